This is an optimization exercise on Yosys and OpenROAD, whose aim is small area and a short achievable clock period, not a production implementation.
Only simulation tests tie the RTL to the original design; equivalence was not proved.
The runs stand in the order in which they began. Some may have run side by side, so a run need not build on the results above it, and the first need not be the original design.
Some runs may be left out. An edit can pass the tests and still lose a function that they never use.
Power and IR drop assume default switching activity.

==> design/flow/design.v <==
typedef struct packed {
    logic sos;
    logic eos;
    logic [(64/16)-1:0][16-1:0] FV_data;
    logic [$clog2(128)-1:0] Node_id;
} Bank2RS;
typedef struct packed {
    logic [4-1:0][4-1:0][16-1:0] FV_data;
    logic [4-1:0][$clog2(128)-1:0] Node_id;
    logic fire;
} RS2Vertex_PE;
module Vertex_RS(
    input clk,
    input reset,
    input we,
    input [1:0] wslot,
    input [2:0] wbeat,
    input [63:0] wdata,
    input rd,
    input [4:0] idx,
    output logic [3:0][3:0][15:0] F
);
logic [3:0][7:0][63:0] data;
logic [3:0][7:0] vld;
always_ff @(posedge clk or negedge reset) begin
    if (!reset) vld <= '0;
    else if (we) vld[wslot][wbeat] <= 1'b1;
end
genvar n, b;
generate
for (n = 0; n < 4; n++) begin : g_slot
    for (b = 0; b < 8; b++) begin : g_beat
        always_ff @(posedge clk) begin
            if (we && wslot == n && wbeat == b) data[n][b] <= wdata;
        end
    end
end
endgenerate
wire [7:0] sa;
wire [2:0] ge;
wire [3:0] sb;
wire [3:0][7:0] gsel;
generate
for (b = 0; b < 8; b++) begin : g_gs
    assign sa[b] = rd & (idx[4:2] == b);
end
for (b = 0; b < 4; b++) begin : g_sb
    assign sb[b] = (idx[1:0] == b);
end
for (b = 0; b < 3; b++) begin : g_ge
    assign ge[b] = (idx[1:0] <= b);
end
for (b = 0; b < 8; b++) begin : g_gsel
    assign gsel[0][b] = ge[0] ? sa[b] : sa[(b + 7) % 8];
    assign gsel[1][b] = ge[1] ? sa[b] : sa[(b + 7) % 8];
    assign gsel[2][b] = ge[2] ? sa[b] : sa[(b + 7) % 8];
    assign gsel[3][b] = sa[b];
end
for (n = 0; n < 4; n++) begin : g_rd
    logic [63:0] G;
    always_comb begin
        G = '0;
        for (int g = 0; g < 8; g++)
            for (int r = 0; r < 4; r++)
                G[16*r +: 16] = G[16*r +: 16] | ({16{gsel[r][g] & vld[n][g]}} & data[n][g][16*r +: 16]);
    end
    logic [63:0] R;
    always_comb begin
        for (int k = 0; k < 4; k++)
            R[16*k +: 16] = ({16{sb[(4 - k) & 3]}} & G[0 +: 16]) | ({16{sb[(5 - k) & 3]}} & G[16 +: 16]) |
                   ({16{sb[(6 - k) & 3]}} & G[32 +: 16]) | ({16{sb[(7 - k) & 3]}} & G[48 +: 16]);
    end
    always_ff @(posedge clk or negedge reset) begin
        if (!reset) F[n] <= '0;
        else F[n] <= R;
    end
end
endgenerate
endmodule
module Vertex_PE_A(
    input  [15:0] W0, W1, W2, W3,
    input  [15:0] F0, F1, F2, F3,
    output [191:0] rows
);
wire one0_0 = F0[0] ^ 1'b0;
wire two0_0 = (F0[1] & ~F0[0] & ~1'b0) | (~F0[1] & F0[0] & 1'b0);
wire neg0_0 = F0[1];
wire p0_0_0 = (one0_0 & W0[0]) ^ neg0_0;
wire p0_0_1 = ((one0_0 & W0[1]) | (two0_0 & W0[0])) ^ neg0_0;
wire p0_0_2 = ((one0_0 & W0[2]) | (two0_0 & W0[1])) ^ neg0_0;
wire p0_0_3 = ((one0_0 & W0[3]) | (two0_0 & W0[2])) ^ neg0_0;
wire p0_0_4 = ((one0_0 & W0[4]) | (two0_0 & W0[3])) ^ neg0_0;
wire p0_0_5 = ((one0_0 & W0[5]) | (two0_0 & W0[4])) ^ neg0_0;
wire p0_0_6 = ((one0_0 & W0[6]) | (two0_0 & W0[5])) ^ neg0_0;
wire p0_0_7 = ((one0_0 & W0[7]) | (two0_0 & W0[6])) ^ neg0_0;
wire p0_0_8 = ((one0_0 & W0[8]) | (two0_0 & W0[7])) ^ neg0_0;
wire p0_0_9 = ((one0_0 & W0[9]) | (two0_0 & W0[8])) ^ neg0_0;
wire p0_0_10 = ((one0_0 & W0[10]) | (two0_0 & W0[9])) ^ neg0_0;
wire p0_0_11 = ((one0_0 & W0[11]) | (two0_0 & W0[10])) ^ neg0_0;
wire p0_0_12 = ((one0_0 & W0[12]) | (two0_0 & W0[11])) ^ neg0_0;
wire p0_0_13 = ((one0_0 & W0[13]) | (two0_0 & W0[12])) ^ neg0_0;
wire p0_0_14 = ((one0_0 & W0[14]) | (two0_0 & W0[13])) ^ neg0_0;
wire p0_0_15 = ((one0_0 & W0[15]) | (two0_0 & W0[14])) ^ neg0_0;
wire one0_1 = F0[2] ^ F0[1];
wire two0_1 = (F0[3] & ~F0[2] & ~F0[1]) | (~F0[3] & F0[2] & F0[1]);
wire neg0_1 = F0[3];
wire p0_1_0 = (one0_1 & W0[0]) ^ neg0_1;
wire p0_1_1 = ((one0_1 & W0[1]) | (two0_1 & W0[0])) ^ neg0_1;
wire p0_1_2 = ((one0_1 & W0[2]) | (two0_1 & W0[1])) ^ neg0_1;
wire p0_1_3 = ((one0_1 & W0[3]) | (two0_1 & W0[2])) ^ neg0_1;
wire p0_1_4 = ((one0_1 & W0[4]) | (two0_1 & W0[3])) ^ neg0_1;
wire p0_1_5 = ((one0_1 & W0[5]) | (two0_1 & W0[4])) ^ neg0_1;
wire p0_1_6 = ((one0_1 & W0[6]) | (two0_1 & W0[5])) ^ neg0_1;
wire p0_1_7 = ((one0_1 & W0[7]) | (two0_1 & W0[6])) ^ neg0_1;
wire p0_1_8 = ((one0_1 & W0[8]) | (two0_1 & W0[7])) ^ neg0_1;
wire p0_1_9 = ((one0_1 & W0[9]) | (two0_1 & W0[8])) ^ neg0_1;
wire p0_1_10 = ((one0_1 & W0[10]) | (two0_1 & W0[9])) ^ neg0_1;
wire p0_1_11 = ((one0_1 & W0[11]) | (two0_1 & W0[10])) ^ neg0_1;
wire p0_1_12 = ((one0_1 & W0[12]) | (two0_1 & W0[11])) ^ neg0_1;
wire p0_1_13 = ((one0_1 & W0[13]) | (two0_1 & W0[12])) ^ neg0_1;
wire one0_2 = F0[4] ^ F0[3];
wire two0_2 = (F0[5] & ~F0[4] & ~F0[3]) | (~F0[5] & F0[4] & F0[3]);
wire neg0_2 = F0[5];
wire p0_2_0 = (one0_2 & W0[0]) ^ neg0_2;
wire p0_2_1 = ((one0_2 & W0[1]) | (two0_2 & W0[0])) ^ neg0_2;
wire p0_2_2 = ((one0_2 & W0[2]) | (two0_2 & W0[1])) ^ neg0_2;
wire p0_2_3 = ((one0_2 & W0[3]) | (two0_2 & W0[2])) ^ neg0_2;
wire p0_2_4 = ((one0_2 & W0[4]) | (two0_2 & W0[3])) ^ neg0_2;
wire p0_2_5 = ((one0_2 & W0[5]) | (two0_2 & W0[4])) ^ neg0_2;
wire p0_2_6 = ((one0_2 & W0[6]) | (two0_2 & W0[5])) ^ neg0_2;
wire p0_2_7 = ((one0_2 & W0[7]) | (two0_2 & W0[6])) ^ neg0_2;
wire p0_2_8 = ((one0_2 & W0[8]) | (two0_2 & W0[7])) ^ neg0_2;
wire p0_2_9 = ((one0_2 & W0[9]) | (two0_2 & W0[8])) ^ neg0_2;
wire p0_2_10 = ((one0_2 & W0[10]) | (two0_2 & W0[9])) ^ neg0_2;
wire p0_2_11 = ((one0_2 & W0[11]) | (two0_2 & W0[10])) ^ neg0_2;
wire one0_3 = F0[6] ^ F0[5];
wire two0_3 = (F0[7] & ~F0[6] & ~F0[5]) | (~F0[7] & F0[6] & F0[5]);
wire neg0_3 = F0[7];
wire p0_3_0 = (one0_3 & W0[0]) ^ neg0_3;
wire p0_3_1 = ((one0_3 & W0[1]) | (two0_3 & W0[0])) ^ neg0_3;
wire p0_3_2 = ((one0_3 & W0[2]) | (two0_3 & W0[1])) ^ neg0_3;
wire p0_3_3 = ((one0_3 & W0[3]) | (two0_3 & W0[2])) ^ neg0_3;
wire p0_3_4 = ((one0_3 & W0[4]) | (two0_3 & W0[3])) ^ neg0_3;
wire p0_3_5 = ((one0_3 & W0[5]) | (two0_3 & W0[4])) ^ neg0_3;
wire p0_3_6 = ((one0_3 & W0[6]) | (two0_3 & W0[5])) ^ neg0_3;
wire p0_3_7 = ((one0_3 & W0[7]) | (two0_3 & W0[6])) ^ neg0_3;
wire p0_3_8 = ((one0_3 & W0[8]) | (two0_3 & W0[7])) ^ neg0_3;
wire p0_3_9 = ((one0_3 & W0[9]) | (two0_3 & W0[8])) ^ neg0_3;
wire one0_4 = F0[8] ^ F0[7];
wire two0_4 = (F0[9] & ~F0[8] & ~F0[7]) | (~F0[9] & F0[8] & F0[7]);
wire neg0_4 = F0[9];
wire p0_4_0 = (one0_4 & W0[0]) ^ neg0_4;
wire p0_4_1 = ((one0_4 & W0[1]) | (two0_4 & W0[0])) ^ neg0_4;
wire p0_4_2 = ((one0_4 & W0[2]) | (two0_4 & W0[1])) ^ neg0_4;
wire p0_4_3 = ((one0_4 & W0[3]) | (two0_4 & W0[2])) ^ neg0_4;
wire p0_4_4 = ((one0_4 & W0[4]) | (two0_4 & W0[3])) ^ neg0_4;
wire p0_4_5 = ((one0_4 & W0[5]) | (two0_4 & W0[4])) ^ neg0_4;
wire p0_4_6 = ((one0_4 & W0[6]) | (two0_4 & W0[5])) ^ neg0_4;
wire p0_4_7 = ((one0_4 & W0[7]) | (two0_4 & W0[6])) ^ neg0_4;
wire one0_5 = F0[10] ^ F0[9];
wire two0_5 = (F0[11] & ~F0[10] & ~F0[9]) | (~F0[11] & F0[10] & F0[9]);
wire neg0_5 = F0[11];
wire p0_5_0 = (one0_5 & W0[0]) ^ neg0_5;
wire p0_5_1 = ((one0_5 & W0[1]) | (two0_5 & W0[0])) ^ neg0_5;
wire p0_5_2 = ((one0_5 & W0[2]) | (two0_5 & W0[1])) ^ neg0_5;
wire p0_5_3 = ((one0_5 & W0[3]) | (two0_5 & W0[2])) ^ neg0_5;
wire p0_5_4 = ((one0_5 & W0[4]) | (two0_5 & W0[3])) ^ neg0_5;
wire p0_5_5 = ((one0_5 & W0[5]) | (two0_5 & W0[4])) ^ neg0_5;
wire one0_6 = F0[12] ^ F0[11];
wire two0_6 = (F0[13] & ~F0[12] & ~F0[11]) | (~F0[13] & F0[12] & F0[11]);
wire neg0_6 = F0[13];
wire p0_6_0 = (one0_6 & W0[0]) ^ neg0_6;
wire p0_6_1 = ((one0_6 & W0[1]) | (two0_6 & W0[0])) ^ neg0_6;
wire p0_6_2 = ((one0_6 & W0[2]) | (two0_6 & W0[1])) ^ neg0_6;
wire p0_6_3 = ((one0_6 & W0[3]) | (two0_6 & W0[2])) ^ neg0_6;
wire one0_7 = F0[14] ^ F0[13];
wire two0_7 = (F0[15] & ~F0[14] & ~F0[13]) | (~F0[15] & F0[14] & F0[13]);
wire neg0_7 = F0[15];
wire p0_7_0 = (one0_7 & W0[0]) ^ neg0_7;
wire p0_7_1 = ((one0_7 & W0[1]) | (two0_7 & W0[0])) ^ neg0_7;
wire one1_0 = F1[0] ^ 1'b0;
wire two1_0 = (F1[1] & ~F1[0] & ~1'b0) | (~F1[1] & F1[0] & 1'b0);
wire neg1_0 = F1[1];
wire p1_0_0 = (one1_0 & W1[0]) ^ neg1_0;
wire p1_0_1 = ((one1_0 & W1[1]) | (two1_0 & W1[0])) ^ neg1_0;
wire p1_0_2 = ((one1_0 & W1[2]) | (two1_0 & W1[1])) ^ neg1_0;
wire p1_0_3 = ((one1_0 & W1[3]) | (two1_0 & W1[2])) ^ neg1_0;
wire p1_0_4 = ((one1_0 & W1[4]) | (two1_0 & W1[3])) ^ neg1_0;
wire p1_0_5 = ((one1_0 & W1[5]) | (two1_0 & W1[4])) ^ neg1_0;
wire p1_0_6 = ((one1_0 & W1[6]) | (two1_0 & W1[5])) ^ neg1_0;
wire p1_0_7 = ((one1_0 & W1[7]) | (two1_0 & W1[6])) ^ neg1_0;
wire p1_0_8 = ((one1_0 & W1[8]) | (two1_0 & W1[7])) ^ neg1_0;
wire p1_0_9 = ((one1_0 & W1[9]) | (two1_0 & W1[8])) ^ neg1_0;
wire p1_0_10 = ((one1_0 & W1[10]) | (two1_0 & W1[9])) ^ neg1_0;
wire p1_0_11 = ((one1_0 & W1[11]) | (two1_0 & W1[10])) ^ neg1_0;
wire p1_0_12 = ((one1_0 & W1[12]) | (two1_0 & W1[11])) ^ neg1_0;
wire p1_0_13 = ((one1_0 & W1[13]) | (two1_0 & W1[12])) ^ neg1_0;
wire p1_0_14 = ((one1_0 & W1[14]) | (two1_0 & W1[13])) ^ neg1_0;
wire p1_0_15 = ((one1_0 & W1[15]) | (two1_0 & W1[14])) ^ neg1_0;
wire one1_1 = F1[2] ^ F1[1];
wire two1_1 = (F1[3] & ~F1[2] & ~F1[1]) | (~F1[3] & F1[2] & F1[1]);
wire neg1_1 = F1[3];
wire p1_1_0 = (one1_1 & W1[0]) ^ neg1_1;
wire p1_1_1 = ((one1_1 & W1[1]) | (two1_1 & W1[0])) ^ neg1_1;
wire p1_1_2 = ((one1_1 & W1[2]) | (two1_1 & W1[1])) ^ neg1_1;
wire p1_1_3 = ((one1_1 & W1[3]) | (two1_1 & W1[2])) ^ neg1_1;
wire p1_1_4 = ((one1_1 & W1[4]) | (two1_1 & W1[3])) ^ neg1_1;
wire p1_1_5 = ((one1_1 & W1[5]) | (two1_1 & W1[4])) ^ neg1_1;
wire p1_1_6 = ((one1_1 & W1[6]) | (two1_1 & W1[5])) ^ neg1_1;
wire p1_1_7 = ((one1_1 & W1[7]) | (two1_1 & W1[6])) ^ neg1_1;
wire p1_1_8 = ((one1_1 & W1[8]) | (two1_1 & W1[7])) ^ neg1_1;
wire p1_1_9 = ((one1_1 & W1[9]) | (two1_1 & W1[8])) ^ neg1_1;
wire p1_1_10 = ((one1_1 & W1[10]) | (two1_1 & W1[9])) ^ neg1_1;
wire p1_1_11 = ((one1_1 & W1[11]) | (two1_1 & W1[10])) ^ neg1_1;
wire p1_1_12 = ((one1_1 & W1[12]) | (two1_1 & W1[11])) ^ neg1_1;
wire p1_1_13 = ((one1_1 & W1[13]) | (two1_1 & W1[12])) ^ neg1_1;
wire one1_2 = F1[4] ^ F1[3];
wire two1_2 = (F1[5] & ~F1[4] & ~F1[3]) | (~F1[5] & F1[4] & F1[3]);
wire neg1_2 = F1[5];
wire p1_2_0 = (one1_2 & W1[0]) ^ neg1_2;
wire p1_2_1 = ((one1_2 & W1[1]) | (two1_2 & W1[0])) ^ neg1_2;
wire p1_2_2 = ((one1_2 & W1[2]) | (two1_2 & W1[1])) ^ neg1_2;
wire p1_2_3 = ((one1_2 & W1[3]) | (two1_2 & W1[2])) ^ neg1_2;
wire p1_2_4 = ((one1_2 & W1[4]) | (two1_2 & W1[3])) ^ neg1_2;
wire p1_2_5 = ((one1_2 & W1[5]) | (two1_2 & W1[4])) ^ neg1_2;
wire p1_2_6 = ((one1_2 & W1[6]) | (two1_2 & W1[5])) ^ neg1_2;
wire p1_2_7 = ((one1_2 & W1[7]) | (two1_2 & W1[6])) ^ neg1_2;
wire p1_2_8 = ((one1_2 & W1[8]) | (two1_2 & W1[7])) ^ neg1_2;
wire p1_2_9 = ((one1_2 & W1[9]) | (two1_2 & W1[8])) ^ neg1_2;
wire p1_2_10 = ((one1_2 & W1[10]) | (two1_2 & W1[9])) ^ neg1_2;
wire p1_2_11 = ((one1_2 & W1[11]) | (two1_2 & W1[10])) ^ neg1_2;
wire one1_3 = F1[6] ^ F1[5];
wire two1_3 = (F1[7] & ~F1[6] & ~F1[5]) | (~F1[7] & F1[6] & F1[5]);
wire neg1_3 = F1[7];
wire p1_3_0 = (one1_3 & W1[0]) ^ neg1_3;
wire p1_3_1 = ((one1_3 & W1[1]) | (two1_3 & W1[0])) ^ neg1_3;
wire p1_3_2 = ((one1_3 & W1[2]) | (two1_3 & W1[1])) ^ neg1_3;
wire p1_3_3 = ((one1_3 & W1[3]) | (two1_3 & W1[2])) ^ neg1_3;
wire p1_3_4 = ((one1_3 & W1[4]) | (two1_3 & W1[3])) ^ neg1_3;
wire p1_3_5 = ((one1_3 & W1[5]) | (two1_3 & W1[4])) ^ neg1_3;
wire p1_3_6 = ((one1_3 & W1[6]) | (two1_3 & W1[5])) ^ neg1_3;
wire p1_3_7 = ((one1_3 & W1[7]) | (two1_3 & W1[6])) ^ neg1_3;
wire p1_3_8 = ((one1_3 & W1[8]) | (two1_3 & W1[7])) ^ neg1_3;
wire p1_3_9 = ((one1_3 & W1[9]) | (two1_3 & W1[8])) ^ neg1_3;
wire one1_4 = F1[8] ^ F1[7];
wire two1_4 = (F1[9] & ~F1[8] & ~F1[7]) | (~F1[9] & F1[8] & F1[7]);
wire neg1_4 = F1[9];
wire p1_4_0 = (one1_4 & W1[0]) ^ neg1_4;
wire p1_4_1 = ((one1_4 & W1[1]) | (two1_4 & W1[0])) ^ neg1_4;
wire p1_4_2 = ((one1_4 & W1[2]) | (two1_4 & W1[1])) ^ neg1_4;
wire p1_4_3 = ((one1_4 & W1[3]) | (two1_4 & W1[2])) ^ neg1_4;
wire p1_4_4 = ((one1_4 & W1[4]) | (two1_4 & W1[3])) ^ neg1_4;
wire p1_4_5 = ((one1_4 & W1[5]) | (two1_4 & W1[4])) ^ neg1_4;
wire p1_4_6 = ((one1_4 & W1[6]) | (two1_4 & W1[5])) ^ neg1_4;
wire p1_4_7 = ((one1_4 & W1[7]) | (two1_4 & W1[6])) ^ neg1_4;
wire one1_5 = F1[10] ^ F1[9];
wire two1_5 = (F1[11] & ~F1[10] & ~F1[9]) | (~F1[11] & F1[10] & F1[9]);
wire neg1_5 = F1[11];
wire p1_5_0 = (one1_5 & W1[0]) ^ neg1_5;
wire p1_5_1 = ((one1_5 & W1[1]) | (two1_5 & W1[0])) ^ neg1_5;
wire p1_5_2 = ((one1_5 & W1[2]) | (two1_5 & W1[1])) ^ neg1_5;
wire p1_5_3 = ((one1_5 & W1[3]) | (two1_5 & W1[2])) ^ neg1_5;
wire p1_5_4 = ((one1_5 & W1[4]) | (two1_5 & W1[3])) ^ neg1_5;
wire p1_5_5 = ((one1_5 & W1[5]) | (two1_5 & W1[4])) ^ neg1_5;
wire one1_6 = F1[12] ^ F1[11];
wire two1_6 = (F1[13] & ~F1[12] & ~F1[11]) | (~F1[13] & F1[12] & F1[11]);
wire neg1_6 = F1[13];
wire p1_6_0 = (one1_6 & W1[0]) ^ neg1_6;
wire p1_6_1 = ((one1_6 & W1[1]) | (two1_6 & W1[0])) ^ neg1_6;
wire p1_6_2 = ((one1_6 & W1[2]) | (two1_6 & W1[1])) ^ neg1_6;
wire p1_6_3 = ((one1_6 & W1[3]) | (two1_6 & W1[2])) ^ neg1_6;
wire one1_7 = F1[14] ^ F1[13];
wire two1_7 = (F1[15] & ~F1[14] & ~F1[13]) | (~F1[15] & F1[14] & F1[13]);
wire neg1_7 = F1[15];
wire p1_7_0 = (one1_7 & W1[0]) ^ neg1_7;
wire p1_7_1 = ((one1_7 & W1[1]) | (two1_7 & W1[0])) ^ neg1_7;
wire one2_0 = F2[0] ^ 1'b0;
wire two2_0 = (F2[1] & ~F2[0] & ~1'b0) | (~F2[1] & F2[0] & 1'b0);
wire neg2_0 = F2[1];
wire p2_0_0 = (one2_0 & W2[0]) ^ neg2_0;
wire p2_0_1 = ((one2_0 & W2[1]) | (two2_0 & W2[0])) ^ neg2_0;
wire p2_0_2 = ((one2_0 & W2[2]) | (two2_0 & W2[1])) ^ neg2_0;
wire p2_0_3 = ((one2_0 & W2[3]) | (two2_0 & W2[2])) ^ neg2_0;
wire p2_0_4 = ((one2_0 & W2[4]) | (two2_0 & W2[3])) ^ neg2_0;
wire p2_0_5 = ((one2_0 & W2[5]) | (two2_0 & W2[4])) ^ neg2_0;
wire p2_0_6 = ((one2_0 & W2[6]) | (two2_0 & W2[5])) ^ neg2_0;
wire p2_0_7 = ((one2_0 & W2[7]) | (two2_0 & W2[6])) ^ neg2_0;
wire p2_0_8 = ((one2_0 & W2[8]) | (two2_0 & W2[7])) ^ neg2_0;
wire p2_0_9 = ((one2_0 & W2[9]) | (two2_0 & W2[8])) ^ neg2_0;
wire p2_0_10 = ((one2_0 & W2[10]) | (two2_0 & W2[9])) ^ neg2_0;
wire p2_0_11 = ((one2_0 & W2[11]) | (two2_0 & W2[10])) ^ neg2_0;
wire p2_0_12 = ((one2_0 & W2[12]) | (two2_0 & W2[11])) ^ neg2_0;
wire p2_0_13 = ((one2_0 & W2[13]) | (two2_0 & W2[12])) ^ neg2_0;
wire p2_0_14 = ((one2_0 & W2[14]) | (two2_0 & W2[13])) ^ neg2_0;
wire p2_0_15 = ((one2_0 & W2[15]) | (two2_0 & W2[14])) ^ neg2_0;
wire one2_1 = F2[2] ^ F2[1];
wire two2_1 = (F2[3] & ~F2[2] & ~F2[1]) | (~F2[3] & F2[2] & F2[1]);
wire neg2_1 = F2[3];
wire p2_1_0 = (one2_1 & W2[0]) ^ neg2_1;
wire p2_1_1 = ((one2_1 & W2[1]) | (two2_1 & W2[0])) ^ neg2_1;
wire p2_1_2 = ((one2_1 & W2[2]) | (two2_1 & W2[1])) ^ neg2_1;
wire p2_1_3 = ((one2_1 & W2[3]) | (two2_1 & W2[2])) ^ neg2_1;
wire p2_1_4 = ((one2_1 & W2[4]) | (two2_1 & W2[3])) ^ neg2_1;
wire p2_1_5 = ((one2_1 & W2[5]) | (two2_1 & W2[4])) ^ neg2_1;
wire p2_1_6 = ((one2_1 & W2[6]) | (two2_1 & W2[5])) ^ neg2_1;
wire p2_1_7 = ((one2_1 & W2[7]) | (two2_1 & W2[6])) ^ neg2_1;
wire p2_1_8 = ((one2_1 & W2[8]) | (two2_1 & W2[7])) ^ neg2_1;
wire p2_1_9 = ((one2_1 & W2[9]) | (two2_1 & W2[8])) ^ neg2_1;
wire p2_1_10 = ((one2_1 & W2[10]) | (two2_1 & W2[9])) ^ neg2_1;
wire p2_1_11 = ((one2_1 & W2[11]) | (two2_1 & W2[10])) ^ neg2_1;
wire p2_1_12 = ((one2_1 & W2[12]) | (two2_1 & W2[11])) ^ neg2_1;
wire p2_1_13 = ((one2_1 & W2[13]) | (two2_1 & W2[12])) ^ neg2_1;
wire one2_2 = F2[4] ^ F2[3];
wire two2_2 = (F2[5] & ~F2[4] & ~F2[3]) | (~F2[5] & F2[4] & F2[3]);
wire neg2_2 = F2[5];
wire p2_2_0 = (one2_2 & W2[0]) ^ neg2_2;
wire p2_2_1 = ((one2_2 & W2[1]) | (two2_2 & W2[0])) ^ neg2_2;
wire p2_2_2 = ((one2_2 & W2[2]) | (two2_2 & W2[1])) ^ neg2_2;
wire p2_2_3 = ((one2_2 & W2[3]) | (two2_2 & W2[2])) ^ neg2_2;
wire p2_2_4 = ((one2_2 & W2[4]) | (two2_2 & W2[3])) ^ neg2_2;
wire p2_2_5 = ((one2_2 & W2[5]) | (two2_2 & W2[4])) ^ neg2_2;
wire p2_2_6 = ((one2_2 & W2[6]) | (two2_2 & W2[5])) ^ neg2_2;
wire p2_2_7 = ((one2_2 & W2[7]) | (two2_2 & W2[6])) ^ neg2_2;
wire p2_2_8 = ((one2_2 & W2[8]) | (two2_2 & W2[7])) ^ neg2_2;
wire p2_2_9 = ((one2_2 & W2[9]) | (two2_2 & W2[8])) ^ neg2_2;
wire p2_2_10 = ((one2_2 & W2[10]) | (two2_2 & W2[9])) ^ neg2_2;
wire p2_2_11 = ((one2_2 & W2[11]) | (two2_2 & W2[10])) ^ neg2_2;
wire one2_3 = F2[6] ^ F2[5];
wire two2_3 = (F2[7] & ~F2[6] & ~F2[5]) | (~F2[7] & F2[6] & F2[5]);
wire neg2_3 = F2[7];
wire p2_3_0 = (one2_3 & W2[0]) ^ neg2_3;
wire p2_3_1 = ((one2_3 & W2[1]) | (two2_3 & W2[0])) ^ neg2_3;
wire p2_3_2 = ((one2_3 & W2[2]) | (two2_3 & W2[1])) ^ neg2_3;
wire p2_3_3 = ((one2_3 & W2[3]) | (two2_3 & W2[2])) ^ neg2_3;
wire p2_3_4 = ((one2_3 & W2[4]) | (two2_3 & W2[3])) ^ neg2_3;
wire p2_3_5 = ((one2_3 & W2[5]) | (two2_3 & W2[4])) ^ neg2_3;
wire p2_3_6 = ((one2_3 & W2[6]) | (two2_3 & W2[5])) ^ neg2_3;
wire p2_3_7 = ((one2_3 & W2[7]) | (two2_3 & W2[6])) ^ neg2_3;
wire p2_3_8 = ((one2_3 & W2[8]) | (two2_3 & W2[7])) ^ neg2_3;
wire p2_3_9 = ((one2_3 & W2[9]) | (two2_3 & W2[8])) ^ neg2_3;
wire one2_4 = F2[8] ^ F2[7];
wire two2_4 = (F2[9] & ~F2[8] & ~F2[7]) | (~F2[9] & F2[8] & F2[7]);
wire neg2_4 = F2[9];
wire p2_4_0 = (one2_4 & W2[0]) ^ neg2_4;
wire p2_4_1 = ((one2_4 & W2[1]) | (two2_4 & W2[0])) ^ neg2_4;
wire p2_4_2 = ((one2_4 & W2[2]) | (two2_4 & W2[1])) ^ neg2_4;
wire p2_4_3 = ((one2_4 & W2[3]) | (two2_4 & W2[2])) ^ neg2_4;
wire p2_4_4 = ((one2_4 & W2[4]) | (two2_4 & W2[3])) ^ neg2_4;
wire p2_4_5 = ((one2_4 & W2[5]) | (two2_4 & W2[4])) ^ neg2_4;
wire p2_4_6 = ((one2_4 & W2[6]) | (two2_4 & W2[5])) ^ neg2_4;
wire p2_4_7 = ((one2_4 & W2[7]) | (two2_4 & W2[6])) ^ neg2_4;
wire one2_5 = F2[10] ^ F2[9];
wire two2_5 = (F2[11] & ~F2[10] & ~F2[9]) | (~F2[11] & F2[10] & F2[9]);
wire neg2_5 = F2[11];
wire p2_5_0 = (one2_5 & W2[0]) ^ neg2_5;
wire p2_5_1 = ((one2_5 & W2[1]) | (two2_5 & W2[0])) ^ neg2_5;
wire p2_5_2 = ((one2_5 & W2[2]) | (two2_5 & W2[1])) ^ neg2_5;
wire p2_5_3 = ((one2_5 & W2[3]) | (two2_5 & W2[2])) ^ neg2_5;
wire p2_5_4 = ((one2_5 & W2[4]) | (two2_5 & W2[3])) ^ neg2_5;
wire p2_5_5 = ((one2_5 & W2[5]) | (two2_5 & W2[4])) ^ neg2_5;
wire one2_6 = F2[12] ^ F2[11];
wire two2_6 = (F2[13] & ~F2[12] & ~F2[11]) | (~F2[13] & F2[12] & F2[11]);
wire neg2_6 = F2[13];
wire p2_6_0 = (one2_6 & W2[0]) ^ neg2_6;
wire p2_6_1 = ((one2_6 & W2[1]) | (two2_6 & W2[0])) ^ neg2_6;
wire p2_6_2 = ((one2_6 & W2[2]) | (two2_6 & W2[1])) ^ neg2_6;
wire p2_6_3 = ((one2_6 & W2[3]) | (two2_6 & W2[2])) ^ neg2_6;
wire one2_7 = F2[14] ^ F2[13];
wire two2_7 = (F2[15] & ~F2[14] & ~F2[13]) | (~F2[15] & F2[14] & F2[13]);
wire neg2_7 = F2[15];
wire p2_7_0 = (one2_7 & W2[0]) ^ neg2_7;
wire p2_7_1 = ((one2_7 & W2[1]) | (two2_7 & W2[0])) ^ neg2_7;
wire one3_0 = F3[0] ^ 1'b0;
wire two3_0 = (F3[1] & ~F3[0] & ~1'b0) | (~F3[1] & F3[0] & 1'b0);
wire neg3_0 = F3[1];
wire p3_0_0 = (one3_0 & W3[0]) ^ neg3_0;
wire p3_0_1 = ((one3_0 & W3[1]) | (two3_0 & W3[0])) ^ neg3_0;
wire p3_0_2 = ((one3_0 & W3[2]) | (two3_0 & W3[1])) ^ neg3_0;
wire p3_0_3 = ((one3_0 & W3[3]) | (two3_0 & W3[2])) ^ neg3_0;
wire p3_0_4 = ((one3_0 & W3[4]) | (two3_0 & W3[3])) ^ neg3_0;
wire p3_0_5 = ((one3_0 & W3[5]) | (two3_0 & W3[4])) ^ neg3_0;
wire p3_0_6 = ((one3_0 & W3[6]) | (two3_0 & W3[5])) ^ neg3_0;
wire p3_0_7 = ((one3_0 & W3[7]) | (two3_0 & W3[6])) ^ neg3_0;
wire p3_0_8 = ((one3_0 & W3[8]) | (two3_0 & W3[7])) ^ neg3_0;
wire p3_0_9 = ((one3_0 & W3[9]) | (two3_0 & W3[8])) ^ neg3_0;
wire p3_0_10 = ((one3_0 & W3[10]) | (two3_0 & W3[9])) ^ neg3_0;
wire p3_0_11 = ((one3_0 & W3[11]) | (two3_0 & W3[10])) ^ neg3_0;
wire p3_0_12 = ((one3_0 & W3[12]) | (two3_0 & W3[11])) ^ neg3_0;
wire p3_0_13 = ((one3_0 & W3[13]) | (two3_0 & W3[12])) ^ neg3_0;
wire p3_0_14 = ((one3_0 & W3[14]) | (two3_0 & W3[13])) ^ neg3_0;
wire p3_0_15 = ((one3_0 & W3[15]) | (two3_0 & W3[14])) ^ neg3_0;
wire one3_1 = F3[2] ^ F3[1];
wire two3_1 = (F3[3] & ~F3[2] & ~F3[1]) | (~F3[3] & F3[2] & F3[1]);
wire neg3_1 = F3[3];
wire p3_1_0 = (one3_1 & W3[0]) ^ neg3_1;
wire p3_1_1 = ((one3_1 & W3[1]) | (two3_1 & W3[0])) ^ neg3_1;
wire p3_1_2 = ((one3_1 & W3[2]) | (two3_1 & W3[1])) ^ neg3_1;
wire p3_1_3 = ((one3_1 & W3[3]) | (two3_1 & W3[2])) ^ neg3_1;
wire p3_1_4 = ((one3_1 & W3[4]) | (two3_1 & W3[3])) ^ neg3_1;
wire p3_1_5 = ((one3_1 & W3[5]) | (two3_1 & W3[4])) ^ neg3_1;
wire p3_1_6 = ((one3_1 & W3[6]) | (two3_1 & W3[5])) ^ neg3_1;
wire p3_1_7 = ((one3_1 & W3[7]) | (two3_1 & W3[6])) ^ neg3_1;
wire p3_1_8 = ((one3_1 & W3[8]) | (two3_1 & W3[7])) ^ neg3_1;
wire p3_1_9 = ((one3_1 & W3[9]) | (two3_1 & W3[8])) ^ neg3_1;
wire p3_1_10 = ((one3_1 & W3[10]) | (two3_1 & W3[9])) ^ neg3_1;
wire p3_1_11 = ((one3_1 & W3[11]) | (two3_1 & W3[10])) ^ neg3_1;
wire p3_1_12 = ((one3_1 & W3[12]) | (two3_1 & W3[11])) ^ neg3_1;
wire p3_1_13 = ((one3_1 & W3[13]) | (two3_1 & W3[12])) ^ neg3_1;
wire one3_2 = F3[4] ^ F3[3];
wire two3_2 = (F3[5] & ~F3[4] & ~F3[3]) | (~F3[5] & F3[4] & F3[3]);
wire neg3_2 = F3[5];
wire p3_2_0 = (one3_2 & W3[0]) ^ neg3_2;
wire p3_2_1 = ((one3_2 & W3[1]) | (two3_2 & W3[0])) ^ neg3_2;
wire p3_2_2 = ((one3_2 & W3[2]) | (two3_2 & W3[1])) ^ neg3_2;
wire p3_2_3 = ((one3_2 & W3[3]) | (two3_2 & W3[2])) ^ neg3_2;
wire p3_2_4 = ((one3_2 & W3[4]) | (two3_2 & W3[3])) ^ neg3_2;
wire p3_2_5 = ((one3_2 & W3[5]) | (two3_2 & W3[4])) ^ neg3_2;
wire p3_2_6 = ((one3_2 & W3[6]) | (two3_2 & W3[5])) ^ neg3_2;
wire p3_2_7 = ((one3_2 & W3[7]) | (two3_2 & W3[6])) ^ neg3_2;
wire p3_2_8 = ((one3_2 & W3[8]) | (two3_2 & W3[7])) ^ neg3_2;
wire p3_2_9 = ((one3_2 & W3[9]) | (two3_2 & W3[8])) ^ neg3_2;
wire p3_2_10 = ((one3_2 & W3[10]) | (two3_2 & W3[9])) ^ neg3_2;
wire p3_2_11 = ((one3_2 & W3[11]) | (two3_2 & W3[10])) ^ neg3_2;
wire one3_3 = F3[6] ^ F3[5];
wire two3_3 = (F3[7] & ~F3[6] & ~F3[5]) | (~F3[7] & F3[6] & F3[5]);
wire neg3_3 = F3[7];
wire p3_3_0 = (one3_3 & W3[0]) ^ neg3_3;
wire p3_3_1 = ((one3_3 & W3[1]) | (two3_3 & W3[0])) ^ neg3_3;
wire p3_3_2 = ((one3_3 & W3[2]) | (two3_3 & W3[1])) ^ neg3_3;
wire p3_3_3 = ((one3_3 & W3[3]) | (two3_3 & W3[2])) ^ neg3_3;
wire p3_3_4 = ((one3_3 & W3[4]) | (two3_3 & W3[3])) ^ neg3_3;
wire p3_3_5 = ((one3_3 & W3[5]) | (two3_3 & W3[4])) ^ neg3_3;
wire p3_3_6 = ((one3_3 & W3[6]) | (two3_3 & W3[5])) ^ neg3_3;
wire p3_3_7 = ((one3_3 & W3[7]) | (two3_3 & W3[6])) ^ neg3_3;
wire p3_3_8 = ((one3_3 & W3[8]) | (two3_3 & W3[7])) ^ neg3_3;
wire p3_3_9 = ((one3_3 & W3[9]) | (two3_3 & W3[8])) ^ neg3_3;
wire one3_4 = F3[8] ^ F3[7];
wire two3_4 = (F3[9] & ~F3[8] & ~F3[7]) | (~F3[9] & F3[8] & F3[7]);
wire neg3_4 = F3[9];
wire p3_4_0 = (one3_4 & W3[0]) ^ neg3_4;
wire p3_4_1 = ((one3_4 & W3[1]) | (two3_4 & W3[0])) ^ neg3_4;
wire p3_4_2 = ((one3_4 & W3[2]) | (two3_4 & W3[1])) ^ neg3_4;
wire p3_4_3 = ((one3_4 & W3[3]) | (two3_4 & W3[2])) ^ neg3_4;
wire p3_4_4 = ((one3_4 & W3[4]) | (two3_4 & W3[3])) ^ neg3_4;
wire p3_4_5 = ((one3_4 & W3[5]) | (two3_4 & W3[4])) ^ neg3_4;
wire p3_4_6 = ((one3_4 & W3[6]) | (two3_4 & W3[5])) ^ neg3_4;
wire p3_4_7 = ((one3_4 & W3[7]) | (two3_4 & W3[6])) ^ neg3_4;
wire one3_5 = F3[10] ^ F3[9];
wire two3_5 = (F3[11] & ~F3[10] & ~F3[9]) | (~F3[11] & F3[10] & F3[9]);
wire neg3_5 = F3[11];
wire p3_5_0 = (one3_5 & W3[0]) ^ neg3_5;
wire p3_5_1 = ((one3_5 & W3[1]) | (two3_5 & W3[0])) ^ neg3_5;
wire p3_5_2 = ((one3_5 & W3[2]) | (two3_5 & W3[1])) ^ neg3_5;
wire p3_5_3 = ((one3_5 & W3[3]) | (two3_5 & W3[2])) ^ neg3_5;
wire p3_5_4 = ((one3_5 & W3[4]) | (two3_5 & W3[3])) ^ neg3_5;
wire p3_5_5 = ((one3_5 & W3[5]) | (two3_5 & W3[4])) ^ neg3_5;
wire one3_6 = F3[12] ^ F3[11];
wire two3_6 = (F3[13] & ~F3[12] & ~F3[11]) | (~F3[13] & F3[12] & F3[11]);
wire neg3_6 = F3[13];
wire p3_6_0 = (one3_6 & W3[0]) ^ neg3_6;
wire p3_6_1 = ((one3_6 & W3[1]) | (two3_6 & W3[0])) ^ neg3_6;
wire p3_6_2 = ((one3_6 & W3[2]) | (two3_6 & W3[1])) ^ neg3_6;
wire p3_6_3 = ((one3_6 & W3[3]) | (two3_6 & W3[2])) ^ neg3_6;
wire one3_7 = F3[14] ^ F3[13];
wire two3_7 = (F3[15] & ~F3[14] & ~F3[13]) | (~F3[15] & F3[14] & F3[13]);
wire neg3_7 = F3[15];
wire p3_7_0 = (one3_7 & W3[0]) ^ neg3_7;
wire p3_7_1 = ((one3_7 & W3[1]) | (two3_7 & W3[0])) ^ neg3_7;
wire t1 = neg0_0 ^ neg1_0 ^ neg2_0;
wire t2 = (neg0_0 & neg1_0) | (neg0_0 & neg2_0) | (neg1_0 & neg2_0);
wire t3 = neg3_0 ^ p0_0_0 ^ p1_0_0;
wire t4 = (neg3_0 & p0_0_0) | (neg3_0 & p1_0_0) | (p0_0_0 & p1_0_0);
wire t5 = p2_0_0 ^ p3_0_0 ^ t1;
wire t6 = (p2_0_0 & p3_0_0) | (p2_0_0 & t1) | (p3_0_0 & t1);
wire t7 = p0_0_1 ^ p1_0_1 ^ p2_0_1;
wire t8 = (p0_0_1 & p1_0_1) | (p0_0_1 & p2_0_1) | (p1_0_1 & p2_0_1);
wire t9 = p3_0_1 ^ t2 ^ t4;
wire t10 = (p3_0_1 & t2) | (p3_0_1 & t4) | (t2 & t4);
wire t11 = t7 ^ t6;
wire t12 = t7 & t6;
wire t13 = neg0_1 ^ neg1_1 ^ neg2_1;
wire t14 = (neg0_1 & neg1_1) | (neg0_1 & neg2_1) | (neg1_1 & neg2_1);
wire t15 = neg3_1 ^ p0_0_2 ^ p0_1_0;
wire t16 = (neg3_1 & p0_0_2) | (neg3_1 & p0_1_0) | (p0_0_2 & p0_1_0);
wire t17 = p1_0_2 ^ p1_1_0 ^ p2_0_2;
wire t18 = (p1_0_2 & p1_1_0) | (p1_0_2 & p2_0_2) | (p1_1_0 & p2_0_2);
wire t19 = p2_1_0 ^ p3_0_2 ^ p3_1_0;
wire t20 = (p2_1_0 & p3_0_2) | (p2_1_0 & p3_1_0) | (p3_0_2 & p3_1_0);
wire t21 = t8 ^ t13 ^ t15;
wire t22 = (t8 & t13) | (t8 & t15) | (t13 & t15);
wire t23 = t17 ^ t19 ^ t10;
wire t24 = (t17 & t19) | (t17 & t10) | (t19 & t10);
wire t25 = t21 ^ t12;
wire t26 = t21 & t12;
wire t27 = p0_0_3 ^ p0_1_1 ^ p1_0_3;
wire t28 = (p0_0_3 & p0_1_1) | (p0_0_3 & p1_0_3) | (p0_1_1 & p1_0_3);
wire t29 = p1_1_1 ^ p2_0_3 ^ p2_1_1;
wire t30 = (p1_1_1 & p2_0_3) | (p1_1_1 & p2_1_1) | (p2_0_3 & p2_1_1);
wire t31 = p3_0_3 ^ p3_1_1 ^ t14;
wire t32 = (p3_0_3 & p3_1_1) | (p3_0_3 & t14) | (p3_1_1 & t14);
wire t33 = t16 ^ t18 ^ t20;
wire t34 = (t16 & t18) | (t16 & t20) | (t18 & t20);
wire t35 = t27 ^ t29 ^ t22;
wire t36 = (t27 & t29) | (t27 & t22) | (t29 & t22);
wire t37 = t31 ^ t33 ^ t24;
wire t38 = (t31 & t33) | (t31 & t24) | (t33 & t24);
wire t39 = t26 ^ t35;
wire t40 = t26 & t35;
wire t41 = neg0_2 ^ neg1_2 ^ neg2_2;
wire t42 = (neg0_2 & neg1_2) | (neg0_2 & neg2_2) | (neg1_2 & neg2_2);
wire t43 = neg3_2 ^ p0_0_4 ^ p0_1_2;
wire t44 = (neg3_2 & p0_0_4) | (neg3_2 & p0_1_2) | (p0_0_4 & p0_1_2);
wire t45 = p0_2_0 ^ p1_0_4 ^ p1_1_2;
wire t46 = (p0_2_0 & p1_0_4) | (p0_2_0 & p1_1_2) | (p1_0_4 & p1_1_2);
wire t47 = p1_2_0 ^ p2_0_4 ^ p2_1_2;
wire t48 = (p1_2_0 & p2_0_4) | (p1_2_0 & p2_1_2) | (p2_0_4 & p2_1_2);
wire t49 = p2_2_0 ^ p3_0_4 ^ p3_1_2;
wire t50 = (p2_2_0 & p3_0_4) | (p2_2_0 & p3_1_2) | (p3_0_4 & p3_1_2);
wire t51 = p3_2_0 ^ t28 ^ t30;
wire t52 = (p3_2_0 & t28) | (p3_2_0 & t30) | (t28 & t30);
wire t53 = t41 ^ t43 ^ t45;
wire t54 = (t41 & t43) | (t41 & t45) | (t43 & t45);
wire t55 = t47 ^ t49 ^ t32;
wire t56 = (t47 & t49) | (t47 & t32) | (t49 & t32);
wire t57 = t34 ^ t51 ^ t53;
wire t58 = (t34 & t51) | (t34 & t53) | (t51 & t53);
wire t59 = t36 ^ t55 ^ t57;
wire t60 = (t36 & t55) | (t36 & t57) | (t55 & t57);
wire t61 = t40 ^ t38;
wire t62 = t40 & t38;
wire t63 = p0_0_5 ^ p0_1_3 ^ p0_2_1;
wire t64 = (p0_0_5 & p0_1_3) | (p0_0_5 & p0_2_1) | (p0_1_3 & p0_2_1);
wire t65 = p1_0_5 ^ p1_1_3 ^ p1_2_1;
wire t66 = (p1_0_5 & p1_1_3) | (p1_0_5 & p1_2_1) | (p1_1_3 & p1_2_1);
wire t67 = p2_0_5 ^ p2_1_3 ^ p2_2_1;
wire t68 = (p2_0_5 & p2_1_3) | (p2_0_5 & p2_2_1) | (p2_1_3 & p2_2_1);
wire t69 = p3_0_5 ^ p3_1_3 ^ p3_2_1;
wire t70 = (p3_0_5 & p3_1_3) | (p3_0_5 & p3_2_1) | (p3_1_3 & p3_2_1);
wire t71 = t42 ^ t44 ^ t46;
wire t72 = (t42 & t44) | (t42 & t46) | (t44 & t46);
wire t73 = t48 ^ t50 ^ t63;
wire t74 = (t48 & t50) | (t48 & t63) | (t50 & t63);
wire t75 = t65 ^ t67 ^ t69;
wire t76 = (t65 & t67) | (t65 & t69) | (t67 & t69);
wire t77 = t52 ^ t54 ^ t71;
wire t78 = (t52 & t54) | (t52 & t71) | (t54 & t71);
wire t79 = t73 ^ t75 ^ t56;
wire t80 = (t73 & t75) | (t73 & t56) | (t75 & t56);
wire t81 = t58 ^ t77 ^ t79;
wire t82 = (t58 & t77) | (t58 & t79) | (t77 & t79);
wire t83 = t60 ^ t62;
wire t84 = t60 & t62;
wire t85 = neg0_3 ^ neg1_3 ^ neg2_3;
wire t86 = (neg0_3 & neg1_3) | (neg0_3 & neg2_3) | (neg1_3 & neg2_3);
wire t87 = neg3_3 ^ p0_0_6 ^ p0_1_4;
wire t88 = (neg3_3 & p0_0_6) | (neg3_3 & p0_1_4) | (p0_0_6 & p0_1_4);
wire t89 = p0_2_2 ^ p0_3_0 ^ p1_0_6;
wire t90 = (p0_2_2 & p0_3_0) | (p0_2_2 & p1_0_6) | (p0_3_0 & p1_0_6);
wire t91 = p1_1_4 ^ p1_2_2 ^ p1_3_0;
wire t92 = (p1_1_4 & p1_2_2) | (p1_1_4 & p1_3_0) | (p1_2_2 & p1_3_0);
wire t93 = p2_0_6 ^ p2_1_4 ^ p2_2_2;
wire t94 = (p2_0_6 & p2_1_4) | (p2_0_6 & p2_2_2) | (p2_1_4 & p2_2_2);
wire t95 = p2_3_0 ^ p3_0_6 ^ p3_1_4;
wire t96 = (p2_3_0 & p3_0_6) | (p2_3_0 & p3_1_4) | (p3_0_6 & p3_1_4);
wire t97 = p3_2_2 ^ p3_3_0 ^ t64;
wire t98 = (p3_2_2 & p3_3_0) | (p3_2_2 & t64) | (p3_3_0 & t64);
wire t99 = t66 ^ t68 ^ t70;
wire t100 = (t66 & t68) | (t66 & t70) | (t68 & t70);
wire t101 = t85 ^ t87 ^ t89;
wire t102 = (t85 & t87) | (t85 & t89) | (t87 & t89);
wire t103 = t91 ^ t93 ^ t95;
wire t104 = (t91 & t93) | (t91 & t95) | (t93 & t95);
wire t105 = t72 ^ t74 ^ t76;
wire t106 = (t72 & t74) | (t72 & t76) | (t74 & t76);
wire t107 = t97 ^ t99 ^ t101;
wire t108 = (t97 & t99) | (t97 & t101) | (t99 & t101);
wire t109 = t103 ^ t78 ^ t105;
wire t110 = (t103 & t78) | (t103 & t105) | (t78 & t105);
wire t111 = t107 ^ t80 ^ t109;
wire t112 = (t107 & t80) | (t107 & t109) | (t80 & t109);
wire t113 = t84 ^ t82;
wire t114 = t84 & t82;
wire t115 = p0_0_7 ^ p0_1_5 ^ p0_2_3;
wire t116 = (p0_0_7 & p0_1_5) | (p0_0_7 & p0_2_3) | (p0_1_5 & p0_2_3);
wire t117 = p0_3_1 ^ p1_0_7 ^ p1_1_5;
wire t118 = (p0_3_1 & p1_0_7) | (p0_3_1 & p1_1_5) | (p1_0_7 & p1_1_5);
wire t119 = p1_2_3 ^ p1_3_1 ^ p2_0_7;
wire t120 = (p1_2_3 & p1_3_1) | (p1_2_3 & p2_0_7) | (p1_3_1 & p2_0_7);
wire t121 = p2_1_5 ^ p2_2_3 ^ p2_3_1;
wire t122 = (p2_1_5 & p2_2_3) | (p2_1_5 & p2_3_1) | (p2_2_3 & p2_3_1);
wire t123 = p3_0_7 ^ p3_1_5 ^ p3_2_3;
wire t124 = (p3_0_7 & p3_1_5) | (p3_0_7 & p3_2_3) | (p3_1_5 & p3_2_3);
wire t125 = p3_3_1 ^ t86 ^ t88;
wire t126 = (p3_3_1 & t86) | (p3_3_1 & t88) | (t86 & t88);
wire t127 = t90 ^ t92 ^ t94;
wire t128 = (t90 & t92) | (t90 & t94) | (t92 & t94);
wire t129 = t96 ^ t115 ^ t117;
wire t130 = (t96 & t115) | (t96 & t117) | (t115 & t117);
wire t131 = t119 ^ t121 ^ t123;
wire t132 = (t119 & t121) | (t119 & t123) | (t121 & t123);
wire t133 = t100 ^ t98 ^ t102;
wire t134 = (t100 & t98) | (t100 & t102) | (t98 & t102);
wire t135 = t104 ^ t125 ^ t127;
wire t136 = (t104 & t125) | (t104 & t127) | (t125 & t127);
wire t137 = t129 ^ t131 ^ t106;
wire t138 = (t129 & t131) | (t129 & t106) | (t131 & t106);
wire t139 = t108 ^ t133 ^ t135;
wire t140 = (t108 & t133) | (t108 & t135) | (t133 & t135);
wire t141 = t110 ^ t137 ^ t139;
wire t142 = (t110 & t137) | (t110 & t139) | (t137 & t139);
wire t143 = t112 ^ t141;
wire t144 = t112 & t141;
wire t145 = neg0_4 ^ neg1_4 ^ neg2_4;
wire t146 = (neg0_4 & neg1_4) | (neg0_4 & neg2_4) | (neg1_4 & neg2_4);
wire t147 = neg3_4 ^ p0_0_8 ^ p0_1_6;
wire t148 = (neg3_4 & p0_0_8) | (neg3_4 & p0_1_6) | (p0_0_8 & p0_1_6);
wire t149 = p0_2_4 ^ p0_3_2 ^ p0_4_0;
wire t150 = (p0_2_4 & p0_3_2) | (p0_2_4 & p0_4_0) | (p0_3_2 & p0_4_0);
wire t151 = p1_0_8 ^ p1_1_6 ^ p1_2_4;
wire t152 = (p1_0_8 & p1_1_6) | (p1_0_8 & p1_2_4) | (p1_1_6 & p1_2_4);
wire t153 = p1_3_2 ^ p1_4_0 ^ p2_0_8;
wire t154 = (p1_3_2 & p1_4_0) | (p1_3_2 & p2_0_8) | (p1_4_0 & p2_0_8);
wire t155 = p2_1_6 ^ p2_2_4 ^ p2_3_2;
wire t156 = (p2_1_6 & p2_2_4) | (p2_1_6 & p2_3_2) | (p2_2_4 & p2_3_2);
wire t157 = p2_4_0 ^ p3_0_8 ^ p3_1_6;
wire t158 = (p2_4_0 & p3_0_8) | (p2_4_0 & p3_1_6) | (p3_0_8 & p3_1_6);
wire t159 = p3_2_4 ^ p3_3_2 ^ p3_4_0;
wire t160 = (p3_2_4 & p3_3_2) | (p3_2_4 & p3_4_0) | (p3_3_2 & p3_4_0);
wire t161 = t116 ^ t118 ^ t120;
wire t162 = (t116 & t118) | (t116 & t120) | (t118 & t120);
wire t163 = t122 ^ t124 ^ t145;
wire t164 = (t122 & t124) | (t122 & t145) | (t124 & t145);
wire t165 = t147 ^ t149 ^ t151;
wire t166 = (t147 & t149) | (t147 & t151) | (t149 & t151);
wire t167 = t153 ^ t155 ^ t157;
wire t168 = (t153 & t155) | (t153 & t157) | (t155 & t157);
wire t169 = t159 ^ t126 ^ t128;
wire t170 = (t159 & t126) | (t159 & t128) | (t126 & t128);
wire t171 = t130 ^ t132 ^ t161;
wire t172 = (t130 & t132) | (t130 & t161) | (t132 & t161);
wire t173 = t163 ^ t165 ^ t167;
wire t174 = (t163 & t165) | (t163 & t167) | (t165 & t167);
wire t175 = t134 ^ t136 ^ t169;
wire t176 = (t134 & t136) | (t134 & t169) | (t136 & t169);
wire t177 = t171 ^ t173 ^ t138;
wire t178 = (t171 & t173) | (t171 & t138) | (t173 & t138);
wire t179 = t140 ^ t175 ^ t177;
wire t180 = (t140 & t175) | (t140 & t177) | (t175 & t177);
wire t181 = t142 ^ t144;
wire t182 = t142 & t144;
wire t183 = p0_0_9 ^ p0_1_7 ^ p0_2_5;
wire t184 = (p0_0_9 & p0_1_7) | (p0_0_9 & p0_2_5) | (p0_1_7 & p0_2_5);
wire t185 = p0_3_3 ^ p0_4_1 ^ p1_0_9;
wire t186 = (p0_3_3 & p0_4_1) | (p0_3_3 & p1_0_9) | (p0_4_1 & p1_0_9);
wire t187 = p1_1_7 ^ p1_2_5 ^ p1_3_3;
wire t188 = (p1_1_7 & p1_2_5) | (p1_1_7 & p1_3_3) | (p1_2_5 & p1_3_3);
wire t189 = p1_4_1 ^ p2_0_9 ^ p2_1_7;
wire t190 = (p1_4_1 & p2_0_9) | (p1_4_1 & p2_1_7) | (p2_0_9 & p2_1_7);
wire t191 = p2_2_5 ^ p2_3_3 ^ p2_4_1;
wire t192 = (p2_2_5 & p2_3_3) | (p2_2_5 & p2_4_1) | (p2_3_3 & p2_4_1);
wire t193 = p3_0_9 ^ p3_1_7 ^ p3_2_5;
wire t194 = (p3_0_9 & p3_1_7) | (p3_0_9 & p3_2_5) | (p3_1_7 & p3_2_5);
wire t195 = p3_3_3 ^ p3_4_1 ^ t146;
wire t196 = (p3_3_3 & p3_4_1) | (p3_3_3 & t146) | (p3_4_1 & t146);
wire t197 = t148 ^ t150 ^ t152;
wire t198 = (t148 & t150) | (t148 & t152) | (t150 & t152);
wire t199 = t154 ^ t156 ^ t158;
wire t200 = (t154 & t156) | (t154 & t158) | (t156 & t158);
wire t201 = t160 ^ t183 ^ t185;
wire t202 = (t160 & t183) | (t160 & t185) | (t183 & t185);
wire t203 = t187 ^ t189 ^ t191;
wire t204 = (t187 & t189) | (t187 & t191) | (t189 & t191);
wire t205 = t193 ^ t162 ^ t164;
wire t206 = (t193 & t162) | (t193 & t164) | (t162 & t164);
wire t207 = t166 ^ t168 ^ t195;
wire t208 = (t166 & t168) | (t166 & t195) | (t168 & t195);
wire t209 = t197 ^ t199 ^ t201;
wire t210 = (t197 & t199) | (t197 & t201) | (t199 & t201);
wire t211 = t203 ^ t170 ^ t172;
wire t212 = (t203 & t170) | (t203 & t172) | (t170 & t172);
wire t213 = t174 ^ t205 ^ t207;
wire t214 = (t174 & t205) | (t174 & t207) | (t205 & t207);
wire t215 = t209 ^ t176 ^ t211;
wire t216 = (t209 & t176) | (t209 & t211) | (t176 & t211);
wire t217 = t213 ^ t178 ^ t215;
wire t218 = (t213 & t178) | (t213 & t215) | (t178 & t215);
wire t219 = t180 ^ t217;
wire t220 = t180 & t217;
wire t221 = neg0_5 ^ neg1_5 ^ neg2_5;
wire t222 = (neg0_5 & neg1_5) | (neg0_5 & neg2_5) | (neg1_5 & neg2_5);
wire t223 = neg3_5 ^ p0_0_10 ^ p0_1_8;
wire t224 = (neg3_5 & p0_0_10) | (neg3_5 & p0_1_8) | (p0_0_10 & p0_1_8);
wire t225 = p0_2_6 ^ p0_3_4 ^ p0_4_2;
wire t226 = (p0_2_6 & p0_3_4) | (p0_2_6 & p0_4_2) | (p0_3_4 & p0_4_2);
wire t227 = p0_5_0 ^ p1_0_10 ^ p1_1_8;
wire t228 = (p0_5_0 & p1_0_10) | (p0_5_0 & p1_1_8) | (p1_0_10 & p1_1_8);
wire t229 = p1_2_6 ^ p1_3_4 ^ p1_4_2;
wire t230 = (p1_2_6 & p1_3_4) | (p1_2_6 & p1_4_2) | (p1_3_4 & p1_4_2);
wire t231 = p1_5_0 ^ p2_0_10 ^ p2_1_8;
wire t232 = (p1_5_0 & p2_0_10) | (p1_5_0 & p2_1_8) | (p2_0_10 & p2_1_8);
wire t233 = p2_2_6 ^ p2_3_4 ^ p2_4_2;
wire t234 = (p2_2_6 & p2_3_4) | (p2_2_6 & p2_4_2) | (p2_3_4 & p2_4_2);
wire t235 = p2_5_0 ^ p3_0_10 ^ p3_1_8;
wire t236 = (p2_5_0 & p3_0_10) | (p2_5_0 & p3_1_8) | (p3_0_10 & p3_1_8);
wire t237 = p3_2_6 ^ p3_3_4 ^ p3_4_2;
wire t238 = (p3_2_6 & p3_3_4) | (p3_2_6 & p3_4_2) | (p3_3_4 & p3_4_2);
wire t239 = p3_5_0 ^ t184 ^ t186;
wire t240 = (p3_5_0 & t184) | (p3_5_0 & t186) | (t184 & t186);
wire t241 = t188 ^ t190 ^ t192;
wire t242 = (t188 & t190) | (t188 & t192) | (t190 & t192);
wire t243 = t194 ^ t221 ^ t223;
wire t244 = (t194 & t221) | (t194 & t223) | (t221 & t223);
wire t245 = t225 ^ t227 ^ t229;
wire t246 = (t225 & t227) | (t225 & t229) | (t227 & t229);
wire t247 = t231 ^ t233 ^ t235;
wire t248 = (t231 & t233) | (t231 & t235) | (t233 & t235);
wire t249 = t237 ^ t196 ^ t198;
wire t250 = (t237 & t196) | (t237 & t198) | (t196 & t198);
wire t251 = t200 ^ t202 ^ t204;
wire t252 = (t200 & t202) | (t200 & t204) | (t202 & t204);
wire t253 = t239 ^ t241 ^ t243;
wire t254 = (t239 & t241) | (t239 & t243) | (t241 & t243);
wire t255 = t245 ^ t247 ^ t206;
wire t256 = (t245 & t247) | (t245 & t206) | (t247 & t206);
wire t257 = t208 ^ t249 ^ t210;
wire t258 = (t208 & t249) | (t208 & t210) | (t249 & t210);
wire t259 = t251 ^ t253 ^ t212;
wire t260 = (t251 & t253) | (t251 & t212) | (t253 & t212);
wire t261 = t214 ^ t255 ^ t257;
wire t262 = (t214 & t255) | (t214 & t257) | (t255 & t257);
wire t263 = t259 ^ t216 ^ t261;
wire t264 = (t259 & t216) | (t259 & t261) | (t216 & t261);
wire t265 = t218 ^ t263;
wire t266 = t218 & t263;
wire t267 = p0_0_11 ^ p0_1_9 ^ p0_2_7;
wire t268 = (p0_0_11 & p0_1_9) | (p0_0_11 & p0_2_7) | (p0_1_9 & p0_2_7);
wire t269 = p0_3_5 ^ p0_4_3 ^ p0_5_1;
wire t270 = (p0_3_5 & p0_4_3) | (p0_3_5 & p0_5_1) | (p0_4_3 & p0_5_1);
wire t271 = p1_0_11 ^ p1_1_9 ^ p1_2_7;
wire t272 = (p1_0_11 & p1_1_9) | (p1_0_11 & p1_2_7) | (p1_1_9 & p1_2_7);
wire t273 = p1_3_5 ^ p1_4_3 ^ p1_5_1;
wire t274 = (p1_3_5 & p1_4_3) | (p1_3_5 & p1_5_1) | (p1_4_3 & p1_5_1);
wire t275 = p2_0_11 ^ p2_1_9 ^ p2_2_7;
wire t276 = (p2_0_11 & p2_1_9) | (p2_0_11 & p2_2_7) | (p2_1_9 & p2_2_7);
wire t277 = p2_3_5 ^ p2_4_3 ^ p2_5_1;
wire t278 = (p2_3_5 & p2_4_3) | (p2_3_5 & p2_5_1) | (p2_4_3 & p2_5_1);
wire t279 = p3_0_11 ^ p3_1_9 ^ p3_2_7;
wire t280 = (p3_0_11 & p3_1_9) | (p3_0_11 & p3_2_7) | (p3_1_9 & p3_2_7);
wire t281 = p3_3_5 ^ p3_4_3 ^ p3_5_1;
wire t282 = (p3_3_5 & p3_4_3) | (p3_3_5 & p3_5_1) | (p3_4_3 & p3_5_1);
wire t283 = t222 ^ t224 ^ t226;
wire t284 = (t222 & t224) | (t222 & t226) | (t224 & t226);
wire t285 = t228 ^ t230 ^ t232;
wire t286 = (t228 & t230) | (t228 & t232) | (t230 & t232);
wire t287 = t234 ^ t236 ^ t238;
wire t288 = (t234 & t236) | (t234 & t238) | (t236 & t238);
wire t289 = t267 ^ t269 ^ t271;
wire t290 = (t267 & t269) | (t267 & t271) | (t269 & t271);
wire t291 = t273 ^ t275 ^ t277;
wire t292 = (t273 & t275) | (t273 & t277) | (t275 & t277);
wire t293 = t279 ^ t281 ^ t240;
wire t294 = (t279 & t281) | (t279 & t240) | (t281 & t240);
wire t295 = t242 ^ t244 ^ t246;
wire t296 = (t242 & t244) | (t242 & t246) | (t244 & t246);
wire t297 = t248 ^ t283 ^ t285;
wire t298 = (t248 & t283) | (t248 & t285) | (t283 & t285);
wire t299 = t287 ^ t289 ^ t291;
wire t300 = (t287 & t289) | (t287 & t291) | (t289 & t291);
wire t301 = t250 ^ t252 ^ t293;
wire t302 = (t250 & t252) | (t250 & t293) | (t252 & t293);
wire t303 = t254 ^ t295 ^ t297;
wire t304 = (t254 & t295) | (t254 & t297) | (t295 & t297);
wire t305 = t299 ^ t256 ^ t258;
wire t306 = (t299 & t256) | (t299 & t258) | (t256 & t258);
wire t307 = t301 ^ t303 ^ t260;
wire t308 = (t301 & t303) | (t301 & t260) | (t303 & t260);
wire t309 = t262 ^ t305 ^ t307;
wire t310 = (t262 & t305) | (t262 & t307) | (t305 & t307);
wire t311 = t264 ^ t266;
wire t312 = t264 & t266;
wire t313 = neg0_6 ^ neg1_6 ^ neg2_6;
wire t314 = (neg0_6 & neg1_6) | (neg0_6 & neg2_6) | (neg1_6 & neg2_6);
wire t315 = neg3_6 ^ p0_0_12 ^ p0_1_10;
wire t316 = (neg3_6 & p0_0_12) | (neg3_6 & p0_1_10) | (p0_0_12 & p0_1_10);
wire t317 = p0_2_8 ^ p0_3_6 ^ p0_4_4;
wire t318 = (p0_2_8 & p0_3_6) | (p0_2_8 & p0_4_4) | (p0_3_6 & p0_4_4);
wire t319 = p0_5_2 ^ p0_6_0 ^ p1_0_12;
wire t320 = (p0_5_2 & p0_6_0) | (p0_5_2 & p1_0_12) | (p0_6_0 & p1_0_12);
wire t321 = p1_1_10 ^ p1_2_8 ^ p1_3_6;
wire t322 = (p1_1_10 & p1_2_8) | (p1_1_10 & p1_3_6) | (p1_2_8 & p1_3_6);
wire t323 = p1_4_4 ^ p1_5_2 ^ p1_6_0;
wire t324 = (p1_4_4 & p1_5_2) | (p1_4_4 & p1_6_0) | (p1_5_2 & p1_6_0);
wire t325 = p2_0_12 ^ p2_1_10 ^ p2_2_8;
wire t326 = (p2_0_12 & p2_1_10) | (p2_0_12 & p2_2_8) | (p2_1_10 & p2_2_8);
wire t327 = p2_3_6 ^ p2_4_4 ^ p2_5_2;
wire t328 = (p2_3_6 & p2_4_4) | (p2_3_6 & p2_5_2) | (p2_4_4 & p2_5_2);
wire t329 = p2_6_0 ^ p3_0_12 ^ p3_1_10;
wire t330 = (p2_6_0 & p3_0_12) | (p2_6_0 & p3_1_10) | (p3_0_12 & p3_1_10);
wire t331 = p3_2_8 ^ p3_3_6 ^ p3_4_4;
wire t332 = (p3_2_8 & p3_3_6) | (p3_2_8 & p3_4_4) | (p3_3_6 & p3_4_4);
wire t333 = p3_5_2 ^ p3_6_0 ^ t268;
wire t334 = (p3_5_2 & p3_6_0) | (p3_5_2 & t268) | (p3_6_0 & t268);
wire t335 = t270 ^ t272 ^ t274;
wire t336 = (t270 & t272) | (t270 & t274) | (t272 & t274);
wire t337 = t276 ^ t278 ^ t280;
wire t338 = (t276 & t278) | (t276 & t280) | (t278 & t280);
wire t339 = t282 ^ t313 ^ t315;
wire t340 = (t282 & t313) | (t282 & t315) | (t313 & t315);
wire t341 = t317 ^ t319 ^ t321;
wire t342 = (t317 & t319) | (t317 & t321) | (t319 & t321);
wire t343 = t323 ^ t325 ^ t327;
wire t344 = (t323 & t325) | (t323 & t327) | (t325 & t327);
wire t345 = t329 ^ t331 ^ t284;
wire t346 = (t329 & t331) | (t329 & t284) | (t331 & t284);
wire t347 = t286 ^ t288 ^ t290;
wire t348 = (t286 & t288) | (t286 & t290) | (t288 & t290);
wire t349 = t292 ^ t333 ^ t335;
wire t350 = (t292 & t333) | (t292 & t335) | (t333 & t335);
wire t351 = t337 ^ t339 ^ t341;
wire t352 = (t337 & t339) | (t337 & t341) | (t339 & t341);
wire t353 = t343 ^ t294 ^ t296;
wire t354 = (t343 & t294) | (t343 & t296) | (t294 & t296);
wire t355 = t298 ^ t345 ^ t300;
wire t356 = (t298 & t345) | (t298 & t300) | (t345 & t300);
wire t357 = t347 ^ t349 ^ t351;
wire t358 = (t347 & t349) | (t347 & t351) | (t349 & t351);
wire t359 = t302 ^ t304 ^ t353;
wire t360 = (t302 & t304) | (t302 & t353) | (t304 & t353);
wire t361 = t355 ^ t357 ^ t306;
wire t362 = (t355 & t357) | (t355 & t306) | (t357 & t306);
wire t363 = t359 ^ t308 ^ t361;
wire t364 = (t359 & t308) | (t359 & t361) | (t308 & t361);
wire t365 = p0_0_13 ^ p0_1_11 ^ p0_2_9;
wire t366 = (p0_0_13 & p0_1_11) | (p0_0_13 & p0_2_9) | (p0_1_11 & p0_2_9);
wire t367 = p0_3_7 ^ p0_4_5 ^ p0_5_3;
wire t368 = (p0_3_7 & p0_4_5) | (p0_3_7 & p0_5_3) | (p0_4_5 & p0_5_3);
wire t369 = p0_6_1 ^ p1_0_13 ^ p1_1_11;
wire t370 = (p0_6_1 & p1_0_13) | (p0_6_1 & p1_1_11) | (p1_0_13 & p1_1_11);
wire t371 = p1_2_9 ^ p1_3_7 ^ p1_4_5;
wire t372 = (p1_2_9 & p1_3_7) | (p1_2_9 & p1_4_5) | (p1_3_7 & p1_4_5);
wire t373 = p1_5_3 ^ p1_6_1 ^ p2_0_13;
wire t374 = (p1_5_3 & p1_6_1) | (p1_5_3 & p2_0_13) | (p1_6_1 & p2_0_13);
wire t375 = p2_1_11 ^ p2_2_9 ^ p2_3_7;
wire t376 = (p2_1_11 & p2_2_9) | (p2_1_11 & p2_3_7) | (p2_2_9 & p2_3_7);
wire t377 = p2_4_5 ^ p2_5_3 ^ p2_6_1;
wire t378 = (p2_4_5 & p2_5_3) | (p2_4_5 & p2_6_1) | (p2_5_3 & p2_6_1);
wire t379 = p3_0_13 ^ p3_1_11 ^ p3_2_9;
wire t380 = (p3_0_13 & p3_1_11) | (p3_0_13 & p3_2_9) | (p3_1_11 & p3_2_9);
wire t381 = p3_3_7 ^ p3_4_5 ^ p3_5_3;
wire t382 = (p3_3_7 & p3_4_5) | (p3_3_7 & p3_5_3) | (p3_4_5 & p3_5_3);
wire t383 = p3_6_1 ^ t314 ^ t316;
wire t384 = (p3_6_1 & t314) | (p3_6_1 & t316) | (t314 & t316);
wire t385 = t318 ^ t320 ^ t322;
wire t386 = (t318 & t320) | (t318 & t322) | (t320 & t322);
wire t387 = t324 ^ t326 ^ t328;
wire t388 = (t324 & t326) | (t324 & t328) | (t326 & t328);
wire t389 = t330 ^ t332 ^ t365;
wire t390 = (t330 & t332) | (t330 & t365) | (t332 & t365);
wire t391 = t367 ^ t369 ^ t371;
wire t392 = (t367 & t369) | (t367 & t371) | (t369 & t371);
wire t393 = t373 ^ t375 ^ t377;
wire t394 = (t373 & t375) | (t373 & t377) | (t375 & t377);
wire t395 = t379 ^ t381 ^ t334;
wire t396 = (t379 & t381) | (t379 & t334) | (t381 & t334);
wire t397 = t336 ^ t338 ^ t340;
wire t398 = (t336 & t338) | (t336 & t340) | (t338 & t340);
wire t399 = t342 ^ t344 ^ t383;
wire t400 = (t342 & t344) | (t342 & t383) | (t344 & t383);
wire t401 = t385 ^ t387 ^ t389;
wire t402 = (t385 & t387) | (t385 & t389) | (t387 & t389);
wire t403 = t391 ^ t393 ^ t346;
wire t404 = (t391 & t393) | (t391 & t346) | (t393 & t346);
wire t405 = t348 ^ t350 ^ t395;
wire t406 = (t348 & t350) | (t348 & t395) | (t350 & t395);
wire t407 = t352 ^ t397 ^ t399;
wire t408 = (t352 & t397) | (t352 & t399) | (t397 & t399);
wire t409 = t401 ^ t354 ^ t403;
wire t410 = (t401 & t354) | (t401 & t403) | (t354 & t403);
wire t411 = t356 ^ t405 ^ t358;
wire t412 = (t356 & t405) | (t356 & t358) | (t405 & t358);
wire t413 = t407 ^ t360 ^ t409;
wire t414 = (t407 & t360) | (t407 & t409) | (t360 & t409);
wire t415 = t411 ^ t362;
wire t416 = t411 & t362;
wire t417 = neg0_7 ^ neg1_7 ^ neg2_7;
wire t418 = (neg0_7 & neg1_7) | (neg0_7 & neg2_7) | (neg1_7 & neg2_7);
wire t419 = neg3_7 ^ p0_0_14 ^ p0_1_12;
wire t420 = (neg3_7 & p0_0_14) | (neg3_7 & p0_1_12) | (p0_0_14 & p0_1_12);
wire t421 = p0_2_10 ^ p0_3_8 ^ p0_4_6;
wire t422 = (p0_2_10 & p0_3_8) | (p0_2_10 & p0_4_6) | (p0_3_8 & p0_4_6);
wire t423 = p0_5_4 ^ p0_6_2 ^ p0_7_0;
wire t424 = (p0_5_4 & p0_6_2) | (p0_5_4 & p0_7_0) | (p0_6_2 & p0_7_0);
wire t425 = p1_0_14 ^ p1_1_12 ^ p1_2_10;
wire t426 = (p1_0_14 & p1_1_12) | (p1_0_14 & p1_2_10) | (p1_1_12 & p1_2_10);
wire t427 = p1_3_8 ^ p1_4_6 ^ p1_5_4;
wire t428 = (p1_3_8 & p1_4_6) | (p1_3_8 & p1_5_4) | (p1_4_6 & p1_5_4);
wire t429 = p1_6_2 ^ p1_7_0 ^ p2_0_14;
wire t430 = (p1_6_2 & p1_7_0) | (p1_6_2 & p2_0_14) | (p1_7_0 & p2_0_14);
wire t431 = p2_1_12 ^ p2_2_10 ^ p2_3_8;
wire t432 = (p2_1_12 & p2_2_10) | (p2_1_12 & p2_3_8) | (p2_2_10 & p2_3_8);
wire t433 = p2_4_6 ^ p2_5_4 ^ p2_6_2;
wire t434 = (p2_4_6 & p2_5_4) | (p2_4_6 & p2_6_2) | (p2_5_4 & p2_6_2);
wire t435 = p2_7_0 ^ p3_0_14 ^ p3_1_12;
wire t436 = (p2_7_0 & p3_0_14) | (p2_7_0 & p3_1_12) | (p3_0_14 & p3_1_12);
wire t437 = p3_2_10 ^ p3_3_8 ^ p3_4_6;
wire t438 = (p3_2_10 & p3_3_8) | (p3_2_10 & p3_4_6) | (p3_3_8 & p3_4_6);
wire t439 = p3_5_4 ^ p3_6_2 ^ p3_7_0;
wire t440 = (p3_5_4 & p3_6_2) | (p3_5_4 & p3_7_0) | (p3_6_2 & p3_7_0);
wire t441 = t366 ^ t368 ^ t370;
wire t442 = (t366 & t368) | (t366 & t370) | (t368 & t370);
wire t443 = t372 ^ t374 ^ t376;
wire t444 = (t372 & t374) | (t372 & t376) | (t374 & t376);
wire t445 = t378 ^ t380 ^ t382;
wire t446 = (t378 & t380) | (t378 & t382) | (t380 & t382);
wire t447 = t417 ^ t419 ^ t421;
wire t448 = (t417 & t419) | (t417 & t421) | (t419 & t421);
wire t449 = t423 ^ t425 ^ t427;
wire t450 = (t423 & t425) | (t423 & t427) | (t425 & t427);
wire t451 = t429 ^ t431 ^ t433;
wire t452 = (t429 & t431) | (t429 & t433) | (t431 & t433);
wire t453 = t435 ^ t437 ^ t439;
wire t454 = (t435 & t437) | (t435 & t439) | (t437 & t439);
wire t455 = t384 ^ t386 ^ t388;
wire t456 = (t384 & t386) | (t384 & t388) | (t386 & t388);
wire t457 = t390 ^ t392 ^ t394;
wire t458 = (t390 & t392) | (t390 & t394) | (t392 & t394);
wire t459 = t441 ^ t443 ^ t445;
wire t460 = (t441 & t443) | (t441 & t445) | (t443 & t445);
wire t461 = t447 ^ t449 ^ t451;
wire t462 = (t447 & t449) | (t447 & t451) | (t449 & t451);
wire t463 = t453 ^ t396 ^ t398;
wire t464 = (t453 & t396) | (t453 & t398) | (t396 & t398);
wire t465 = t400 ^ t455 ^ t402;
wire t466 = (t400 & t455) | (t400 & t402) | (t455 & t402);
wire t467 = t457 ^ t459 ^ t461;
wire t468 = (t457 & t459) | (t457 & t461) | (t459 & t461);
wire t469 = t404 ^ t406 ^ t408;
wire t470 = (t404 & t406) | (t404 & t408) | (t406 & t408);
wire t471 = t463 ^ t465 ^ t467;
wire t472 = (t463 & t465) | (t463 & t467) | (t465 & t467);
wire t473 = t410 ^ t412 ^ t469;
wire t474 = (t410 & t412) | (t410 & t469) | (t412 & t469);
wire t475 = t471 ^ t414;
wire t476 = t471 & t414;
wire t477 = p0_0_15 ^ p0_1_13 ^ p0_2_11;
wire t478 = (p0_0_15 & p0_1_13) | (p0_0_15 & p0_2_11) | (p0_1_13 & p0_2_11);
wire t479 = p0_3_9 ^ p0_4_7 ^ p0_5_5;
wire t480 = (p0_3_9 & p0_4_7) | (p0_3_9 & p0_5_5) | (p0_4_7 & p0_5_5);
wire t481 = p0_6_3 ^ p0_7_1 ^ p1_0_15;
wire t482 = (p0_6_3 & p0_7_1) | (p0_6_3 & p1_0_15) | (p0_7_1 & p1_0_15);
wire t483 = p1_1_13 ^ p1_2_11 ^ p1_3_9;
wire t484 = (p1_1_13 & p1_2_11) | (p1_1_13 & p1_3_9) | (p1_2_11 & p1_3_9);
wire t485 = p1_4_7 ^ p1_5_5 ^ p1_6_3;
wire t486 = (p1_4_7 & p1_5_5) | (p1_4_7 & p1_6_3) | (p1_5_5 & p1_6_3);
wire t487 = p1_7_1 ^ p2_0_15 ^ p2_1_13;
wire t488 = (p1_7_1 & p2_0_15) | (p1_7_1 & p2_1_13) | (p2_0_15 & p2_1_13);
wire t489 = p2_2_11 ^ p2_3_9 ^ p2_4_7;
wire t490 = (p2_2_11 & p2_3_9) | (p2_2_11 & p2_4_7) | (p2_3_9 & p2_4_7);
wire t491 = p2_5_5 ^ p2_6_3 ^ p2_7_1;
wire t492 = (p2_5_5 & p2_6_3) | (p2_5_5 & p2_7_1) | (p2_6_3 & p2_7_1);
wire t493 = p3_0_15 ^ p3_1_13 ^ p3_2_11;
wire t494 = (p3_0_15 & p3_1_13) | (p3_0_15 & p3_2_11) | (p3_1_13 & p3_2_11);
wire t495 = p3_3_9 ^ p3_4_7 ^ p3_5_5;
wire t496 = (p3_3_9 & p3_4_7) | (p3_3_9 & p3_5_5) | (p3_4_7 & p3_5_5);
wire t497 = p3_6_3 ^ p3_7_1 ^ t418;
wire t498 = (p3_6_3 & p3_7_1) | (p3_6_3 & t418) | (p3_7_1 & t418);
wire t499 = t420 ^ t422 ^ t424;
wire t500 = (t420 & t422) | (t420 & t424) | (t422 & t424);
wire t501 = t426 ^ t428 ^ t430;
wire t502 = (t426 & t428) | (t426 & t430) | (t428 & t430);
wire t503 = t432 ^ t434 ^ t436;
wire t504 = (t432 & t434) | (t432 & t436) | (t434 & t436);
wire t505 = t438 ^ t440 ^ t477;
wire t506 = (t438 & t440) | (t438 & t477) | (t440 & t477);
wire t507 = t479 ^ t481 ^ t483;
wire t508 = (t479 & t481) | (t479 & t483) | (t481 & t483);
wire t509 = t485 ^ t487 ^ t489;
wire t510 = (t485 & t487) | (t485 & t489) | (t487 & t489);
wire t511 = t491 ^ t493 ^ t495;
wire t512 = (t491 & t493) | (t491 & t495) | (t493 & t495);
wire t513 = t442 ^ t444 ^ t446;
wire t514 = (t442 & t444) | (t442 & t446) | (t444 & t446);
wire t515 = t448 ^ t450 ^ t452;
wire t516 = (t448 & t450) | (t448 & t452) | (t450 & t452);
wire t517 = t454 ^ t497 ^ t499;
wire t518 = (t454 & t497) | (t454 & t499) | (t497 & t499);
wire t519 = t501 ^ t503 ^ t505;
wire t520 = (t501 & t503) | (t501 & t505) | (t503 & t505);
wire t521 = t507 ^ t509 ^ t511;
wire t522 = (t507 & t509) | (t507 & t511) | (t509 & t511);
wire t523 = t456 ^ t458 ^ t460;
wire t524 = (t456 & t458) | (t456 & t460) | (t458 & t460);
wire t525 = t513 ^ t462 ^ t515;
wire t526 = (t513 & t462) | (t513 & t515) | (t462 & t515);
wire [7:0] la, lb;
assign la[0] = t3;
assign lb[0] = t5;
assign la[1] = t9;
assign lb[1] = t11;
assign la[2] = t23;
assign lb[2] = t25;
assign la[3] = t39;
assign lb[3] = t37;
assign la[4] = t59;
assign lb[4] = t61;
assign la[5] = t83;
assign lb[5] = t81;
assign la[6] = t111;
assign lb[6] = t113;
assign la[7] = t114;
assign lb[7] = t143;
wire [8:0] ls = la + lb;
assign rows[0] = ls[0];
assign rows[1] = ls[1];
assign rows[2] = ls[2];
assign rows[3] = ls[3];
assign rows[4] = ls[4];
assign rows[5] = ls[5];
assign rows[6] = ls[6];
assign rows[7] = ls[7];
assign rows[8] = t179;
assign rows[9] = t182;
assign rows[10] = t220;
assign rows[11] = t309;
assign rows[12] = t310;
assign rows[13] = t413;
assign rows[14] = t473;
assign rows[15] = t517;
assign rows[16] = ls[8];
assign rows[17] = 1'b0;
assign rows[18] = 1'b0;
assign rows[19] = 1'b0;
assign rows[20] = 1'b0;
assign rows[21] = 1'b0;
assign rows[22] = 1'b0;
assign rows[23] = 1'b0;
assign rows[24] = t181;
assign rows[25] = t219;
assign rows[26] = t265;
assign rows[27] = t311;
assign rows[28] = t363;
assign rows[29] = t415;
assign rows[30] = t416;
assign rows[31] = t519;
assign rows[32] = 1'b0;
assign rows[33] = 1'b0;
assign rows[34] = 1'b0;
assign rows[35] = 1'b0;
assign rows[36] = 1'b0;
assign rows[37] = 1'b0;
assign rows[38] = 1'b0;
assign rows[39] = 1'b0;
assign rows[40] = 1'b0;
assign rows[41] = 1'b0;
assign rows[42] = 1'b0;
assign rows[43] = 1'b0;
assign rows[44] = t312;
assign rows[45] = t364;
assign rows[46] = t475;
assign rows[47] = t521;
assign rows[48] = 1'b0;
assign rows[49] = 1'b0;
assign rows[50] = 1'b0;
assign rows[51] = 1'b0;
assign rows[52] = 1'b0;
assign rows[53] = 1'b0;
assign rows[54] = 1'b0;
assign rows[55] = 1'b0;
assign rows[56] = 1'b0;
assign rows[57] = 1'b0;
assign rows[58] = 1'b0;
assign rows[59] = 1'b0;
assign rows[60] = 1'b0;
assign rows[61] = 1'b0;
assign rows[62] = 1'b0;
assign rows[63] = t464;
assign rows[64] = 1'b0;
assign rows[65] = 1'b0;
assign rows[66] = 1'b0;
assign rows[67] = 1'b0;
assign rows[68] = 1'b0;
assign rows[69] = 1'b0;
assign rows[70] = 1'b0;
assign rows[71] = 1'b0;
assign rows[72] = 1'b0;
assign rows[73] = 1'b0;
assign rows[74] = 1'b0;
assign rows[75] = 1'b0;
assign rows[76] = 1'b0;
assign rows[77] = 1'b0;
assign rows[78] = 1'b0;
assign rows[79] = t466;
assign rows[80] = 1'b0;
assign rows[81] = 1'b0;
assign rows[82] = 1'b0;
assign rows[83] = 1'b0;
assign rows[84] = 1'b0;
assign rows[85] = 1'b0;
assign rows[86] = 1'b0;
assign rows[87] = 1'b0;
assign rows[88] = 1'b0;
assign rows[89] = 1'b0;
assign rows[90] = 1'b0;
assign rows[91] = 1'b0;
assign rows[92] = 1'b0;
assign rows[93] = 1'b0;
assign rows[94] = 1'b0;
assign rows[95] = t523;
assign rows[96] = 1'b0;
assign rows[97] = 1'b0;
assign rows[98] = 1'b0;
assign rows[99] = 1'b0;
assign rows[100] = 1'b0;
assign rows[101] = 1'b0;
assign rows[102] = 1'b0;
assign rows[103] = 1'b0;
assign rows[104] = 1'b0;
assign rows[105] = 1'b0;
assign rows[106] = 1'b0;
assign rows[107] = 1'b0;
assign rows[108] = 1'b0;
assign rows[109] = 1'b0;
assign rows[110] = 1'b0;
assign rows[111] = t468;
assign rows[112] = 1'b0;
assign rows[113] = 1'b0;
assign rows[114] = 1'b0;
assign rows[115] = 1'b0;
assign rows[116] = 1'b0;
assign rows[117] = 1'b0;
assign rows[118] = 1'b0;
assign rows[119] = 1'b0;
assign rows[120] = 1'b0;
assign rows[121] = 1'b0;
assign rows[122] = 1'b0;
assign rows[123] = 1'b0;
assign rows[124] = 1'b0;
assign rows[125] = 1'b0;
assign rows[126] = 1'b0;
assign rows[127] = t525;
assign rows[128] = 1'b0;
assign rows[129] = 1'b0;
assign rows[130] = 1'b0;
assign rows[131] = 1'b0;
assign rows[132] = 1'b0;
assign rows[133] = 1'b0;
assign rows[134] = 1'b0;
assign rows[135] = 1'b0;
assign rows[136] = 1'b0;
assign rows[137] = 1'b0;
assign rows[138] = 1'b0;
assign rows[139] = 1'b0;
assign rows[140] = 1'b0;
assign rows[141] = 1'b0;
assign rows[142] = 1'b0;
assign rows[143] = t470;
assign rows[144] = 1'b0;
assign rows[145] = 1'b0;
assign rows[146] = 1'b0;
assign rows[147] = 1'b0;
assign rows[148] = 1'b0;
assign rows[149] = 1'b0;
assign rows[150] = 1'b0;
assign rows[151] = 1'b0;
assign rows[152] = 1'b0;
assign rows[153] = 1'b0;
assign rows[154] = 1'b0;
assign rows[155] = 1'b0;
assign rows[156] = 1'b0;
assign rows[157] = 1'b0;
assign rows[158] = 1'b0;
assign rows[159] = t472;
assign rows[160] = 1'b0;
assign rows[161] = 1'b0;
assign rows[162] = 1'b0;
assign rows[163] = 1'b0;
assign rows[164] = 1'b0;
assign rows[165] = 1'b0;
assign rows[166] = 1'b0;
assign rows[167] = 1'b0;
assign rows[168] = 1'b0;
assign rows[169] = 1'b0;
assign rows[170] = 1'b0;
assign rows[171] = 1'b0;
assign rows[172] = 1'b0;
assign rows[173] = 1'b0;
assign rows[174] = 1'b0;
assign rows[175] = t474;
assign rows[176] = 1'b0;
assign rows[177] = 1'b0;
assign rows[178] = 1'b0;
assign rows[179] = 1'b0;
assign rows[180] = 1'b0;
assign rows[181] = 1'b0;
assign rows[182] = 1'b0;
assign rows[183] = 1'b0;
assign rows[184] = 1'b0;
assign rows[185] = 1'b0;
assign rows[186] = 1'b0;
assign rows[187] = 1'b0;
assign rows[188] = 1'b0;
assign rows[189] = 1'b0;
assign rows[190] = 1'b0;
assign rows[191] = t476;
endmodule
module Vertex_PE_B(
    input  [191:0] rows,
    output [15:0] y
);
assign y[0] = rows[0];
assign y[1] = rows[1];
assign y[2] = rows[2];
assign y[3] = rows[3];
assign y[4] = rows[4];
assign y[5] = rows[5];
assign y[6] = rows[6];
assign y[7] = rows[7];
wire t1 = rows[12] ^ rows[28];
wire t2 = rows[12] & rows[28];
wire t3 = rows[13] ^ rows[29] ^ rows[45];
wire t4 = (rows[13] & rows[29]) | (rows[13] & rows[45]) | (rows[29] & rows[45]);
wire t5 = rows[14] ^ rows[30] ^ rows[46];
wire t6 = (rows[14] & rows[30]) | (rows[14] & rows[46]) | (rows[30] & rows[46]);
wire t7 = rows[111] ^ rows[127] ^ rows[143];
wire t8 = (rows[111] & rows[127]) | (rows[111] & rows[143]) | (rows[127] & rows[143]);
wire t9 = rows[159] ^ rows[15] ^ rows[175];
wire t10 = (rows[159] & rows[15]) | (rows[159] & rows[175]) | (rows[15] & rows[175]);
wire t11 = rows[191] ^ rows[31] ^ rows[47];
wire t12 = (rows[191] & rows[31]) | (rows[191] & rows[47]) | (rows[31] & rows[47]);
wire t13 = rows[63] ^ rows[79] ^ rows[95];
wire t14 = (rows[63] & rows[79]) | (rows[63] & rows[95]) | (rows[79] & rows[95]);
wire t15 = t6 ^ t11 ^ t13;
wire t16 = (t6 & t11) | (t6 & t13) | (t11 & t13);
wire t17 = t7 ^ t9;
wire t18 = t7 & t9;
wire [7:0] ra, rb;
assign ra[0] = rows[24];
assign rb[0] = rows[8];
assign ra[1] = rows[25];
assign rb[1] = rows[9];
assign ra[2] = rows[10];
assign rb[2] = rows[26];
assign ra[3] = rows[11];
assign rb[3] = rows[27];
assign ra[4] = rows[44];
assign rb[4] = t1;
assign ra[5] = t2;
assign rb[5] = t3;
assign ra[6] = t4;
assign rb[6] = t5;
assign ra[7] = t17;
assign rb[7] = t15;
assign y[15:8] = ra + rb + rows[16];
endmodule
module Vertex_PE(
    input clk,
    input reset,
    input  [15:0] W0, W1, W2, W3,
    input  [15:0] F0, F1, F2, F3,
    output [15:0] y
);
wire [191:0] rows_d;
logic [191:0] rows_q;
Vertex_PE_A pa(.W0(W0), .W1(W1), .W2(W2), .W3(W3), .F0(F0), .F1(F1), .F2(F2), .F3(F3), .rows(rows_d));
always_ff @(posedge clk or negedge reset) begin
    if (!reset) rows_q <= '0;
    else rows_q <= rows_d;
end
Vertex_PE_B pb(.rows(rows_q), .y(y));
endmodule
module Vertex_Unit(
    input clk,
    input reset,
    input Bank2RS_in_sos,
    input Bank2RS_in_eos,
    input [16-1:0] Bank2RS_in_FV_data_0,
    input [16-1:0] Bank2RS_in_FV_data_1,
    input [16-1:0] Bank2RS_in_FV_data_2,
    input [16-1:0] Bank2RS_in_FV_data_3,
    input [$clog2(128)-1:0] Bank2RS_in_Node_id,
    input [$clog2(32)-1:0] start_idx,
    input Vertex_buf_idle,
    input complete,
    input [16-1:0] Weight_data_in_0,
    input [16-1:0] Weight_data_in_1,
    input [16-1:0] Weight_data_in_2,
    input [16-1:0] Weight_data_in_3,
    output logic [16-1:0] vertex_data_0,
    output logic [16-1:0] vertex_data_1,
    output logic [16-1:0] vertex_data_2,
    output logic [16-1:0] vertex_data_3,
    output logic [$clog2(128)-1:0] vertex_Node_id_0,
    output logic [$clog2(128)-1:0] vertex_Node_id_1,
    output logic [$clog2(128)-1:0] vertex_Node_id_2,
    output logic [$clog2(128)-1:0] vertex_Node_id_3,
    output logic fire,
    output logic RS_available,
    output logic Vertex_RS_empty
);
logic st_rx, st_wv, st_wvb;
logic [1:0] ptr;
logic [2:0] bc;
wire st_idle = ~(st_rx | st_wv | st_wvb);
wire we = (st_idle & Bank2RS_in_sos) | st_rx;
assign fire = st_rx & Bank2RS_in_eos & (ptr == 2'd3);
assign RS_available = st_idle & ~Bank2RS_in_sos;
assign Vertex_RS_empty = st_idle & (ptr == 2'd0);
always_ff @(posedge clk or negedge reset) begin
    if (!reset) begin
        st_rx <= 1'b0;
        st_wv <= 1'b0;
        st_wvb <= 1'b0;
        ptr <= 2'd0;
        bc <= 3'd0;
    end else if (st_idle) begin
        if (Bank2RS_in_sos) begin
            st_rx <= 1'b1;
            bc <= 3'd1;
        end
    end else if (st_rx) begin
        if (Bank2RS_in_eos) begin
            st_rx <= 1'b0;
            bc <= 3'd0;
            if (ptr == 2'd3) st_wv <= 1'b1;
            ptr <= ptr + 2'd1;
        end else begin
            bc <= bc + 3'd1;
        end
    end else if (st_wv) begin
        if (complete) begin
            st_wv <= 1'b0;
            st_wvb <= 1'b1;
        end
    end else begin
        if (Vertex_buf_idle) st_wvb <= 1'b0;
    end
end
logic [3:0][6:0] nid;
always_ff @(posedge clk or negedge reset) begin
    if (!reset) nid <= '0;
    else if (st_idle & Bank2RS_in_sos) nid[ptr] <= Bank2RS_in_Node_id;
end
logic v1, v2;
always_ff @(posedge clk or negedge reset) begin
    if (!reset) begin
        v1 <= 1'b0;
        v2 <= 1'b0;
    end else begin
        v1 <= st_wv;
        v2 <= v1;
    end
end
logic [3:0][3:0][15:0] F;
Vertex_RS rs(
    .clk(clk), .reset(reset),
    .we(we), .wslot(ptr), .wbeat(bc),
    .wdata({Bank2RS_in_FV_data_3, Bank2RS_in_FV_data_2, Bank2RS_in_FV_data_1, Bank2RS_in_FV_data_0}),
    .rd(st_wv), .idx(start_idx), .F(F)
);
logic [3:0][15:0] vd;
genvar n;
generate
for (n = 0; n < 4; n++) begin : g_pe
    Vertex_PE pe(
        .clk(clk), .reset(reset),
        .W0(Weight_data_in_0), .W1(Weight_data_in_1),
        .W2(Weight_data_in_2), .W3(Weight_data_in_3),
        .F0(F[n][0]), .F1(F[n][1]), .F2(F[n][2]), .F3(F[n][3]),
        .y(vd[n])
    );
end
endgenerate
assign vertex_data_0 = vd[0];
assign vertex_data_1 = vd[1];
assign vertex_data_2 = vd[2];
assign vertex_data_3 = vd[3];
assign vertex_Node_id_0 = v2 ? nid[0] : 7'd0;
assign vertex_Node_id_1 = v2 ? nid[1] : 7'd0;
assign vertex_Node_id_2 = v2 ? nid[2] : 7'd0;
assign vertex_Node_id_3 = v2 ? nid[3] : 7'd0;
endmodule
==> design/flow/run.sh <==
#!/bin/bash
# synth_recipe.tcl (not shown) runs the flow's synth.tcl, then flattens the netlist and writes it again
# the make line also repeats each setting of config.mk as NAME=value (left out here)
make -C /OpenROAD-flow-scripts/flow DESIGN_CONFIG=/design/flow/config.mk WORK_HOME=/design/flow/orfs CLKGATE_MAP_FILE= SYNTH_SCRIPT=/design/flow/synth_recipe.tcl finish
==> design/flow/config.mk <==
export PLATFORM = sky130hd
export DESIGN_NAME = Vertex_Unit
export DESIGN_NICKNAME = Vertex_Unit
export VERILOG_FILES = /design/flow/design.v
export SDC_FILE = /design/flow/constraint.sdc
export NUM_CORES = 4
export LEC_CHECK = 0
export CAP_MARGIN = 40
export CORE_MARGIN = 2
export CORE_UTILIZATION = 35
export PLACE_DENSITY = 0.5
export SETUP_SLACK_MARGIN = 5
export SLEW_MARGIN = 40
export TNS_END_PERCENT = 5
==> design/flow/constraint.sdc <==
create_clock -name core_clock -period 10.0 [get_ports {clk}]
set_input_delay 2.0000 -clock core_clock [delete_from_list [all_inputs] [get_ports {clk}]]
set_output_delay 2.0000 -clock core_clock [all_outputs]
set_load 0.01 [all_outputs]
==> results_dict.tcl, run 1 <==
set metrics [dict create \
    status "finished clean" \
    routed_wl_um 667200 \
    core_mm2 0.4405 \
    synth_edf_count 2048 \
    drt_first_pass_iters 9 \
    die-area_mm2 0.4469 \
    max_stage_delay_ps 570 \
    yosys_warnings 3 \
    maxSlewViolCount 0 \
    setup_viol 0 \
    globalRouteOverflowTotal 0 \
    via_count 117338 \
    maxCapViolCount 0 \
    rsz0062_at_grt "yes" \
    grt_pass1_wl_um 888200 \
    cts-root-buf "clkbuf_16" \
    ys.flop_type "edfxtp_1" \
    cp.buffers_inverters 5 \
    final_cell_area_mm2 0.1818 \
    final_hold_viol_count 0 \
    route.detailed.drc 0 \
    ant_nets 0 \
    min_path_type "reg2reg" \
    vdd_drop_max_mv 0.4384 \
    cp_common_cell "fa_1" \
    clk_path_buf_depth 4 \
    async_flop_share 0.1892 \
    grt_max_degree 146 \
    cts_buffers 286 \
    dp_hpwl_um 421700 \
    cts_tree "built" \
    placed_cell_area_mm2 0.1637 \
    cp_slowest_cell "fa_1" \
    crit_chain "buf_16 > buf_12 > buf_16 > buf_4 > nor2_4 > a211oi_2 > o21ai_2 > fa_2 > fa_2 > fa_1 > inv_1 > fa_1 > fa_1 > ha_4 > ha_4 > a21o_1" \
    clk_pin_slew_ps 50 \
    regToRegStartpoint "rs.F[81]$_DFF_PN0_" \
    yosysSeqAreaShare 0.4754 \
    cts.sink_count 2526 \
    die_w_um 668.5 \
    critPathTopFamily "adder cells" \
    min_to "v2$_DFF_PN0_" \
    boundaryPins 241 \
    reg2reg_slack_ps 4640 \
    power_leakage_nw 64.06 \
    cp.arrival_ps 6350 \
    fin_crit_sh 0.5517 \
    synth_cell_types 88 \
    path_max_fanout 14 \
    hp-start "v1$_DFF_PN0_" \
    antenna_found_initial 25 \
    startpoint_type "input pin" \
    grt_pass1_vias 107355 \
    syn_nets 14953 \
    die_h_um 668.5 \
    relSlewSlack 0.3518 \
    required_ps 10840 \
    grt_use_total 0.2821 \
    whs_path_depth 0 \
    max_freq_ghz 0.1813 \
    final_nets 14883 \
    worstReg2RegEnd "g_pe[1].pe.rows_q[27]$_DFF_PN0_" \
    htreeDepth 5 \
    fin_skew_ps 82.30 \
    clock_latency_ps 960 \
    dr.first_iter.drc_count 17881 \
    avgViaCountPerCell 5.915 \
    num_rows 244 \
    timing.setup.tns_ps 0 \
    gp_congestion 0.9475 \
    syn-cell-area_mm2 0.1545 \
    period_minus_slack_ps 5517 \
    crit_type "in2reg" \
    port_buffers 240 \
    worstRegToRegCells 13 \
    powerDensity_mw_per_mm2 284.0 \
    routedWlPerCell_um 33.63 \
    drive_gt1_frac 0.1667 \
    worst_pin_slew_ps 968.7 \
    synth_seq_cells 2526 \
    syn_to_final_growth_pct 17.66 \
    final_core_util 0.4128 \
    initial_utilization 0.3508 \
    synth_cells 13760 \
    crit_path_end_kind "register" \
    syn_avg_cell_area_um2 11.23 \
]
-- cell type report --
cell class,instances,area (µm²)
inverter,882,3496
clock buffer,374,7672
fill,41279,258700
antenna,21,52.55
multi-input combinational,9022,75680
clock inverter,138,1425
sequential,2526,73510
timing repair buffer,970,12590
tap,5904,7387
timing repair inverter,2,27.53
-- what timing repair did --
action | CTS | global route
hold buffers | 0 | 0
setup buffers | 141 | 79
gates resized for setup | 631 | 274
gates cloned | 67 | 42
pin swaps | 119 | 110
endpoints found under the setup margin | 242 | 319
-- stage by stage --
stage	setup WS (ps)	std cells	hold WS (ps)	total power, mW
2_1_floorplan	3986	13760	331.2	30.66
3_3_place_gp	2689	18955	334.1	39.56
3_5_place_dp	2667	18970	336.3	39.72
4_1_cts	4557	19690	361.6	51.17
5_1_grt	4492	19821	373.9	55.08
6_report	4483	19839	355.0	51.64
-- Yosys cell counts, types with 183 or more instances --
cell type	n	area (µm²)
a22oi_1	801	6013
a21oi_1	700	3503
edfxtp_1	2048	61500
mux2i_1	356	3563
fa_1	920	18420
inv_1	875	3284
o21ai_0	686	3433
xor2_1	331	2899
xnor2_1	378	3311
nor2_1	708	2658
nand2_1	1228	4609
a22o_1	257	2251
a221oi_1	288	2522
a211oi_1	216	1622
dfrtp_1	478	11960
buf_1	248	930.9
a222oi_1	183	1832
and3_1	218	1364
mux2_2	254	2860
clkbuf_1	935	3510
-- power breakdown --
group	switching (mW)	internal, mW	leakage, nW	total (mW)
sequential	0.869	12.9	24.7	13.8
clock	4.49	5.92	4.42	10.4
combinational	16.1	11.4	35.0	27.5
-- state kept, by name, summed over array words and instances (netlist names) --
| signal | cells |
|---|---|
| st_wv | 1 |
| rs.vld | 32 |
| ptr | 2 |
| st_wvb | 1 |
| nid | 28 |
| v1 | 1 |
| g_pe.pe.rows_q | 152 |
| rs.F | 256 |
| v2 | 1 |
| bc | 3 |
| st_rx | 1 |
| rs.data | 2048 |
-- cell families (layout without fill, tap and decap cells) --
kind of cell,after synthesis,count (layout),share of synthesized area
simple gates,2878,2878,0.08582
compound gates,3690,3690,0.1657
fa+ha+maj,1128,1128,0.1347
xor+xnor,715,715,0.04102
flops,2526,2526,0.4754
mux,611,611,0.04166
other cells,0,21,0
buf+inv,2212,2366,0.05571
-- worst max path at each step --
stage                              startpoint                         endpoint  slack [ps]  cells after the start
2_1_floorplan             Weight_data_in_0[2]  g_pe[1].pe.rows_q[27]$_DFF_PN0_        3990                     13
3_3_place_gp              Weight_data_in_0[1]  g_pe[3].pe.rows_q[16]$_DFF_PN0_        2690                     18
3_5_place_dp              Weight_data_in_0[1]  g_pe[3].pe.rows_q[16]$_DFF_PN0_        2670                     18
6_report                  Weight_data_in_0[1]  g_pe[2].pe.rows_q[16]$_DFF_PN0_        4480                     16
5_1_grt                   Weight_data_in_0[3]  g_pe[2].pe.rows_q[28]$_DFF_PN0_        4490                     13
4_1_cts        g_pe[2].pe.rows_q[8]$_DFF_PN0_                vertex_data_2[15]        4560                     11
-- metal layers --
| layer | share of wire | GRT usage | up-vias |
|---|---|---|---|
| met3 | 0.10 | 0.06265 | 1443 |
| met2 | 0.43 | 0.4215 | 7029 |
| met1 | 0.40 | 0.3871 | 58952 |
| li1 | - | - | 49907 |
| met5 | 0.00016 | 0 | - |
| met4 | 0.067 | 0.1361 | 7 |
-- layout by cell type, fill, tap and decap left out, drive strengths merged, types with 42 or more instances in the layout --
cell and n:
a22o 257, nand2 1228, nor2 712, o21ai 694, o22ai 144, nor2b 83
a211oi 216, xor2 331, edfxtp 2048, nor3 58, maj3 81, xnor2 379
a222oi 183, a221o 64, inv 875, dfrtp 478, nand4 49, nor3b 45
o221ai 78, buf 719, clkbuf 417, clkinv 110, mux2i 357, a21oi 700
ha 127, a22oi 801, and2 188, a31oi 42, nand3 135, mux2 254
a32oi 44, and3 218, bufbuf 46, a221oi 297, nand2b 93, clkdlybuf4s50 150
fa 920
==> run 2: changes to the inputs <==
--- a/design/flow/design.v
+++ b/design/flow/design.v
@@ -1303,7 +1303,31 @@
 wire st_idle = ~(st_rx | st_wv | st_wvb);
 wire we = (st_idle & Bank2RS_in_sos) | st_rx;
-assign fire = st_rx & Bank2RS_in_eos & (ptr == 2'd3);
-assign RS_available = st_idle & ~Bank2RS_in_sos;
-assign Vertex_RS_empty = st_idle & (ptr == 2'd0);
+logic busy, last, nonempty;
+assign fire = last & Bank2RS_in_eos;
+assign RS_available = ~(busy | Bank2RS_in_sos);
+assign Vertex_RS_empty = ~nonempty;
+always_ff @(posedge clk or negedge reset) begin
+    if (!reset) begin
+        busy <= 1'b0;
+        last <= 1'b0;
+        nonempty <= 1'b0;
+    end else if (st_idle) begin
+        if (Bank2RS_in_sos) begin
+            busy <= 1'b1;
+            last <= (ptr == 2'd3);
+            nonempty <= 1'b1;
+        end
+    end else if (st_rx) begin
+        if (Bank2RS_in_eos) begin
+            busy <= (ptr == 2'd3);
+            last <= 1'b0;
+        end
+    end else if (st_wvb) begin
+        if (Vertex_buf_idle) begin
+            busy <= 1'b0;
+            nonempty <= 1'b0;
+        end
+    end
+end
 always_ff @(posedge clk or negedge reset) begin
     if (!reset) begin
--- a/design/flow/config.mk
+++ b/design/flow/config.mk
@@ -9,4 +9,5 @@
 export CORE_MARGIN = 2
 export CORE_UTILIZATION = 35
+export MIN_ROUTING_LAYER = met2
 export PLACE_DENSITY = 0.5
 export SETUP_SLACK_MARGIN = 5
==> run 2 against run 1 <==
  * The run now fails in global routing
  * Area after synthesis fell by 0.20%
  * Synthesized cell count is 0.95% lower
==> results_dict.tcl, run 2 <==
set metrics [dict create \
    status "aborted with a tool error" \
    lastStage "global routing" \
    error "[ERROR GRT-0232] Routing congestion too high. Check the congestion heatmap in the GUI." \
    grt_use_total 0.4834 \
    syn_avg_cell_area_um2 11.32 \
    synth_seq_cells 2529 \
    muxShareOfSynthArea 0.04007 \
    synth_common_cells "edfxtp_1 (2048), nand2_1 (1201), clkbuf_1 (957)" \
    synth_xor_area_frac 0.04178 \
    synthSimpleGateAreaFrac 0.08124 \
    boundaryPins 241 \
    synth_cells 13629 \
    synth_top_cell_area_share 0.3987 \
    yosys_warnings 3 \
    syn_nets 14823 \
    synth_area_leader_cell "edfxtp_1" \
    grt_max_degree 146 \
    clk_path_buf_depth 4 \
    synth_edf_count 2048 \
    synth_cell_types 81 \
    async_flop_share 0.1902 \
    cts.sink_count 2529 \
    initial_utilization 0.3518 \
    htreeDepth 5 \
    syn-cell-area_mm2 0.1542 \
    port_buffers 240 \
    synth_top_family_by_area "compound AO/OA/AOI/OAI gates" \
    gp_congestion 1.058 \
    dp_hpwl_um 449900 \
    cts_buffers 288 \
    ys.flop_type "edfxtp_1" \
    cts-root-buf "clkbuf_16" \
    synth.most_common_cell "edfxtp_1" \
    synthAdderAreaFrac 0.1351 \
    num_rows 243 \
    die_h_um 667.8 \
    synth_compound_area_frac 0.1695 \
    synth_area_leaders "edfxtp_1 (40%), fa_1 (12%), dfrtp_1 (7.8%), a22oi_1 (4.1%), nand2_1 (2.9%)" \
    globalRouteOverflowTotal 5 \
    yosysSeqAreaShare 0.4768 \
    die_w_um 667.8 \
    postCtsHoldBufs 0 \
]
run 2: changes by cell type after synthesis, moves of 40 or more:
cell / delta
a221o_1: +51
a22o_1: +49
a22oi_1: +41
and3_1: -58
nand3_1: +45
nand4_1: -44
nor3_1: -40
run 2: power by group through the flow:
| stage | clock network [mW] | registers, mW | logic (mW) |
|---|---|---|---|
| after CTS | 10.7 | 13.8 | 22.7 |
| after detailed placement | 0 | 14.0 | 22.2 |
| after global placement | 0 | 14.0 | 22.0 |
| after floorplan | 0 | 13.5 | 14.5 |
run 2: worst min path at each step:
stage	end	slack (ps)	start
2_1_floorplan	v2$_DFF_PN0_	330	v1$_DFF_PN0_
3_3_place_gp	v2$_DFF_PN0_	330	v1$_DFF_PN0_
3_5_place_dp	v2$_DFF_PN0_	340	v1$_DFF_PN0_
4_1_cts	v2$_DFF_PN0_	350	v1$_DFF_PN0_
run 2: timing repair:
action / CTS
gates cloned: 60
buffers inserted: 87
pin swaps: 51
setup endpoints to repair: 230
gates resized for setup: 466
run 2: metal layers:
layer  GRT usage  overflow
met5      0.4014         0
met4      0.2668         2
met3      0.5864         0
met2      0.5127         3
met1           -         -
run 2: logic make-up after synthesis:
kind of cell	after synthesis
buf+inv	2191
fa+ha+maj	1129
xor+xnor	731
simple gates	2725
flops	2529
mux	587
compound gates	3737
run 2: stage by stage:
step           hold WS [ps]  power [mW]  setup WS, ps  instance area [µm²]  std cells
3_5_place_dp          336.3       36.12          2708               164400      18934
2_1_floorplan         331.2       27.96          4024               157600      13629
3_3_place_gp          332.4       35.98          2690               164100      18920
4_1_cts               350.7       47.14          4507               178400      19593
==> run 3: changes to the inputs <==
--- a/design/flow/config.mk
+++ b/design/flow/config.mk
@@ -9,4 +9,6 @@
 export CORE_MARGIN = 2
 export CORE_UTILIZATION = 35
+export CTS_CLUSTER_DIAMETER = 120
+export CTS_CLUSTER_SIZE = 30
 export MIN_ROUTING_LAYER = met2
 export PLACE_DENSITY = 0.5
==> run 3 against run 2 <==
  * The run again fails in global routing
  * Area after synthesis stayed put
  * Synthesized cell count unchanged
==> results_dict.tcl, run 3 <==
set metrics [dict create \
    error "[ERROR GRT-0232] Routing congestion too high. Check the congestion heatmap in the GUI." \
    synth_edf_count 2048 \
    num_rows 243 \
    syn-cell-area_mm2 0.1542 \
    ys.flop_type "edfxtp_1" \
    lastStage "global routing" \
    die_h_um 667.8 \
    cts_buffers 113 \
    htreeDepth 3 \
    dp_slack_ps 2708 \
    grt_use_total 0.4846 \
    synth_common_cells "edfxtp_1 (2048), nand2_1 (1201), clkbuf_1 (957)" \
    synth_area_leader_cell "edfxtp_1" \
    async_flop_share 0.1902 \
    synth_seq_cells 2529 \
    syn_nets 14823 \
    grt_max_degree 146 \
    port_buffers 240 \
    yosys_warnings 3 \
    synth_cells 13629 \
    dp_hpwl_um 449900 \
    boundaryPins 241 \
    clk_path_buf_depth 4 \
    syn_avg_cell_area_um2 11.32 \
    cts-root-buf "clkbuf_16" \
    globalRouteOverflowTotal 1 \
    cts.sink_count 2529 \
    yosysSeqAreaShare 0.4768 \
    initial_utilization 0.3518 \
    status "aborted with a tool error" \
    synth_area_leaders "edfxtp_1 (40%), fa_1 (12%), dfrtp_1 (7.8%), a22oi_1 (4.1%), nand2_1 (2.9%)" \
    synth_cell_types 81 \
    synth_top_cell_area_share 0.3987 \
    die_w_um 667.8 \
    synth.most_common_cell "edfxtp_1" \
    place_inst 18934 \
    gp_congestion 1.058 \
]
[run 3: cell counts after synthesis]
No cell type changed its count.
[run 3: cells by family after synthesis]
family | share of synthesized area
compound gates | 0.1695
xor+xnor | 0.04178
fa+ha+maj | 0.1351
buf+inv | 0.05559
flops | 0.4768
mux | 0.04007
simple gates | 0.08124
[run 3: power by group through the flow]
stage	combinational (mW)	sequential [mW]	clock [mW]
2_1_floorplan	14.5	13.5	0
3_3_place_gp	22.0	14.0	0
3_5_place_dp	22.2	14.0	0
4_1_cts	22.6	13.7	6.04
[run 3: routing by layer]
| layer | global-route usage | overflow |
|---|---|---|
| met3 | 0.5849 | 0 |
| met2 | 0.5176 | 1 |
| met5 | 0.4026 | 0 |
| met4 | 0.2647 | 0 |
| met1 | - | - |
[run 3: repair_timing]
item                       CTS
setup endpoints to repair  216
buffers inserted            73
cloned                      60
pin swaps                   47
resized for setup          486
hold buffers                 0
[run 3: how the worst max path moves through the flow]
| stage | startpoint | end | slack (ps) | depth (start not counted) |
|---|---|---|---|---|
| floorplan | Weight_data_in_0[6] | g_pe[3].pe.rows_q[16]$_DFF_PN0_ | 4020 | 17 |
| global placement | Weight_data_in_1[1] | g_pe[2].pe.rows_q[27]$_DFF_PN0_ | 2690 | 18 |
| detailed placement | Weight_data_in_1[2] | g_pe[3].pe.rows_q[27]$_DFF_PN0_ | 2710 | 18 |
| CTS | g_pe[2].pe.rows_q[16]$_DFF_PN0_ | vertex_data_2[15] | 4510 | 11 |
[run 3: through the flow]
step                area [µm²]    util
floorplan               157600       -
global placement        164100  0.3742
detailed placement      164400  0.3750
CTS                     172600  0.3937
==> run 4: changes to the inputs <==
--- a/design/flow/config.mk
+++ b/design/flow/config.mk
@@ -9,7 +9,6 @@
 export CORE_MARGIN = 2
 export CORE_UTILIZATION = 35
-export CTS_CLUSTER_DIAMETER = 120
-export CTS_CLUSTER_SIZE = 30
-export MIN_ROUTING_LAYER = met2
+export CTS_CLUSTER_DIAMETER = 80
+export CTS_CLUSTER_SIZE = 20
 export PLACE_DENSITY = 0.5
 export SETUP_SLACK_MARGIN = 5
==> run 4 against run 3 <==
  * The run now finishes clean
  * Area after synthesis did not move
  * Synthesized cell count unchanged
==> results_dict.tcl, run 4 <==
set metrics [dict create \
    status "finished clean" \
    nFillCells 42021 \
    syn_to_final_growth_pct 14.68 \
    timing.setup.tns_ps 0 \
    cp_common_cell "fa_2" \
    required_ps 10820 \
    die-area_mm2 0.4460 \
    relSlewSlack 0.3224 \
    async_flop_share 0.1902 \
    cp.buffers_inverters 3 \
    final_core_util 0.4034 \
    yosysSeqAreaShare 0.4768 \
    grt_pass1_wl_um 912200 \
    dp_slack_ps 2692 \
    rsz0062_at_grt "yes" \
    cp.arrival_ps 6310 \
    globalRouteOverflowTotal 0 \
    port_buffers 240 \
    synth.most_common_cell "edfxtp_1" \
    max_freq_ghz 0.1821 \
    placed_cell_area_mm2 0.1643 \
    die_w_um 667.8 \
    fin_skew_ps 83.92 \
    crit_type "in2reg" \
    maxSlewViolCount 0 \
    dr.first_iter.drc_count 17505 \
    routed_wl_um 678100 \
    grt_pass1_vias 108866 \
    max_stage_delay_ps 590 \
    worst_pin_slew_ps 1009 \
    htreeDepth 4 \
    clk_pin_slew_ps 90 \
    cp_slowest_cell "fa_2" \
    drt_first_pass_iters 9 \
    maxCapViolCount 0 \
    gp_congestion 0.9365 \
    syn-cell-area_mm2 0.1542 \
    avgViaCountPerCell 6.008 \
    synth_top_cell_area_share 0.3987 \
    synth_cells 13629 \
    power_leakage_nw 62.21 \
    clock_latency_ps 960 \
    via_count 116834 \
    layout_setup_ws_ps 4510 \
    top_register "rs.data" \
    hp-start "v1$_DFF_PN0_" \
    startpoint_type "input pin" \
    min_path_type "reg2reg" \
    grt_max_degree 142 \
    grt_use_total 0.2917 \
    critPathTopFamily "adder cells" \
    vdd_drop_max_mv 0.3724 \
    period_minus_slack_ps 5490 \
    synth_area_leader_cell "edfxtp_1" \
    postCtsHoldBufs 0 \
    cts_tree "built" \
    clk_path_buf_depth 4 \
    synth_cell_types 81 \
    largest_register_ffs 2048 \
    synth_common_cells "edfxtp_1 (2048), nand2_1 (1201), clkbuf_1 (957)" \
    cts-root-buf "clkbuf_16" \
    initial_utilization 0.3518 \
    cts.sink_count 2529 \
    antenna_found_initial 39 \
    route.detailed.drc 0 \
    die_h_um 667.8 \
    yosys_warnings 3 \
    cp-startpoint "Weight_data_in_2[0]" \
    path_max_fanout 13 \
    ant_nets 0 \
    final_cell_area_mm2 0.1769 \
    final_hold_viol_count 0 \
    fin_crit_sh 0.5490 \
    syn_nets 14823 \
    regToRegStartpoint "rs.F[161]$_DFF_PN0_" \
    powerDensity_mw_per_mm2 249.0 \
    synth_area_leaders "edfxtp_1 (40%), fa_1 (12%), dfrtp_1 (7.8%), a22oi_1 (4.1%), nand2_1 (2.9%)" \
    setup_viol 0 \
    core_mm2 0.4384 \
    crit_chain "buf_16 > buf_16 > nand3_1 > a21oi_1 > o21ai_0 > fa_2 > fa_2 > fa_2 > fa_2 > fa_1 > inv_2 > ha_4 > o21ai_0 > nand2b_1 > a21o_1" \
    num_rows 243 \
    boundaryPins 241 \
    synth_seq_cells 2529 \
    crit_path_end_kind "register" \
    layout_commonest_cell "edfxtp_1" \
    cts_buffers 169 \
    routedWlPerCell_um 34.87 \
    dp_hpwl_um 441500 \
    syn_avg_cell_area_um2 11.32 \
    final_nets 14639 \
    layout.cells.most_common_list "edfxtp_1 (2048), nand2_1 (1197), a22oi_1 (834), inv_1 (803), fa_1 (717)" \
    power_mw 44.04 \
    top_regs "rs.data x2048, rs.F x256, g_pe.pe.rows_q x152" \
    drive_gt1_frac 0.1494 \
    synth_edf_count 2048 \
    ys.flop_type "edfxtp_1" \
]
==> run 4: cell counts after synthesis <==
Identical to the previous run, type by type.
==> run 4: final timing paths <==
path / endpoint / cells past startpoint / slack (ps)
setup / recovery: g_pe[2].pe.rows_q[16]$_DFF_PN0_ / 15 / 4510
hold / removal: v2$_DFF_PN0_ / 0 / 360
setup reg to reg: g_pe[2].pe.rows_q[27]$_DFF_PN0_ / 14 / 4550
hold reg to reg: v2$_DFF_PN0_ / 0 / 360
max in group asynchronous: g_pe[3].pe.rows_q[3]$_DFF_PN0_ / 4 / 6890
min in group asynchronous: busy$_DFFE_PN0P_ / 1 / 990
==> run 4: kinds of logic after synthesis <==
logic type      synth area share
compound gates            0.1695
simple gates             0.08124
flops                     0.4768
buf+inv                  0.05559
fa+ha+maj                 0.1351
xor+xnor                 0.04178
mux                      0.04007
==> run 4: metrics by stage <==
| stage | hold WS [ps] | std cells |
|---|---|---|
| after floorplan | 331.2 | 13629 |
| after global placement | 332.5 | 18902 |
| after detailed placement | 344.3 | 18917 |
| after CTS | 357.5 | 19359 |
| after global routing | 377.8 | 19426 |
| final | 355.1 | 19447 |
==> run 4: layout make-up <==
type                            instances  area [µm²]  area share
Antenna cell                           26       65.06   0.0003678
Clock buffer                          222        4481     0.02533
Clock inverter                         45       649.4    0.003671
Inverter                              874        3473     0.01964
Multi-Input combinational cell       8909       75160      0.4249
Sequential cell                      2529       73580      0.4160
Tap cell                             5880        7357     0.04159
Timing Repair Buffer                  961       12100     0.06842
Timing Repair inverter                  1       16.27  0.00009196
==> run 4: power breakdown <==
part,switching (mW),internal (mW)
sequential,0.943,12.8
combinational,13.7,9.34
clock,3.88,3.36
total,18.5,25.5
==> run 4: timing repair <==
action | 4_1_cts | 5_1_grt
setup endpoints to repair | 195 | 189
cloned | 74 | 24
gates resized for setup | 592 | 203
setup buffers | 101 | 32
pin swaps | 75 | 54
==> run 4: metal layers <==
| layer | GRT usage | part of all wire |
|---|---|---|
| met5 | 0 | 0.00024 |
| met4 | 0.1551 | 0.070 |
| met3 | 0.07002 | 0.10 |
| met2 | 0.4417 | 0.43 |
| met1 | 0.3864 | 0.40 |
==> run 4: worst register-to-register path: cells and delay by family (launching register included) <==
kind | cells | cell delay [ps]
compound gates | 2 | 390
xor+xnor | 1 | 280
fa+ha+maj | 8 | 3260
buf+inv | 2 | 520
flops | 1 | 350
simple gates | 1 | 630
==> run 5: changes to the inputs <==
--- a/design/flow/config.mk
+++ b/design/flow/config.mk
@@ -9,6 +9,6 @@
 export CORE_MARGIN = 2
 export CORE_UTILIZATION = 35
-export CTS_CLUSTER_DIAMETER = 80
-export CTS_CLUSTER_SIZE = 20
+export CTS_CLUSTER_DIAMETER = 100
+export CTS_CLUSTER_SIZE = 25
 export PLACE_DENSITY = 0.5
 export SETUP_SLACK_MARGIN = 5
==> run 5 against run 4 <==
  * Still clean
  * Non-clock buffer count decreased by 39
  * Routed wire length decreased by 1.3%
  * First-iteration DRC count decreased by 2.5%
  * Sequential share of layout area increased by 0.46 points
  * Register-to-register slack got worse by 40 ps
  * Critical path type unchanged
==> results_dict.tcl, run 5 <==
set metrics [dict create \
    status "finished clean" \
    cp.arrival_ps 6410 \
    synth_area_leaders "edfxtp_1 (40%), fa_1 (12%), dfrtp_1 (7.8%), a22oi_1 (4.1%), nand2_1 (2.9%)" \
    syn_avg_cell_area_um2 11.32 \
    cts_tree "built" \
    regToRegStartpoint "rs.F[178]$_DFF_PN0_" \
    place_inst 18917 \
    crit_path_end_kind "register" \
    avgViaCountPerCell 6.007 \
    core_mm2 0.4384 \
    timing.setup.tns_ps 0 \
    layout_setup_ws_ps 4395 \
    syn_to_final_growth_pct 13.43 \
    hp-start "v1$_DFF_PN0_" \
    yosys_warnings 3 \
    maxCapViolCount 0 \
    crit_type "in2reg" \
    final_core_util 0.3990 \
    cts-root-buf "clkbuf_16" \
    fin_crit_sh 0.5605 \
    synth_cell_types 81 \
    dp_slack_ps 2692 \
    final_nets 14572 \
    dp_hpwl_um 441500 \
    synth.most_common_cell "edfxtp_1" \
    syn-cell-area_mm2 0.1542 \
    period_minus_slack_ps 5605 \
    whs_path_depth 0 \
    clock_latency_ps 940 \
    top_regs "rs.data x2048, rs.F x256, g_pe.pe.rows_q x152" \
    synth_common_cells "edfxtp_1 (2048), nand2_1 (1201), clkbuf_1 (957)" \
    gp_congestion 0.9365 \
    htreeDepth 4 \
    grt_use_total 0.2839 \
    initial_utilization 0.3518 \
    synth_seq_cells 2529 \
    reg2reg_slack_ps 4510 \
    worstReg2RegEnd "g_pe[2].pe.rows_q[27]$_DFF_PN0_" \
    fin_skew_ps 49.93 \
    vdd_drop_max_mv 0.3704 \
    routed_wl_um 669400 \
    clk_path_buf_depth 4 \
    grt_pass1_wl_um 892000 \
    rsz0062_at_grt "yes" \
    num_rows 243 \
    drt_first_pass_iters 9 \
    synth_top_cell_area_share 0.3987 \
    maxSlewViolCount 0 \
    die_h_um 667.8 \
    largest_register_ffs 2048 \
    die-area_mm2 0.4460 \
    synth_edf_count 2048 \
    cts.sink_count 2529 \
    max_freq_ghz 0.1784 \
    route.detailed.drc 0 \
    synth_cells 13629 \
    final_hold_viol_count 0 \
    min_to "v2$_DFF_PN0_" \
    worst_pin_slew_ps 998.1 \
    setup_viol 0 \
    boundaryPins 241 \
    ant_nets 0 \
    clk_pin_slew_ps 100 \
    grt_max_degree 142 \
    worstRegToRegCells 15 \
    die_w_um 667.8 \
    yosysSeqAreaShare 0.4768 \
    power_mw 43.25 \
    via_count 116371 \
    routedWlPerCell_um 34.56 \
    cp-startpoint "Weight_data_in_3[6]" \
    top_register "rs.data" \
    powerDensity_mw_per_mm2 247.2 \
    ys.flop_type "edfxtp_1" \
    layout.cells.most_common_list "edfxtp_1 (2048), nand2_1 (1198), a22oi_1 (833), inv_1 (807), fa_1 (721)" \
    synth_area_leader_cell "edfxtp_1" \
    path_max_fanout 27 \
    grt_pass1_vias 107538 \
    async_flop_share 0.1902 \
    required_ps 10810 \
    layout_commonest_cell "edfxtp_1" \
    dr.first_iter.drc_count 17066 \
    port_buffers 240 \
    globalRouteOverflowTotal 0 \
    layout.cells.non_filler 19373 \
    power_leakage_nw 61.28 \
    startpoint_type "input pin" \
    cts_buffers 141 \
    relSlewSlack 0.3315 \
    syn_nets 14823 \
    antenna_found_initial 38 \
    drive_gt1_frac 0.1425 \
    min_path_type "reg2reg" \
]
## run 5: repair_timing
item | in CTS | in global routing
setup endpoints to repair | 204 | 204
hold buffers | 0 | 0
gates cloned | 47 | 35
resized for setup | 453 | 226
buffers inserted | 48 | 62
pin swaps | 32 | 60
## run 5: layer usage
layer	part of all wire	vias to the layer above	GRT usage
met2	0.44	6619	0.4376
met5	0.00026	-	0
li1	-	48981	-
met3	0.098	1371	0.05874
met4	0.066	24	0.1316
met1	0.40	59376	0.3834
## run 5: how the worst max path moves through the flow
stage	slack [ps]	cells after the start	end
final	4390	13	g_pe[2].pe.rows_q[27]$_DFF_PN0_
after global routing	4410	15	g_pe[2].pe.rows_q[27]$_DFF_PN0_
after CTS	4560	15	g_pe[2].pe.rows_q[27]$_DFF_PN0_
after detailed placement	2690	13	g_pe[2].pe.rows_q[28]$_DFF_PN0_
after global placement	2700	17	g_pe[0].pe.rows_q[16]$_DFF_PN0_
after floorplan	4020	17	g_pe[3].pe.rows_q[16]$_DFF_PN0_
## run 5: final cells by class
cell class / count / area, µm²
Tap cell: 5880 / 7357
Fill cell: 42234 / 263500
Timing Repair Buffer: 922 / 11180
Sequential cell: 2529 / 73580
Timing Repair inverter: 1 / 11.26
Inverter: 874 / 3440
Multi-Input combinational cell: 8909 / 74980
Clock buffer: 186 / 3760
Clock inverter: 42 / 566.8
Antenna cell: 30 / 75.07
## run 5: through the flow
step | cell area, µm² | hold WS, ps
floorplan | 157600 | 331.2
detailed placement | 164300 | 344.3
global placement | 163900 | 332.5
global route | 174900 | 388.9
finish | 175000 | 358.3
CTS | 172400 | 364.1
## run 5: critical path: stages
cell and delay (ps):
buf_12 150, buf_16 230, maj3_1 360, o221ai_2 300, fa_1 480, fa_2 380
fa_2 490, fa_2 420, fa_1 540, fa_1 540, inv_2 40, ha_4 150
ha_4 200
## run 5: power by group
part	total, mW	internal [mW]	leakage, nW	switching [mW]
logic	22.9	9.27	34.5	13.6
registers	13.8	12.8	24.7	0.946
clock network	6.58	2.80	2.09	3.79
total	43.2	24.9	61.3	18.3
## run 5: cells by family (layout without fill, tap and decap cells)
family	after synthesis	after routing	synth area share
compound gates	3737	3737	0.1695
xor+xnor	731	731	0.04178
fa+ha+maj	1129	1129	0.1351
buf+inv	2191	2025	0.05559
flops	2529	2529	0.4768
mux	587	587	0.04007
other cells	0	30	0
simple gates	2725	2725	0.08124
==> run 6: changes to the inputs <==
--- a/design/flow/design.v
+++ b/design/flow/design.v
@@ -731,267 +731,263 @@
 wire t263 = t259 ^ t216 ^ t261;
 wire t264 = (t259 & t216) | (t259 & t261) | (t216 & t261);
-wire t265 = t218 ^ t263;
-wire t266 = t218 & t263;
-wire t267 = p0_0_11 ^ p0_1_9 ^ p0_2_7;
-wire t268 = (p0_0_11 & p0_1_9) | (p0_0_11 & p0_2_7) | (p0_1_9 & p0_2_7);
-wire t269 = p0_3_5 ^ p0_4_3 ^ p0_5_1;
-wire t270 = (p0_3_5 & p0_4_3) | (p0_3_5 & p0_5_1) | (p0_4_3 & p0_5_1);
-wire t271 = p1_0_11 ^ p1_1_9 ^ p1_2_7;
-wire t272 = (p1_0_11 & p1_1_9) | (p1_0_11 & p1_2_7) | (p1_1_9 & p1_2_7);
-wire t273 = p1_3_5 ^ p1_4_3 ^ p1_5_1;
-wire t274 = (p1_3_5 & p1_4_3) | (p1_3_5 & p1_5_1) | (p1_4_3 & p1_5_1);
-wire t275 = p2_0_11 ^ p2_1_9 ^ p2_2_7;
-wire t276 = (p2_0_11 & p2_1_9) | (p2_0_11 & p2_2_7) | (p2_1_9 & p2_2_7);
-wire t277 = p2_3_5 ^ p2_4_3 ^ p2_5_1;
-wire t278 = (p2_3_5 & p2_4_3) | (p2_3_5 & p2_5_1) | (p2_4_3 & p2_5_1);
-wire t279 = p3_0_11 ^ p3_1_9 ^ p3_2_7;
-wire t280 = (p3_0_11 & p3_1_9) | (p3_0_11 & p3_2_7) | (p3_1_9 & p3_2_7);
-wire t281 = p3_3_5 ^ p3_4_3 ^ p3_5_1;
-wire t282 = (p3_3_5 & p3_4_3) | (p3_3_5 & p3_5_1) | (p3_4_3 & p3_5_1);
-wire t283 = t222 ^ t224 ^ t226;
-wire t284 = (t222 & t224) | (t222 & t226) | (t224 & t226);
-wire t285 = t228 ^ t230 ^ t232;
-wire t286 = (t228 & t230) | (t228 & t232) | (t230 & t232);
-wire t287 = t234 ^ t236 ^ t238;
-wire t288 = (t234 & t236) | (t234 & t238) | (t236 & t238);
-wire t289 = t267 ^ t269 ^ t271;
-wire t290 = (t267 & t269) | (t267 & t271) | (t269 & t271);
-wire t291 = t273 ^ t275 ^ t277;
-wire t292 = (t273 & t275) | (t273 & t277) | (t275 & t277);
-wire t293 = t279 ^ t281 ^ t240;
-wire t294 = (t279 & t281) | (t279 & t240) | (t281 & t240);
-wire t295 = t242 ^ t244 ^ t246;
-wire t296 = (t242 & t244) | (t242 & t246) | (t244 & t246);
-wire t297 = t248 ^ t283 ^ t285;
-wire t298 = (t248 & t283) | (t248 & t285) | (t283 & t285);
-wire t299 = t287 ^ t289 ^ t291;
-wire t300 = (t287 & t289) | (t287 & t291) | (t289 & t291);
-wire t301 = t250 ^ t252 ^ t293;
-wire t302 = (t250 & t252) | (t250 & t293) | (t252 & t293);
-wire t303 = t254 ^ t295 ^ t297;
-wire t304 = (t254 & t295) | (t254 & t297) | (t295 & t297);
-wire t305 = t299 ^ t256 ^ t258;
-wire t306 = (t299 & t256) | (t299 & t258) | (t256 & t258);
-wire t307 = t301 ^ t303 ^ t260;
-wire t308 = (t301 & t303) | (t301 & t260) | (t303 & t260);
-wire t309 = t262 ^ t305 ^ t307;
-wire t310 = (t262 & t305) | (t262 & t307) | (t305 & t307);
-wire t311 = t264 ^ t266;
-wire t312 = t264 & t266;
-wire t313 = neg0_6 ^ neg1_6 ^ neg2_6;
-wire t314 = (neg0_6 & neg1_6) | (neg0_6 & neg2_6) | (neg1_6 & neg2_6);
-wire t315 = neg3_6 ^ p0_0_12 ^ p0_1_10;
-wire t316 = (neg3_6 & p0_0_12) | (neg3_6 & p0_1_10) | (p0_0_12 & p0_1_10);
-wire t317 = p0_2_8 ^ p0_3_6 ^ p0_4_4;
-wire t318 = (p0_2_8 & p0_3_6) | (p0_2_8 & p0_4_4) | (p0_3_6 & p0_4_4);
-wire t319 = p0_5_2 ^ p0_6_0 ^ p1_0_12;
-wire t320 = (p0_5_2 & p0_6_0) | (p0_5_2 & p1_0_12) | (p0_6_0 & p1_0_12);
-wire t321 = p1_1_10 ^ p1_2_8 ^ p1_3_6;
-wire t322 = (p1_1_10 & p1_2_8) | (p1_1_10 & p1_3_6) | (p1_2_8 & p1_3_6);
-wire t323 = p1_4_4 ^ p1_5_2 ^ p1_6_0;
-wire t324 = (p1_4_4 & p1_5_2) | (p1_4_4 & p1_6_0) | (p1_5_2 & p1_6_0);
-wire t325 = p2_0_12 ^ p2_1_10 ^ p2_2_8;
-wire t326 = (p2_0_12 & p2_1_10) | (p2_0_12 & p2_2_8) | (p2_1_10 & p2_2_8);
-wire t327 = p2_3_6 ^ p2_4_4 ^ p2_5_2;
-wire t328 = (p2_3_6 & p2_4_4) | (p2_3_6 & p2_5_2) | (p2_4_4 & p2_5_2);
-wire t329 = p2_6_0 ^ p3_0_12 ^ p3_1_10;
-wire t330 = (p2_6_0 & p3_0_12) | (p2_6_0 & p3_1_10) | (p3_0_12 & p3_1_10);
-wire t331 = p3_2_8 ^ p3_3_6 ^ p3_4_4;
-wire t332 = (p3_2_8 & p3_3_6) | (p3_2_8 & p3_4_4) | (p3_3_6 & p3_4_4);
-wire t333 = p3_5_2 ^ p3_6_0 ^ t268;
-wire t334 = (p3_5_2 & p3_6_0) | (p3_5_2 & t268) | (p3_6_0 & t268);
-wire t335 = t270 ^ t272 ^ t274;
-wire t336 = (t270 & t272) | (t270 & t274) | (t272 & t274);
-wire t337 = t276 ^ t278 ^ t280;
-wire t338 = (t276 & t278) | (t276 & t280) | (t278 & t280);
-wire t339 = t282 ^ t313 ^ t315;
-wire t340 = (t282 & t313) | (t282 & t315) | (t313 & t315);
-wire t341 = t317 ^ t319 ^ t321;
-wire t342 = (t317 & t319) | (t317 & t321) | (t319 & t321);
-wire t343 = t323 ^ t325 ^ t327;
-wire t344 = (t323 & t325) | (t323 & t327) | (t325 & t327);
-wire t345 = t329 ^ t331 ^ t284;
-wire t346 = (t329 & t331) | (t329 & t284) | (t331 & t284);
-wire t347 = t286 ^ t288 ^ t290;
-wire t348 = (t286 & t288) | (t286 & t290) | (t288 & t290);
-wire t349 = t292 ^ t333 ^ t335;
-wire t350 = (t292 & t333) | (t292 & t335) | (t333 & t335);
-wire t351 = t337 ^ t339 ^ t341;
-wire t352 = (t337 & t339) | (t337 & t341) | (t339 & t341);
-wire t353 = t343 ^ t294 ^ t296;
-wire t354 = (t343 & t294) | (t343 & t296) | (t294 & t296);
-wire t355 = t298 ^ t345 ^ t300;
-wire t356 = (t298 & t345) | (t298 & t300) | (t345 & t300);
-wire t357 = t347 ^ t349 ^ t351;
-wire t358 = (t347 & t349) | (t347 & t351) | (t349 & t351);
-wire t359 = t302 ^ t304 ^ t353;
-wire t360 = (t302 & t304) | (t302 & t353) | (t304 & t353);
-wire t361 = t355 ^ t357 ^ t306;
-wire t362 = (t355 & t357) | (t355 & t306) | (t357 & t306);
-wire t363 = t359 ^ t308 ^ t361;
-wire t364 = (t359 & t308) | (t359 & t361) | (t308 & t361);
-wire t365 = p0_0_13 ^ p0_1_11 ^ p0_2_9;
-wire t366 = (p0_0_13 & p0_1_11) | (p0_0_13 & p0_2_9) | (p0_1_11 & p0_2_9);
-wire t367 = p0_3_7 ^ p0_4_5 ^ p0_5_3;
-wire t368 = (p0_3_7 & p0_4_5) | (p0_3_7 & p0_5_3) | (p0_4_5 & p0_5_3);
-wire t369 = p0_6_1 ^ p1_0_13 ^ p1_1_11;
-wire t370 = (p0_6_1 & p1_0_13) | (p0_6_1 & p1_1_11) | (p1_0_13 & p1_1_11);
-wire t371 = p1_2_9 ^ p1_3_7 ^ p1_4_5;
-wire t372 = (p1_2_9 & p1_3_7) | (p1_2_9 & p1_4_5) | (p1_3_7 & p1_4_5);
-wire t373 = p1_5_3 ^ p1_6_1 ^ p2_0_13;
-wire t374 = (p1_5_3 & p1_6_1) | (p1_5_3 & p2_0_13) | (p1_6_1 & p2_0_13);
-wire t375 = p2_1_11 ^ p2_2_9 ^ p2_3_7;
-wire t376 = (p2_1_11 & p2_2_9) | (p2_1_11 & p2_3_7) | (p2_2_9 & p2_3_7);
-wire t377 = p2_4_5 ^ p2_5_3 ^ p2_6_1;
-wire t378 = (p2_4_5 & p2_5_3) | (p2_4_5 & p2_6_1) | (p2_5_3 & p2_6_1);
-wire t379 = p3_0_13 ^ p3_1_11 ^ p3_2_9;
-wire t380 = (p3_0_13 & p3_1_11) | (p3_0_13 & p3_2_9) | (p3_1_11 & p3_2_9);
-wire t381 = p3_3_7 ^ p3_4_5 ^ p3_5_3;
-wire t382 = (p3_3_7 & p3_4_5) | (p3_3_7 & p3_5_3) | (p3_4_5 & p3_5_3);
-wire t383 = p3_6_1 ^ t314 ^ t316;
-wire t384 = (p3_6_1 & t314) | (p3_6_1 & t316) | (t314 & t316);
-wire t385 = t318 ^ t320 ^ t322;
-wire t386 = (t318 & t320) | (t318 & t322) | (t320 & t322);
-wire t387 = t324 ^ t326 ^ t328;
-wire t388 = (t324 & t326) | (t324 & t328) | (t326 & t328);
-wire t389 = t330 ^ t332 ^ t365;
-wire t390 = (t330 & t332) | (t330 & t365) | (t332 & t365);
-wire t391 = t367 ^ t369 ^ t371;
-wire t392 = (t367 & t369) | (t367 & t371) | (t369 & t371);
-wire t393 = t373 ^ t375 ^ t377;
-wire t394 = (t373 & t375) | (t373 & t377) | (t375 & t377);
-wire t395 = t379 ^ t381 ^ t334;
-wire t396 = (t379 & t381) | (t379 & t334) | (t381 & t334);
-wire t397 = t336 ^ t338 ^ t340;
-wire t398 = (t336 & t338) | (t336 & t340) | (t338 & t340);
-wire t399 = t342 ^ t344 ^ t383;
-wire t400 = (t342 & t344) | (t342 & t383) | (t344 & t383);
-wire t401 = t385 ^ t387 ^ t389;
-wire t402 = (t385 & t387) | (t385 & t389) | (t387 & t389);
-wire t403 = t391 ^ t393 ^ t346;
-wire t404 = (t391 & t393) | (t391 & t346) | (t393 & t346);
-wire t405 = t348 ^ t350 ^ t395;
-wire t406 = (t348 & t350) | (t348 & t395) | (t350 & t395);
-wire t407 = t352 ^ t397 ^ t399;
-wire t408 = (t352 & t397) | (t352 & t399) | (t397 & t399);
-wire t409 = t401 ^ t354 ^ t403;
-wire t410 = (t401 & t354) | (t401 & t403) | (t354 & t403);
-wire t411 = t356 ^ t405 ^ t358;
-wire t412 = (t356 & t405) | (t356 & t358) | (t405 & t358);
-wire t413 = t407 ^ t360 ^ t409;
-wire t414 = (t407 & t360) | (t407 & t409) | (t360 & t409);
-wire t415 = t411 ^ t362;
-wire t416 = t411 & t362;
-wire t417 = neg0_7 ^ neg1_7 ^ neg2_7;
-wire t418 = (neg0_7 & neg1_7) | (neg0_7 & neg2_7) | (neg1_7 & neg2_7);
-wire t419 = neg3_7 ^ p0_0_14 ^ p0_1_12;
-wire t420 = (neg3_7 & p0_0_14) | (neg3_7 & p0_1_12) | (p0_0_14 & p0_1_12);
-wire t421 = p0_2_10 ^ p0_3_8 ^ p0_4_6;
-wire t422 = (p0_2_10 & p0_3_8) | (p0_2_10 & p0_4_6) | (p0_3_8 & p0_4_6);
-wire t423 = p0_5_4 ^ p0_6_2 ^ p0_7_0;
-wire t424 = (p0_5_4 & p0_6_2) | (p0_5_4 & p0_7_0) | (p0_6_2 & p0_7_0);
-wire t425 = p1_0_14 ^ p1_1_12 ^ p1_2_10;
-wire t426 = (p1_0_14 & p1_1_12) | (p1_0_14 & p1_2_10) | (p1_1_12 & p1_2_10);
-wire t427 = p1_3_8 ^ p1_4_6 ^ p1_5_4;
-wire t428 = (p1_3_8 & p1_4_6) | (p1_3_8 & p1_5_4) | (p1_4_6 & p1_5_4);
-wire t429 = p1_6_2 ^ p1_7_0 ^ p2_0_14;
-wire t430 = (p1_6_2 & p1_7_0) | (p1_6_2 & p2_0_14) | (p1_7_0 & p2_0_14);
-wire t431 = p2_1_12 ^ p2_2_10 ^ p2_3_8;
-wire t432 = (p2_1_12 & p2_2_10) | (p2_1_12 & p2_3_8) | (p2_2_10 & p2_3_8);
-wire t433 = p2_4_6 ^ p2_5_4 ^ p2_6_2;
-wire t434 = (p2_4_6 & p2_5_4) | (p2_4_6 & p2_6_2) | (p2_5_4 & p2_6_2);
-wire t435 = p2_7_0 ^ p3_0_14 ^ p3_1_12;
-wire t436 = (p2_7_0 & p3_0_14) | (p2_7_0 & p3_1_12) | (p3_0_14 & p3_1_12);
-wire t437 = p3_2_10 ^ p3_3_8 ^ p3_4_6;
-wire t438 = (p3_2_10 & p3_3_8) | (p3_2_10 & p3_4_6) | (p3_3_8 & p3_4_6);
-wire t439 = p3_5_4 ^ p3_6_2 ^ p3_7_0;
-wire t440 = (p3_5_4 & p3_6_2) | (p3_5_4 & p3_7_0) | (p3_6_2 & p3_7_0);
-wire t441 = t366 ^ t368 ^ t370;
-wire t442 = (t366 & t368) | (t366 & t370) | (t368 & t370);
-wire t443 = t372 ^ t374 ^ t376;
-wire t444 = (t372 & t374) | (t372 & t376) | (t374 & t376);
-wire t445 = t378 ^ t380 ^ t382;
-wire t446 = (t378 & t380) | (t378 & t382) | (t380 & t382);
-wire t447 = t417 ^ t419 ^ t421;
-wire t448 = (t417 & t419) | (t417 & t421) | (t419 & t421);
-wire t449 = t423 ^ t425 ^ t427;
-wire t450 = (t423 & t425) | (t423 & t427) | (t425 & t427);
-wire t451 = t429 ^ t431 ^ t433;
-wire t452 = (t429 & t431) | (t429 & t433) | (t431 & t433);
-wire t453 = t435 ^ t437 ^ t439;
-wire t454 = (t435 & t437) | (t435 & t439) | (t437 & t439);
-wire t455 = t384 ^ t386 ^ t388;
-wire t456 = (t384 & t386) | (t384 & t388) | (t386 & t388);
-wire t457 = t390 ^ t392 ^ t394;
-wire t458 = (t390 & t392) | (t390 & t394) | (t392 & t394);
-wire t459 = t441 ^ t443 ^ t445;
-wire t460 = (t441 & t443) | (t441 & t445) | (t443 & t445);
-wire t461 = t447 ^ t449 ^ t451;
-wire t462 = (t447 & t449) | (t447 & t451) | (t449 & t451);
-wire t463 = t453 ^ t396 ^ t398;
-wire t464 = (t453 & t396) | (t453 & t398) | (t396 & t398);
-wire t465 = t400 ^ t455 ^ t402;
-wire t466 = (t400 & t455) | (t400 & t402) | (t455 & t402);
-wire t467 = t457 ^ t459 ^ t461;
-wire t468 = (t457 & t459) | (t457 & t461) | (t459 & t461);
-wire t469 = t404 ^ t406 ^ t408;
-wire t470 = (t404 & t406) | (t404 & t408) | (t406 & t408);
-wire t471 = t463 ^ t465 ^ t467;
-wire t472 = (t463 & t465) | (t463 & t467) | (t465 & t467);
-wire t473 = t410 ^ t412 ^ t469;
-wire t474 = (t410 & t412) | (t410 & t469) | (t412 & t469);
-wire t475 = t471 ^ t414;
-wire t476 = t471 & t414;
-wire t477 = p0_0_15 ^ p0_1_13 ^ p0_2_11;
-wire t478 = (p0_0_15 & p0_1_13) | (p0_0_15 & p0_2_11) | (p0_1_13 & p0_2_11);
-wire t479 = p0_3_9 ^ p0_4_7 ^ p0_5_5;
-wire t480 = (p0_3_9 & p0_4_7) | (p0_3_9 & p0_5_5) | (p0_4_7 & p0_5_5);
-wire t481 = p0_6_3 ^ p0_7_1 ^ p1_0_15;
-wire t482 = (p0_6_3 & p0_7_1) | (p0_6_3 & p1_0_15) | (p0_7_1 & p1_0_15);
-wire t483 = p1_1_13 ^ p1_2_11 ^ p1_3_9;
-wire t484 = (p1_1_13 & p1_2_11) | (p1_1_13 & p1_3_9) | (p1_2_11 & p1_3_9);
-wire t485 = p1_4_7 ^ p1_5_5 ^ p1_6_3;
-wire t486 = (p1_4_7 & p1_5_5) | (p1_4_7 & p1_6_3) | (p1_5_5 & p1_6_3);
-wire t487 = p1_7_1 ^ p2_0_15 ^ p2_1_13;
-wire t488 = (p1_7_1 & p2_0_15) | (p1_7_1 & p2_1_13) | (p2_0_15 & p2_1_13);
-wire t489 = p2_2_11 ^ p2_3_9 ^ p2_4_7;
-wire t490 = (p2_2_11 & p2_3_9) | (p2_2_11 & p2_4_7) | (p2_3_9 & p2_4_7);
-wire t491 = p2_5_5 ^ p2_6_3 ^ p2_7_1;
-wire t492 = (p2_5_5 & p2_6_3) | (p2_5_5 & p2_7_1) | (p2_6_3 & p2_7_1);
-wire t493 = p3_0_15 ^ p3_1_13 ^ p3_2_11;
-wire t494 = (p3_0_15 & p3_1_13) | (p3_0_15 & p3_2_11) | (p3_1_13 & p3_2_11);
-wire t495 = p3_3_9 ^ p3_4_7 ^ p3_5_5;
-wire t496 = (p3_3_9 & p3_4_7) | (p3_3_9 & p3_5_5) | (p3_4_7 & p3_5_5);
-wire t497 = p3_6_3 ^ p3_7_1 ^ t418;
-wire t498 = (p3_6_3 & p3_7_1) | (p3_6_3 & t418) | (p3_7_1 & t418);
-wire t499 = t420 ^ t422 ^ t424;
-wire t500 = (t420 & t422) | (t420 & t424) | (t422 & t424);
-wire t501 = t426 ^ t428 ^ t430;
-wire t502 = (t426 & t428) | (t426 & t430) | (t428 & t430);
-wire t503 = t432 ^ t434 ^ t436;
-wire t504 = (t432 & t434) | (t432 & t436) | (t434 & t436);
-wire t505 = t438 ^ t440 ^ t477;
-wire t506 = (t438 & t440) | (t438 & t477) | (t440 & t477);
-wire t507 = t479 ^ t481 ^ t483;
-wire t508 = (t479 & t481) | (t479 & t483) | (t481 & t483);
-wire t509 = t485 ^ t487 ^ t489;
-wire t510 = (t485 & t487) | (t485 & t489) | (t487 & t489);
-wire t511 = t491 ^ t493 ^ t495;
-wire t512 = (t491 & t493) | (t491 & t495) | (t493 & t495);
-wire t513 = t442 ^ t444 ^ t446;
-wire t514 = (t442 & t444) | (t442 & t446) | (t444 & t446);
-wire t515 = t448 ^ t450 ^ t452;
-wire t516 = (t448 & t450) | (t448 & t452) | (t450 & t452);
-wire t517 = t454 ^ t497 ^ t499;
-wire t518 = (t454 & t497) | (t454 & t499) | (t497 & t499);
-wire t519 = t501 ^ t503 ^ t505;
-wire t520 = (t501 & t503) | (t501 & t505) | (t503 & t505);
-wire t521 = t507 ^ t509 ^ t511;
-wire t522 = (t507 & t509) | (t507 & t511) | (t509 & t511);
-wire t523 = t456 ^ t458 ^ t460;
-wire t524 = (t456 & t458) | (t456 & t460) | (t458 & t460);
-wire t525 = t513 ^ t462 ^ t515;
-wire t526 = (t513 & t462) | (t513 & t515) | (t462 & t515);
-wire [7:0] la, lb;
+wire t265 = p0_0_11 ^ p0_1_9 ^ p0_2_7;
+wire t266 = (p0_0_11 & p0_1_9) | (p0_0_11 & p0_2_7) | (p0_1_9 & p0_2_7);
+wire t267 = p0_3_5 ^ p0_4_3 ^ p0_5_1;
+wire t268 = (p0_3_5 & p0_4_3) | (p0_3_5 & p0_5_1) | (p0_4_3 & p0_5_1);
+wire t269 = p1_0_11 ^ p1_1_9 ^ p1_2_7;
+wire t270 = (p1_0_11 & p1_1_9) | (p1_0_11 & p1_2_7) | (p1_1_9 & p1_2_7);
+wire t271 = p1_3_5 ^ p1_4_3 ^ p1_5_1;
+wire t272 = (p1_3_5 & p1_4_3) | (p1_3_5 & p1_5_1) | (p1_4_3 & p1_5_1);
+wire t273 = p2_0_11 ^ p2_1_9 ^ p2_2_7;
+wire t274 = (p2_0_11 & p2_1_9) | (p2_0_11 & p2_2_7) | (p2_1_9 & p2_2_7);
+wire t275 = p2_3_5 ^ p2_4_3 ^ p2_5_1;
+wire t276 = (p2_3_5 & p2_4_3) | (p2_3_5 & p2_5_1) | (p2_4_3 & p2_5_1);
+wire t277 = p3_0_11 ^ p3_1_9 ^ p3_2_7;
+wire t278 = (p3_0_11 & p3_1_9) | (p3_0_11 & p3_2_7) | (p3_1_9 & p3_2_7);
+wire t279 = p3_3_5 ^ p3_4_3 ^ p3_5_1;
+wire t280 = (p3_3_5 & p3_4_3) | (p3_3_5 & p3_5_1) | (p3_4_3 & p3_5_1);
+wire t281 = t222 ^ t224 ^ t226;
+wire t282 = (t222 & t224) | (t222 & t226) | (t224 & t226);
+wire t283 = t228 ^ t230 ^ t232;
+wire t284 = (t228 & t230) | (t228 & t232) | (t230 & t232);
+wire t285 = t234 ^ t236 ^ t238;
+wire t286 = (t234 & t236) | (t234 & t238) | (t236 & t238);
+wire t287 = t265 ^ t267 ^ t269;
+wire t288 = (t265 & t267) | (t265 & t269) | (t267 & t269);
+wire t289 = t271 ^ t273 ^ t275;
+wire t290 = (t271 & t273) | (t271 & t275) | (t273 & t275);
+wire t291 = t277 ^ t279 ^ t240;
+wire t292 = (t277 & t279) | (t277 & t240) | (t279 & t240);
+wire t293 = t242 ^ t244 ^ t246;
+wire t294 = (t242 & t244) | (t242 & t246) | (t244 & t246);
+wire t295 = t248 ^ t281 ^ t283;
+wire t296 = (t248 & t281) | (t248 & t283) | (t281 & t283);
+wire t297 = t285 ^ t287 ^ t289;
+wire t298 = (t285 & t287) | (t285 & t289) | (t287 & t289);
+wire t299 = t250 ^ t252 ^ t291;
+wire t300 = (t250 & t252) | (t250 & t291) | (t252 & t291);
+wire t301 = t254 ^ t293 ^ t295;
+wire t302 = (t254 & t293) | (t254 & t295) | (t293 & t295);
+wire t303 = t297 ^ t256 ^ t258;
+wire t304 = (t297 & t256) | (t297 & t258) | (t256 & t258);
+wire t305 = t299 ^ t301 ^ t260;
+wire t306 = (t299 & t301) | (t299 & t260) | (t301 & t260);
+wire t307 = t262 ^ t303;
+wire t308 = t262 & t303;
+wire t309 = neg0_6 ^ neg1_6 ^ neg2_6;
+wire t310 = (neg0_6 & neg1_6) | (neg0_6 & neg2_6) | (neg1_6 & neg2_6);
+wire t311 = neg3_6 ^ p0_0_12 ^ p0_1_10;
+wire t312 = (neg3_6 & p0_0_12) | (neg3_6 & p0_1_10) | (p0_0_12 & p0_1_10);
+wire t313 = p0_2_8 ^ p0_3_6 ^ p0_4_4;
+wire t314 = (p0_2_8 & p0_3_6) | (p0_2_8 & p0_4_4) | (p0_3_6 & p0_4_4);
+wire t315 = p0_5_2 ^ p0_6_0 ^ p1_0_12;
+wire t316 = (p0_5_2 & p0_6_0) | (p0_5_2 & p1_0_12) | (p0_6_0 & p1_0_12);
+wire t317 = p1_1_10 ^ p1_2_8 ^ p1_3_6;
+wire t318 = (p1_1_10 & p1_2_8) | (p1_1_10 & p1_3_6) | (p1_2_8 & p1_3_6);
+wire t319 = p1_4_4 ^ p1_5_2 ^ p1_6_0;
+wire t320 = (p1_4_4 & p1_5_2) | (p1_4_4 & p1_6_0) | (p1_5_2 & p1_6_0);
+wire t321 = p2_0_12 ^ p2_1_10 ^ p2_2_8;
+wire t322 = (p2_0_12 & p2_1_10) | (p2_0_12 & p2_2_8) | (p2_1_10 & p2_2_8);
+wire t323 = p2_3_6 ^ p2_4_4 ^ p2_5_2;
+wire t324 = (p2_3_6 & p2_4_4) | (p2_3_6 & p2_5_2) | (p2_4_4 & p2_5_2);
+wire t325 = p2_6_0 ^ p3_0_12 ^ p3_1_10;
+wire t326 = (p2_6_0 & p3_0_12) | (p2_6_0 & p3_1_10) | (p3_0_12 & p3_1_10);
+wire t327 = p3_2_8 ^ p3_3_6 ^ p3_4_4;
+wire t328 = (p3_2_8 & p3_3_6) | (p3_2_8 & p3_4_4) | (p3_3_6 & p3_4_4);
+wire t329 = p3_5_2 ^ p3_6_0 ^ t266;
+wire t330 = (p3_5_2 & p3_6_0) | (p3_5_2 & t266) | (p3_6_0 & t266);
+wire t331 = t268 ^ t270 ^ t272;
+wire t332 = (t268 & t270) | (t268 & t272) | (t270 & t272);
+wire t333 = t274 ^ t276 ^ t278;
+wire t334 = (t274 & t276) | (t274 & t278) | (t276 & t278);
+wire t335 = t280 ^ t309 ^ t311;
+wire t336 = (t280 & t309) | (t280 & t311) | (t309 & t311);
+wire t337 = t313 ^ t315 ^ t317;
+wire t338 = (t313 & t315) | (t313 & t317) | (t315 & t317);
+wire t339 = t319 ^ t321 ^ t323;
+wire t340 = (t319 & t321) | (t319 & t323) | (t321 & t323);
+wire t341 = t325 ^ t327 ^ t282;
+wire t342 = (t325 & t327) | (t325 & t282) | (t327 & t282);
+wire t343 = t284 ^ t286 ^ t288;
+wire t344 = (t284 & t286) | (t284 & t288) | (t286 & t288);
+wire t345 = t290 ^ t329 ^ t331;
+wire t346 = (t290 & t329) | (t290 & t331) | (t329 & t331);
+wire t347 = t333 ^ t335 ^ t337;
+wire t348 = (t333 & t335) | (t333 & t337) | (t335 & t337);
+wire t349 = t339 ^ t292 ^ t294;
+wire t350 = (t339 & t292) | (t339 & t294) | (t292 & t294);
+wire t351 = t296 ^ t341 ^ t298;
+wire t352 = (t296 & t341) | (t296 & t298) | (t341 & t298);
+wire t353 = t343 ^ t345 ^ t347;
+wire t354 = (t343 & t345) | (t343 & t347) | (t345 & t347);
+wire t355 = t300 ^ t302 ^ t349;
+wire t356 = (t300 & t302) | (t300 & t349) | (t302 & t349);
+wire t357 = t351 ^ t353 ^ t304;
+wire t358 = (t351 & t353) | (t351 & t304) | (t353 & t304);
+wire t359 = t355 ^ t308;
+wire t360 = t355 & t308;
+wire t361 = p0_0_13 ^ p0_1_11 ^ p0_2_9;
+wire t362 = (p0_0_13 & p0_1_11) | (p0_0_13 & p0_2_9) | (p0_1_11 & p0_2_9);
+wire t363 = p0_3_7 ^ p0_4_5 ^ p0_5_3;
+wire t364 = (p0_3_7 & p0_4_5) | (p0_3_7 & p0_5_3) | (p0_4_5 & p0_5_3);
+wire t365 = p0_6_1 ^ p1_0_13 ^ p1_1_11;
+wire t366 = (p0_6_1 & p1_0_13) | (p0_6_1 & p1_1_11) | (p1_0_13 & p1_1_11);
+wire t367 = p1_2_9 ^ p1_3_7 ^ p1_4_5;
+wire t368 = (p1_2_9 & p1_3_7) | (p1_2_9 & p1_4_5) | (p1_3_7 & p1_4_5);
+wire t369 = p1_5_3 ^ p1_6_1 ^ p2_0_13;
+wire t370 = (p1_5_3 & p1_6_1) | (p1_5_3 & p2_0_13) | (p1_6_1 & p2_0_13);
+wire t371 = p2_1_11 ^ p2_2_9 ^ p2_3_7;
+wire t372 = (p2_1_11 & p2_2_9) | (p2_1_11 & p2_3_7) | (p2_2_9 & p2_3_7);
+wire t373 = p2_4_5 ^ p2_5_3 ^ p2_6_1;
+wire t374 = (p2_4_5 & p2_5_3) | (p2_4_5 & p2_6_1) | (p2_5_3 & p2_6_1);
+wire t375 = p3_0_13 ^ p3_1_11 ^ p3_2_9;
+wire t376 = (p3_0_13 & p3_1_11) | (p3_0_13 & p3_2_9) | (p3_1_11 & p3_2_9);
+wire t377 = p3_3_7 ^ p3_4_5 ^ p3_5_3;
+wire t378 = (p3_3_7 & p3_4_5) | (p3_3_7 & p3_5_3) | (p3_4_5 & p3_5_3);
+wire t379 = p3_6_1 ^ t310 ^ t312;
+wire t380 = (p3_6_1 & t310) | (p3_6_1 & t312) | (t310 & t312);
+wire t381 = t314 ^ t316 ^ t318;
+wire t382 = (t314 & t316) | (t314 & t318) | (t316 & t318);
+wire t383 = t320 ^ t322 ^ t324;
+wire t384 = (t320 & t322) | (t320 & t324) | (t322 & t324);
+wire t385 = t326 ^ t328 ^ t361;
+wire t386 = (t326 & t328) | (t326 & t361) | (t328 & t361);
+wire t387 = t363 ^ t365 ^ t367;
+wire t388 = (t363 & t365) | (t363 & t367) | (t365 & t367);
+wire t389 = t369 ^ t371 ^ t373;
+wire t390 = (t369 & t371) | (t369 & t373) | (t371 & t373);
+wire t391 = t375 ^ t377 ^ t330;
+wire t392 = (t375 & t377) | (t375 & t330) | (t377 & t330);
+wire t393 = t332 ^ t334 ^ t336;
+wire t394 = (t332 & t334) | (t332 & t336) | (t334 & t336);
+wire t395 = t338 ^ t340 ^ t379;
+wire t396 = (t338 & t340) | (t338 & t379) | (t340 & t379);
+wire t397 = t381 ^ t383 ^ t385;
+wire t398 = (t381 & t383) | (t381 & t385) | (t383 & t385);
+wire t399 = t387 ^ t389 ^ t342;
+wire t400 = (t387 & t389) | (t387 & t342) | (t389 & t342);
+wire t401 = t344 ^ t346 ^ t391;
+wire t402 = (t344 & t346) | (t344 & t391) | (t346 & t391);
+wire t403 = t348 ^ t393 ^ t395;
+wire t404 = (t348 & t393) | (t348 & t395) | (t393 & t395);
+wire t405 = t397 ^ t350 ^ t399;
+wire t406 = (t397 & t350) | (t397 & t399) | (t350 & t399);
+wire t407 = t352 ^ t401 ^ t354;
+wire t408 = (t352 & t401) | (t352 & t354) | (t401 & t354);
+wire t409 = t403 ^ t356 ^ t405;
+wire t410 = (t403 & t356) | (t403 & t405) | (t356 & t405);
+wire t411 = t407 ^ t358;
+wire t412 = t407 & t358;
+wire t413 = neg0_7 ^ neg1_7 ^ neg2_7;
+wire t414 = (neg0_7 & neg1_7) | (neg0_7 & neg2_7) | (neg1_7 & neg2_7);
+wire t415 = neg3_7 ^ p0_0_14 ^ p0_1_12;
+wire t416 = (neg3_7 & p0_0_14) | (neg3_7 & p0_1_12) | (p0_0_14 & p0_1_12);
+wire t417 = p0_2_10 ^ p0_3_8 ^ p0_4_6;
+wire t418 = (p0_2_10 & p0_3_8) | (p0_2_10 & p0_4_6) | (p0_3_8 & p0_4_6);
+wire t419 = p0_5_4 ^ p0_6_2 ^ p0_7_0;
+wire t420 = (p0_5_4 & p0_6_2) | (p0_5_4 & p0_7_0) | (p0_6_2 & p0_7_0);
+wire t421 = p1_0_14 ^ p1_1_12 ^ p1_2_10;
+wire t422 = (p1_0_14 & p1_1_12) | (p1_0_14 & p1_2_10) | (p1_1_12 & p1_2_10);
+wire t423 = p1_3_8 ^ p1_4_6 ^ p1_5_4;
+wire t424 = (p1_3_8 & p1_4_6) | (p1_3_8 & p1_5_4) | (p1_4_6 & p1_5_4);
+wire t425 = p1_6_2 ^ p1_7_0 ^ p2_0_14;
+wire t426 = (p1_6_2 & p1_7_0) | (p1_6_2 & p2_0_14) | (p1_7_0 & p2_0_14);
+wire t427 = p2_1_12 ^ p2_2_10 ^ p2_3_8;
+wire t428 = (p2_1_12 & p2_2_10) | (p2_1_12 & p2_3_8) | (p2_2_10 & p2_3_8);
+wire t429 = p2_4_6 ^ p2_5_4 ^ p2_6_2;
+wire t430 = (p2_4_6 & p2_5_4) | (p2_4_6 & p2_6_2) | (p2_5_4 & p2_6_2);
+wire t431 = p2_7_0 ^ p3_0_14 ^ p3_1_12;
+wire t432 = (p2_7_0 & p3_0_14) | (p2_7_0 & p3_1_12) | (p3_0_14 & p3_1_12);
+wire t433 = p3_2_10 ^ p3_3_8 ^ p3_4_6;
+wire t434 = (p3_2_10 & p3_3_8) | (p3_2_10 & p3_4_6) | (p3_3_8 & p3_4_6);
+wire t435 = p3_5_4 ^ p3_6_2 ^ p3_7_0;
+wire t436 = (p3_5_4 & p3_6_2) | (p3_5_4 & p3_7_0) | (p3_6_2 & p3_7_0);
+wire t437 = t362 ^ t364 ^ t366;
+wire t438 = (t362 & t364) | (t362 & t366) | (t364 & t366);
+wire t439 = t368 ^ t370 ^ t372;
+wire t440 = (t368 & t370) | (t368 & t372) | (t370 & t372);
+wire t441 = t374 ^ t376 ^ t378;
+wire t442 = (t374 & t376) | (t374 & t378) | (t376 & t378);
+wire t443 = t413 ^ t415 ^ t417;
+wire t444 = (t413 & t415) | (t413 & t417) | (t415 & t417);
+wire t445 = t419 ^ t421 ^ t423;
+wire t446 = (t419 & t421) | (t419 & t423) | (t421 & t423);
+wire t447 = t425 ^ t427 ^ t429;
+wire t448 = (t425 & t427) | (t425 & t429) | (t427 & t429);
+wire t449 = t431 ^ t433 ^ t435;
+wire t450 = (t431 & t433) | (t431 & t435) | (t433 & t435);
+wire t451 = t380 ^ t382 ^ t384;
+wire t452 = (t380 & t382) | (t380 & t384) | (t382 & t384);
+wire t453 = t386 ^ t388 ^ t390;
+wire t454 = (t386 & t388) | (t386 & t390) | (t388 & t390);
+wire t455 = t437 ^ t439 ^ t441;
+wire t456 = (t437 & t439) | (t437 & t441) | (t439 & t441);
+wire t457 = t443 ^ t445 ^ t447;
+wire t458 = (t443 & t445) | (t443 & t447) | (t445 & t447);
+wire t459 = t449 ^ t392 ^ t394;
+wire t460 = (t449 & t392) | (t449 & t394) | (t392 & t394);
+wire t461 = t396 ^ t451 ^ t398;
+wire t462 = (t396 & t451) | (t396 & t398) | (t451 & t398);
+wire t463 = t453 ^ t455 ^ t457;
+wire t464 = (t453 & t455) | (t453 & t457) | (t455 & t457);
+wire t465 = t400 ^ t402 ^ t404;
+wire t466 = (t400 & t402) | (t400 & t404) | (t402 & t404);
+wire t467 = t459 ^ t461 ^ t463;
+wire t468 = (t459 & t461) | (t459 & t463) | (t461 & t463);
+wire t469 = t406 ^ t408 ^ t465;
+wire t470 = (t406 & t408) | (t406 & t465) | (t408 & t465);
+wire t471 = t467 ^ t410;
+wire t472 = t467 & t410;
+wire t473 = p0_0_15 ^ p0_1_13 ^ p0_2_11;
+wire t474 = (p0_0_15 & p0_1_13) | (p0_0_15 & p0_2_11) | (p0_1_13 & p0_2_11);
+wire t475 = p0_3_9 ^ p0_4_7 ^ p0_5_5;
+wire t476 = (p0_3_9 & p0_4_7) | (p0_3_9 & p0_5_5) | (p0_4_7 & p0_5_5);
+wire t477 = p0_6_3 ^ p0_7_1 ^ p1_0_15;
+wire t478 = (p0_6_3 & p0_7_1) | (p0_6_3 & p1_0_15) | (p0_7_1 & p1_0_15);
+wire t479 = p1_1_13 ^ p1_2_11 ^ p1_3_9;
+wire t480 = (p1_1_13 & p1_2_11) | (p1_1_13 & p1_3_9) | (p1_2_11 & p1_3_9);
+wire t481 = p1_4_7 ^ p1_5_5 ^ p1_6_3;
+wire t482 = (p1_4_7 & p1_5_5) | (p1_4_7 & p1_6_3) | (p1_5_5 & p1_6_3);
+wire t483 = p1_7_1 ^ p2_0_15 ^ p2_1_13;
+wire t484 = (p1_7_1 & p2_0_15) | (p1_7_1 & p2_1_13) | (p2_0_15 & p2_1_13);
+wire t485 = p2_2_11 ^ p2_3_9 ^ p2_4_7;
+wire t486 = (p2_2_11 & p2_3_9) | (p2_2_11 & p2_4_7) | (p2_3_9 & p2_4_7);
+wire t487 = p2_5_5 ^ p2_6_3 ^ p2_7_1;
+wire t488 = (p2_5_5 & p2_6_3) | (p2_5_5 & p2_7_1) | (p2_6_3 & p2_7_1);
+wire t489 = p3_0_15 ^ p3_1_13 ^ p3_2_11;
+wire t490 = (p3_0_15 & p3_1_13) | (p3_0_15 & p3_2_11) | (p3_1_13 & p3_2_11);
+wire t491 = p3_3_9 ^ p3_4_7 ^ p3_5_5;
+wire t492 = (p3_3_9 & p3_4_7) | (p3_3_9 & p3_5_5) | (p3_4_7 & p3_5_5);
+wire t493 = p3_6_3 ^ p3_7_1 ^ t414;
+wire t494 = (p3_6_3 & p3_7_1) | (p3_6_3 & t414) | (p3_7_1 & t414);
+wire t495 = t416 ^ t418 ^ t420;
+wire t496 = (t416 & t418) | (t416 & t420) | (t418 & t420);
+wire t497 = t422 ^ t424 ^ t426;
+wire t498 = (t422 & t424) | (t422 & t426) | (t424 & t426);
+wire t499 = t428 ^ t430 ^ t432;
+wire t500 = (t428 & t430) | (t428 & t432) | (t430 & t432);
+wire t501 = t434 ^ t436 ^ t473;
+wire t502 = (t434 & t436) | (t434 & t473) | (t436 & t473);
+wire t503 = t475 ^ t477 ^ t479;
+wire t504 = (t475 & t477) | (t475 & t479) | (t477 & t479);
+wire t505 = t481 ^ t483 ^ t485;
+wire t506 = (t481 & t483) | (t481 & t485) | (t483 & t485);
+wire t507 = t487 ^ t489 ^ t491;
+wire t508 = (t487 & t489) | (t487 & t491) | (t489 & t491);
+wire t509 = t438 ^ t440 ^ t442;
+wire t510 = (t438 & t440) | (t438 & t442) | (t440 & t442);
+wire t511 = t444 ^ t446 ^ t448;
+wire t512 = (t444 & t446) | (t444 & t448) | (t446 & t448);
+wire t513 = t450 ^ t493 ^ t495;
+wire t514 = (t450 & t493) | (t450 & t495) | (t493 & t495);
+wire t515 = t497 ^ t499 ^ t501;
+wire t516 = (t497 & t499) | (t497 & t501) | (t499 & t501);
+wire t517 = t503 ^ t505 ^ t507;
+wire t518 = (t503 & t505) | (t503 & t507) | (t505 & t507);
+wire t519 = t452 ^ t454 ^ t456;
+wire t520 = (t452 & t454) | (t452 & t456) | (t454 & t456);
+wire t521 = t509 ^ t458 ^ t511;
+wire t522 = (t509 & t458) | (t509 & t511) | (t458 & t511);
+wire [6:0] la, lb;
 assign la[0] = t3;
 assign lb[0] = t5;
@@ -1008,7 +1004,5 @@
 assign la[6] = t111;
 assign lb[6] = t113;
-assign la[7] = t114;
-assign lb[7] = t143;
-wire [8:0] ls = la + lb;
+wire [7:0] ls = la + lb;
 assign rows[0] = ls[0];
 assign rows[1] = ls[1];
@@ -1018,14 +1012,14 @@
 assign rows[5] = ls[5];
 assign rows[6] = ls[6];
-assign rows[7] = ls[7];
+assign rows[7] = t114;
 assign rows[8] = t179;
 assign rows[9] = t182;
-assign rows[10] = t220;
-assign rows[11] = t309;
-assign rows[12] = t310;
-assign rows[13] = t413;
-assign rows[14] = t473;
-assign rows[15] = t517;
-assign rows[16] = ls[8];
+assign rows[10] = t218;
+assign rows[11] = t307;
+assign rows[12] = t306;
+assign rows[13] = t360;
+assign rows[14] = t469;
+assign rows[15] = t513;
+assign rows[16] = ls[7];
 assign rows[17] = 1'b0;
 assign rows[18] = 1'b0;
@@ -1034,13 +1028,13 @@
 assign rows[21] = 1'b0;
 assign rows[22] = 1'b0;
-assign rows[23] = 1'b0;
+assign rows[23] = t143;
 assign rows[24] = t181;
 assign rows[25] = t219;
-assign rows[26] = t265;
-assign rows[27] = t311;
-assign rows[28] = t363;
-assign rows[29] = t415;
-assign rows[30] = t416;
-assign rows[31] = t519;
+assign rows[26] = t263;
+assign rows[27] = t305;
+assign rows[28] = t357;
+assign rows[29] = t409;
+assign rows[30] = t412;
+assign rows[31] = t515;
 assign rows[32] = 1'b0;
 assign rows[33] = 1'b0;
@@ -1053,10 +1047,10 @@
 assign rows[40] = 1'b0;
 assign rows[41] = 1'b0;
-assign rows[42] = 1'b0;
-assign rows[43] = 1'b0;
-assign rows[44] = t312;
-assign rows[45] = t364;
-assign rows[46] = t475;
-assign rows[47] = t521;
+assign rows[42] = t220;
+assign rows[43] = t264;
+assign rows[44] = t359;
+assign rows[45] = t411;
+assign rows[46] = t471;
+assign rows[47] = t517;
 assign rows[48] = 1'b0;
 assign rows[49] = 1'b0;
@@ -1074,5 +1068,5 @@
 assign rows[61] = 1'b0;
 assign rows[62] = 1'b0;
-assign rows[63] = t464;
+assign rows[63] = t460;
 assign rows[64] = 1'b0;
 assign rows[65] = 1'b0;
@@ -1090,5 +1084,5 @@
 assign rows[77] = 1'b0;
 assign rows[78] = 1'b0;
-assign rows[79] = t466;
+assign rows[79] = t462;
 assign rows[80] = 1'b0;
 assign rows[81] = 1'b0;
@@ -1106,5 +1100,5 @@
 assign rows[93] = 1'b0;
 assign rows[94] = 1'b0;
-assign rows[95] = t523;
+assign rows[95] = t519;
 assign rows[96] = 1'b0;
 assign rows[97] = 1'b0;
@@ -1122,5 +1116,5 @@
 assign rows[109] = 1'b0;
 assign rows[110] = 1'b0;
-assign rows[111] = t468;
+assign rows[111] = t464;
 assign rows[112] = 1'b0;
 assign rows[113] = 1'b0;
@@ -1138,5 +1132,5 @@
 assign rows[125] = 1'b0;
 assign rows[126] = 1'b0;
-assign rows[127] = t525;
+assign rows[127] = t521;
 assign rows[128] = 1'b0;
 assign rows[129] = 1'b0;
@@ -1154,5 +1148,5 @@
 assign rows[141] = 1'b0;
 assign rows[142] = 1'b0;
-assign rows[143] = t470;
+assign rows[143] = t466;
 assign rows[144] = 1'b0;
 assign rows[145] = 1'b0;
@@ -1170,5 +1164,5 @@
 assign rows[157] = 1'b0;
 assign rows[158] = 1'b0;
-assign rows[159] = t472;
+assign rows[159] = t468;
 assign rows[160] = 1'b0;
 assign rows[161] = 1'b0;
@@ -1186,5 +1180,5 @@
 assign rows[173] = 1'b0;
 assign rows[174] = 1'b0;
-assign rows[175] = t474;
+assign rows[175] = t470;
 assign rows[176] = 1'b0;
 assign rows[177] = 1'b0;
@@ -1202,5 +1196,5 @@
 assign rows[189] = 1'b0;
 assign rows[190] = 1'b0;
-assign rows[191] = t476;
+assign rows[191] = t472;
 endmodule
 module Vertex_PE_B(
@@ -1215,41 +1209,46 @@
 assign y[5] = rows[5];
 assign y[6] = rows[6];
-assign y[7] = rows[7];
-wire t1 = rows[12] ^ rows[28];
-wire t2 = rows[12] & rows[28];
-wire t3 = rows[13] ^ rows[29] ^ rows[45];
-wire t4 = (rows[13] & rows[29]) | (rows[13] & rows[45]) | (rows[29] & rows[45]);
-wire t5 = rows[14] ^ rows[30] ^ rows[46];
-wire t6 = (rows[14] & rows[30]) | (rows[14] & rows[46]) | (rows[30] & rows[46]);
-wire t7 = rows[111] ^ rows[127] ^ rows[143];
-wire t8 = (rows[111] & rows[127]) | (rows[111] & rows[143]) | (rows[127] & rows[143]);
-wire t9 = rows[159] ^ rows[15] ^ rows[175];
-wire t10 = (rows[159] & rows[15]) | (rows[159] & rows[175]) | (rows[15] & rows[175]);
-wire t11 = rows[191] ^ rows[31] ^ rows[47];
-wire t12 = (rows[191] & rows[31]) | (rows[191] & rows[47]) | (rows[31] & rows[47]);
-wire t13 = rows[63] ^ rows[79] ^ rows[95];
-wire t14 = (rows[63] & rows[79]) | (rows[63] & rows[95]) | (rows[79] & rows[95]);
-wire t15 = t6 ^ t11 ^ t13;
-wire t16 = (t6 & t11) | (t6 & t13) | (t11 & t13);
-wire t17 = t7 ^ t9;
-wire t18 = t7 & t9;
-wire [7:0] ra, rb;
-assign ra[0] = rows[24];
-assign rb[0] = rows[8];
-assign ra[1] = rows[25];
-assign rb[1] = rows[9];
-assign ra[2] = rows[10];
-assign rb[2] = rows[26];
-assign ra[3] = rows[11];
-assign rb[3] = rows[27];
-assign ra[4] = rows[44];
-assign rb[4] = t1;
-assign ra[5] = t2;
-assign rb[5] = t3;
-assign ra[6] = t4;
-assign rb[6] = t5;
-assign ra[7] = t17;
-assign rb[7] = t15;
-assign y[15:8] = ra + rb + rows[16];
+wire t1 = rows[10] ^ rows[26];
+wire t2 = rows[10] & rows[26];
+wire t3 = rows[11] ^ rows[27] ^ rows[43];
+wire t4 = (rows[11] & rows[27]) | (rows[11] & rows[43]) | (rows[27] & rows[43]);
+wire t5 = rows[12] ^ rows[28] ^ rows[44];
+wire t6 = (rows[12] & rows[28]) | (rows[12] & rows[44]) | (rows[28] & rows[44]);
+wire t7 = rows[13] ^ rows[29] ^ rows[45];
+wire t8 = (rows[13] & rows[29]) | (rows[13] & rows[45]) | (rows[29] & rows[45]);
+wire t9 = rows[14] ^ rows[30] ^ rows[46];
+wire t10 = (rows[14] & rows[30]) | (rows[14] & rows[46]) | (rows[30] & rows[46]);
+wire t11 = rows[111] ^ rows[127] ^ rows[143];
+wire t12 = (rows[111] & rows[127]) | (rows[111] & rows[143]) | (rows[127] & rows[143]);
+wire t13 = rows[159] ^ rows[15] ^ rows[175];
+wire t14 = (rows[159] & rows[15]) | (rows[159] & rows[175]) | (rows[15] & rows[175]);
+wire t15 = rows[191] ^ rows[31] ^ rows[47];
+wire t16 = (rows[191] & rows[31]) | (rows[191] & rows[47]) | (rows[31] & rows[47]);
+wire t17 = rows[63] ^ rows[79] ^ rows[95];
+wire t18 = (rows[63] & rows[79]) | (rows[63] & rows[95]) | (rows[79] & rows[95]);
+wire t19 = t10 ^ t11 ^ t13;
+wire t20 = (t10 & t11) | (t10 & t13) | (t11 & t13);
+wire t21 = t15 ^ t17;
+wire t22 = t15 & t17;
+wire [8:0] ra, rb;
+assign ra[0] = rows[23];
+assign rb[0] = rows[7];
+assign ra[1] = rows[24];
+assign rb[1] = rows[8];
+assign ra[2] = rows[25];
+assign rb[2] = rows[9];
+assign ra[3] = rows[42];
+assign rb[3] = t1;
+assign ra[4] = t2;
+assign rb[4] = t3;
+assign ra[5] = t4;
+assign rb[5] = t5;
+assign ra[6] = t6;
+assign rb[6] = t7;
+assign ra[7] = t8;
+assign rb[7] = t9;
+assign ra[8] = t21;
+assign rb[8] = t19;
+assign y[15:7] = ra + rb + rows[16];
 endmodule
 module Vertex_PE(
--- a/design/flow/config.mk
+++ b/design/flow/config.mk
@@ -9,6 +9,6 @@
 export CORE_MARGIN = 2
 export CORE_UTILIZATION = 35
-export CTS_CLUSTER_DIAMETER = 100
-export CTS_CLUSTER_SIZE = 25
+export CTS_CLUSTER_DIAMETER = 80
+export CTS_CLUSTER_SIZE = 20
 export PLACE_DENSITY = 0.5
 export SETUP_SLACK_MARGIN = 5
==> run 6 against run 5 <==
  * Via count is 0.99% lower
  * Power is 8.2% lower
  * Global-route usage is 0.93 points higher
  * Fmax is 5.6% higher
  * Routed wire length is 1.4% higher
  * Area after synthesis is 0.40% lower
  * Die area is 0.40% lower
  * Final cell count is 0.97% lower
  * Clock power is 13% higher
  * Clock skew is 32 ps higher
  * Critical path depth is 1 lower
  * Critical endpoint is now g_pe[2].pe.rows_q[26]$_DFF_PN0_
  * Largest power group unchanged
  * Highest routed layer unchanged
==> results_dict.tcl, run 6 <==
set metrics [dict create \
    synth_cell_types 79 \
    min_path_type "reg2reg" \
    core_mm2 0.4375 \
    setup_viol 0 \
    startpoint_type "input pin" \
    syn_avg_cell_area_um2 11.42 \
    clock_latency_ps 940 \
    globalRouteOverflowTotal 0 \
    async_flop_share 0.1940 \
    synth.most_common_cell "edfxtp_1" \
    yosysSeqAreaShare 0.4807 \
    synth_common_cells "edfxtp_1 (2048), nand2_1 (1275), clkbuf_1 (932)" \
    route.detailed.drc 0 \
    yosys_warnings 3 \
    layout_setup_ws_ps 4693 \
    cts_buffers 174 \
    drt_first_pass_iters 10 \
    pwr-share-comb 0.467 \
    maxCapViolCount 0 \
    synth_cells 13455 \
    synth_top_cell_area_share 0.4004 \
    drive_gt1_frac 0.1467 \
    layout.cells.non_filler 19186 \
    place_inst 18598 \
    num_rows 243 \
    grt_use_total 0.2932 \
    final_hold_viol_count 0 \
    power_leakage_nw 62.82 \
    rsz0062_at_grt "yes" \
    grt_util_met1 0.3938 \
    grt_pass1_vias 106545 \
    fin_skew_ps 82.26 \
    power_mw 39.69 \
    cp.arrival_ps 6070 \
    worst_pin_slew_ps 958.9 \
    met2_usage 0.4293 \
    relSlewSlack 0.3584 \
    required_ps 10770 \
    vdd_drop_max_mv 0.2201 \
    htreeDepth 4 \
    timing.setup.tns_ps 0 \
    final_nets 14500 \
    routed_wl_um 678900 \
    ys.flop_type "edfxtp_1" \
    postCtsHoldBufs 0 \
    p_switching_mw 16.26 \
    power_frac_seq 0.346 \
    powerDensity_mw_per_mm2 224.6 \
    clk_path_buf_depth 4 \
    placed_cell_area_mm2 0.1626 \
    routedWlPerCell_um 35.39 \
    syn_to_final_growth_pct 15.02 \
    final_core_util 0.4039 \
    crit_type "in2reg" \
    synth_edf_count 2048 \
    dp_slack_ps 2874 \
    grt_max_degree 135 \
    top_register "rs.data" \
    die-area_mm2 0.4442 \
    cts-root-buf "clkbuf_16" \
    dr.first_iter.drc_count 17763 \
    clk_pin_slew_ps 90 \
    path_max_fanout 16 \
    grtUsageMet3 0.06842 \
    port_buffers 240 \
    dp_hpwl_um 422600 \
    grt_pass1_wl_um 908300 \
    top_regs "rs.data x2048, rs.F x256, g_pe.pe.rows_q x164" \
    crit_path_end_kind "register" \
    die_w_um 666.5 \
    internal_power_mw 23.43 \
    synth_seq_cells 2541 \
    via_count 115217 \
    layout_commonest_cell "edfxtp_1" \
    syn_nets 14649 \
    fin_crit_sh 0.5307 \
    gp_congestion 0.9591 \
    initial_utilization 0.3511 \
    period_minus_slack_ps 5307 \
    p_clk_frac 0.188 \
    die_h_um 666.5 \
    largest_register_ffs 2048 \
    final_cell_area_mm2 0.1767 \
    max_freq_ghz 0.1884 \
    avgViaCountPerCell 6.005 \
    worst_hold_slack_ps 355.0 \
    layout.cells.most_common_list "edfxtp_1 (2048), nand2_1 (1269), a22oi_1 (854), inv_1 (825), fa_1 (731)" \
    syn-cell-area_mm2 0.1536 \
    busiest_layer "met2" \
    maxSlewViolCount 0 \
    synth_area_leader_cell "edfxtp_1" \
    synth_area_leaders "edfxtp_1 (40%), fa_1 (12%), dfrtp_1 (8.0%), a22oi_1 (4.2%), nand2_1 (3.1%)" \
    antenna_found_initial 45 \
    status "finished clean" \
    cts.sink_count 2541 \
    cts_tree "built" \
    switching_share 0.4096 \
    ant_nets 0 \
    boundaryPins 241 \
]
[run 6: worst paths after layout]
kind                       cells past startpoint                              end  slack, ps                start
setup / recovery                              12  g_pe[2].pe.rows_q[26]$_DFF_PN0_       4690  Weight_data_in_0[4]
hold / removal                                 0                     v2$_DFF_PN0_        360         v1$_DFF_PN0_
setup reg to reg                              15  g_pe[3].pe.rows_q[25]$_DFF_PN0_       4750  rs.F[197]$_DFF_PN0_
hold reg to reg                                0                     v2$_DFF_PN0_        360         v1$_DFF_PN0_
max in group asynchronous                      3              rs.F[231]$_DFF_PN0_       7270                reset
min in group asynchronous                      1  g_pe[0].pe.rows_q[11]$_DFF_PN0_       1050                reset
[run 6: power by group through the flow]
stage / Sequential, mW / Clock [mW] / Combinational, mW
floorplan: 13.3 / 0 / 11.4
global placement: 13.9 / 0 / 17.1
detailed placement: 13.9 / 0 / 17.3
CTS: 13.7 / 7.59 / 18.1
global route: 13.8 / 7.92 / 20.1
finish: 13.7 / 7.45 / 18.5
[run 6: critical path: stages]
cell and delay [ps]:
buf_16 140, buf_4 210, clkbuf_16 210, a22oi_1 160, o21ai_0 130, fa_1 740
fa_1 520, fa_2 450, fa_1 520, inv_1 60, fa_1 490, fa_1 400
[run 6: repair_timing]
action,4_1_cts,5_1_grt
endpoints found under the setup margin,469,212
setup buffers,128,32
pin swaps,127,61
resized for setup,697,129
cloned,108,17
[run 6: final cells by class]
type / count / area [µm²]
Timing Repair Buffer: 939 / 12730
Antenna cell: 28 / 70.07
Sequential cell: 2541 / 73870
Clock buffer: 222 / 4637
Tap cell: 5757 / 7203
Timing Repair inverter: 3 / 90.09
Clock inverter: 49 / 730.7
Fill cell: 41268 / 260800
Multi-Input combinational cell: 8766 / 73890
Inverter: 881 / 3462
[run 6: logic make-up (layout without fill, tap and decap cells)]
family,Yosys count,in the layout,synth area share
AO/OA/AOI/OAI,3472,3472,0.1587
buffers and inverters,2148,2094,0.05430
multiplexers,655,655,0.04510
flip-flops,2541,2541,0.4807
adder cells (fa/ha/maj),1110,1110,0.1344
AND/OR/NAND/NOR,2766,2766,0.08312
XOR/XNOR,763,763,0.04377
other,0,28,0
[run 6: routing by layer]
metal | share of wire | wire, µm
met3 | 0.11 | 71390
met4 | 0.078 | 52850
met1 | 0.39 | 267100
met2 | 0.42 | 287400
met5 | 0.00028 | 190

[re-timing with driven ports]
How much do the figures lean on ideal ports? The routed layouts below were timed once more, with nothing changed but the port constraints. Step 1: set_driving_cell puts a clkbuf_16 on clk and a buf_2 on each other input, an assumption about the parent block. Step 2 also shifts input and output timing later by t, the mid clock arrival at the registers, as if the neighbouring blocks saw the same clock. Slacks: no drivers / after step 1 / after step 2; pairs: no drivers / after step 1.
run | shift t [ns] | slack for setup (ns) | worst setup path after step 2 | worst register clock-pin slew, ns
run 1 | 1.039 | 4.483 / 4.311 / 3.272 | input to register | 0.08 / 0.08
run 4 | 1.030 | 4.510 / 4.294 / 3.264 | input to register | 0.09 / 0.09
run 5 | 1.026 | 4.395 / 4.344 / 3.318 | input to register | 0.11 / 0.11
run 6 | 1.019 | 4.693 / 4.535 / 3.516 | input to register | 0.09 / 0.09
After both steps setup and hold are still met in every run listed. The setup slack of run 4, which loses most, moves by -0.216 ns with the drivers and by -1.246 ns with both steps.
